Context: an optimization exercise on an open-source flow, tuned for small area, a short achievable clock period and few clock cycles. The choices shown serve that exercise and are no tape-out recipe.
RTL that was checked went through simulation tests only; none was proved equivalent to the original.
Order is by start time. A run may have started before the one above it ended, and the first run may already hold edits.
The series may have gaps, and a smaller design here may also do less where the tests do not look.
For runs 2, 3, 10 and 16, only the layout was checked, not whether the RTL still works.
Power figures rest on the tool's default switching activity, not on a simulated workload.

--- flow/config.mk ---
export PLATFORM = sky130hd
export DESIGN_NAME = cpu
export DESIGN_NICKNAME = cpu
export VERILOG_FILES = /design/flow/design.v
export SDC_FILE = /design/flow/constraint.sdc
export NUM_CORES = 4
export LEC_CHECK = 0
export CAP_MARGIN = 20
export CORE_MARGIN = 2
export CORE_UTILIZATION = 40
export SLEW_MARGIN = 20
export SYNTH_MEMORY_MAX_BITS = 16384
--- flow/constraint.sdc ---
create_clock -name core_clock -period 12.0 [get_ports {Clk}]
set_input_delay 2.4000 -clock core_clock [delete_from_list [all_inputs] [get_ports {Clk}]]
set_output_delay 2.4000 -clock core_clock [all_outputs]
set_load 0.01 [all_outputs]
--- flow/run.sh ---
#!/bin/bash
# synth_recipe.tcl (not shown) runs the flow's synth.tcl, then flattens the netlist and writes it again
# the make line also repeats each setting of config.mk as NAME=value (left out here)
make -C /OpenROAD-flow-scripts/flow DESIGN_CONFIG=/design/flow/config.mk WORK_HOME=/design/flow/orfs CLKGATE_MAP_FILE= SYNTH_SCRIPT=/design/flow/synth_recipe.tcl finish
--- flow/design.v ---
module ALU(A,B,OP,C, opcode);
	input signed [16-1:0]A;
	input signed [16-1:0]B;
	input [3:0]OP;
	output reg signed [16-1:0]C;					   
	input [3:0] opcode;
	always @ (A or B or OP) begin
		if(OP == 4'b0000) begin C = A + B; end               
		else if(OP == 4'b0001) begin                         
			C = A - B;
		end
		else if (OP == 4'b0010) begin C <= ~(A & B); end
		else if (OP == 4'b0011) begin C <= ~(A | B); end
		else if (OP == 4'b0100) begin C <= A ~^ B; end
		else if (OP == 4'b0101) begin C <= (A & B); end              
		else if (OP == 4'b0110) begin C <= (A | B); end              
		else if (OP == 4'b0111) begin C <= (A ^ B); end
		else if (OP == 4'b1000) begin C <= A; end
		else if (OP == 4'b1001) begin C <= ~A; end                   
		else if (OP == 4'b1010) begin C <= {A[15], A[15:1]}; end     
		else if (OP == 4'b1011) begin C <= A >>> 1; end
		else if (OP == 4'b1100) begin C <= ~(A) + 1; end             
		else if (OP == 4'b1101) begin C <= A << 1; end               
		else if (OP == 4'b1110) begin C <= A <<< 1; end
		else begin C <= {B[7:0], 8'h00}; end      
	end
endmodule
module br_resolve_unit (
	readData1,
	readData2,
	instruction,
	bcond
);
	input signed [16-1:0] readData1;
	input signed [16-1:0] readData2;
	input [16-1:0] instruction;
	output bcond;
	wire [3:0] opcode = instruction[15:12];
	wire equal = ((readData1 - readData2) == 0) ? 1 : 0;
	wire greater = (readData1 > 0) ? 1 : 0;
	wire less = (readData1 < 0) ? 1 : 0;
	wire BNE_taken = (opcode == 4'd0 && !equal) ? 1 : 0;
	wire BEQ_taken = (opcode == 4'd1 && equal) ? 1 : 0;
	wire BGZ_taken = (opcode == 4'd2 && greater) ? 1 : 0;
	wire BLZ_taken = (opcode == 4'd3 && less) ? 1 : 0;
	assign bcond = (BNE_taken || BEQ_taken || BGZ_taken || BLZ_taken) ? 1 : 0;
endmodule					
module control_unit (instruction, signal);
	input [16-1:0] instruction;
	output reg [16-1:0] signal;
	always @ (*)
	begin
		signal = 0;
		if(instruction[15:12] == 4'd15)        
		begin
			case(instruction[5:0])
				6'd0: signal = 16'h0810;    
				6'd1: signal = 16'h0811;	
				6'd7: signal = 16'h081a;
				6'd6: signal = 16'h081d;
				6'd3: signal = 16'h0816;
				6'd4: signal = 16'h0819;
				6'd5: signal = 16'h081c;
				6'd2: signal = 16'h0815;
				6'd28: signal = 16'h0001;
				6'd29: signal = 16'h2000;
				6'd25: signal = 16'h3400;
				6'd26: signal = 16'h5410;
			endcase
		end
		else
		begin
			case(instruction[15:12])
				4'd4: signal = 16'h0030;
				4'd8: signal = 16'h0060;
				4'd7: signal = 16'h01b0;
				4'd0: signal = 16'h0201;
				4'd1: signal = 16'h0201;
				4'd2: signal = 16'h0201;
				4'd3: signal = 16'h0201;
				4'd9: signal = 16'h0400;
				4'd6: signal = 16'h103f;
				4'd5: signal = 16'h0036;
				4'd10: signal = 16'h4410;
			endcase
		end
	end
endmodule					
module forwarding_unit (
	EX_MEM_RegWrite, 
	EX_MEM_rd, 
	MEM_WB_RegWrite, 
	MEM_WB_rd, 
	ID_EX_rs, 
	ID_EX_rt, 
	f_A, 
	f_B
);
	input EX_MEM_RegWrite;
	input [1:0] EX_MEM_rd;
	input MEM_WB_RegWrite;
	input [1:0] MEM_WB_rd;
	input [1:0] ID_EX_rs;
	input [1:0] ID_EX_rt;
	output [1:0] f_A;
	output [1:0] f_B;
	wire EX_rs_hazard;
	wire EX_rt_hazard;
	wire MEM_rs_hazard;
	wire MEM_rt_hazard;
	assign EX_rs_hazard = (EX_MEM_RegWrite && (EX_MEM_rd == ID_EX_rs));
	assign EX_rt_hazard = (EX_MEM_RegWrite && (EX_MEM_rd == ID_EX_rt));
	assign MEM_rs_hazard = (MEM_WB_RegWrite && (MEM_WB_rd == ID_EX_rs)) && (!EX_rs_hazard);
	assign MEM_rt_hazard = (MEM_WB_RegWrite && (MEM_WB_rd == ID_EX_rt)) && (!EX_rt_hazard);
	assign f_A = EX_rs_hazard ? 2'b10 : (MEM_rs_hazard ? 2'b01 : 2'b00);
	assign f_B = EX_rt_hazard ? 2'b10 : (MEM_rt_hazard ? 2'b01 : 2'b00);
endmodule					
module ID_forwarding_unit (
	EX_MEM_RegWrite, 
	EX_MEM_rd, 
	MEM_WB_RegWrite, 
	MEM_WB_rd, 
	IF_ID_rs, 
	IF_ID_rt, 
	f_A, 
	f_B
);
	input EX_MEM_RegWrite;
	input [1:0] EX_MEM_rd;
	input MEM_WB_RegWrite;
	input [1:0] MEM_WB_rd;
	input [1:0] IF_ID_rs;
	input [1:0] IF_ID_rt;
	output [1:0] f_A;
	output [1:0] f_B;
	wire EX_rs_hazard;
	wire EX_rt_hazard;
	wire MEM_rs_hazard;
	wire MEM_rt_hazard;
	assign EX_rs_hazard = (EX_MEM_RegWrite && (EX_MEM_rd == IF_ID_rs));
	assign EX_rt_hazard = (EX_MEM_RegWrite && (EX_MEM_rd == IF_ID_rt));
	assign MEM_rs_hazard = (MEM_WB_RegWrite && (MEM_WB_rd == IF_ID_rs)) && (!EX_rs_hazard);
	assign MEM_rt_hazard = (MEM_WB_RegWrite && (MEM_WB_rd == IF_ID_rt)) && (!EX_rt_hazard);
	assign f_A = EX_rs_hazard ? 2'b10 : (MEM_rs_hazard ? 2'b01 : 2'b00);
	assign f_B = EX_rt_hazard ? 2'b10 : (MEM_rt_hazard ? 2'b01 : 2'b00);
endmodule					
module hazard_detection_unit (
	ID_EX_signal, 
	ID_EX_rd,
	EX_MEM_signal,
	EX_MEM_rd,  
	IF_ID_rs, 
	IF_ID_rt, 
	IF_ID_signal,
	stall
);
	input [16-1:0] ID_EX_signal;
	input [1:0] ID_EX_rd;
	input [16-1:0] EX_MEM_signal;
	input [1:0] EX_MEM_rd;
	input [1:0] IF_ID_rs;
	input [1:0] IF_ID_rt;
	input [16-1:0] IF_ID_signal;
	output stall;
	wire ID_EX_MemRead = ID_EX_signal[8];
	wire IF_ID_isBR = IF_ID_signal[9];
	wire IF_ID_isJPR = (IF_ID_signal[15:12] == 3);
	wire IF_ID_isJRL = (IF_ID_signal[15:12] == 5);
	wire IF_ID_isRegJMP = IF_ID_isJPR || IF_ID_isJRL;
	wire ID_EX_isNOP = !ID_EX_signal[4];
	wire EX_MEM_isNOP = !EX_MEM_signal[4];
	wire EX_MEM_MemRead = EX_MEM_signal[8];
	wire br_jmp_stall = ID_EX_isNOP ? 0 : ((IF_ID_isBR || IF_ID_isRegJMP) ? ((ID_EX_rd == IF_ID_rs || ID_EX_rd == IF_ID_rt) ? 1 : 0) : 0);
	wire br_jmp_mem_stall = EX_MEM_isNOP ? 0 : (((IF_ID_isBR || IF_ID_isRegJMP) && EX_MEM_MemRead) ? ((EX_MEM_rd == IF_ID_rs || EX_MEM_rd == IF_ID_rt) ? 1 : 0) : 0);
	wire alu_stall = ID_EX_isNOP ? 0 : (ID_EX_MemRead ? ((ID_EX_rd == IF_ID_rs || ID_EX_rd == IF_ID_rt) ? 1 : 0) : 0);
	assign stall = br_jmp_stall || br_jmp_mem_stall || alu_stall;
endmodule					
module register_file (r1, r2, rd, writeData, regWrite, readData1, readData2, clk, reset_n);
	input [1:0] r1;
	input [1:0] r2;
	input [1:0] rd;
	input [16-1:0] writeData;
	input regWrite;
	output [16-1:0] readData1;
	output [16-1:0] readData2;
	input clk;
	input reset_n;
	reg [16-1:0] registers[0:3];
	assign readData1 = (regWrite && rd == r1) ? writeData : registers[r1];
	assign readData2 = (regWrite && rd == r2) ? writeData : registers[r2];
	always @(posedge clk)
	begin
		if(!reset_n)
		begin
			registers[0] <= 0;
			registers[1] <= 0;
			registers[2] <= 0;
			registers[3] <= 0;
		end
		else if(regWrite) registers[rd] <= writeData;
	end
endmodule
module i_cache(IF_PC, i_cache_result, clk, reset_n, outside_hit, readM1, address1, data1);
	input [16-1:0] IF_PC;
	input clk;
	input reset_n;
	output outside_hit;
	output [16-1:0] i_cache_result;
	output readM1;
	output [16-1:0] address1;
	input [64-1:0] data1;
	assign readM1 = 1;
	reg [128-1:0] data_bank [0:2-1];
	reg [32-1:0] tag_bank [0:2-1];
	reg [16-1:0] i;
	wire [12:0] IF_PC_tag = IF_PC[16-1:16-13];
	wire [0:0] IF_PC_idx = IF_PC[16-14:16-14];
	wire [1:0] IF_PC_bo = IF_PC[16-15:0];
	wire hit_1 = (IF_PC_tag == tag_bank[IF_PC_idx][32-1:32-13]) && (tag_bank[IF_PC_idx][32-14] == 1);
	wire hit_2 = (IF_PC_tag == tag_bank[IF_PC_idx][32-17:32-29]) && (tag_bank[IF_PC_idx][32-30] == 1);
	wire hit = hit_1 | hit_2;
	wire [16-1:0] hit_result = hit ? (hit_1 
		? (IF_PC_bo==0 ? data_bank[IF_PC_idx][127:112] : (IF_PC_bo==1 ? data_bank[IF_PC_idx][111:96]: (IF_PC_bo == 2 ? data_bank[IF_PC_idx][95:80]: data_bank[IF_PC_idx][79:64])))	 
		: (IF_PC_bo==0 ? data_bank[IF_PC_idx][63:48] : (IF_PC_bo==1 ? data_bank[IF_PC_idx][47:32]: (IF_PC_bo == 2 ? data_bank[IF_PC_idx][31:16]: data_bank[IF_PC_idx][15:0])))		 
		): 0;	 
	reg [3:0] miss_cnt;
	assign i_cache_result = (hit==1 && miss_cnt==0) ? hit_result :0 ;
	assign outside_hit = (hit==1 && miss_cnt==0) ? 1 :0 ;
	assign address1 = (miss_cnt) ? IF_PC - (IF_PC % 4) : 0;
	reg [16-1:0] i_cache_miss_cnt;
	always @ (posedge clk) begin
		if(!reset_n) begin
			for(i = 0; i < 2; i = i + 1) begin
				data_bank[i] <= 64'h0000000000000000;
				tag_bank[i] <=  32'h00000000;
				miss_cnt <= 0;
			end
			i_cache_miss_cnt <= 0;
		end
		else begin
			if(miss_cnt==1) begin
				i_cache_miss_cnt = i_cache_miss_cnt+1;
			end
			if(!hit || (miss_cnt != 0)) begin
				begin	 
					if(tag_bank[IF_PC_idx][32-16] == 0) begin
						if(tag_bank[IF_PC_idx][32-15] == 1) begin  
						end 
						else if(miss_cnt == 3) begin 
							data_bank[IF_PC_idx][128-1 : 128-64] <= data1;
						end
						if (miss_cnt==4) begin	 
							tag_bank[IF_PC_idx][32-1:32-13] <= IF_PC_tag;
							tag_bank[IF_PC_idx][32-14] <= 1;	 
							tag_bank[IF_PC_idx][32-15] <= 0;	 
							tag_bank[IF_PC_idx][32-16] <= 1;	 
							tag_bank[IF_PC_idx][32-32] <= 0;
							miss_cnt <= 0;
						end
						else begin
							miss_cnt <= miss_cnt +1;
						end
					end
					else begin
						if(tag_bank[IF_PC_idx][32-15] == 1) begin  
						end 
						else if(miss_cnt == 3) begin 
							data_bank[IF_PC_idx][128-65 : 128-128] <= data1;
						end
						if (miss_cnt==4) begin	
							tag_bank[IF_PC_idx][32-17:3] <= IF_PC_tag;
							tag_bank[IF_PC_idx][2] <= 1;	 
							tag_bank[IF_PC_idx][1] <= 0;	 
							tag_bank[IF_PC_idx][0] <= 1;	 
							tag_bank[IF_PC_idx][32-16] <= 0;	 
							miss_cnt <= 0;
						end
						else begin
							miss_cnt <= miss_cnt +1;
						end
					end 
				end
			end
		end
	end
endmodule
module d_cache(d_cache_result, clk, reset_n, outside_hit, 
	DP_readM2, DP_writeM2, DP_address2, DP_data2, readM2, writeM2, address2, data2_in, data2_out);
	output [16-1:0] d_cache_result;	 
	input clk;
	input reset_n;
	output outside_hit;
	input DP_readM2;
	input DP_writeM2;
	input [16-1:0] DP_address2;
	input [16-1:0] DP_data2;
	output readM2;
	output writeM2;
	output [16-1:0] address2;
	input [64-1:0] data2_in;
	output [64-1:0] data2_out;
	reg [128-1:0] data_bank [0:2-1];
	reg [32-1:0] tag_bank [0:2-1];
	reg [16-1:0] i;
	wire [12:0] addr_tag = DP_address2[16-1:16-13];
	wire [0:0] addr_idx = DP_address2[16-14:16-14];
	wire [1:0] addr_bo = DP_address2[16-15:0];
	wire hit_1 = (addr_tag == tag_bank[addr_idx][32-1:32-13]) && (tag_bank[addr_idx][32-14] == 1);
	wire hit_2 = (addr_tag == tag_bank[addr_idx][32-17:32-29]) && (tag_bank[addr_idx][32-30] == 1);
	wire hit = (!DP_readM2 && !DP_writeM2) ? 1 : (hit_1 | hit_2);
	reg [3:0] miss_cnt;
	wire [16-1:0] hit_result = hit ? (hit_1 
		? (addr_bo==0 ? data_bank[addr_idx][127:112] : (addr_bo==1 ? data_bank[addr_idx][111:96]: (addr_bo == 2 ? data_bank[addr_idx][95:80]: data_bank[addr_idx][79:64])))	 
		: (addr_bo==0 ? data_bank[addr_idx][63:48] : (addr_bo==1 ? data_bank[addr_idx][47:32]: (addr_bo == 2 ? data_bank[addr_idx][31:16]: data_bank[addr_idx][15:0])))		 
		): 0;	 
	assign d_cache_result = (hit==1 && miss_cnt==0) ? hit_result :0 ;
	assign outside_hit = (hit==1 && miss_cnt==0) ? 1 :0 ;
	wire victim_first = (tag_bank[addr_idx][32-16] == 0);
	wire victim_dirty = victim_first ? tag_bank[addr_idx][32-15] : tag_bank[addr_idx][1];
	wire [12:0] victim_tag = victim_first ? tag_bank[addr_idx][32-1:32-13] : tag_bank[addr_idx][32-17:3];
	assign address2 = (miss_cnt) ? ((victim_dirty == 1 && miss_cnt==1) ? {victim_tag, addr_idx, 2'b00} : DP_address2 - (DP_address2 % 4)) : 0;
	assign writeM2 = (miss_cnt==1) ? victim_dirty : 0;
	assign readM2 = (miss_cnt==2) ? 1 : 0;
	assign data2_out = victim_first ? data_bank[addr_idx][128-1 : 128-64]
		: data_bank[addr_idx][128-65 : 128-128];
	always @ (posedge clk) begin
		if(!reset_n) begin
			for(i = 0; i < 2; i = i + 1) begin
				data_bank[i] <= 128'h0;
				tag_bank[i] <= 32'h00000000;
			end
			miss_cnt <= 0;
		end
		else begin
			if(!hit || (miss_cnt != 0)) begin
				if(victim_first) begin
					if(miss_cnt == 4) begin 
						data_bank[addr_idx][128-1 : 128-64] <= data2_in;
					end
					else if(miss_cnt == 5) begin	 
						if(DP_writeM2) begin
							if(addr_bo==0) data_bank[addr_idx][128-1:128-16] <= DP_data2;
							if(addr_bo==1) data_bank[addr_idx][128-17:128-32] <= DP_data2;
							if(addr_bo==2) data_bank[addr_idx][128-33:128-48] <= DP_data2;
							if(addr_bo==3) data_bank[addr_idx][128-49:128-64] <= DP_data2;
						end
					end
					if (miss_cnt==6) begin	
						tag_bank[addr_idx][32-1:32-13] <= addr_tag;
						tag_bank[addr_idx][32-14] <= 1;	 
						tag_bank[addr_idx][32-15] <= DP_writeM2;	 
						tag_bank[addr_idx][32-16] <= 1;	 
						tag_bank[addr_idx][32-32] <= 0;
						miss_cnt <= 0;
					end
					else begin
						miss_cnt <= miss_cnt +1;
					end
				end
				else begin
					if(miss_cnt == 4) begin 
						data_bank[addr_idx][128-65 : 128-128] <= data2_in;
					end
					else if(miss_cnt == 5) begin
						if(DP_writeM2) begin
							if(addr_bo==0) data_bank[addr_idx][128-65:128-80] <= DP_data2;
							if(addr_bo==1) data_bank[addr_idx][128-81:128-96] <= DP_data2;
							if(addr_bo==2) data_bank[addr_idx][128-97:128-112] <= DP_data2;
							if(addr_bo==3) data_bank[addr_idx][128-113:128-128] <= DP_data2;
						end
					end
					if (miss_cnt==6) begin
						tag_bank[addr_idx][32-17:3] <= addr_tag;
						tag_bank[addr_idx][2] <= 1;	 
						tag_bank[addr_idx][1] <= DP_writeM2;	 
						tag_bank[addr_idx][0] <= 1;	 
						tag_bank[addr_idx][32-16] <= 0;	 
						miss_cnt <= 0;
					end
					else begin
						miss_cnt <= miss_cnt +1;
					end
				end 
			end
			else if(hit) begin   
				if(DP_writeM2) begin
					if(hit_1) begin
						if(addr_bo==0) data_bank[addr_idx][128-1:128-16] <= DP_data2;
						if(addr_bo==1) data_bank[addr_idx][128-17:128-32] <= DP_data2;
						if(addr_bo==2) data_bank[addr_idx][128-33:128-48] <= DP_data2;
						if(addr_bo==3) data_bank[addr_idx][128-49:128-64] <= DP_data2;
						tag_bank[addr_idx][32-15] <= 1;
					end
					else if(hit_2) begin
						if(addr_bo==0) data_bank[addr_idx][128-65:128-80] <= DP_data2;
						if(addr_bo==1) data_bank[addr_idx][128-81:128-96] <= DP_data2;
						if(addr_bo==2) data_bank[addr_idx][128-97:128-112] <= DP_data2;
						if(addr_bo==3) data_bank[addr_idx][128-113:128-128] <= DP_data2;
						tag_bank[addr_idx][1] <= 1;
					end
				end
			end
		end
	end
endmodule
module data_path (
	clk,
	reset_n,
	data1,
	readM2,
	writeM2,
	address2,
	wdata2,
	rdata2,
	output_reg,
	instruction,
	PC,
	nextPC,
	signal,
	is_halted,
	num_inst,
	hit,
	d_hit
);
	input clk;
	input reset_n;
	output readM2;
	output writeM2;
	output [16-1:0] address2;
	input [16-1:0] data1;
	output [16-1:0] wdata2;
	input [16-1:0] rdata2;
	output wire [16-1:0] output_reg;
	output [16-1:0] instruction;
	input [16-1:0] PC;
	output [16-1:0] nextPC;
	input [16-1:0] signal;
	output is_halted;
	output [16-1:0] num_inst;
	input hit;
	input d_hit;
	reg [16-1:0] num_inst_counter;
	assign num_inst = num_inst_counter;
	reg [16-1:0] IF_ID_ins;
	reg [16-1:0] IF_ID_nextPC;
	reg [16-1:0] IF_ID_PC;
	assign instruction = IF_ID_ins;
	wire IF_ID_isJAL = signal[15:12] == 4;
	wire IF_ID_isJPR = signal[15:12] == 3;
	wire IF_ID_isJRL = signal[15:12] == 5;
	wire [1:0] rs = IF_ID_ins[11:10];
	wire [1:0] rt = (IF_ID_isJAL || IF_ID_isJRL) ? 2 : IF_ID_ins[9:8];
	wire hazard_stall;
	wire [1:0] rd;
	wire isBR = signal[9];
	wire [16-1:0] writeData;
	wire [16-1:0] readData1;
	wire [16-1:0] readData2;
	reg [16-1:0] ID_EX_ins;
	reg [16-1:0] ID_EX_signal;
	reg [16-1:0] ID_EX_readData1;
	reg [16-1:0] ID_EX_readData2;
	reg [16-1:0] ID_EX_sign_extended;
	reg [1:0] ID_EX_rs;
	reg [1:0] ID_EX_rt;
	reg [1:0] ID_EX_rd;
	reg [16-1:0] ID_EX_nextPC;   		 
	wire [16-1:0] forward_readData1;     
	wire [16-1:0] forward_readData2;     
	wire [1:0] ID_f_A;                           
	wire [1:0] ID_f_B;                           
	wire [16-1:0] sign_extended = { {8{IF_ID_ins[7]}}, IF_ID_ins[7:0] };
	wire [16-1:0] jmp_target = (IF_ID_isJRL || IF_ID_isJPR) ? forward_readData1 : {PC[15:12], IF_ID_ins[11:0]};
	wire [16-1:0] br_target = IF_ID_PC + IF_ID_ins[7:0] + 1;
	wire regFileWrite;
	wire bcond;
	br_resolve_unit BR_RES (forward_readData1, forward_readData2, IF_ID_ins, bcond);
	register_file regFile (rs, rt, rd, writeData, regFileWrite, readData1, readData2, clk, reset_n);
	wire [3:0] OP = ID_EX_signal[3:0];
	wire [3:0] isLHI = ID_EX_signal[15:12] == 1;
	wire [3:0] ID_EX_isJAL = ID_EX_signal[15:12] == 4;
	wire [3:0] ID_EX_isJRL = ID_EX_signal[15:12] == 5;
	wire [3:0] opcode = ID_EX_ins[15:12];
	wire ALUSrc = ID_EX_signal[5];
	wire [16-1:0] forwardA;
	wire [16-1:0] A = (isLHI == 4'b0001) ? 0 : forwardA;         
	wire [16-1:0] forwardB;
	wire [16-1:0] B = ALUSrc ? ID_EX_sign_extended : forwardB;
	wire [16-1:0] ALUOut;
	ALU alu(A, B, OP, ALUOut, opcode);
	wire RegDst = ID_EX_signal[11];
	reg [16-1:0] EX_MEM_rs;
	reg [16-1:0] EX_MEM_rt;
	reg [16-1:0] EX_MEM_ALUout;
	reg [1:0] EX_MEM_rd;
	reg [16-1:0] EX_MEM_ins;
	reg [16-1:0] EX_MEM_sig;
	wire MemRead = EX_MEM_sig[8];
	wire MemWrite = EX_MEM_sig[6];
	assign wdata2 = MemWrite ? EX_MEM_rt : 0;
	wire [16-1:0] data2 = MemRead ? rdata2 : wdata2;
	assign readM2 = MemRead ? 1 : 0;
	assign writeM2 = MemWrite ? 1 : 0;
	reg [16-1:0] MEM_WB_ins;
	reg [16-1:0] MEM_WB_sig;
	reg [16-1:0] MEM_WB_data;
	reg [16-1:0] MEM_WB_ALUout;
	reg [16-1:0] MEM_WB_rs;
	reg [16-1:0] MEM_WB_rt;
	reg [1:0] MEM_WB_rd;
	assign address2 = EX_MEM_ALUout;
	wire MemtoReg = MEM_WB_sig[7];
	wire RegWrite = MEM_WB_sig[4];
	reg [16-1:0] WWD_output;
	assign writeData = MemtoReg ? MEM_WB_data : MEM_WB_ALUout;
	assign regFileWrite = RegWrite;
	assign output_reg = WWD_output;
	assign rd = MEM_WB_rd;
	wire [1:0] f_A;
	wire [1:0] f_B;
	forwarding_unit FOW (EX_MEM_sig[4], EX_MEM_rd, MEM_WB_sig[4], MEM_WB_rd, ID_EX_rs, ID_EX_rt, f_A, f_B);
	ID_forwarding_unit ID_FOW (EX_MEM_sig[4], EX_MEM_rd, MEM_WB_sig[4], MEM_WB_rd, rs, rt, ID_f_A, ID_f_B);
	assign forwardA = (f_A == 2'b10) ? EX_MEM_ALUout : ((f_A == 2'b01) ? writeData : ID_EX_readData1);
	assign forwardB = (f_B == 2'b10) ? EX_MEM_ALUout : ((f_B == 2'b01) ? writeData : ID_EX_readData2);
	assign forward_readData1 = (ID_f_A == 2'b10) ? EX_MEM_ALUout : ((ID_f_A == 2'b01) ? writeData : readData1);
	assign forward_readData2 = (ID_f_B == 2'b10) ? EX_MEM_ALUout : ((ID_f_B == 2'b01) ? writeData : readData2);
	wire isJMP = signal[10];
	hazard_detection_unit HAZ(ID_EX_signal, RegDst ? ID_EX_rd : ID_EX_rt, EX_MEM_sig, EX_MEM_rd, rs, rt, signal, hazard_stall);
	wire IF_mem_stall = !hit;
	wire MEM_mem_stall = !d_hit;
	wire MEM_access = ID_EX_signal[6] || ID_EX_signal[8];
	wire stall = hazard_stall || IF_mem_stall || MEM_mem_stall;
	assign is_halted = (MEM_WB_sig[15:12] == 2);
	wire [16-1:0] btb_result;
	wire take;
	assign btb_result = PC + 1;
	assign take = 1'b0;
	wire prediction_fail = isBR ? (bcond ? PC != br_target : PC != IF_ID_PC + 1) : (isJMP ? PC!=jmp_target : 0);
	wire flush = prediction_fail;
	wire [16-1:0] right_br_target = bcond ? br_target : IF_ID_PC + 1;
	wire [16-1:0] predict_PC = isJMP ? btb_result : ((take && isBR) ? btb_result : PC + 1);
	assign nextPC = stall || MEM_mem_stall ? PC : ((isBR) ? (!prediction_fail ? predict_PC : right_br_target) : (isJMP ? (!prediction_fail ? predict_PC : jmp_target) : predict_PC));
	always @ (posedge clk) begin
		if(!reset_n) begin
			IF_ID_ins <= 16'hf00f;
			IF_ID_nextPC <= 0;
		end
		else begin
			if(!MEM_mem_stall) begin
				if(flush && !stall) IF_ID_ins <= 16'hf00f;
				if (!stall && !flush) begin 
					IF_ID_ins <= data1;
					IF_ID_nextPC <= nextPC;
					IF_ID_PC <= PC;
				end
			end
		end
	end
	always @ (posedge clk) begin
		if(!reset_n) begin
			ID_EX_ins <= 16'hf00f;
			ID_EX_signal <= 16'b0;
		end
		else begin
			if(!MEM_mem_stall) begin
				if(!stall) begin
					ID_EX_ins <= IF_ID_ins;
					ID_EX_signal <= signal;
					ID_EX_readData1 <= readData1;
					ID_EX_readData2 <= readData2;
					ID_EX_sign_extended <= sign_extended;
					ID_EX_rs <= rs;
					ID_EX_rt <= rt;
					ID_EX_rd <= IF_ID_ins[7:6];
					ID_EX_nextPC <= IF_ID_PC + 1;
				end
				if(stall) begin
					ID_EX_ins <= 16'hf00f;
					ID_EX_signal <= 16'b0;
				end
			end
		end
	end
	always @ (posedge clk) begin
		if(!reset_n) begin
			EX_MEM_ins <= 16'hf00f;
			EX_MEM_sig <= 16'b0;
		end
		else if(!MEM_mem_stall) begin
			EX_MEM_rs <= forwardA;
			EX_MEM_rt <= forwardB;
			EX_MEM_rd <= RegDst ? ID_EX_rd : ID_EX_rt;
			EX_MEM_ALUout <= (ID_EX_isJAL || ID_EX_isJRL)  ? ID_EX_nextPC : ALUOut;
			EX_MEM_ins <= ID_EX_ins;
			EX_MEM_sig <= ID_EX_signal;
		end
	end
	reg [16-1:0] WWD_reg;
	always @ (posedge clk) begin
		if(!reset_n) begin
			MEM_WB_ins <= 16'hf00f;
			MEM_WB_sig <= 16'b0;
		end
		else if(!MEM_mem_stall) begin
			MEM_WB_ins <= EX_MEM_ins;
			MEM_WB_sig <= EX_MEM_sig;
			MEM_WB_rs <= EX_MEM_rs;
			MEM_WB_rt <= EX_MEM_rt;
			MEM_WB_rd <= EX_MEM_rd;
			MEM_WB_ALUout <= EX_MEM_ALUout;
			MEM_WB_data <= data2;
			WWD_reg <= MEM_WB_rs;
		end
	end
	always @ (posedge clk) begin
		if(!reset_n) begin
			num_inst_counter <= 0;
		end
		else if(MEM_WB_sig && !MEM_mem_stall) begin 
			num_inst_counter <= num_inst_counter + 1;
			WWD_output <= MEM_WB_rs;
		end
	end
endmodule
module cpu(Clk, Reset_N, readM1, address1, data1, readM2, writeM2, address2, data2_in, data2_out, num_inst, output_port, is_halted);
	input Clk;
	wire Clk;
	input Reset_N;
	wire Reset_N;
	output readM1;
	wire readM1;
	output [16-1:0] address1;
	wire [16-1:0] address1;
	output readM2;
	wire readM2;
	output writeM2;
	wire writeM2;
	output [16-1:0] address2;
	wire [16-1:0] address2;
	input [64-1:0] data1;
	wire [64-1:0] data1;
	input [64-1:0] data2_in;
	wire [64-1:0] data2_in;
	output [64-1:0] data2_out;
	wire [64-1:0] data2_out;
	output [16-1:0] num_inst;
	wire [16-1:0] num_inst;
	output [16-1:0] output_port;
	wire [16-1:0] output_port;
	output is_halted;
	wire is_halted;
	wire [16-1:0] output_reg;
	wire [16-1:0] instruction;
	reg [16-1:0] PC;
	wire [16-1:0] nextPC;
	wire [16-1:0] signal;
	assign output_port = output_reg;
	wire [16-1:0] i_cache_result;
	wire hit;
	i_cache INS_CACHE (PC, i_cache_result, Clk, Reset_N, hit, readM1, address1, data1);
	wire [16-1:0] d_cache_result;
	wire d_hit;
	wire DP_readM2;
	wire DP_writeM2;
	wire [16-1:0] DP_address2;
	wire [16-1:0] DP_wdata2;
	d_cache DATA_CACHE(d_cache_result, Clk, Reset_N, d_hit,
		DP_readM2, DP_writeM2, DP_address2, DP_wdata2, readM2, writeM2, address2, data2_in, data2_out);
	data_path DP (
		Clk,
		Reset_N,
		i_cache_result,
		DP_readM2,
		DP_writeM2,
		DP_address2,
		DP_wdata2,
		d_cache_result,
		output_reg,
		instruction,
		PC,
		nextPC,
		signal,
		is_halted,
		num_inst,
		hit,
		d_hit
	);
	control_unit CON (instruction, signal);
	always @ (posedge Clk) begin
		if(!Reset_N) begin
			PC <= 0;
		end
		else begin
			PC <= nextPC;
		end
	end
endmodule
==> impl_metrics.json, run 1 <==
{
  "final_common_cell": "edfxtp_1",
  "cts_resized": 0,
  "synthFlopType": "edfxtp_1",
  "yosys_register_bits": 1009,
  "status": "timing/DRC/antenna clean",
  "antenna_found_initial": 15,
  "post_drt_wl_per_cell_um": 26.8,
  "clockBufferDepth": 3,
  "cts_inserted_buffers": 113,
  "die_h_um": 377,
  "required_ns": 12.63,
  "power_leakage_nw": 22.7,
  "clk_pin_slew_ns": 0.06,
  "ant_nets": 0,
  "yosysSeqAreaShare_pct": 52.1,
  "setup-tns-final_ns": 0,
  "initial_core_util_pct": 40.4,
  "fillers": 12647,
  "period_share_pct": 87.5,
  "grt_pass1_vias": 40320,
  "setup_viol": 0,
  "core_area_um2": 138000,
  "dp_cells": 6858,
  "power.density_nw_per_um2": 133,
  "synth-edff-count": 880,
  "worst_pin_slew_ns": 1.18,
  "critPathLaunchType": "register",
  "avgSynthCellArea_um2": 11.0,
  "cts_hold_buf": 0,
  "placementRows": 136,
  "yosysTopAreaCellShare_pct": 47.4,
  "rsz0062_at_grt": "no",
  "ir_drop_mv": 0.122,
  "ios": 262,
  "drt_iter0_drc": 4747,
  "ys_types": 103,
  "critPathSlowestCell": "nand3_1",
  "diodes": 0,
  "gp_congestion": 0.962,
  "fin_skew_ns": 0.0846,
  "path_max_fanout": 30,
  "worstSkewPairLatency_ns": 0.77,
  "synthToLayoutAreaGrowth_pct": 14.8,
  "critPathTopFamily": "simple AND/OR/NAND/NOR gates",
  "dp_hpwl_um": 130000,
  "endpoint_kind": "register",
  "crit_buf_inv": 1,
  "layout_common_cells": "edfxtp_1, nor2_1, and2_1, mux2i_1, nand2_1",
  "dieArea_um2": 142000,
  "port_buffers": 256,
  "post_cts_buffers": 0,
  "synth_cells": 5047,
  "slowest_delay_ns": 0.74,
  "viasPerCell": 5.95,
  "grt_max_degree": 165,
  "synthArstFlopShare_pct": 0,
  "vias": 42061,
  "dr.pass1.iters": 9,
  "cts_root_buf": "clkbuf_16",
  "cts_tree": "yes",
  "hold_ws_ns": 0.418,
  "fin_cells": 7073,
  "overflow": 0,
  "grt_util_all_layers_pct": 26.1,
  "drive_gt1_share_pct": 10.9,
  "cp.arrival_ns": 11.14,
  "synthTopCellsByArea": "edfxtp_1, mux2i_1, mux4_2",
  "wirelength_um": 189000,
  "synthesis.area_um2": 55700,
  "cts.sinks": 1009,
  "drc_errors": 0,
  "crit_top_cell": "mux2i_1",
  "min_path_type": "reg -> reg",
  "relSlewSlack_pct": 21.0,
  "crit_type": "reg -> reg",
  "slew_viol_final": 0,
  "cts_max_level": 3,
  "die_w_um": 377,
  "nets": 5399,
  "grt_pass1_wl_um": 275000,
  "timing.max_cap.violations": 0,
  "fmax_mhz": 95.2,
  "synth_warnings": 7,
  "hold_viol": 0,
  "synth_top_area_cell": "edfxtp_1",
  "period_minus_slack_ns": 10.50
}
[metal layers]
metal,GRT usage [%],share of wire [%],wire length (um),vias up
li1,-,-,-,18762
met1,35.4,41,78000,20813
met2,40.9,46,86200,2080
met3,6.04,9.6,18300,382
met4,9.20,3.6,6750,24
met5,0,0.082,155,-
[power by group]
| group | leakage, nW | switching (mW) | internal [mW] |
|---|---|---|---|
| clock network | 1.84 | 1.49 | 2.05 |
| registers | 9.89 | 0.0827 | 3.96 |
| logic | 11.0 | 0.567 | 0.378 |
| total | 22.7 | 2.14 | 6.39 |
[path summary, 6_finish.rpt]
check / startpoint / to / slack [ns] / depth (start not counted)
worst max-delay path: DP.IF_ID_ins[12]$_SDFFE_PN1P_ / register / 1.50 / 31
worst min-delay path: DP.EX_MEM_rs[12]$_DFFE_PP_ / DP.MEM_WB_rs[12]$_DFFE_PP_ / 0.42 / 0
worst max register to register: DP.IF_ID_ins[12]$_SDFFE_PN1P_ / register / 1.50 / 31
worst min register to register: DP.EX_MEM_rs[12]$_DFFE_PP_ / DP.MEM_WB_rs[12]$_DFFE_PP_ / 0.42 / 0
[metrics by stage]
stage | power, mW | area [um2] | utilization [%] | worst slack, ns
after global routing | 8.78 | 64000 | 46.4 | 0.780
after global placement | 5.04 | 60200 | 43.6 | 1.82
after detailed placement | 5.05 | 60200 | 43.6 | 1.62
after floorplan | 4.61 | 55700 | - | 4.08
after CTS | 8.58 | 63900 | 46.4 | 1.66
final | 8.53 | 64000 | 46.4 | 1.50
[registers in the layout, summed over array words and instances (netlist names), 58 cells and up, named ones only]
signal	count
INS_CACHE.data_bank	256
DP.regFile.registers	64
INS_CACHE.tag_bank	58
DATA_CACHE.tag_bank	62
DATA_CACHE.data_bank	256
[cells by family (layout without fill, tap and decap cells)]
logic type	after synthesis	count (layout)	synth area share, %
mux	543	543	13.0
flops	1009	1009	52.1
fa+ha+maj	89	89	2.04
other cells	2	5	0.0135
compound gates	913	913	10.5
simple gates	1834	1834	16.1
xor+xnor	185	185	2.97
buf+inv	472	701	3.41
[area by class of cell]
cell class	instances	area [um2]	area share [%]
timing repair buffer	386	3570	5.58
inverter	101	380	0.595
clock buffer	145	3000	4.69
sequential	1009	29000	45.4
tap	1794	2240	3.51
multi-input combinational	3569	25000	39.0
clock inverter	69	783	1.22
[synthesized netlist by cell type (all sizes together) (23+ instances only)]
cell and number:
a211oi 117, a21oi 279, a31oi 39, and2 365, and3 53, buf 81, clkbuf 290, dfxtp 129
edfxtp 880, ha 86, inv 99, mux2 48, mux2i 356, mux4 139, nand2 348, nand2b 32
nand3 90, nand4 29, nor2 626, nor2b 96, nor3 76, nor4 41, o211ai 54, o21ai 203
o31ai 23, or2 23, xnor2 128, xor2 57
[worst reg2reg max path: cells and delay by family (launching register included)]
kind / cells / cell delay, ns
flops: 1 / 0.44
fa+ha+maj: 2 / 0.71
simple gates: 12 / 4.15
buf+inv: 1 / 0.36
xor+xnor: 1 / 0.23
mux: 5 / 1.58
compound gates: 10 / 2.92
==> run 2, diff against run 1 <==
==> flow/design.v (replaced) <==
module cpu(Clk, Reset_N, readM1, address1, data1, readM2, writeM2, address2, data2_in, data2_out, num_inst, output_port, is_halted);
	input Clk;
	input Reset_N;
	output readM1;
	output [16-1:0] address1;
	input [64-1:0] data1;
	output readM2;
	output writeM2;
	output [16-1:0] address2;
	input [64-1:0] data2_in;
	output [64-1:0] data2_out;
	output [16-1:0] num_inst;
	output [16-1:0] output_port;
	output is_halted;
	reg [15:0] pc;               
	reg [63:0] s0, s1;
	reg vs0, vs1;                
	reg pa0, pa1;                
	reg pb0, pb1;                
	reg [13:0] ra;               
	reg rqv, rqs;                
	assign readM1 = rqv;
	assign address1 = {ra, 2'b00};
	wire cur = pc[2];
	wire [13:0] cl = pc[15:2];
	wire [13:0] cl1 = cl + 14'd1;
	wire [13:0] cl2 = cl + 14'd2;
	wire vcur = cur ? vs1 : vs0;
	wire acur = cur ? pb1 : pb0;
	wire [63:0] scur = cur ? s1 : s0;
	reg [15:0] wbuf, warr;
	always @(*) begin
		case (pc[1:0])
			2'd0: begin wbuf = scur[63:48]; warr = data1[63:48]; end
			2'd1: begin wbuf = scur[47:32]; warr = data1[47:32]; end
			2'd2: begin wbuf = scur[31:16]; warr = data1[31:16]; end
			default: begin wbuf = scur[15:0]; warr = data1[15:0]; end
		endcase
	end
	wire f_have = vcur || acur;
	wire [15:0] fw = vcur ? wbuf : warr;
	wire f_jmp = vcur && ((wbuf[15:12] == 4'd9) || (wbuf[15:12] == 4'd10));
	wire [15:0] f_jtgt = {pc[15:12], wbuf[11:0]};
	wire f_jsame = (wbuf[11:2] == cl[9:0]);
	wire f_jnext = (wbuf[11:2] == cl1[9:0]) && (cl1[13:10] == pc[15:12]);
	reg [15:0] ir;
	reg xv;
	reg xpd;                     
	reg [15:0] xl;               
	reg m1v, m1w, m1ld, m1st, m1hlt;
	reg [1:0] m1rd, m1rs, m1rt;
	reg [15:0] m1res;
	reg m2v, m2w, m2ld, m2st, m2hlt;
	reg [1:0] m2rd, m2rs, m2rt;
	reg [15:0] m2res;
	reg m3v, m3w, m3ld, m3st, m3hlt;
	reg [1:0] m3rd, m3rs, m3rt;
	reg [15:0] m3res;
	reg [15:0] R0, R1, R2, R3;
	wire [3:0] op = ir[15:12];
	wire [5:0] fn = ir[5:0];
	wire [1:0] rs = ir[11:10];
	wire [1:0] rt = ir[9:8];
	wire isR = (op == 4'd15);
	wire d_add = isR && fn == 6'd0;
	wire d_sub = isR && fn == 6'd1;
	wire d_and = isR && fn == 6'd2;
	wire d_orr = isR && fn == 6'd3;
	wire d_not = isR && fn == 6'd4;
	wire d_tcp = isR && fn == 6'd5;
	wire d_shl = isR && fn == 6'd6;
	wire d_shr = isR && fn == 6'd7;
	wire d_jpr = isR && fn == 6'd25;
	wire d_jrl = isR && fn == 6'd26;
	wire d_wwd = isR && fn == 6'd28;
	wire d_hlt = isR && fn == 6'd29;
	wire d_adi = (op == 4'd4);
	wire d_ori = (op == 4'd5);
	wire d_lhi = (op == 4'd6);
	wire d_lwd = (op == 4'd7);
	wire d_swd = (op == 4'd8);
	wire d_bne = (op == 4'd0);
	wire d_beq = (op == 4'd1);
	wire d_bgz = (op == 4'd2);
	wire d_blz = (op == 4'd3);
	wire d_jmp = (op == 4'd9);
	wire d_jal = (op == 4'd10);
	wire d_alu2 = d_add || d_sub || d_and || d_orr;
	wire d_alu1 = d_not || d_tcp || d_shl || d_shr;
	wire d_br = d_bne || d_beq || d_bgz || d_blz;
	wire d_jr = d_jpr || d_jrl;
	wire d_defined = d_alu2 || d_alu1 || d_jr || d_wwd || d_hlt || d_adi || d_ori || d_lhi
		|| d_lwd || d_swd || d_br || d_jmp || d_jal;
	wire d_wr = d_alu2 || d_alu1 || d_jrl || d_adi || d_ori || d_lhi || d_lwd || d_jal;
	wire [1:0] d_rd = (d_jal || d_jrl) ? 2'd2 : (isR ? ir[7:6] : rt);
	wire use_rs = d_alu2 || d_alu1 || d_jr || d_adi || d_ori || d_lwd || d_swd || d_br;
	wire use_rt = d_alu2 || d_bne || d_beq;
	wire d_mem = d_lwd || d_swd;
	reg [15:0] rfa, rfb;
	always @(*) begin
		case (rs)
			2'd0: rfa = R0; 2'd1: rfa = R1; 2'd2: rfa = R2; default: rfa = R3;
		endcase
		case (rt)
			2'd0: rfb = R0; 2'd1: rfb = R1; 2'd2: rfb = R2; default: rfb = R3;
		endcase
	end
	wire [15:0] A = (m1w && m1rd == rs) ? m1res : (m2w && m2rd == rs) ? m2res : (m3w && m3rd == rs) ? m3res : rfa;
	wire [15:0] B = (m1w && m1rd == rt) ? m1res : (m2w && m2rd == rt) ? m2res : (m3w && m3rd == rt) ? m3res : rfb;
	wire haz_rs = (m1ld && m1rd == rs) || (m2ld && m2rd == rs) || (m3ld && m3rd == rs);
	wire haz_rt = (m1ld && m1rd == rt) || (m2ld && m2rd == rt) || (m3ld && m3rd == rt);
	wire st_busy = m1st || m2st || m3st;
	wire x_stall = xv && ((use_rs && haz_rs) || (use_rt && haz_rt) || (d_mem && st_busy));
	wire x_go = xv && !x_stall;
	wire [15:0] simm = {{8{ir[7]}}, ir[7:0]};
	wire addimm = d_adi || d_lwd || d_swd;
	wire [15:0] ax = d_tcp ? 16'd0 : A;
	wire [15:0] ay = d_sub ? ~B : (d_tcp ? ~A : (addimm ? simm : B));
	wire [15:0] sum = ax + ay + {15'd0, (d_sub || d_tcp)};
	reg [15:0] res;
	always @(*) begin
		if (d_add || d_sub || d_tcp || addimm) res = sum;
		else if (d_and) res = A & B;
		else if (d_orr) res = A | B;
		else if (d_ori) res = A | simm;
		else if (d_not) res = ~A;
		else if (d_shl) res = {A[14:0], 1'b0};
		else if (d_shr) res = {A[15], A[15:1]};
		else if (d_lhi) res = {ir[7:0], 8'd0};
		else res = xl;       
	end
	wire eq = (A == B);
	wire taken = (d_bne && !eq) || (d_beq && eq) || (d_bgz && !A[15] && (A != 16'd0)) || (d_blz && A[15]);
	wire d_jx = (d_jmp || d_jal) && !xpd;
	wire x_redir = x_go && (taken || d_jr || d_jx);
	wire [9:0] boff = {8'd0, xl[1:0]} + {2'd0, ir[7:0]};
	wire [3:0] xtop = (xl[11:0] == 12'd0) ? xl[15:12] - 4'd1 : xl[15:12];
	wire [15:0] x_rtgt = d_jr ? A : {xtop, ir[11:0]};
	wire x_rsame = (x_rtgt[15:2] == cl);
	wire x_rnext = (x_rtgt[15:2] == cl1);
	wire [15:0] x_tgt = d_br ? (xl + {8'd0, ir[7:0]}) : x_rtgt;
	wire x_same = d_br ? (boff[9:2] == 8'd0) : x_rsame;
	wire x_next = d_br ? (boff[9:2] == 8'd1) : x_rnext;
	wire f_go = f_have && !x_stall;        
	wire f_redir = f_go && f_jmp;
	wire [15:0] pc_inc = pc + 16'd1;
	reg [15:0] pc_n;
	reg k_shift, k_miss;
	always @(*) begin
		pc_n = pc;
		k_shift = 1'b0;
		k_miss = 1'b0;
		if (x_redir) begin
			pc_n = x_tgt;
			k_shift = !x_same && x_next;
			k_miss = !x_same && !x_next;
		end else if (f_redir) begin
			pc_n = f_jtgt;
			k_shift = !f_jsame && f_jnext;
			k_miss = !f_jsame && !f_jnext;
		end else if (f_go) begin
			pc_n = pc_inc;
			k_shift = (pc[1:0] == 2'd3);
		end
	end
	wire cancel0 = k_miss || (k_shift && !cur);
	wire cancel1 = k_miss || (k_shift && cur);
	wire nvs0 = !cancel0 && (vs0 || pb0);
	wire nvs1 = !cancel1 && (vs1 || pb1);
	wire npa0 = !cancel0 && rqv && !rqs;
	wire npa1 = !cancel1 && rqv && rqs;
	wire npb0 = !cancel0 && pa0;
	wire npb1 = !cancel1 && pa1;
	wire ncur = k_shift ? !cur : cur;
	wire need_c = ncur ? !(nvs1 || npa1 || npb1) : !(nvs0 || npa0 || npb0);
	wire need_n = ncur ? !(nvs0 || npa0 || npb0) : !(nvs1 || npa1 || npb1);
	always @(posedge Clk) begin
		if (!Reset_N) begin
			pc <= 16'd0;
			vs0 <= 1'b0; vs1 <= 1'b0;
			pa0 <= 1'b0; pa1 <= 1'b0;
			pb0 <= 1'b0; pb1 <= 1'b0;
			ra <= 14'd0;
			rqv <= 1'b1;
			rqs <= 1'b0;
		end else begin
			pc <= pc_n;
			vs0 <= nvs0; vs1 <= nvs1;
			pa0 <= npa0; pa1 <= npa1;
			pb0 <= npb0; pb1 <= npb1;
			if (k_miss) begin
				ra <= pc_n[15:2];
				rqs <= pc_n[2];
				rqv <= 1'b1;
			end else if (need_c) begin
				ra <= k_shift ? cl1 : cl;
				rqs <= ncur;
				rqv <= 1'b1;
			end else begin
				ra <= k_shift ? cl2 : cl1;
				rqs <= !ncur;
				rqv <= need_n;
			end
		end
		if (pb0) s0 <= data1;
		if (pb1) s1 <= data1;
	end
	always @(posedge Clk) begin
		if (!Reset_N) begin
			xv <= 1'b0;
		end else if (x_redir) begin
			xv <= 1'b0;
		end else if (!x_stall) begin
			xv <= f_have;
			xpd <= f_jmp;
			ir <= fw;
			xl <= pc_inc;
		end
	end
	always @(posedge Clk) begin
		if (!Reset_N) begin
			m1v <= 1'b0; m1w <= 1'b0; m1ld <= 1'b0; m1st <= 1'b0; m1hlt <= 1'b0;
			m2v <= 1'b0; m2w <= 1'b0; m2ld <= 1'b0; m2st <= 1'b0; m2hlt <= 1'b0;
			m3v <= 1'b0; m3w <= 1'b0; m3ld <= 1'b0; m3st <= 1'b0; m3hlt <= 1'b0;
		end else begin
			m1v <= x_go && d_defined;
			m1w <= x_go && d_wr;
			m1ld <= x_go && d_lwd;
			m1st <= x_go && d_swd;
			m1hlt <= x_go && d_hlt;
			m2v <= m1v; m2w <= m1w; m2ld <= m1ld; m2st <= m1st; m2hlt <= m1hlt;
			m3v <= m2v; m3w <= m2w; m3ld <= m2ld; m3st <= m2st; m3hlt <= m2hlt;
		end
		m1rd <= d_rd; m1rs <= rs; m1rt <= rt; m1res <= res;
		m2rd <= m1rd; m2rs <= m1rs; m2rt <= m1rt; m2res <= m1res;
		m3rd <= m2rd; m3rs <= m2rs; m3rt <= m2rt; m3res <= m2res;
	end
	reg [63:0] sline;
	reg [13:0] saddr;
	reg swr;
	assign readM2 = m1ld || m1st;
	assign writeM2 = swr;
	assign address2 = swr ? {saddr, 2'b00} : m1res;
	assign data2_out = sline;
	reg [15:0] ldw;
	always @(*) begin
		case (m3res[1:0])
			2'd0: ldw = data2_in[63:48];
			2'd1: ldw = data2_in[47:32];
			2'd2: ldw = data2_in[31:16];
			default: ldw = data2_in[15:0];
		endcase
	end
	reg [15:0] rf_rs3, rf_rt3;
	always @(*) begin
		case (m3rs)
			2'd0: rf_rs3 = R0; 2'd1: rf_rs3 = R1; 2'd2: rf_rs3 = R2; default: rf_rs3 = R3;
		endcase
		case (m3rt)
			2'd0: rf_rt3 = R0; 2'd1: rf_rt3 = R1; 2'd2: rf_rt3 = R2; default: rf_rt3 = R3;
		endcase
	end
	wire [15:0] wd = m3ld ? ldw : m3res;
	always @(posedge Clk) begin
		if (!Reset_N) begin
			R0 <= 16'd0; R1 <= 16'd0; R2 <= 16'd0; R3 <= 16'd0;
		end else if (m3w) begin
			case (m3rd)
				2'd0: R0 <= wd;
				2'd1: R1 <= wd;
				2'd2: R2 <= wd;
				default: R3 <= wd;
			endcase
		end
	end
	always @(posedge Clk) begin
		if (!Reset_N) begin
			swr <= 1'b0;
		end else begin
			swr <= m3st;
		end
		saddr <= m3res[15:2];
		sline[63:48] <= (m3res[1:0] == 2'd0) ? rf_rt3 : data2_in[63:48];
		sline[47:32] <= (m3res[1:0] == 2'd1) ? rf_rt3 : data2_in[47:32];
		sline[31:16] <= (m3res[1:0] == 2'd2) ? rf_rt3 : data2_in[31:16];
		sline[15:0]  <= (m3res[1:0] == 2'd3) ? rf_rt3 : data2_in[15:0];
	end
	reg [15:0] ninst;
	reg [15:0] outp;
	always @(posedge Clk) begin
		if (!Reset_N) begin
			ninst <= 16'd0;
		end else if (m3v) begin
			ninst <= ninst + 16'd1;
			outp <= rf_rs3;
		end
	end
	assign num_inst = ninst;
	assign output_port = outp;
	assign is_halted = m3v && m3hlt;
endmodule
--- a/flow/config.mk
+++ b/flow/config.mk
@@ -5,6 +5,7 @@
 export SDC_FILE = /design/flow/constraint.sdc
 export NUM_CORES = 4
 export LEC_CHECK = 0
+export ABC_CLOCK_PERIOD_IN_PS = 3000
 export CAP_MARGIN = 20
 export CORE_MARGIN = 2
 export CORE_UTILIZATION = 40
==> impl_metrics.json, run 2 <==
{
  "nets": 2762,
  "yosysTopAreaCellShare_pct": 22.5,
  "wl_met3_um": 5520,
  "min_path_type": "reg -> reg",
  "fin_ws_ns": 4.84,
  "crit_top_cell": "inv_1",
  "ir_drop_mv": 0.140,
  "critPathSlowestCell": "dfxtp_1",
  "rsz0062_at_grt": "no",
  "ys_types": 93,
  "wl_met1_um": 36400,
  "power.density_nw_per_um2": 212,
  "top_layer": "met5",
  "die_w_um": 253,
  "fillers": 5700,
  "synth-edff-count": 177,
  "total_power_mw": 6.30,
  "synthFlopType": "dfxtp_1",
  "dp_hpwl_um": 63300,
  "placementRows": 91,
  "dieArea_um2": 64200,
  "synthesis.area_um2": 24900,
  "timing.max_cap.violations": 0,
  "cp.arrival_ns": 7.69,
  "status": "timing/DRC/antenna clean",
  "cts_hold_buf": 0,
  "relSlewSlack_pct": 29.4,
  "preCtsSetupSlack_ns": 4.73,
  "overflow": 0,
  "ios": 262,
  "wirelength_um": 87200,
  "hold_ws_ns": 0.311,
  "grt_pass1_wl_um": 130000,
  "setup_viol": 0,
  "wl_met2_um": 42000,
  "post_cts_buffers": 0,
  "cts_inserted_buffers": 51,
  "slowest_delay_ns": 0.85,
  "slew_viol_final": 0,
  "grt_pass1_vias": 20070,
  "initial_core_util_pct": 40.4,
  "synthTopCellsByArea": "dfxtp_1, edfxtp_1, mux4_2",
  "yosys_register_bits": 456,
  "vias": 20599,
  "synth.most_common_cell": "dfxtp_1",
  "crit_start": "m3w$_SDFF_PN0_",
  "synth_cells": 2396,
  "port_buffers": 259,
  "worstPathCellList": "inv_1 > o31ai_1 > a31oi_1 > mux2i_1 > inv_1 > ha_1 > nor4_1 > nand4_1 > xor2_1 > a21oi_1 > a31oi_1 > a21oi_2 > buf_4 > o211ai_2 > and2_1 > ha_1 > a21oi_1 > inv_1 > o21ai_1 > and3_1 > nor4_1 > or4_1 > nand3_1",
  "layout_common_cells": "dfxtp_1, clkdlybuf4s50_1, nor2_1, edfxtp_1, nand2_1",
  "cts_tree": "yes",
  "largest_registers": "s0 (64), s1 (64), sline (64)",
  "grt_max_degree": 91,
  "clockBufferDepth": 3,
  "synthArstFlopShare_pct": 0,
  "clk_pin_slew_ns": 0.06,
  "hold_viol": 0,
  "antenna_found_initial": 1,
  "place_area_um2": 28000,
  "cts_root_buf": "clkbuf_16",
  "final_util_pct": 48.2,
  "fin_cells": 3442,
  "viasPerCell": 5.98,
  "power_leakage_nw": 10.9,
  "dr.pass1.iters": 7,
  "drt_iter0_drc": 1837,
  "synth_warnings": 1,
  "drc_errors": 0,
  "fin_skew_ns": 0.0196,
  "required_ns": 12.54,
  "final_common_cell": "dfxtp_1",
  "post_drt_wl_per_cell_um": 25.3,
  "diodes": 0,
  "hold_start": "m2rt[1]$_DFF_P_",
  "avgSynthCellArea_um2": 10.4,
  "finish.instance_area_um2": 29700,
  "crit-reg2reg-launch": "m3w$_SDFF_PN0_",
  "ant_nets": 0,
  "cts_resized": 0,
  "drive_gt1_share_pct": 12.9,
  "synthToLayoutAreaGrowth_pct": 19.5,
  "crit_type": "reg -> reg",
  "core_area_um2": 61600,
  "grt_util_all_layers_pct": 26.8,
  "worstSkewPairLatency_ns": 0.61,
  "synth_top_area_cell": "dfxtp_1",
  "synthTopCellsByCount": "dfxtp_1, nor2_1, edfxtp_1",
  "critPathLaunchType": "register",
  "fmax_mhz": 140,
  "yosysSeqAreaShare_pct": 43.8,
  "gp_congestion": 0.940,
  "die_h_um": 253,
  "worst_pin_slew_ns": 1.06,
  "path_max_fanout": 38,
  "period_minus_slack_ns": 7.16,
  "period_share_pct": 59.6,
  "dp_cells": 3347,
  "cts.sinks": 456,
  "endpoint_kind": "register",
  "setup-tns-final_ns": 0,
  "cts_max_level": 2
}
-- run 2: cell types whose count changed after synthesis, moves of 57 or more --
cell / change
a21oi_1: -164
and2_1: -328
clkbuf_1: -164
dfxtp_1: +150
edfxtp_1: -703
mux2i_1: -296
mux4_2: -57
nand2_1: -211
nor2_1: -401
nor2b_1: -79
o21ai_0: -101
xnor2_1: -59
-- run 2: cell type report --
type,count,area (um2),area share [%]
Tap cell,837,1050,3.53
Inverter,80,300,1.01
Sequential cell,456,10900,36.7
Clock buffer,68,1380,4.65
Timing Repair Buffer,305,2950,9.92
Clock inverter,26,254,0.855
Multi-Input combinational cell,1670,12900,43.3
-- run 2: logic make-up after synthesis --
| group | share of synthesized area (%) |
|---|---|
| adder cells (fa/ha/maj) | 3.51 |
| AND/OR/NAND/NOR | 12.3 |
| buffers and inverters | 4.54 |
| XOR/XNOR | 4.49 |
| other | 0.0151 |
| multiplexers | 14.1 |
| AO/OA/AOI/OAI | 17.2 |
| flip-flops | 43.8 |
-- run 2: path summary, 6_finish.rpt --
path                            to  depth (start not counted)  slack, ns
setup / recovery  ra[8]$_SDFF_PN0_                         23       4.84
hold / removal     m3rt[1]$_DFF_P_                          0       0.31
setup reg to reg  ra[8]$_SDFF_PN0_                         23       4.84
hold reg to reg    m3rt[1]$_DFF_P_                          0       0.31
-- run 2: layer usage --
metal,global-route usage [%],up-vias
li1,-,9377
met1,35.1,10218
met2,45.4,847
met3,3.77,155
met4,9.37,2
met5,0,-
-- run 2: worst max-delay path, delay by kind of cell (launching register included) --
family | cells | cell delay (ns)
AOI/OAI and AO/OA | 8 | 1.85
and+or+nand+nor | 7 | 1.82
buffers and inverters | 4 | 1.09
DFF | 1 | 0.85
muxes | 1 | 0.68
adders and majority gates | 2 | 0.54
xor gates and xnor gates | 1 | 0.20
-- run 2: report_power, final --
group / leakage, nW / internal, mW / total [mW] / switching [mW]
registers: 3.95 / 1.96 / 2.35 / 0.394
clock network: 0.800 / 0.878 / 1.54 / 0.661
logic: 6.11 / 0.996 / 2.41 / 1.41
total: 10.9 / 3.83 / 6.30 / 2.47
==> run 3, diff against run 2 <==
--- a/flow/config.mk
+++ b/flow/config.mk
@@ -9,5 +9,6 @@
 export CAP_MARGIN = 20
 export CORE_MARGIN = 2
 export CORE_UTILIZATION = 40
+export SETUP_SLACK_MARGIN = 5
 export SLEW_MARGIN = 20
 export SYNTH_MEMORY_MAX_BITS = 16384
==> impl_metrics.json, run 3 <==
{
  "yosys_register_bits": 456,
  "worst_pin_slew_ns": 1.05,
  "finish.instance_area_um2": 29800,
  "power_leakage_nw": 10.9,
  "worstSkewPairLatency_ns": 0.61,
  "preCtsSetupSlack_ns": 4.73,
  "crit-reg2reg-launch": "ir[11]$_DFFE_PP_",
  "path_max_fanout": 38,
  "synth-edff-count": 177,
  "post_drt_wl_per_cell_um": 25.4,
  "relSlewSlack_pct": 30.2,
  "fin_ws_ns": 5.44,
  "dp_hpwl_um": 63300,
  "setup-tns-final_ns": 0,
  "grt_max_degree": 91,
  "synth_warnings": 1,
  "initial_core_util_pct": 40.4,
  "status": "timing/DRC/antenna clean",
  "cts_hold_buf": 0,
  "core_area_um2": 61600,
  "period_share_pct": 54.7,
  "cp.arrival_ns": 7.10,
  "synth_cells": 2396,
  "drt_iter0_drc": 1897,
  "critPathTopFamily": "simple AND/OR/NAND/NOR gates",
  "ys_types": 93,
  "antenna_found_initial": 1,
  "min_path_type": "reg -> reg",
  "port_buffers": 259,
  "worstRegToRegCells": 25,
  "drc_errors": 0,
  "fin_skew_ns": 0.0202,
  "largest_registers": "s0 (64), s1 (64), sline (64)",
  "die_h_um": 253,
  "fmax_mhz": 152,
  "layout_common_cells": "dfxtp_1, clkdlybuf4s50_1, nor2_1, edfxtp_1, nand2_1",
  "yosysTopAreaCellShare_pct": 22.5,
  "fin_cells": 3444,
  "wirelength_um": 87300,
  "clockBufferDepth": 3,
  "synthTopCellsByArea": "dfxtp_1, edfxtp_1, mux4_2",
  "clk_pin_slew_ns": 0.06,
  "dieArea_um2": 64200,
  "viasPerCell": 5.96,
  "dp_cells": 3347,
  "cts_max_level": 2,
  "die_w_um": 253,
  "power.density_nw_per_um2": 212,
  "ios": 262,
  "crit_cells": 25,
  "cts_tree": "yes",
  "vias": 20535,
  "final_common_cell": "dfxtp_1",
  "placementRows": 91,
  "diodes": 0,
  "synthArstFlopShare_pct": 0,
  "hold_start": "m2rt[1]$_DFF_P_",
  "setup_viol": 0,
  "yosysSeqAreaShare_pct": 43.8,
  "avgSynthCellArea_um2": 10.4,
  "cts_inserted_buffers": 51,
  "slew_viol_final": 0,
  "grt_pass1_wl_um": 130000,
  "ant_nets": 0,
  "rsz0062_at_grt": "no",
  "total_power_mw": 6.33,
  "critPathLaunchType": "register",
  "hold_ws_ns": 0.310,
  "hold_viol": 0,
  "crit_type": "reg -> reg",
  "endpoint_kind": "register",
  "synthToLayoutAreaGrowth_pct": 19.9,
  "gp_congestion": 0.940,
  "slowest_delay_ns": 0.49,
  "synthFlopType": "dfxtp_1",
  "dr.pass1.iters": 6,
  "synth_top_area_cell": "dfxtp_1",
  "synthesis.area_um2": 24900,
  "place_area_um2": 28000,
  "cts.sinks": 456,
  "nets": 2764,
  "critPathSlowestCell": "or4_1",
  "rrSetupSlack_ns": 5.44,
  "overflow": 0,
  "synthTopCellsByCount": "dfxtp_1, nor2_1, edfxtp_1",
  "final_util_pct": 48.4,
  "synth.most_common_cell": "dfxtp_1",
  "cts_root_buf": "clkbuf_16",
  "crit_buf_inv": 3,
  "timing.max_cap.violations": 0,
  "crit_start": "ir[11]$_DFFE_PP_",
  "grt_util_all_layers_pct": 26.9,
  "drive_gt1_share_pct": 13.4,
  "period_minus_slack_ns": 6.56,
  "required_ns": 12.54,
  "holdPathStages": 0,
  "ir_drop_mv": 0.140,
  "grt_pass1_vias": 20051
}
-- run 3: changes by cell type in the layout (fill, tap and decap cells not counted), moves of 2 or more --
cell / delta
buf_6: +4
dfxtp_1: -3
dfxtp_2: +3
nor2_1: -3
nor2_2: +3
xnor2_2: -2
xnor2_4: +2
xor2_2: -2
xor2_4: +2
-- run 3: repair_timing --
action,in CTS,in global routing
hold endpoints to repair,0,0
gates resized for setup,1,18
endpoints found under the setup margin,12,13
cloned,0,0
buffers inserted,1,2
-- run 3: layout make-up --
cell class,instances,area (um2)
fillers,5696,31800
multi-input cells,1670,12900
flip-flops and latches,456,10900
repair buffers,307,2970
clock buffers,68,1380
well taps,837,1050
inverters,80,300
clock inverters,26,254
-- run 3: worst paths after layout --
check / endpoint
worst max-delay path: ra[8]$_SDFF_PN0_
worst min-delay path: m3rt[1]$_DFF_P_
worst max register to register: ra[8]$_SDFF_PN0_
worst min register to register: m3rt[1]$_DFF_P_
-- run 3: report_power, final --
group	internal, mW	leakage, nW	switching (mW)
Combinational	1.01	6.13	1.42
Sequential	1.96	3.95	0.400
Clock	0.878	0.800	0.659
Total	3.85	10.9	2.48
-- run 3: cells by family after synthesis --
kind of cell / Yosys count / share of synthesized area (%)
AOI/OAI and AO/OA: 601 / 17.2
xor gates and xnor gates: 124 / 4.49
adders and majority gates: 68 / 3.51
buffers and inverters: 271 / 4.54
DFF: 456 / 43.8
muxes: 235 / 14.1
other: 1 / 0.0151
and+or+nand+nor: 640 / 12.3
-- run 3: metal layers --
layer / track usage (%) / up-vias / part of all wire, %
met5: 0 / - / 0.014
met1: 35.1 / 10185 / 42
met3: 3.87 / 150 / 6.2
li1: - / 9396 / -
met4: 9.65 / 2 / 3.7
met2: 45.4 / 802 / 48
==> run 4, diff against run 3 <==
==> flow/design.v (replaced) <==
module cpu(Clk, Reset_N, readM1, address1, data1, readM2, writeM2, address2, data2_in, data2_out, num_inst, output_port, is_halted);
	input Clk;
	input Reset_N;
	output readM1;
	output [16-1:0] address1;
	input [64-1:0] data1;
	output readM2;
	output writeM2;
	output [16-1:0] address2;
	input [64-1:0] data2_in;
	output [64-1:0] data2_out;
	output [16-1:0] num_inst;
	output [16-1:0] output_port;
	output is_halted;
	reg [15:0] pc;               
	reg [63:0] s0, s1;           
	reg vs0, vs1;                
	reg pa0, pa1;                
	reg pb0, pb1;                
	reg [13:0] ra;               
	reg rqv, rqs;                
	reg xv;                      
	reg [15:0] ir;
	reg [15:0] xl;               
	reg [3:0] xtop;              
	reg xdef, xwr, xld, xst, xhlt, xmem;
	reg [1:0] xrd;
	reg xbne, xbeq, xbgz, xblz, xjr, xjx, xlnk;
	reg xurs, xurt;              
	reg xadd, xsub, xtcp, xaddi, xand, xorr, xori, xnot, xshl, xshr, xlhi;
	reg fa1, fa2, fa3;           
	reg fb1, fb2, fb3;           
	reg la1, la2, la3;           
	reg lb1, lb2, lb3;           
	reg m1v, m1w, m1ld, m1st, m1hlt, m1mem;
	reg [1:0] m1rd, m1rs, m1rt;
	reg [15:0] m1res;
	reg m2v, m2w, m2ld, m2st, m2hlt;
	reg [1:0] m2rd, m2rs, m2rt;
	reg [15:0] m2res;
	reg m3v, m3w, m3ld, m3st, m3hlt;
	reg [1:0] m3rd, m3rs, m3rt;
	reg [15:0] m3res;
	reg [15:0] R0, R1, R2, R3;
	reg [63:0] sline;            
	reg [15:0] a2;               
	reg swr;
	reg [15:0] ninst;
	reg [15:0] outp;
	assign readM1 = rqv;
	assign address1 = {ra, 2'b00};
	wire cur = pc[2];
	wire [13:0] cl = pc[15:2];
	wire [13:0] cl1 = cl + 14'd1;
	wire [13:0] cl2 = cl + 14'd2;
	wire vcur = cur ? vs1 : vs0;
	wire acur = cur ? pb1 : pb0;
	reg [15:0] wbuf, warr;
	always @(*) begin
		case (pc[2:0])
			3'd0: wbuf = s0[63:48];
			3'd1: wbuf = s0[47:32];
			3'd2: wbuf = s0[31:16];
			3'd3: wbuf = s0[15:0];
			3'd4: wbuf = s1[63:48];
			3'd5: wbuf = s1[47:32];
			3'd6: wbuf = s1[31:16];
			default: wbuf = s1[15:0];
		endcase
		case (pc[1:0])
			2'd0: warr = data1[63:48];
			2'd1: warr = data1[47:32];
			2'd2: warr = data1[31:16];
			default: warr = data1[15:0];
		endcase
	end
	wire f_have = vcur || acur;
	wire [15:0] fw = vcur ? wbuf : warr;
	wire f_jmp = vcur && ((wbuf[15:12] == 4'd9) || (wbuf[15:12] == 4'd10));
	wire [15:0] f_jtgt = {pc[15:12], wbuf[11:0]};
	wire f_jsame = (wbuf[11:2] == cl[9:0]);
	wire f_jnext = (wbuf[11:2] == cl1[9:0]) && (cl1[13:10] == pc[15:12]);
	wire [3:0] f_op = fw[15:12];
	wire [5:0] f_fn = fw[5:0];
	wire [1:0] f_rs = fw[11:10];
	wire [1:0] f_rt = fw[9:8];
	wire f_isR = (f_op == 4'd15);
	wire f_add = f_isR && f_fn == 6'd0;
	wire f_sub = f_isR && f_fn == 6'd1;
	wire f_and = f_isR && f_fn == 6'd2;
	wire f_orr = f_isR && f_fn == 6'd3;
	wire f_not = f_isR && f_fn == 6'd4;
	wire f_tcp = f_isR && f_fn == 6'd5;
	wire f_shl = f_isR && f_fn == 6'd6;
	wire f_shr = f_isR && f_fn == 6'd7;
	wire f_jpr = f_isR && f_fn == 6'd25;
	wire f_jrl = f_isR && f_fn == 6'd26;
	wire f_wwd = f_isR && f_fn == 6'd28;
	wire f_hlt = f_isR && f_fn == 6'd29;
	wire f_adi = (f_op == 4'd4);
	wire f_ori = (f_op == 4'd5);
	wire f_lhi = (f_op == 4'd6);
	wire f_lwd = (f_op == 4'd7);
	wire f_swd = (f_op == 4'd8);
	wire f_bne = (f_op == 4'd0);
	wire f_beq = (f_op == 4'd1);
	wire f_bgz = (f_op == 4'd2);
	wire f_blz = (f_op == 4'd3);
	wire f_jmpop = (f_op == 4'd9);
	wire f_jal = (f_op == 4'd10);
	wire f_alu2 = f_add || f_sub || f_and || f_orr;
	wire f_alu1 = f_not || f_tcp || f_shl || f_shr;
	wire f_br = f_bne || f_beq || f_bgz || f_blz;
	wire f_jr = f_jpr || f_jrl;
	wire f_def = f_alu2 || f_alu1 || f_jr || f_wwd || f_hlt || f_adi || f_ori || f_lhi
		|| f_lwd || f_swd || f_br || f_jmpop || f_jal;
	wire f_wr = f_alu2 || f_alu1 || f_jrl || f_adi || f_ori || f_lhi || f_lwd || f_jal;
	wire [1:0] f_rd = (f_jal || f_jrl) ? 2'd2 : (f_isR ? fw[7:6] : f_rt);
	wire f_urs = f_alu2 || f_alu1 || f_jr || f_adi || f_ori || f_lwd || f_swd || f_br;
	wire f_urt = f_alu2 || f_bne || f_beq;
	wire [1:0] rs = ir[11:10];
	wire [1:0] rt = ir[9:8];
	reg [15:0] rfa, rfb;
	always @(*) begin
		case (rs)
			2'd0: rfa = R0; 2'd1: rfa = R1; 2'd2: rfa = R2; default: rfa = R3;
		endcase
		case (rt)
			2'd0: rfb = R0; 2'd1: rfb = R1; 2'd2: rfb = R2; default: rfb = R3;
		endcase
	end
	wire fa0 = !(fa1 || fa2 || fa3);
	wire fb0 = !(fb1 || fb2 || fb3);
	wire [15:0] A = ({16{fa1}} & m1res) | ({16{fa2}} & m2res) | ({16{fa3}} & m3res) | ({16{fa0}} & rfa);
	wire [15:0] B = ({16{fb1}} & m1res) | ({16{fb2}} & m2res) | ({16{fb3}} & m3res) | ({16{fb0}} & rfb);
	wire st_busy = m1st || m2st || m3st;
	wire x_stall = xv && ((xurs && (la1 || la2 || la3)) || (xurt && (lb1 || lb2 || lb3)) || (xmem && st_busy));
	wire x_go = xv && !x_stall;
	wire [15:0] simm = {{8{ir[7]}}, ir[7:0]};
	wire [15:0] ax = xtcp ? 16'd0 : A;
	wire [15:0] ay = xsub ? ~B : (xtcp ? ~A : (xaddi ? simm : B));
	wire [15:0] sum = ax + ay + {15'd0, (xsub || xtcp)};
	wire [15:0] res = ({16{xadd || xsub || xtcp || xaddi}} & sum)
		| ({16{xand}} & (A & B))
		| ({16{xorr}} & (A | B))
		| ({16{xori}} & (A | simm))
		| ({16{xnot}} & ~A)
		| ({16{xshl}} & {A[14:0], 1'b0})
		| ({16{xshr}} & {A[15], A[15:1]})
		| ({16{xlhi}} & {ir[7:0], 8'd0})
		| ({16{xlnk}} & xl);             
	wire eq = (A == B);
	wire taken = (xbne && !eq) || (xbeq && eq) || (xbgz && !A[15] && (A != 16'd0)) || (xblz && A[15]);
	wire xbr = xbne || xbeq || xbgz || xblz;
	wire x_redir = x_go && (taken || xjr || xjx);
	wire [2:0] blo = {1'b0, xl[1:0]} + {1'b0, ir[1:0]};
	wire bhi0 = (ir[7:2] == 6'd0);
	wire bhi1 = (ir[7:2] == 6'd1);
	wire b_same = bhi0 && !blo[2];
	wire b_next = (bhi0 && blo[2]) || (bhi1 && !blo[2]);
	wire [15:0] b_tgt = xl + {8'd0, ir[7:0]};
	wire [15:0] j_tgt = xjr ? A : {xtop, ir[11:0]};
	wire j_same = xjr ? (A[15:2] == cl) : ({xtop, ir[11:2]} == cl);
	wire j_next = xjr ? (A[15:2] == cl1) : ({xtop, ir[11:2]} == cl1);
	wire [15:0] x_tgt = xbr ? b_tgt : j_tgt;
	wire x_same = xbr ? b_same : j_same;
	wire x_next = xbr ? b_next : j_next;
	wire x_shift = !x_same && x_next;
	wire x_miss = !x_same && !x_next;
	wire f_go = f_have && !x_stall;        
	wire f_redir = f_go && f_jmp;
	wire [15:0] pc_inc = pc + 16'd1;
	wire n_shift = f_redir ? (!f_jsame && f_jnext) : (f_go && pc[1:0] == 2'd3);
	wire n_miss = f_redir && !f_jsame && !f_jnext;
	wire [15:0] n_pc = f_redir ? f_jtgt : (f_go ? pc_inc : pc);
	wire k_shift = x_redir ? x_shift : n_shift;
	wire k_miss = x_redir ? x_miss : n_miss;
	wire [15:0] pc_n = x_redir ? x_tgt : n_pc;
	wire keep0 = vs0 || pb0 || pa0 || (rqv && !rqs);
	wire keep1 = vs1 || pb1 || pa1 || (rqv && rqs);
	wire need_stay = cur ? !keep1 : !keep0;        
	wire need_shift = cur ? !keep0 : !keep1;       
	wire [13:0] ra_stay = need_stay ? cl : cl1;
	wire stay_rqv = need_stay || need_shift;
	wire rqs_stay = need_stay ? cur : !cur;
	wire [13:0] ra_shift = need_shift ? cl1 : cl2;
	wire rqs_shift = !cur;
	always @(posedge Clk) begin
		if (!Reset_N) begin
			pc <= 16'd0;
			vs0 <= 1'b0; vs1 <= 1'b0;
			pa0 <= 1'b0; pa1 <= 1'b0;
			pb0 <= 1'b0; pb1 <= 1'b0;
			ra <= 14'd0;
			rqv <= 1'b1;
			rqs <= 1'b0;
		end else begin
			pc <= pc_n;
			if (k_miss) begin
				vs0 <= 1'b0; vs1 <= 1'b0;
				pa0 <= 1'b0; pa1 <= 1'b0;
				pb0 <= 1'b0; pb1 <= 1'b0;
			end else if (k_shift) begin
				if (cur) begin
					vs1 <= 1'b0; pa1 <= 1'b0; pb1 <= 1'b0;
					vs0 <= vs0 || pb0; pa0 <= rqv && !rqs; pb0 <= pa0;
				end else begin
					vs0 <= 1'b0; pa0 <= 1'b0; pb0 <= 1'b0;
					vs1 <= vs1 || pb1; pa1 <= rqv && rqs; pb1 <= pa1;
				end
			end else begin
				vs0 <= vs0 || pb0; pa0 <= rqv && !rqs; pb0 <= pa0;
				vs1 <= vs1 || pb1; pa1 <= rqv && rqs; pb1 <= pa1;
			end
			if (x_redir) begin
				ra <= x_tgt[15:2];
				rqs <= x_tgt[2];
				rqv <= 1'b1;
			end else if (n_miss) begin
				ra <= f_jtgt[15:2];
				rqs <= f_jtgt[2];
				rqv <= 1'b1;
			end else if (n_shift) begin
				ra <= ra_shift;
				rqs <= need_shift ? !cur : cur;
				rqv <= 1'b1;
			end else begin
				ra <= ra_stay;
				rqs <= rqs_stay;
				rqv <= stay_rqv;
			end
		end
		if (pb0) s0 <= data1;
		if (pb1) s1 <= data1;
	end
	wire nx1w = xv && xwr;       
	always @(posedge Clk) begin
		if (!Reset_N) begin
			xv <= 1'b0;
		end else if (x_redir) begin
			xv <= 1'b0;
		end else if (!x_stall) begin
			xv <= f_have;
		end
		if (!x_stall) begin
			ir <= fw;
			xl <= pc_inc;
			xtop <= pc[15:12];
			xdef <= f_def; xwr <= f_wr; xld <= f_lwd; xst <= f_swd; xhlt <= f_hlt;
			xmem <= f_lwd || f_swd;
			xrd <= f_rd;
			xbne <= f_bne; xbeq <= f_beq; xbgz <= f_bgz; xblz <= f_blz;
			xjr <= f_jr;
			xlnk <= f_jal || f_jrl;
			xjx <= (f_jmpop || f_jal) && !f_jmp;
			xurs <= f_urs; xurt <= f_urt;
			xadd <= f_add; xsub <= f_sub; xtcp <= f_tcp; xaddi <= f_adi || f_lwd || f_swd;
			xand <= f_and; xorr <= f_orr; xori <= f_ori; xnot <= f_not;
			xshl <= f_shl; xshr <= f_shr; xlhi <= f_lhi;
			fa1 <= nx1w && xrd == f_rs;
			fa2 <= !(nx1w && xrd == f_rs) && m1w && m1rd == f_rs;
			fa3 <= !(nx1w && xrd == f_rs) && !(m1w && m1rd == f_rs) && m2w && m2rd == f_rs;
			fb1 <= nx1w && xrd == f_rt;
			fb2 <= !(nx1w && xrd == f_rt) && m1w && m1rd == f_rt;
			fb3 <= !(nx1w && xrd == f_rt) && !(m1w && m1rd == f_rt) && m2w && m2rd == f_rt;
			la1 <= xv && xld && xrd == f_rs;
			la2 <= m1ld && m1rd == f_rs;
			la3 <= m2ld && m2rd == f_rs;
			lb1 <= xv && xld && xrd == f_rt;
			lb2 <= m1ld && m1rd == f_rt;
			lb3 <= m2ld && m2rd == f_rt;
		end else begin
			fa1 <= 1'b0; fa2 <= fa1; fa3 <= fa2;
			fb1 <= 1'b0; fb2 <= fb1; fb3 <= fb2;
			la1 <= 1'b0; la2 <= la1; la3 <= la2;
			lb1 <= 1'b0; lb2 <= lb1; lb3 <= lb2;
		end
	end
	always @(posedge Clk) begin
		if (!Reset_N) begin
			m1v <= 1'b0; m1w <= 1'b0; m1ld <= 1'b0; m1st <= 1'b0; m1hlt <= 1'b0; m1mem <= 1'b0;
			m2v <= 1'b0; m2w <= 1'b0; m2ld <= 1'b0; m2st <= 1'b0; m2hlt <= 1'b0;
			m3v <= 1'b0; m3w <= 1'b0; m3ld <= 1'b0; m3st <= 1'b0; m3hlt <= 1'b0;
		end else begin
			m1v <= x_go && xdef;
			m1w <= x_go && xwr;
			m1ld <= x_go && xld;
			m1st <= x_go && xst;
			m1hlt <= x_go && xhlt;
			m1mem <= x_go && xmem;
			m2v <= m1v; m2w <= m1w; m2ld <= m1ld; m2st <= m1st; m2hlt <= m1hlt;
			m3v <= m2v; m3w <= m2w; m3ld <= m2ld; m3st <= m2st; m3hlt <= m2hlt;
		end
		m1rd <= xrd; m1rs <= rs; m1rt <= rt; m1res <= res;
		m2rd <= m1rd; m2rs <= m1rs; m2rt <= m1rt; m2res <= m1res;
		m3rd <= m2rd; m3rs <= m2rs; m3rt <= m2rt; m3res <= m2res;
	end
	assign readM2 = m1mem;
	assign writeM2 = swr;
	assign address2 = a2;
	assign data2_out = sline;
	reg [15:0] ldw;
	always @(*) begin
		case (m3res[1:0])
			2'd0: ldw = data2_in[63:48];
			2'd1: ldw = data2_in[47:32];
			2'd2: ldw = data2_in[31:16];
			default: ldw = data2_in[15:0];
		endcase
	end
	reg [15:0] rf_rs3, rf_rt3;
	always @(*) begin
		case (m3rs)
			2'd0: rf_rs3 = R0; 2'd1: rf_rs3 = R1; 2'd2: rf_rs3 = R2; default: rf_rs3 = R3;
		endcase
		case (m3rt)
			2'd0: rf_rt3 = R0; 2'd1: rf_rt3 = R1; 2'd2: rf_rt3 = R2; default: rf_rt3 = R3;
		endcase
	end
	wire [15:0] wd = m3ld ? ldw : m3res;
	always @(posedge Clk) begin
		if (!Reset_N) begin
			R0 <= 16'd0; R1 <= 16'd0; R2 <= 16'd0; R3 <= 16'd0;
		end else if (m3w) begin
			case (m3rd)
				2'd0: R0 <= wd;
				2'd1: R1 <= wd;
				2'd2: R2 <= wd;
				default: R3 <= wd;
			endcase
		end
	end
	always @(posedge Clk) begin
		if (!Reset_N) begin
			swr <= 1'b0;
		end else begin
			swr <= m3st;
		end
		a2 <= m3st ? {m3res[15:2], 2'b00} : sum;
		sline[63:48] <= (m3res[1:0] == 2'd0) ? rf_rt3 : data2_in[63:48];
		sline[47:32] <= (m3res[1:0] == 2'd1) ? rf_rt3 : data2_in[47:32];
		sline[31:16] <= (m3res[1:0] == 2'd2) ? rf_rt3 : data2_in[31:16];
		sline[15:0]  <= (m3res[1:0] == 2'd3) ? rf_rt3 : data2_in[15:0];
	end
	always @(posedge Clk) begin
		if (!Reset_N) begin
			ninst <= 16'd0;
		end else if (m3v) begin
			ninst <= ninst + 16'd1;
			outp <= rf_rs3;
		end
	end
	assign num_inst = ninst;
	assign output_port = outp;
	assign is_halted = m3hlt;
endmodule
==> flow/flow/run.sh (new file) <==
#!/bin/bash
# The standard layout, with timing repair aimed at a shorter period than
# the clock constraint (the constraint itself is unchanged).
bash standard.sh SETUP_SLACK_MARGIN=8.5 finish > standard.log 2>&1
==> flow/standard.sh (new file) <==
#!/bin/bash
# synth_recipe.tcl (not shown) runs the flow's synth.tcl, then flattens the netlist and writes it again
# the make line also repeats each setting of config.mk as NAME=value (left out here)
make -C /OpenROAD-flow-scripts/flow DESIGN_CONFIG=/design/flow/config.mk WORK_HOME=/design/flow/orfs CLKGATE_MAP_FILE= SYNTH_SCRIPT=/design/flow/synth_recipe.tcl "${@:-finish}"
removed: flow/run.sh
==> impl_metrics.json, run 4 <==
{
  "regArea_um2": 12100,
  "gp_congestion": 0.966,
  "layout_common_cells": "dfxtp_1, nor2_1, edfxtp_1, nand2_1, buf_4",
  "worstSkewPairLatency_ns": 0.64,
  "power.density_nw_per_um2": 237,
  "cts.sinks": 497,
  "wirelength_um": 92500,
  "path_max_fanout": 3,
  "grt_pass1_vias": 22298,
  "preCtsSetupSlack_ns": 6.85,
  "final_common_cell": "dfxtp_1",
  "core_area_um2": 63100,
  "slew_viol_final": 0,
  "grt_max_degree": 87,
  "fin_ws_ns": 7.95,
  "crit_type": "in -> reg",
  "multi_input_area_um2": 14300,
  "finish.instance_area_um2": 34400,
  "drive_gt1_share_pct": 35.3,
  "ir_drop_mv": 0.150,
  "hold_start": "m1rt[1]$_DFF_P_",
  "rrSetupSlack_ns": 7.97,
  "min_path_type": "reg -> reg",
  "cts_tree": "yes",
  "ant_nets": 0,
  "rr_endpoint": "ra[4]$_SDFF_PN0_",
  "synthToLayoutAreaGrowth_pct": 34.9,
  "rsz0062_at_grt": "yes",
  "synth.most_common_cell": "dfxtp_1",
  "overflow": 0,
  "relSlewSlack_pct": 30.5,
  "initial_core_util_pct": 40.4,
  "largest_registers": "s0 (64), s1 (64), sline (64)",
  "fmax_mhz": 247,
  "worstRegToRegCells": 17,
  "place_area_um2": 28900,
  "yosys_register_bits": 497,
  "status": "timing/DRC/antenna clean",
  "worst_pin_slew_ns": 1.04,
  "crit-reg2reg-launch": "pc[0]$_SDFFE_PN0P_",
  "synth_cells": 2450,
  "cts_root_buf": "clkbuf_16",
  "viasPerCell": 6.00,
  "holdPathStages": 0,
  "clk_pin_slew_ns": 0.06,
  "period_share_pct": 33.7,
  "cp.arrival_ns": 4.39,
  "timing.max_cap.violations": 0,
  "power_leakage_nw": 12.9,
  "dp_hpwl_um": 61400,
  "vias": 22427,
  "final_util_pct": 54.5,
  "synth_top_area_cell": "edfxtp_1",
  "yosysTopAreaCellShare_pct": 24.0,
  "cts_max_level": 2,
  "fillers": 5500,
  "hold_viol": 0,
  "endpoint_kind": "register",
  "nets": 3044,
  "setup-tns-final_ns": 0,
  "synthArstFlopShare_pct": 0,
  "synth-edff-count": 204,
  "grt_pass1_wl_um": 139000,
  "synth_warnings": 1,
  "yosysSeqAreaShare_pct": 47.1,
  "drc_errors": 0,
  "port_buffers": 259,
  "dieArea_um2": 65700,
  "clockBufferDepth": 3,
  "fin_skew_ns": 0.0387,
  "dr.pass1.iters": 8,
  "placementRows": 92,
  "synthTopCellsByArea": "edfxtp_1, dfxtp_1, mux4_2",
  "grt_util_all_layers_pct": 27.0,
  "worstHoldEndpoint": "m2rt[1]$_DFF_P_",
  "avgSynthCellArea_um2": 10.4,
  "synthFlopType": "dfxtp_1",
  "die_h_um": 256,
  "synthesis.area_um2": 25500,
  "antenna_found_initial": 2,
  "die_w_um": 256,
  "drt_iter0_drc": 2741,
  "ys_types": 93,
  "required_ns": 12.35,
  "critPathLaunchType": "primary input",
  "post_drt_wl_per_cell_um": 24.7,
  "setup_viol": 0,
  "synthTopCellsByCount": "dfxtp_1, nor2_1, edfxtp_1",
  "cts_inserted_buffers": 54,
  "period_minus_slack_ns": 4.05,
  "ios": 262
}
-- run 4: critical path, cell delays in order --
cell	delay [ns]
buf_6	0.09
a222oi_1	0.51
o21ai_2	0.12
mux2i_4	0.21
nor4_4	0.08
and2_4	0.16
nand4b_1	0.15
buf_4	0.16
a21oi_4	0.04
or4_4	0.47
-- run 4: cells by family (layout without fill, tap and decap cells) --
family / Yosys count / in the layout / share of synthesized area [%]
AND/OR/NAND/NOR: 692 / 693 / 12.5
flip-flops: 497 / 497 / 47.1
other: 1 / 3 / 0.0147
XOR/XNOR: 114 / 114 / 3.97
buffers and inverters: 261 / 702 / 4.09
multiplexers: 227 / 227 / 12.8
AO/OA/AOI/OAI: 591 / 591 / 16.2
adder cells (fa/ha/maj): 67 / 67 / 3.37
-- run 4: layout make-up --
cell class | count | share of cell area, %
Multi-Input combinational cell | 1694 | 41.5
Sequential cell | 497 | 35.1
Timing Repair Buffer | 511 | 13.8
Clock buffer | 64 | 4.19
Tap cell | 846 | 3.08
Clock inverter | 37 | 1.17
Inverter | 88 | 1.07
Timing Repair inverter | 2 | 0.0437
Antenna cell | 1 | 0.00728
-- run 4: per-stage QoR --
stage	total power [mW]	hold WS, ns	std cells
5_1_grt	8.47	0.330	3739
3_3_place_gp	5.04	0.311	3425
4_1_cts	7.74	0.314	3687
3_5_place_dp	5.05	0.315	3425
2_1_floorplan	4.09	0.310	2451
6_report	8.14	0.315	3740
-- run 4: how the worst max path moves through the flow --
stage / start / endpoint / slack (ns) / cells past startpoint
final: data1[28] / xurs$_DFFE_PN_ / 7.95 / 10
after global routing: ir[11]$_DFFE_PN_ / m1res[14]$_DFF_P_ / 7.85 / 20
after CTS: ir[11]$_DFFE_PN_ / m1res[14]$_DFF_P_ / 7.95 / 19
after detailed placement: data1[28] / xurs$_DFFE_PN_ / 6.85 / 9
after global placement: data1[28] / xurs$_DFFE_PN_ / 6.90 / 9
after floorplan: data1[28] / xurs$_DFFE_PN_ / 7.69 / 8
-- run 4: metal layers --
| layer | GRT usage, % | wire length [um] |
|---|---|---|
| met5 | 0 | 23 |
| met4 | 11.9 | 4380 |
| met3 | 4.26 | 7410 |
| met2 | 44.2 | 43700 |
| met1 | 35.4 | 37000 |
-- run 4: what timing repair did --
item / 4_1_cts / 5_1_grt
pin swaps: 119 / 101
setup buffers: 146 / 50
hold buffers: 0 / 0
gates cloned: 15 / 2
setup endpoints to repair: 326 / 151
gates resized for setup: 1069 / 172
-- run 4: report_power, final --
group          internal (mW)  leakage [nW]  total (mW)  switching (mW)
Clock                  0.995         0.895        1.73           0.738
Combinational           1.82          7.54        3.95            2.13
Sequential              2.11          4.44        2.46           0.346
Testbench counts for the RTL of run 4, summed over its fixed seeds: cycles 9,944.
==> run 5, diff against run 4 <==
==> flow/flow/run.sh (replaced) <==
#!/bin/bash
# The standard layout, with timing repair aimed at a shorter period than
# the clock constraint (the constraint itself is unchanged).
bash standard.sh SETUP_SLACK_MARGIN=9.5 finish > standard.log 2>&1
==> impl_metrics.json, run 5 <==
{
  "status": "timing/DRC/antenna clean",
  "synth-edff-count": 204,
  "hold_start": "m2rs[0]$_DFF_P_",
  "crit_buf_inv": 3,
  "grtUsageMet3_pct": 5.57,
  "dieArea_um2": 65700,
  "cp-endpoint": "xdef$_DFFE_PN_",
  "seqPwrFrac_pct": 29.3,
  "critPathLaunchType": "primary input",
  "largest_registers": "s0 (64), s1 (64), sline (64)",
  "setup-tns-final_ns": 0,
  "min_path_type": "reg -> reg",
  "dp_cells": 3425,
  "synthArstFlopShare_pct": 0,
  "power.density_nw_per_um2": 233,
  "dr.pass1.iters": 9,
  "path_max_fanout": 3,
  "relSlewSlack_pct": 21.0,
  "timing.max_cap.violations": 0,
  "ios": 262,
  "p_sw_mw": 3.41,
  "grt_pass1_wl_um": 145000,
  "yosys_register_bits": 497,
  "nets": 3118,
  "worstPathCellList": "buf_6 > a222oi_1 > o21ai_2 > a21boi_2 > buf_4 > nor4_4 > and2_4 > buf_4 > nand4_1 > o21ai_0 > or3_1",
  "hold_ws_ns": 0.320,
  "endpoint_kind": "register",
  "overflow": 0,
  "synth.most_common_cell": "dfxtp_1",
  "initial_core_util_pct": 40.4,
  "crit_type": "in -> reg",
  "cp.arrival_ns": 4.48,
  "die_h_um": 256,
  "layout_common_cells": "buf_6, nor2_1, buf_4, edfxtp_1, dfxtp_1",
  "critPathSlowestCell": "a222oi_1",
  "fin_skew_ns": 0.0307,
  "grt_pass1_vias": 22559,
  "final_common_cell": "buf_6",
  "grt_max_degree": 68,
  "total_power_mw": 8.55,
  "vias": 23183,
  "critPathTopFamily": "compound AO/OA/AOI/OAI gates",
  "preCtsSetupSlack_ns": 6.56,
  "met1_usage_pct": 37.1,
  "yosysSeqAreaShare_pct": 47.1,
  "die_w_um": 256,
  "required_ns": 12.38,
  "antenna_found_initial": 2,
  "place_area_um2": 29400,
  "crit_top_cell": "buf_4",
  "clk_pin_slew_ns": 0.06,
  "ir_drop_mv": 0.168,
  "synth_cells": 2450,
  "synth_warnings": 1,
  "cts_tree": "yes",
  "drc_errors": 0,
  "worstSkewPairLatency_ns": 0.63,
  "cts_root_buf": "clkbuf_16",
  "p_int_mw": 5.14,
  "synthTopCellsByCount": "dfxtp_1, nor2_1, edfxtp_1",
  "synthesis.area_um2": 25500,
  "rr_endpoint": "a2[13]$_DFF_P_",
  "avgSynthCellArea_um2": 10.4,
  "synthTopCellsByArea": "edfxtp_1, dfxtp_1, mux4_2",
  "rrSetupSlack_ns": 7.93,
  "ant_nets": 0,
  "crit_start": "data1[31]",
  "synthToLayoutAreaGrowth_pct": 44.1,
  "port_buffers": 259,
  "wirelength_um": 100000,
  "period_share_pct": 34.2,
  "cts_inserted_buffers": 55,
  "gr-max-usage-layer": "met2",
  "cts.sinks": 497,
  "setup_viol": 0,
  "power_leakage_nw": 14.0,
  "rsz0062_at_grt": "yes",
  "drt_iter0_drc": 2441,
  "slew_viol_final": 0,
  "clkPwrFrac_pct": 19.9,
  "crit_cells": 11,
  "final_util_pct": 58.2,
  "worstRegToRegCells": 18,
  "clockBufferDepth": 3,
  "placementRows": 92,
  "ys_types": 93,
  "drive_gt1_share_pct": 46.1,
  "crit-reg2reg-launch": "ir[11]$_DFFE_PN_",
  "cts_max_level": 2,
  "use_met2_pct": 47.2,
  "core_area_um2": 63100,
  "fmax_mhz": 244,
  "dp_hpwl_um": 63600,
  "post_drt_wl_per_cell_um": 26.3,
  "period_minus_slack_ns": 4.10,
  "hold_viol": 0,
  "synth_top_area_cell": "edfxtp_1",
  "yosysTopAreaCellShare_pct": 24.0,
  "slowest_delay_ns": 0.65,
  "cts_hold_buf": 0,
  "synthFlopType": "dfxtp_1",
  "gp_congestion": 0.949,
  "grt_util_all_layers_pct": 28.9,
  "worst_pin_slew_ns": 1.18,
  "fin_cells": 3817,
  "finish.instance_area_um2": 36700,
  "viasPerCell": 6.07,
  "switching_share_pct": 39.9,
  "fin_ws_ns": 7.90,
  "combPwrFrac_pct": 50.8
}
==> run 5: cell counts after synthesis <==
No cell type changed its count.
==> run 5: final cells by class <==
| cell class | count | area [um2] |
|---|---|---|
| fillers | 5256 | 26400 |
| multi-input cells | 1694 | 15100 |
| flip-flops and latches | 497 | 12200 |
| repair buffers | 578 | 5940 |
| clock buffers | 76 | 1570 |
| well taps | 846 | 1060 |
| inverters | 88 | 400 |
| clock inverters | 28 | 260 |
| repair inverters | 8 | 168 |
| diodes | 2 | 5.00 |
==> run 5: power by group through the flow <==
stage	registers (mW)	logic, mW	clock network [mW]
final	2.50	4.35	1.70
after global routing	2.52	4.55	1.80
after CTS	2.47	3.74	1.73
after detailed placement	2.49	2.73	0
after global placement	2.48	2.71	0
after floorplan	2.34	1.86	0
==> run 5: worst min path at each step <==
stage                       to  slack (ns)  cells after the start
6_report       m3rs[0]$_DFF_P_        0.32                      0
5_1_grt        m3rt[1]$_DFF_P_        0.33                      0
4_1_cts        m3rs[0]$_DFF_P_        0.32                      0
3_5_place_dp   m3rs[0]$_DFF_P_        0.31                      0
3_3_place_gp   m2rt[1]$_DFF_P_        0.31                      0
2_1_floorplan  m2rs[0]$_DFF_P_        0.31                      0
==> run 5: cell families after synthesis <==
logic type | count (synthesis) | synth area share [%]
AND/OR/NAND/NOR | 692 | 12.5
AO/OA/AOI/OAI | 591 | 16.2
flip-flops | 497 | 47.1
buffers and inverters | 261 | 4.09
multiplexers | 227 | 12.8
XOR/XNOR | 114 | 3.97
adder cells (fa/ha/maj) | 67 | 3.37
other | 1 | 0.0147
==> run 5: layer usage <==
metal  up-vias  routed length [um]
li1      10102                   -
met1     11508               39600
met2      1277               46900
met3       296                8650
met4         0                5350
met5         -                   0
==> run 5: repair_timing <==
action	in CTS	in global routing
pin swaps	174	151
cloned	19	4
endpoints found under the hold margin	0	0
resized for setup	1518	260
buffers inserted	174	89
endpoints found under the setup margin	447	421
==> run 6, diff against run 5 <==
==> flow/flow/run.sh (replaced) <==
#!/bin/bash
# The standard layout, with timing repair aimed at a shorter period than
# the clock constraint (the constraint itself is unchanged).
bash standard.sh SETUP_SLACK_MARGIN=8.5 finish > standard.log 2>&1
--- a/flow/config.mk
+++ b/flow/config.mk
@@ -5,7 +5,7 @@
 export SDC_FILE = /design/flow/constraint.sdc
 export NUM_CORES = 4
 export LEC_CHECK = 0
-export ABC_CLOCK_PERIOD_IN_PS = 3000
+export ABC_CLOCK_PERIOD_IN_PS = 2000
 export CAP_MARGIN = 20
 export CORE_MARGIN = 2
 export CORE_UTILIZATION = 40
==> impl_metrics.json, run 6 <==
{
  "cts_inserted_buffers": 54,
  "fin_skew_ns": 0.0387,
  "core_area_um2": 63100,
  "vias": 22427,
  "synthesis.area_um2": 25500,
  "ir_drop_mv": 0.150,
  "crit_type": "in -> reg",
  "status": "timing/DRC/antenna clean",
  "synth.most_common_cell": "dfxtp_1",
  "synth_top_area_cell": "edfxtp_1",
  "synthToLayoutAreaGrowth_pct": 34.9,
  "place_area_um2": 28900,
  "worstPathCellList": "buf_6 > a222oi_1 > o21ai_2 > mux2i_4 > nor4_4 > and2_4 > nand4b_1 > buf_4 > a21oi_4 > or4_4",
  "viasPerCell": 6.00,
  "synthXorXnorAreaFrac_pct": 3.97,
  "synth_cells": 2450,
  "ant_nets": 0,
  "synthTopCellsByArea": "edfxtp_1, dfxtp_1, mux4_2",
  "die_w_um": 256,
  "placementRows": 92,
  "timing.max_cap.violations": 0,
  "slowest_delay_ns": 0.51,
  "dr.pass1.iters": 8,
  "post_drt_wl_per_cell_um": 24.7,
  "endpoint_kind": "register",
  "synthMuxAreaShare_pct": 12.8,
  "crit-reg2reg-launch": "pc[0]$_SDFFE_PN0P_",
  "ys_types": 93,
  "wirelength_um": 92500,
  "critPathLaunchType": "primary input",
  "setup-tns-final_ns": 0,
  "relSlewSlack_pct": 30.5,
  "layout_common_cells": "dfxtp_1, nor2_1, edfxtp_1, nand2_1, buf_4",
  "cts_hold_buf": 0,
  "dp_cells": 3425,
  "synthTopCellsByCount": "dfxtp_1, nor2_1, edfxtp_1",
  "grt_pass1_wl_um": 139000,
  "rr_endpoint": "ra[4]$_SDFF_PN0_",
  "synth_adder_area_share_pct": 3.37,
  "grt_max_degree": 87,
  "cts_root_buf": "clkbuf_16",
  "required_ns": 12.35,
  "overflow": 0,
  "die_h_um": 256,
  "cts.sinks": 497,
  "total_power_mw": 8.14,
  "final_util_pct": 54.5,
  "largest_registers": "s0 (64), s1 (64), sline (64)",
  "power.density_nw_per_um2": 237,
  "critPathSlowestCell": "a222oi_1",
  "cp.arrival_ns": 4.39,
  "hold_viol": 0,
  "worst_pin_slew_ns": 1.04,
  "dieArea_um2": 65700,
  "antenna_found_initial": 2,
  "port_buffers": 259,
  "hold_start": "m1rt[1]$_DFF_P_",
  "gp_congestion": 0.966,
  "setup_viol": 0,
  "final_common_cell": "dfxtp_1",
  "rsz0062_at_grt": "yes",
  "worstRegToRegCells": 17,
  "nets": 3044,
  "avgSynthCellArea_um2": 10.4,
  "yosys_register_bits": 497,
  "synthArstFlopShare_pct": 0,
  "synthFlopType": "dfxtp_1",
  "cts_tree": "yes",
  "holdPathStages": 0,
  "synth_top_family_by_area": "compound AO/OA/AOI/OAI gates",
  "path_max_fanout": 3,
  "drt_iter0_drc": 2741,
  "preCtsSetupSlack_ns": 6.85,
  "power_leakage_nw": 12.9,
  "initial_core_util_pct": 40.4,
  "ios": 262,
  "rrSetupSlack_ns": 7.97,
  "worstSkewPairLatency_ns": 0.64,
  "cts_max_level": 2,
  "fmax_mhz": 247,
  "fin_cells": 3740,
  "yosysTopAreaCellShare_pct": 24.0,
  "slew_viol_final": 0,
  "synth_compound_area_share_pct": 16.2,
  "synth-edff-count": 204,
  "synthSimpleGateAreaFrac_pct": 12.5,
  "synth_warnings": 1,
  "dp_hpwl_um": 61400,
  "fin_ws_ns": 7.95,
  "clk_pin_slew_ns": 0.06,
  "min_path_type": "reg -> reg",
  "grt_pass1_vias": 22298,
  "period_share_pct": 33.7,
  "yosysSeqAreaShare_pct": 47.1,
  "hold_ws_ns": 0.315,
  "finish.instance_area_um2": 34400,
  "fillers": 5500,
  "clockBufferDepth": 3,
  "period_minus_slack_ns": 4.05,
  "drc_errors": 0,
  "worstHoldEndpoint": "m2rt[1]$_DFF_P_",
  "drive_gt1_share_pct": 35.3,
  "grt_util_all_layers_pct": 27.0
}
-- run 6: cell counts after synthesis --
No cell type changed its count.
-- run 6: worst max-delay path by stage --
stage | endpoint | from | slack (ns)
after global placement | xurs$_DFFE_PN_ | data1[28] | 6.90
after floorplan | xurs$_DFFE_PN_ | data1[28] | 7.69
after global routing | m1res[14]$_DFF_P_ | ir[11]$_DFFE_PN_ | 7.85
after detailed placement | xurs$_DFFE_PN_ | data1[28] | 6.85
after CTS | m1res[14]$_DFF_P_ | ir[11]$_DFFE_PN_ | 7.95
final | xurs$_DFFE_PN_ | data1[28] | 7.95
-- run 6: power breakdown --
| part | internal (mW) | switching (mW) |
|---|---|---|
| clock | 0.995 | 0.738 |
| sequential | 2.11 | 0.346 |
| combinational | 1.82 | 2.13 |
| total | 4.93 | 3.22 |
-- run 6: per-layer routing --
layer / vias up / routed length, um / track usage [%]
met5: - / 23 / 0
met4: 4 / 4380 / 11.9
met3: 268 / 7410 / 4.26
met2: 1146 / 43700 / 44.2
met1: 11036 / 37000 / 35.4
li1: 9973 / - / -
-- run 6: timing repair --
item / CTS / global route
gates cloned: 15 / 2
setup buffers: 146 / 50
pin swaps: 119 / 101
endpoints found under the setup margin: 326 / 151
resized for setup: 1069 / 172
-- run 6: area by class of cell --
cell class                 count  area (um2)  area share [%]
multi-input combinational   1694       14300            41.5
sequential                   497       12100            35.1
timing repair buffer         511        4740            13.8
clock buffer                  64        1440            4.19
tap                          846        1060            3.08
clock inverter                37         402            1.17
inverter                      88         367            1.07
timing repair inverter         2        15.0          0.0437
antenna                        1        2.50         0.00728
-- run 6: critical path: cells and delay by family --
kind,cells,cell delay (ns)
and+or+nand+nor,4,0.86
muxes,1,0.21
AOI/OAI and AO/OA,3,0.67
buffers and inverters,2,0.25
-- run 6: cell families after synthesis --
kind of cell | count (synthesis)
adders and majority gates | 67
muxes | 227
buffers and inverters | 261
DFF | 497
other | 1
and+or+nand+nor | 692
AOI/OAI and AO/OA | 591
xor gates and xnor gates | 114
==> run 7, diff against run 6 <==
==> flow/config.mk (replaced) <==
export PLATFORM = sky130hd
export DESIGN_NAME = cpu
export DESIGN_NICKNAME = cpu
export VERILOG_FILES = /design/flow/design.v
export SDC_FILE = /design/flow/constraint.sdc
export NUM_CORES = 4
export LEC_CHECK = 0
export ABC_CLOCK_PERIOD_IN_PS = 3000
export CAP_MARGIN = 20
export CORE_MARGIN = 2
export CORE_UTILIZATION = 60
export SETUP_SLACK_MARGIN = 5
export SLEW_MARGIN = 20
export SYNTH_MEMORY_MAX_BITS = 16384
==> impl_metrics.json, run 7 <==
{
  "clk_pin_slew_ns": 0.06,
  "cts_root_buf": "clkbuf_16",
  "port_buffers": 259,
  "cts_inserted_buffers": 52,
  "hold_start": "m1rt[0]$_DFF_P_",
  "wirelength_um": 98400,
  "dr.pass1.iters": 14,
  "status": "timing/DRC/antenna clean",
  "synthFlopType": "dfxtp_1",
  "drive_gt1_share_pct": 35.5,
  "synth-edff-count": 204,
  "avgSynthCellArea_um2": 10.4,
  "ir_drop_mv": 0.181,
  "power_leakage_nw": 13.1,
  "final_common_cell": "dfxtp_1",
  "cts_hold_buf": 0,
  "hold_viol": 0,
  "yosys_register_bits": 497,
  "synth.most_common_cell": "dfxtp_1",
  "crit-reg2reg-launch": "ir[11]$_DFFE_PN_",
  "rsz0062_at_grt": "yes",
  "nets": 3074,
  "yosysSeqAreaShare_pct": 47.1,
  "ys_types": 93,
  "layout_common_cells": "dfxtp_1, nor2_1, edfxtp_1, buf_4, nand2_1",
  "fmax_mhz": 236,
  "synthTopCellsByCount": "dfxtp_1, nor2_1, edfxtp_1",
  "viasPerCell": 6.97,
  "synthToLayoutAreaGrowth_pct": 34.0,
  "post_drt_wl_per_cell_um": 28.4,
  "fin_skew_ns": 0.0236,
  "worstSkewPairLatency_ns": 0.64,
  "antenna_found_initial": 2,
  "cts.sinks": 497,
  "endpoint_kind": "register",
  "die_w_um": 210,
  "ios": 262,
  "overflow": 0,
  "relSlewSlack_pct": 33.5,
  "grt_pass1_wl_um": 140000,
  "drt_iter0_drc": 4088,
  "gp_congestion": 1.02,
  "min_path_type": "reg -> reg",
  "grt_util_all_layers_pct": 42.0,
  "grt_max_degree": 95,
  "synthTopCellsByArea": "edfxtp_1, dfxtp_1, mux4_2",
  "synth_cells": 2450,
  "synth_top_area_cell": "edfxtp_1",
  "initial_core_util_pct": 60.7,
  "clockBufferDepth": 3,
  "ant_nets": 0,
  "fillers": 2406,
  "cts_tree": "yes",
  "dp_hpwl_um": 59900,
  "finish.instance_area_um2": 34200,
  "cts_max_level": 2,
  "place_area_um2": 28600,
  "placementRows": 75,
  "synthArstFlopShare_pct": 0,
  "die_h_um": 210,
  "grt_pass1_vias": 22901,
  "timing.max_cap.violations": 0,
  "synth_warnings": 1,
  "critPathLaunchType": "register",
  "period_minus_slack_ns": 4.24,
  "setup-tns-final_ns": 0,
  "cp.arrival_ns": 4.79,
  "drc_errors": 0,
  "required_ns": 12.55,
  "power.density_nw_per_um2": 235,
  "largest_registers": "s0 (64), s1 (64), sline (64)",
  "slew_viol_final": 0,
  "yosysTopAreaCellShare_pct": 24.0,
  "critPathSlowestCell": "mux4_2",
  "dp_cells": 3123,
  "worst_pin_slew_ns": 0.996,
  "worstPathCellList": "buf_12 > buf_6 > buf_6 > buf_6 > mux4_2 > buf_6 > or4_4 > o21ai_2 > nand4_1 > o211ai_1 > a41o_2 > buf_12 > buf_12 > clkinvlp_4 > buf_12 > nor3_4 > nand4_1 > a41oi_2",
  "core_area_um2": 41900,
  "synthesis.area_um2": 25500,
  "slowest_delay_ns": 0.48,
  "crit_type": "reg -> reg",
  "vias": 24107,
  "period_share_pct": 35.3,
  "dieArea_um2": 44100,
  "fin_cells": 3461,
  "crit_start": "ir[11]$_DFFE_PN_",
  "diodes": 0,
  "setup_viol": 0,
  "path_max_fanout": 8
}
-- run 7: cell count changes in the layout (fill, tap and decap cells not counted), sizes merged --
cell | before | now
buf | 398 | 428
dlygate4sd2 | 15 | 9
clkbuf | 69 | 74
dlymetal6s2s | 1 | 4
bufbuf | 6 | 8
bufinv | 6 | 4
clkdlybuf4s15 | 6 | 4
clkdlybuf4s50 | 80 | 82
clkinv | 23 | 21
clkinvlp | 9 | 7
a21oi | 132 | 133
diode | 1 | 0
nor4 | 24 | 23
or4 | 8 | 9
-- run 7: path summary, 6_finish.rpt --
path / endpoint / slack [ns] / depth (start not counted)
hold / removal: m2rt[0]$_DFF_P_ / 0.33 / 0
setup reg to reg: ra[6]$_SDFF_PN0_ / 7.76 / 18
setup / recovery: ra[6]$_SDFF_PN0_ / 7.76 / 18
hold reg to reg: m2rt[0]$_DFF_P_ / 0.33 / 0
-- run 7: layout make-up --
class	instances	area, um2	share of cell area [%]
Multi-Input combinational cell	1695	14400	42.1
Clock inverter	31	295	0.865
Timing Repair Buffer	542	4920	14.4
Inverter	88	367	1.07
Clock buffer	67	1430	4.18
Sequential cell	497	12100	35.4
Timing Repair inverter	2	16.3	0.0476
Tap cell	539	674	1.97
-- run 7: worst max-delay path: cells and delay by family (launching register included) --
| kind | cells | cell delay [ns] |
|---|---|---|
| flops | 1 | 0.43 |
| buf+inv | 9 | 1.23 |
| simple gates | 4 | 0.79 |
| compound gates | 4 | 1.20 |
| mux | 1 | 0.48 |
-- run 7: kinds of logic (layout without fill, tap and decap cells) --
kind of cell / Yosys count / after routing / share of synthesized area (%)
multiplexers: 227 / 227 / 12.8
other: 1 / 2 / 0.0147
flip-flops: 497 / 497 / 47.1
AND/OR/NAND/NOR: 692 / 693 / 12.5
XOR/XNOR: 114 / 114 / 3.97
AO/OA/AOI/OAI: 591 / 592 / 16.2
adder cells (fa/ha/maj): 67 / 67 / 3.37
buffers and inverters: 261 / 730 / 4.09
-- run 7: timing repair --
item,CTS,global route
resized for setup,1004,213
pin swaps,154,126
setup buffers,158,64
endpoints found under the setup margin,324,153
cloned,17,1
-- run 7: through the flow --
step	worst slack, ns	hold slack, ns	util, %	total power [mW]
floorplan	7.69	0.310	-	4.09
global placement	6.80	0.310	68.2	4.99
detailed placement	6.73	0.312	68.2	5.02
CTS	7.95	0.326	78.0	7.37
global route	7.73	0.332	81.4	8.24
finish	7.76	0.328	81.4	8.03
-- run 7: where the power goes --
part           leakage [nW]  switching, mW  total, mW  internal, mW
clock                 0.852          0.725       1.66         0.932
sequential             4.44          0.366       2.48          2.11
combinational          7.79           2.16       3.90          1.74
total                  13.1           3.25       8.03          4.78
-- run 7: routing by layer --
layer	vias up	GRT usage, %	wire length (um)
met2	2012	67.8	45900
met5	-	0	22
met1	11436	50.1	33000
met3	627	10.9	11600
met4	4	27.2	7880
li1	10028	-	-
==> run 8, diff against run 7 <==
--- a/flow/config.mk
+++ b/flow/config.mk
@@ -8,7 +8,8 @@
 export ABC_CLOCK_PERIOD_IN_PS = 3000
 export CAP_MARGIN = 20
 export CORE_MARGIN = 2
-export CORE_UTILIZATION = 60
+export CORE_UTILIZATION = 40
 export SETUP_SLACK_MARGIN = 5
 export SLEW_MARGIN = 20
 export SYNTH_MEMORY_MAX_BITS = 16384
+export TNS_END_PERCENT = 10
==> impl_metrics.json, run 8 <==
{
  "grt_pass1_vias": 21898,
  "ir_drop_mv": 0.137,
  "grt_pass1_wl_um": 134000,
  "yosys_register_bits": 497,
  "synth_cells": 2450,
  "synth_top_area_cell": "edfxtp_1",
  "period_share_pct": 34.6,
  "vias": 22229,
  "die_h_um": 256,
  "cts.sinks": 497,
  "dieArea_um2": 65700,
  "nets": 3008,
  "largest_registers": "s0 (64), s1 (64), sline (64)",
  "synth-edff-count": 204,
  "wl_met3_um": 7130,
  "synth.most_common_cell": "dfxtp_1",
  "synthesis.area_um2": 25500,
  "holdPathStages": 0,
  "clockBufferDepth": 3,
  "die_w_um": 256,
  "worstHoldEndpoint": "m3rs[0]$_DFF_P_",
  "port_buffers": 259,
  "fin_skew_ns": 0.0412,
  "required_ns": 12.46,
  "power.density_nw_per_um2": 229,
  "fin_ws_ns": 7.85,
  "post_drt_wl_per_cell_um": 24.2,
  "synthFlopType": "dfxtp_1",
  "ios": 262,
  "power_leakage_nw": 12.5,
  "dp_hpwl_um": 59600,
  "setup-tns-final_ns": 0,
  "fillers": 5550,
  "rsz0062_at_grt": "yes",
  "overflow": 0,
  "yosysSeqAreaShare_pct": 47.1,
  "wl_met2_um": 42800,
  "critPathLaunchType": "register",
  "wirelength_um": 89900,
  "total_power_mw": 7.78,
  "final_common_cell": "dfxtp_1",
  "grt_max_degree": 83,
  "ant_nets": 0,
  "cts_inserted_buffers": 55,
  "viasPerCell": 5.99,
  "worst_pin_slew_ns": 1.16,
  "layout_common_cells": "dfxtp_1, nor2_1, clkdlybuf4s50_1, edfxtp_1, nand2_1",
  "cts_tree": "yes",
  "cts_max_level": 2,
  "core_area_um2": 63100,
  "rr_endpoint": "m1res[12]$_DFF_P_",
  "endpoint_kind": "register",
  "min_path_type": "reg -> reg",
  "avgSynthCellArea_um2": 10.4,
  "gp_congestion": 0.940,
  "hold_viol": 0,
  "hold_start": "m2rs[0]$_DFF_P_",
  "status": "timing/DRC/antenna clean",
  "drc_errors": 0,
  "cp.arrival_ns": 4.61,
  "period_minus_slack_ns": 4.15,
  "timing.max_cap.violations": 0,
  "relSlewSlack_pct": 22.4,
  "setup_viol": 0,
  "drive_gt1_share_pct": 26.7,
  "placementRows": 92,
  "path_max_fanout": 5,
  "cts_root_buf": "clkbuf_16",
  "yosysTopAreaCellShare_pct": 24.0,
  "slew_viol_final": 0,
  "rrSetupSlack_ns": 7.85,
  "synth_warnings": 1,
  "synthTopCellsByCount": "dfxtp_1, nor2_1, edfxtp_1",
  "clk_pin_slew_ns": 0.06,
  "wl_met1_um": 36200,
  "worstSkewPairLatency_ns": 0.64,
  "top_layer": "met5",
  "grt_util_all_layers_pct": 26.2,
  "synthTopCellsByArea": "edfxtp_1, dfxtp_1, mux4_2",
  "antenna_found_initial": 6,
  "ys_types": 93,
  "crit_type": "reg -> reg",
  "preCtsSetupSlack_ns": 6.81,
  "worstRegToRegCells": 21,
  "synthArstFlopShare_pct": 0,
  "synthToLayoutAreaGrowth_pct": 33.3,
  "crit-reg2reg-launch": "ir[9]$_DFFE_PN_",
  "drt_iter0_drc": 2367,
  "initial_core_util_pct": 40.4,
  "fmax_mhz": 241,
  "dr.pass1.iters": 13
}
run 8: changes by cell type in the layout (fill, tap and decap cells not counted), moves of 10 or more:
cell	before	now
clkdlybuf4s50_1	82	212
o21ai_0	73	83
dfxtp_2	35	10
o21ai_1	30	16
nor2_4	15	3
buf_6	78	41
buf_4	202	154
buf_2	117	9
dfxtp_1	248	278
run 8: routing by layer:
metal | vias to the layer above | global-route usage (%)
li1 | 9923 | -
met1 | 10960 | 34.2
met2 | 1092 | 43.4
met3 | 250 | 4.71
met4 | 4 | 9.96
met5 | - | 0
run 8: how the worst max path moves through the flow:
stage / start / end / cells past startpoint
global placement: data1[28] / xurs$_DFFE_PN_ / 9
detailed placement: data1[28] / xurs$_DFFE_PN_ / 9
finish: ir[9]$_DFFE_PN_ / m1res[12]$_DFF_P_ / 21
global route: ir[9]$_DFFE_PN_ / m1res[14]$_DFF_P_ / 20
floorplan: data1[28] / xurs$_DFFE_PN_ / 8
CTS: pc[0]$_SDFFE_PN0P_ / ra[10]$_SDFF_PN0_ / 14
run 8: final cells by class:
type | instances | area, um2 | share of cell area (%)
timing repair inverter | 1 | 7.51 | 0.0221
clock buffer | 73 | 1530 | 4.49
antenna | 3 | 7.51 | 0.0221
sequential | 497 | 12000 | 35.4
tap | 846 | 1060 | 3.12
timing repair buffer | 475 | 4720 | 13.9
clock inverter | 31 | 302 | 0.888
multi-input combinational | 1694 | 14000 | 41.1
inverter | 88 | 352 | 1.04
run 8: cells by family (layout without fill, tap and decap cells):
logic type                 after synthesis  count (layout)  share of synthesized area, %
AOI/OAI and AO/OA                      591             591                          16.2
DFF                                    497             497                          47.1
adders and majority gates               67              67                          3.37
other                                    1               5                        0.0147
and+or+nand+nor                        692             693                          12.5
buffers and inverters                  261             668                          4.09
xor gates and xnor gates               114             114                          3.97
muxes                                  227             227                          12.8
run 8: stage by stage:
step	hold slack, ns	area [um2]	util, %	std cells
after global routing	0.334	33900	53.8	3707
after global placement	0.310	28900	45.8	3425
after CTS	0.327	33000	52.3	3660
after detailed placement	0.312	28900	45.8	3425
final	0.316	34000	53.8	3708
after floorplan	0.310	25700	-	2451
run 8: power by group:
| group | leakage (nW) | switching [mW] | internal [mW] | total [mW] |
|---|---|---|---|---|
| Sequential | 4.43 | 0.337 | 2.11 | 2.45 |
| Clock | 0.891 | 0.727 | 0.984 | 1.71 |
| Combinational | 7.21 | 1.97 | 1.66 | 3.62 |
| Total | 12.5 | 3.03 | 4.75 | 7.78 |
run 8: repair_timing:
item                                    in CTS  in global routing
gates cloned                                11                  1
hold buffers                                 0                  0
resized for setup                          320                177
endpoints found under the setup margin     343                333
pin swaps                                  106                108
setup buffers                              120                 44
run 8: worst max-delay path, stage by stage, from the launching register on:
cell	delay [ns]
edfxtp_1	0.42
buf_12	0.17
mux4_2	0.35
inv_2	0.05
o21ai_4	0.17
mux2i_1	0.12
o21ai_2	0.15
o21ai_2	0.08
fa_2	0.41
fa_2	0.40
inv_2	0.06
a21oi_2	0.04
o21bai_1	0.20
a21o_1	0.17
a21o_1	0.25
a21oi_2	0.10
o211ai_1	0.18
buf_4	0.18
buf_4	0.12
nand2_4	0.05
xor2_4	0.17
o21ai_0	0.13
==> run 9, diff against run 8 <==
==> flow/flow/run.sh (replaced) <==
#!/bin/bash
# The standard layout, with timing repair aimed at a shorter period than
# the clock constraint (the constraint itself is unchanged).
bash standard.sh SETUP_SLACK_MARGIN=7.9 finish > standard.log 2>&1
--- a/flow/config.mk
+++ b/flow/config.mk
@@ -12,4 +12,3 @@
 export SETUP_SLACK_MARGIN = 5
 export SLEW_MARGIN = 20
 export SYNTH_MEMORY_MAX_BITS = 16384
-export TNS_END_PERCENT = 10
==> impl_metrics.json, run 9 <==
{
  "status": "timing/DRC/antenna clean",
  "fin_skew_ns": 0.0486,
  "avgSynthCellArea_um2": 10.4,
  "regArea_um2": 12000,
  "setup_viol": 0,
  "power.density_nw_per_um2": 228,
  "overflow": 0,
  "synthFlopType": "dfxtp_1",
  "synth.most_common_cell": "dfxtp_1",
  "vias": 21613,
  "cts_inserted_buffers": 54,
  "final_util_pct": 51.9,
  "path_max_fanout": 5,
  "hold_viol": 0,
  "multi_input_area_um2": 13200,
  "grt_pass1_vias": 20979,
  "cts_root_buf": "clkbuf_16",
  "worstSkewPairLatency_ns": 0.63,
  "drt_iter0_drc": 2338,
  "period_minus_slack_ns": 4.10,
  "cts_tree": "yes",
  "gp_congestion": 0.951,
  "port_buffers": 259,
  "critPathLaunchType": "register",
  "dp_hpwl_um": 59300,
  "placementRows": 92,
  "largest_registers": "s0 (64), s1 (64), sline (64)",
  "grt_pass1_wl_um": 129000,
  "core_area_um2": 63100,
  "endpoint_kind": "register",
  "grt_util_all_layers_pct": 25.0,
  "ys_types": 93,
  "ios": 262,
  "ant_nets": 0,
  "synthTopCellsByCount": "dfxtp_1, nor2_1, edfxtp_1",
  "period_share_pct": 34.2,
  "cts.sinks": 497,
  "crit_type": "reg -> reg",
  "timing.max_cap.violations": 0,
  "clk_pin_slew_ns": 0.06,
  "setup-tns-final_ns": 0,
  "yosysSeqAreaShare_pct": 47.1,
  "synth-edff-count": 204,
  "synthToLayoutAreaGrowth_pct": 28.4,
  "cts_max_level": 2,
  "final_common_cell": "dfxtp_1",
  "viasPerCell": 5.94,
  "die_h_um": 256,
  "drive_gt1_share_pct": 21.0,
  "post_drt_wl_per_cell_um": 24.0,
  "synth_top_area_cell": "edfxtp_1",
  "nets": 2943,
  "drc_errors": 0,
  "required_ns": 12.48,
  "yosysTopAreaCellShare_pct": 24.0,
  "rsz0062_at_grt": "yes",
  "slew_viol_final": 0,
  "initial_core_util_pct": 40.4,
  "synth_cells": 2450,
  "synth_warnings": 1,
  "antenna_found_initial": 3,
  "min_path_type": "reg -> reg",
  "synthArstFlopShare_pct": 0,
  "power_leakage_nw": 12.0,
  "relSlewSlack_pct": 26.1,
  "rrSetupSlack_ns": 7.90,
  "die_w_um": 256,
  "layout_common_cells": "dfxtp_1, nor2_1, clkdlybuf4s50_1, edfxtp_1, nand2_1",
  "yosys_register_bits": 497,
  "dr.pass1.iters": 8,
  "wirelength_um": 87400,
  "worst_pin_slew_ns": 1.10,
  "clockBufferDepth": 3,
  "fillers": 5702,
  "synthTopCellsByArea": "edfxtp_1, dfxtp_1, mux4_2",
  "fmax_mhz": 244,
  "grt_max_degree": 84,
  "synthesis.area_um2": 25500,
  "ir_drop_mv": 0.151,
  "cp.arrival_ns": 4.58,
  "dieArea_um2": 65700
}
## run 9: changes by cell type in the layout (fill, tap and decap cells not counted), sizes merged, moves of 2 or more
cell           change
buf               -78
bufbuf             -4
clkbuf             +6
clkdlybuf4s15      +4
clkdlybuf4s50     +19
clkinv            -12
diode              -2
dlygate4sd2        -6
inv                +2
## run 9: cells by family after synthesis
kind of cell | share of synthesized area (%)
other cells | 0.0147
fa+ha+maj | 3.37
compound gates | 16.2
simple gates | 12.5
mux | 12.8
flops | 47.1
buf+inv | 4.09
xor+xnor | 3.97
## run 9: area by class of cell
type / count / area share (%)
clock inverters: 22 / 0.864
flip-flops and latches: 497 / 36.7
diodes: 1 / 0.00765
repair buffers: 410 / 12.5
clock buffers: 80 / 5.15
repair inverters: 2 / 0.0382
inverters: 88 / 1.06
well taps: 846 / 3.23
multi-input cells: 1694 / 40.4
## run 9: repair_timing
item / in CTS / in global routing
setup endpoints to repair: 118 / 61
hold buffers: 0 / 0
gates cloned: 6 / 5
gates resized for setup: 138 / 129
endpoints found under the hold margin: 0 / 0
pin swaps: 44 / 71
buffers inserted: 45 / 53
## run 9: metal layers
layer	vias to the layer above	GRT usage, %	part of all wire [%]
li1	9763	-	-
met1	10581	33.7	41
met2	1087	41.2	48
met3	182	3.73	8.2
met4	0	8.62	3.3
met5	-	0	0
## run 9: metrics by stage
stage | setup slack (ns) | area, um2 | hold WS [ns] | total power [mW] | cells
after detailed placement | 6.15 | 28800 | 0.313 | 5.00 | 3428
after global placement | 6.29 | 28800 | 0.312 | 4.98 | 3428
after global routing | 7.73 | 32700 | 0.321 | 7.78 | 3639
final | 7.90 | 32700 | 0.320 | 7.47 | 3640
after floorplan | 7.69 | 25500 | 0.310 | 4.06 | 2451
after CTS | 7.78 | 31700 | 0.312 | 7.07 | 3581
## run 9: worst max-delay path, stage by stage (launching register included)
cell,delay [ns]
edfxtp_1,0.41
buf_12,0.14
mux4_2,0.51
inv_2,0.09
o21ai_4,0.07
nor2_2,0.14
a211oi_1,0.07
o31a_1,0.33
ha_1,0.27
nor2b_1,0.12
o21ai_1,0.20
a21oi_2,0.09
o21ai_2,0.20
a21boi_4,0.11
o2111ai_2,0.24
nand3_2,0.15
a41o_4,0.30
nand3_1,0.08
or3b_2,0.46
## run 9: worst paths after layout
check,end,from,cells after the start
setup / recovery,m1res[15]$_DFF_P_,ir[9]$_DFFE_PN_,18
setup reg to reg,m1res[15]$_DFF_P_,ir[9]$_DFFE_PN_,18
hold / removal,m2rt[0]$_DFF_P_,m1rt[0]$_DFF_P_,0
hold reg to reg,m2rt[0]$_DFF_P_,m1rt[0]$_DFF_P_,0
## run 9: power by group
| part | switching [mW] | internal [mW] | total, mW |
|---|---|---|---|
| Clock | 0.724 | 1.09 | 1.81 |
| Sequential | 0.311 | 2.11 | 2.42 |
| Combinational | 1.83 | 1.40 | 3.24 |
==> run 10, diff against run 9 <==
--- a/flow/design.v
+++ b/flow/design.v
@@ -80,44 +80,18 @@
 	wire [15:0] f_jtgt = {pc[15:12], wbuf[11:0]};
 	wire f_jsame = (wbuf[11:2] == cl[9:0]);
 	wire f_jnext = (wbuf[11:2] == cl1[9:0]) && (cl1[13:10] == pc[15:12]);
-	wire [3:0] f_op = fw[15:12];
-	wire [5:0] f_fn = fw[5:0];
+	wire [26:0] dbuf, darr;
+	fdec DBUF (wbuf, dbuf);
+	fdec DARR (warr, darr);
+	wire [26:0] fd = vcur ? dbuf : darr;
 	wire [1:0] f_rs = fw[11:10];
 	wire [1:0] f_rt = fw[9:8];
-	wire f_isR = (f_op == 4'd15);
-	wire f_add = f_isR && f_fn == 6'd0;
-	wire f_sub = f_isR && f_fn == 6'd1;
-	wire f_and = f_isR && f_fn == 6'd2;
-	wire f_orr = f_isR && f_fn == 6'd3;
-	wire f_not = f_isR && f_fn == 6'd4;
-	wire f_tcp = f_isR && f_fn == 6'd5;
-	wire f_shl = f_isR && f_fn == 6'd6;
-	wire f_shr = f_isR && f_fn == 6'd7;
-	wire f_jpr = f_isR && f_fn == 6'd25;
-	wire f_jrl = f_isR && f_fn == 6'd26;
-	wire f_wwd = f_isR && f_fn == 6'd28;
-	wire f_hlt = f_isR && f_fn == 6'd29;
-	wire f_adi = (f_op == 4'd4);
-	wire f_ori = (f_op == 4'd5);
-	wire f_lhi = (f_op == 4'd6);
-	wire f_lwd = (f_op == 4'd7);
-	wire f_swd = (f_op == 4'd8);
-	wire f_bne = (f_op == 4'd0);
-	wire f_beq = (f_op == 4'd1);
-	wire f_bgz = (f_op == 4'd2);
-	wire f_blz = (f_op == 4'd3);
-	wire f_jmpop = (f_op == 4'd9);
-	wire f_jal = (f_op == 4'd10);
-	wire f_alu2 = f_add || f_sub || f_and || f_orr;
-	wire f_alu1 = f_not || f_tcp || f_shl || f_shr;
-	wire f_br = f_bne || f_beq || f_bgz || f_blz;
-	wire f_jr = f_jpr || f_jrl;
-	wire f_def = f_alu2 || f_alu1 || f_jr || f_wwd || f_hlt || f_adi || f_ori || f_lhi
-		|| f_lwd || f_swd || f_br || f_jmpop || f_jal;
-	wire f_wr = f_alu2 || f_alu1 || f_jrl || f_adi || f_ori || f_lhi || f_lwd || f_jal;
-	wire [1:0] f_rd = (f_jal || f_jrl) ? 2'd2 : (f_isR ? fw[7:6] : f_rt);
-	wire f_urs = f_alu2 || f_alu1 || f_jr || f_adi || f_ori || f_lwd || f_swd || f_br;
-	wire f_urt = f_alu2 || f_bne || f_beq;
+	wire f_def = fd[0], f_wr = fd[1], f_lwd = fd[2], f_swd = fd[3], f_hlt = fd[4];
+	wire [1:0] f_rd = fd[6:5];
+	wire f_bne = fd[7], f_beq = fd[8], f_bgz = fd[9], f_blz = fd[10], f_jr = fd[11];
+	wire f_jop = fd[12], f_lnk = fd[13], f_urs = fd[14], f_urt = fd[15];
+	wire f_add = fd[16], f_sub = fd[17], f_tcp = fd[18], f_addi = fd[19], f_and = fd[20];
+	wire f_orr = fd[21], f_ori = fd[22], f_not = fd[23], f_shl = fd[24], f_shr = fd[25], f_lhi = fd[26];
 	wire [1:0] rs = ir[11:10];
 	wire [1:0] rt = ir[9:8];
 	reg [15:0] rfa, rfb;
@@ -139,7 +113,8 @@
 	wire [15:0] simm = {{8{ir[7]}}, ir[7:0]};
 	wire [15:0] ax = xtcp ? 16'd0 : A;
 	wire [15:0] ay = xsub ? ~B : (xtcp ? ~A : (xaddi ? simm : B));
-	wire [15:0] sum = ax + ay + {15'd0, (xsub || xtcp)};
+	wire [15:0] sum;
+	add16 ADD (ax, ay, xsub || xtcp, sum);
 	wire [15:0] res = ({16{xadd || xsub || xtcp || xaddi}} & sum)
 		| ({16{xand}} & (A & B))
 		| ({16{xorr}} & (A | B))
@@ -251,10 +226,10 @@
 			xrd <= f_rd;
 			xbne <= f_bne; xbeq <= f_beq; xbgz <= f_bgz; xblz <= f_blz;
 			xjr <= f_jr;
-			xlnk <= f_jal || f_jrl;
-			xjx <= (f_jmpop || f_jal) && !f_jmp;
+			xlnk <= f_lnk;
+			xjx <= f_jop && !f_jmp;
 			xurs <= f_urs; xurt <= f_urt;
-			xadd <= f_add; xsub <= f_sub; xtcp <= f_tcp; xaddi <= f_adi || f_lwd || f_swd;
+			xadd <= f_add; xsub <= f_sub; xtcp <= f_tcp; xaddi <= f_addi;
 			xand <= f_and; xorr <= f_orr; xori <= f_ori; xnot <= f_not;
 			xshl <= f_shl; xshr <= f_shr; xlhi <= f_lhi;
 			fa1 <= nx1w && xrd == f_rs;
@@ -354,3 +329,72 @@
 	assign output_port = outp;
 	assign is_halted = m3hlt;
 endmodule
+module fdec(w, o);
+	input [15:0] w;
+	output [26:0] o;
+	wire [3:0] op = w[15:12];
+	wire [5:0] fn = w[5:0];
+	wire isR = (op == 4'd15);
+	wire add = isR && fn == 6'd0;
+	wire sub = isR && fn == 6'd1;
+	wire an = isR && fn == 6'd2;
+	wire orr = isR && fn == 6'd3;
+	wire nt = isR && fn == 6'd4;
+	wire tcp = isR && fn == 6'd5;
+	wire shl = isR && fn == 6'd6;
+	wire shr = isR && fn == 6'd7;
+	wire jpr = isR && fn == 6'd25;
+	wire jrl = isR && fn == 6'd26;
+	wire wwd = isR && fn == 6'd28;
+	wire hlt = isR && fn == 6'd29;
+	wire adi = (op == 4'd4);
+	wire ori = (op == 4'd5);
+	wire lhi = (op == 4'd6);
+	wire lwd = (op == 4'd7);
+	wire swd = (op == 4'd8);
+	wire bne = (op == 4'd0);
+	wire beq = (op == 4'd1);
+	wire bgz = (op == 4'd2);
+	wire blz = (op == 4'd3);
+	wire jmp = (op == 4'd9);
+	wire jal = (op == 4'd10);
+	wire alu2 = add || sub || an || orr;
+	wire alu1 = nt || tcp || shl || shr;
+	wire br = bne || beq || bgz || blz;
+	wire jr = jpr || jrl;
+	wire def = alu2 || alu1 || jr || wwd || hlt || adi || ori || lhi || lwd || swd || br || jmp || jal;
+	wire wr = alu2 || alu1 || jrl || adi || ori || lhi || lwd || jal;
+	wire [1:0] rd = (jal || jrl) ? 2'd2 : (isR ? w[7:6] : w[9:8]);
+	wire urs = alu2 || alu1 || jr || adi || ori || lwd || swd || br;
+	wire urt = alu2 || bne || beq;
+	assign o = {lhi, shr, shl, nt, ori, orr, an, adi || lwd || swd, tcp, sub, add,
+		urt, urs, jal || jrl, jmp || jal, jr, blz, bgz, beq, bne, rd, hlt, swd, lwd, wr, def};
+endmodule
+module add16(a, b, cin, s);
+	input [15:0] a, b;
+	input cin;
+	output [15:0] s;
+	wire [15:0] p = a ^ b;
+	wire [15:0] g0 = a & b;
+	wire [15:0] G1, P1, G2, P2, G3, P3, G4, P4;
+	genvar i;
+	generate
+		for (i = 0; i < 16; i = i + 1) begin : lvl
+			wire gi = (i == 0) ? (g0[0] | (p[0] & cin)) : g0[i];
+			assign G1[i] = (i >= 1) ? (gi | (p[i] & ((i == 1) ? (g0[0] | (p[0] & cin)) : g0[i-1]))) : gi;
+			assign P1[i] = (i >= 1) ? (p[i] & p[i-1]) : p[i];
+		end
+		for (i = 0; i < 16; i = i + 1) begin : l2
+			assign G2[i] = (i >= 2) ? (G1[i] | (P1[i] & G1[i-2])) : G1[i];
+			assign P2[i] = (i >= 2) ? (P1[i] & P1[i-2]) : P1[i];
+		end
+		for (i = 0; i < 16; i = i + 1) begin : l3
+			assign G3[i] = (i >= 4) ? (G2[i] | (P2[i] & G2[i-4])) : G2[i];
+			assign P3[i] = (i >= 4) ? (P2[i] & P2[i-4]) : P2[i];
+		end
+		for (i = 0; i < 16; i = i + 1) begin : l4
+			assign G4[i] = (i >= 8) ? (G3[i] | (P3[i] & G3[i-8])) : G3[i];
+		end
+	endgenerate
+	assign s = p ^ {G4[14:0], cin};
+endmodule
==> flow/flow/run.sh (replaced) <==
#!/bin/bash
# The standard layout, with timing repair aimed at a shorter period than
# the clock constraint (the constraint itself is unchanged).
bash standard.sh SETUP_SLACK_MARGIN=8.5 finish > standard.log 2>&1
==> impl_metrics.json, run 10 <==
{
  "synthFlopType": "dfxtp_1",
  "drive_gt1_share_pct": 35.5,
  "grt_pass1_wl_um": 137000,
  "synth_cells": 2456,
  "gr-max-usage-layer": "met2",
  "synth_top_area_cell": "edfxtp_1",
  "clockBufferDepth": 3,
  "synth-edff-count": 204,
  "die_h_um": 257,
  "crit-reg2reg-launch": "ir[10]$_DFFE_PN_",
  "nets": 3065,
  "endpoint_kind": "register",
  "synth_warnings": 1,
  "total_power_mw": 9.40,
  "crit_start": "ir[10]$_DFFE_PN_",
  "viasPerCell": 5.99,
  "hold_ws_ns": 0.313,
  "yosysSeqAreaShare_pct": 46.9,
  "synthToLayoutAreaGrowth_pct": 35.2,
  "cts.sinks": 497,
  "cp-endpoint": "ra[8]$_SDFF_PN0_",
  "rsz0062_at_grt": "yes",
  "preCtsSetupSlack_ns": 6.80,
  "worstRegToRegCells": 17,
  "synth.most_common_cell": "dfxtp_1",
  "setup_viol": 0,
  "rrSetupSlack_ns": 7.77,
  "drc_errors": 0,
  "cts_max_level": 2,
  "power.density_nw_per_um2": 272,
  "timing.max_cap.violations": 0,
  "slowest_delay_ns": 0.44,
  "crit_type": "reg -> reg",
  "antenna_found_initial": 0,
  "diodes": 0,
  "period_minus_slack_ns": 4.23,
  "required_ns": 12.53,
  "port_buffers": 259,
  "synthArstFlopShare_pct": 0,
  "worst_pin_slew_ns": 1.16,
  "vias": 22516,
  "core_area_um2": 63100,
  "setup-tns-final_ns": 0,
  "slew_viol_final": 0,
  "placementRows": 92,
  "dp_hpwl_um": 61700,
  "drt_iter0_drc": 2405,
  "hold_viol": 0,
  "dr.pass1.iters": 9,
  "worstSkewPairLatency_ns": 0.63,
  "cts_inserted_buffers": 53,
  "grtUsageMet3_pct": 3.89,
  "synthTopCellsByCount": "dfxtp_1, nor2_1, nand2_1",
  "path_max_fanout": 8,
  "synthesis.area_um2": 25600,
  "relSlewSlack_pct": 22.0,
  "post_drt_wl_per_cell_um": 24.7,
  "fin_ws_ns": 7.77,
  "fin_skew_ns": 0.0403,
  "critPathSlowestCell": "or3b_2",
  "overflow": 0,
  "final_common_cell": "dfxtp_1",
  "yosysTopAreaCellShare_pct": 24.0,
  "ys_types": 85,
  "ir_drop_mv": 0.151,
  "cts_hold_buf": 0,
  "grt_max_degree": 80,
  "worstPathCellList": "buf_6 > buf_8 > clkbuf_16 > or3b_2 > o2111ai_1 > nand2_2 > ha_1 > nor4_2 > nand4_1 > mux2_4 > a2111oi_4 > o21ai_4 > and2_4 > buf_6 > nor2_4 > a21boi_0 > o221ai_1",
  "cp.arrival_ns": 4.76,
  "power_leakage_nw": 13.0,
  "use_met2_pct": 44.5,
  "initial_core_util_pct": 40.5,
  "cts_tree": "yes",
  "status": "timing/DRC/antenna clean",
  "ios": 262,
  "cts_root_buf": "clkbuf_16",
  "crit_top_cell": "buf_6",
  "die_w_um": 257,
  "met1_usage_pct": 34.7,
  "avgSynthCellArea_um2": 10.4,
  "yosys_register_bits": 497,
  "critPathLaunchType": "register",
  "layout_common_cells": "dfxtp_1, edfxtp_1, nor2_1, nand2_1, buf_4",
  "clk_pin_slew_ns": 0.06,
  "ant_nets": 0,
  "min_path_type": "reg -> reg",
  "largest_registers": "s0 (64), s1 (64), sline (64)",
  "grt_util_all_layers_pct": 26.9,
  "gp_congestion": 0.972,
  "dieArea_um2": 65900,
  "period_share_pct": 35.3,
  "rr_endpoint": "ra[8]$_SDFF_PN0_",
  "fmax_mhz": 236,
  "synthTopCellsByArea": "edfxtp_1, dfxtp_1, mux4_2",
  "grt_pass1_vias": 21833,
  "wirelength_um": 92800
}
==> run 10: cell count changes in the layout (fill, tap and decap cells not counted), moves of 32 or more <==
| cell | previous run | this run |
|---|---|---|
| clkdlybuf4s50_1 | 231 | 81 |
| dfxtp_2 | 8 | 44 |
| dfxtp_1 | 283 | 225 |
| buf_4 | 123 | 173 |
| buf_6 | 4 | 110 |
| buf_2 | 2 | 90 |
| a21oi_1 | 103 | 71 |
| nor2_1 | 257 | 196 |
==> run 10: repair_timing <==
action                                  CTS  global route
buffers inserted                        151            55
resized for setup                       963           192
cloned                                   11             6
pin swaps                               117            98
endpoints found under the setup margin  310           188
==> run 10: power by group <==
group | total (mW) | internal (mW) | switching [mW]
registers | 2.52 | 2.14 | 0.374
clock network | 1.76 | 1.03 | 0.726
logic | 5.12 | 2.26 | 2.86
total | 9.40 | 5.44 | 3.96
==> run 10: worst min-delay path by stage <==
stage,slack [ns],depth (start not counted),end,from
2_1_floorplan,0.31,0,m2rs[0]$_DFF_P_,m1rs[0]$_DFF_P_
3_3_place_gp,0.31,0,m3rt[1]$_DFF_P_,m2rt[1]$_DFF_P_
3_5_place_dp,0.31,0,m3rt[1]$_DFF_P_,m2rt[1]$_DFF_P_
4_1_cts,0.32,0,m3rs[0]$_DFF_P_,m2rs[0]$_DFF_P_
5_1_grt,0.31,0,m3rs[0]$_DFF_P_,m2rs[0]$_DFF_P_
6_report,0.31,0,m3rs[0]$_DFF_P_,m2rs[0]$_DFF_P_
==> run 10: layer usage <==
metal	up-vias	wire length [um]	share of wire, %
met4	0	4780	5.2
met1	11027	37200	40
met3	270	6800	7.3
met5	-	0	0
li1	10068	-	-
met2	1151	44000	47
==> run 10: logic make-up after synthesis <==
group / Yosys count / share of synthesized area, %
AOI/OAI and AO/OA: 573 / 15.5
xor gates and xnor gates: 115 / 3.94
adders and majority gates: 68 / 3.40
buffers and inverters: 244 / 3.81
DFF: 497 / 46.9
muxes: 236 / 12.8
other: 1 / 0.0147
and+or+nand+nor: 722 / 13.6
==> run 10: critical path, delay by kind of cell (launching register included) <==
kind / cells / cell delay [ns]
flops: 1 / 0.41
simple gates: 6 / 1.47
mux: 1 / 0.35
compound gates: 5 / 0.99
buf+inv: 4 / 0.57
fa+ha+maj: 1 / 0.33
==> run 10: cell type report <==
type | instances | area [um2]
inverters | 80 | 314
well taps | 846 | 1060
multi-input cells | 1721 | 14400
repair buffers | 516 | 4790
clock buffers | 67 | 1560
fillers | 5409 | 28500
clock inverters | 31 | 330
flip-flops and latches | 497 | 12100
==> run 10: per-stage QoR <==
step | std cells | utilization, % | area [um2]
global placement | 3436 | 46.4 | 29300
floorplan | 2457 | - | 26100
detailed placement | 3436 | 46.4 | 29300
CTS | 3696 | 52.7 | 33300
global route | 3758 | 54.8 | 34500
finish | 3758 | 54.8 | 34500
==> run 11, diff against run 10 <==
==> flow/design.v: back to that of run 4 <==
==> flow/flow/run.sh (replaced) <==
#!/bin/bash
# The standard layout, with timing repair aimed at a shorter period than
# the clock constraint (the constraint itself is unchanged).
bash standard.sh SETUP_SLACK_MARGIN=7.6 finish > standard.log 2>&1
==> impl_metrics.json, run 11 <==
{
  "cts_root_buf": "clkbuf_16",
  "clkPwrFrac_pct": 24.1,
  "layout_common_cells": "dfxtp_1, nor2_1, clkdlybuf4s50_1, edfxtp_1, nand2_1",
  "relSlewSlack_pct": 29.9,
  "grt_max_degree": 83,
  "diodes": 0,
  "fmax_mhz": 228,
  "avgSynthCellArea_um2": 10.4,
  "crit_top_cell": "nor2_1",
  "initial_core_util_pct": 40.4,
  "period_share_pct": 36.5,
  "timing.max_cap.violations": 0,
  "slew_viol_final": 0,
  "endpoint_kind": "register",
  "yosysTopAreaCellShare_pct": 24.0,
  "yosysSeqAreaShare_pct": 47.1,
  "required_ns": 12.33,
  "ant_nets": 0,
  "die_h_um": 256,
  "synthArstFlopShare_pct": 0,
  "viasPerCell": 5.96,
  "status": "timing/DRC/antenna clean",
  "rsz0062_at_grt": "yes",
  "port_buffers": 259,
  "synthesis.area_um2": 25500,
  "switching_share_pct": 39.1,
  "placementRows": 92,
  "final_util_pct": 49.9,
  "drc_errors": 0,
  "combPwrFrac_pct": 41.6,
  "crit_type": "in -> reg",
  "synthToLayoutAreaGrowth_pct": 23.5,
  "p_sw_mw": 2.74,
  "overflow": 0,
  "antenna_found_initial": 0,
  "synth-edff-count": 204,
  "synth_top_area_cell": "edfxtp_1",
  "dr.pass1.iters": 6,
  "multi_input_area_um2": 12800,
  "die_w_um": 256,
  "critPathLaunchType": "primary input",
  "cts_hold_buf": 0,
  "grt_util_all_layers_pct": 25.3,
  "nets": 2886,
  "ios": 262,
  "ys_types": 93,
  "worst_pin_slew_ns": 1.05,
  "ir_drop_mv": 0.129,
  "synthFlopType": "dfxtp_1",
  "cts_max_level": 2,
  "power.density_nw_per_um2": 223,
  "grt_pass1_wl_um": 130000,
  "dieArea_um2": 65700,
  "synth_warnings": 1,
  "power_leakage_nw": 11.4,
  "critPathSlowestCell": "o21ai_0",
  "p_int_mw": 4.27,
  "hold_ws_ns": 0.325,
  "synth.most_common_cell": "dfxtp_1",
  "clk_pin_slew_ns": 0.06,
  "hold_viol": 0,
  "synth_cells": 2450,
  "final_common_cell": "dfxtp_1",
  "vias": 21358,
  "post_drt_wl_per_cell_um": 24.3,
  "seqPwrFrac_pct": 34.3,
  "regArea_um2": 12000,
  "setup_viol": 0,
  "drive_gt1_share_pct": 16.0,
  "synthTopCellsByArea": "edfxtp_1, dfxtp_1, mux4_2",
  "dp_hpwl_um": 60500,
  "synthTopCellsByCount": "dfxtp_1, nor2_1, edfxtp_1",
  "cts_tree": "yes",
  "worstPathCellList": "clkdlybuf4s50_1 > a222oi_1 > nor2_1 > a21oi_1 > o21ai_0 > nor2_1 > nand2_2 > nand2_1 > or4_1",
  "grt_pass1_vias": 21025,
  "cts.sinks": 497,
  "yosys_register_bits": 497,
  "fillers": 5820,
  "gp_congestion": 0.958,
  "core_area_um2": 63100,
  "fin_skew_ns": 0.0448,
  "setup-tns-final_ns": 0,
  "wirelength_um": 87100,
  "cts_inserted_buffers": 56,
  "cp.arrival_ns": 4.71,
  "slowest_delay_ns": 0.65,
  "path_max_fanout": 4,
  "min_path_type": "reg -> reg",
  "drt_iter0_drc": 2495,
  "worstSkewPairLatency_ns": 0.64,
  "clockBufferDepth": 3,
  "period_minus_slack_ns": 4.38,
  "largest_registers": "s0 (64), s1 (64), sline (64)"
}
## run 11: changes by cell type after synthesis, moves of 15 or more
cell	change
a21oi_1	+26
nor2_1	+47
nor3_1	+17
nor2b_1	-19
mux2_2	-25
xor2_1	-15
nand2_1	-32
nand3b_1	-15
## run 11: final cells by class
type                    count  share of cell area [%]
multi-input cells        1693                    40.5
flip-flops and latches    497                    38.1
repair buffers            353                    11.1
clock buffers              76                    4.91
well taps                 846                    3.36
inverters                  88                    1.06
clock inverters            29                   0.831
repair inverters            1                  0.0239
## run 11: what timing repair did
| action | 4_1_cts | 5_1_grt |
|---|---|---|
| gates cloned | 1 | 2 |
| setup buffers | 21 | 23 |
| pin swaps | 11 | 26 |
| setup endpoints to repair | 66 | 57 |
| gates resized for setup | 48 | 51 |
## run 11: worst paths after layout
path	start	to	slack, ns	depth (start not counted)
max	data1[20]	xurs$_DFFE_PN_	7.62	9
min	m2rs[1]$_DFF_P_	m3rs[1]$_DFF_P_	0.32	0
max reg2reg	ir[11]$_DFFE_PN_	ra[7]$_SDFF_PN0_	7.63	12
min reg2reg	m2rs[1]$_DFF_P_	m3rs[1]$_DFF_P_	0.32	0
## run 11: metal layers
| metal | routed length (um) | global-route usage (%) | part of all wire [%] | vias to the layer above |
|---|---|---|---|---|
| met1 | 35700 | 34.1 | 41 | 10486 |
| met4 | 3070 | 8.46 | 3.5 | 0 |
| met5 | 0 | 0 | 0 | - |
| met2 | 41500 | 42.0 | 48 | 1039 |
| met3 | 6810 | 3.59 | 7.8 | 196 |
| li1 | - | - | - | 9637 |
## run 11: cells by family after synthesis
group           share of synthesized area [%]
compound gates                           16.2
xor+xnor                                 3.97
fa+ha+maj                                3.37
buf+inv                                  4.09
flops                                    47.1
mux                                      12.8
other cells                            0.0147
simple gates                             12.5
## run 11: per-stage QoR
step	cells	cell area, um2	setup slack, ns	total power [mW]
after floorplan	2451	25500	7.61	4.05
after detailed placement	3431	28800	6.73	5.01
after global placement	3431	28800	6.79	5.00
after CTS	3558	31100	7.58	6.85
final	3583	31500	7.62	7.01
after global routing	3583	31500	7.49	7.32
## run 11: power groups by stage
stage / registers (mW) / clock network, mW / logic, mW
3_5_place_dp: 2.42 / 0 / 2.59
6_report: 2.40 / 1.69 / 2.92
2_1_floorplan: 2.32 / 0 / 1.72
5_1_grt: 2.43 / 1.79 / 3.11
4_1_cts: 2.39 / 1.72 / 2.74
3_3_place_gp: 2.41 / 0 / 2.59
## run 11: critical path, delay by kind of cell
family          cells  cell delay [ns]
simple gates        5             0.91
buf+inv             1             0.55
compound gates      3             0.84
Testbench counts for the RTL of run 11, summed over its fixed seeds: cycles 9,944.
==> run 12, diff against run 11 <==
==> flow/flow/run.sh (replaced) <==
#!/bin/bash
# The standard layout, with timing repair aimed at a shorter period than
# the clock constraint (the constraint itself is unchanged).
bash standard.sh SETUP_SLACK_MARGIN=7.9 finish > standard.log 2>&1
--- a/flow/config.mk
+++ b/flow/config.mk
@@ -6,9 +6,9 @@
 export NUM_CORES = 4
 export LEC_CHECK = 0
 export ABC_CLOCK_PERIOD_IN_PS = 3000
-export CAP_MARGIN = 20
+export CAP_MARGIN = 10
 export CORE_MARGIN = 2
 export CORE_UTILIZATION = 40
 export SETUP_SLACK_MARGIN = 5
-export SLEW_MARGIN = 20
+export SLEW_MARGIN = 10
 export SYNTH_MEMORY_MAX_BITS = 16384
==> impl_metrics.json, run 12 <==
{
  "period_minus_slack_ns": 4.10,
  "cts_max_level": 2,
  "synthesis.area_um2": 25500,
  "synth_cells": 2450,
  "clkPwrFrac_pct": 24.3,
  "endpoint_kind": "register",
  "yosysTopAreaCellShare_pct": 24.0,
  "synth-edff-count": 204,
  "drive_gt1_share_pct": 21.0,
  "grt_pass1_wl_um": 129000,
  "switching_share_pct": 38.4,
  "synthTopCellsByCount": "dfxtp_1, nor2_1, edfxtp_1",
  "worstPathCellList": "buf_12 > mux4_2 > inv_2 > o21ai_4 > nor2_2 > a211oi_1 > o31a_1 > ha_1 > nor2b_1 > o21ai_1 > a21oi_2 > o21ai_2 > a21boi_4 > o2111ai_2 > nand3_2 > a41o_4 > nand3_1 > or3b_2",
  "gp_congestion": 0.951,
  "synth.most_common_cell": "dfxtp_1",
  "nets": 2943,
  "path_max_fanout": 5,
  "cts_root_buf": "clkbuf_16",
  "drt_iter0_drc": 2338,
  "seqPwrFrac_pct": 32.4,
  "overflow": 0,
  "status": "timing/DRC/antenna clean",
  "setup-tns-final_ns": 0,
  "yosysSeqAreaShare_pct": 47.1,
  "grt_pass1_vias": 20979,
  "drc_errors": 0,
  "synth_top_area_cell": "edfxtp_1",
  "setup_viol": 0,
  "ys_types": 93,
  "cts_inserted_buffers": 54,
  "worstSkewPairLatency_ns": 0.63,
  "min_path_type": "reg -> reg",
  "timing.max_cap.violations": 0,
  "final_util_pct": 51.9,
  "dr.pass1.iters": 8,
  "ir_drop_mv": 0.151,
  "viasPerCell": 5.94,
  "dp_hpwl_um": 59300,
  "avgSynthCellArea_um2": 10.4,
  "slowest_delay_ns": 0.51,
  "dieArea_um2": 65700,
  "synth_warnings": 1,
  "placementRows": 92,
  "required_ns": 12.48,
  "antenna_found_initial": 3,
  "synthFlopType": "dfxtp_1",
  "die_w_um": 256,
  "clk_pin_slew_ns": 0.06,
  "critPathLaunchType": "register",
  "fin_skew_ns": 0.0486,
  "layout_common_cells": "dfxtp_1, nor2_1, clkdlybuf4s50_1, edfxtp_1, nand2_1",
  "grt_max_degree": 84,
  "cp.arrival_ns": 4.58,
  "slew_viol_final": 0,
  "synthToLayoutAreaGrowth_pct": 28.4,
  "fin_cells": 3640,
  "vias": 21613,
  "wirelength_um": 87400,
  "clockBufferDepth": 3,
  "cts_hold_buf": 0,
  "p_int_mw": 4.60,
  "relSlewSlack_pct": 26.1,
  "yosys_register_bits": 497,
  "post_drt_wl_per_cell_um": 24.0,
  "cts.sinks": 497,
  "grt_util_all_layers_pct": 25.0,
  "ios": 262,
  "die_h_um": 256,
  "core_area_um2": 63100,
  "ant_nets": 0,
  "cts_tree": "yes",
  "final_common_cell": "dfxtp_1",
  "fmax_mhz": 244,
  "p_sw_mw": 2.87,
  "synthTopCellsByArea": "edfxtp_1, dfxtp_1, mux4_2",
  "dp_cells": 3428,
  "period_share_pct": 34.2,
  "worst_pin_slew_ns": 1.10,
  "rsz0062_at_grt": "yes",
  "port_buffers": 259,
  "hold_viol": 0,
  "fillers": 5702,
  "crit_type": "reg -> reg",
  "power_leakage_nw": 12.0,
  "combPwrFrac_pct": 43.3,
  "power.density_nw_per_um2": 228,
  "synthArstFlopShare_pct": 0,
  "largest_registers": "s0 (64), s1 (64), sline (64)",
  "initial_core_util_pct": 40.4,
  "critPathSlowestCell": "mux4_2"
}
[run 12: area by class of cell]
type / count / area [um2] / area share [%]
Antenna cell: 1 / 2.50 / 0.00765
Timing Repair Buffer: 410 / 4100 / 12.5
Timing Repair inverter: 2 / 12.5 / 0.0382
Clock buffer: 80 / 1690 / 5.15
Clock inverter: 22 / 283 / 0.864
Multi-Input combinational cell: 1694 / 13200 / 40.4
Sequential cell: 497 / 12000 / 36.7
Inverter: 88 / 345 / 1.06
Tap cell: 846 / 1060 / 3.23
[run 12: metal layers]
metal  up-vias  track usage [%]  routed length (um)
li1       9763                -                   -
met1     10581             33.7               35700
met2      1087             41.2               41600
met3       182             3.73                7140
met4         0             8.62                2870
met5         -                0                   0
[run 12: critical path: cells and delay by family (launching register included)]
kind	cells	cell delay [ns]
compound gates	9	1.61
fa+ha+maj	1	0.27
flops	1	0.41
simple gates	5	0.95
mux	1	0.51
buf+inv	2	0.23
[run 12: power groups by stage]
stage	clock network (mW)	logic (mW)	registers [mW]
6_report	1.81	3.24	2.42
3_5_place_dp	0	2.57	2.44
4_1_cts	1.84	2.83	2.40
3_3_place_gp	0	2.55	2.43
5_1_grt	1.91	3.43	2.45
2_1_floorplan	0	1.73	2.32
[run 12: logic make-up after synthesis]
group | count (synthesis) | synth area share (%)
other | 1 | 0.0147
and+or+nand+nor | 692 | 12.5
buffers and inverters | 261 | 4.09
AOI/OAI and AO/OA | 591 | 16.2
xor gates and xnor gates | 114 | 3.97
DFF | 497 | 47.1
muxes | 227 | 12.8
adders and majority gates | 67 | 3.37
[run 12: final timing paths]
check	start	end	slack, ns	depth (start not counted)
max	ir[9]$_DFFE_PN_	m1res[15]$_DFF_P_	7.90	18
min	m1rt[0]$_DFF_P_	m2rt[0]$_DFF_P_	0.32	0
max reg2reg	ir[9]$_DFFE_PN_	m1res[15]$_DFF_P_	7.90	18
min reg2reg	m1rt[0]$_DFF_P_	m2rt[0]$_DFF_P_	0.32	0
[run 12: repair_timing]
action | 4_1_cts | 5_1_grt
endpoints found under the setup margin | 118 | 61
buffers inserted | 45 | 53
cloned | 6 | 5
pin swaps | 44 | 71
resized for setup | 138 | 129
[run 12: through the flow]
step,hold WS [ns],setup slack (ns),instance area [um2],total power [mW]
floorplan,0.310,7.69,25500,4.06
global placement,0.312,6.29,28800,4.98
detailed placement,0.313,6.15,28800,5.00
CTS,0.312,7.78,31700,7.07
global route,0.321,7.73,32700,7.78
finish,0.320,7.90,32700,7.47
==> run 13, diff against run 12 <==
==> flow/flow/run.sh (replaced) <==
#!/bin/bash
# The standard layout, with timing repair aimed at a shorter period than
# the clock constraint (the constraint itself is unchanged).
bash standard.sh SETUP_SLACK_MARGIN=8.2 finish > standard.log 2>&1
--- a/flow/config.mk
+++ b/flow/config.mk
@@ -6,9 +6,9 @@
 export NUM_CORES = 4
 export LEC_CHECK = 0
 export ABC_CLOCK_PERIOD_IN_PS = 3000
-export CAP_MARGIN = 10
+export CAP_MARGIN = 20
 export CORE_MARGIN = 2
 export CORE_UTILIZATION = 40
 export SETUP_SLACK_MARGIN = 5
-export SLEW_MARGIN = 10
+export SLEW_MARGIN = 20
 export SYNTH_MEMORY_MAX_BITS = 16384
==> impl_metrics.json, run 13 <==
{
  "power_leakage_nw": 12.8,
  "slowest_delay_ns": 0.41,
  "yosysSeqAreaShare_pct": 47.1,
  "cts.sinks": 497,
  "synthTopCellsByArea": "edfxtp_1, dfxtp_1, mux4_2",
  "worstRegToRegCells": 18,
  "ir_drop_mv": 0.121,
  "die_h_um": 256,
  "hold_viol": 0,
  "fin_ws_ns": 7.86,
  "worstHoldEndpoint": "m3rt[0]$_DFF_P_",
  "worstPathCellList": "buf_12 > buf_6 > buf_12 > mux4_2 > a221o_2 > buf_6 > ha_4 > nor4_4 > nand4_1 > mux2i_1 > a41o_2 > buf_12 > buf_12 > buf_4 > a311oi_4 > a21oi_4 > a21oi_2 > and4b_1",
  "relSlewSlack_pct": 27.5,
  "critPathLaunchType": "register",
  "synth_cells": 2450,
  "endpoint_kind": "register",
  "rsz0062_at_grt": "yes",
  "synth_warnings": 1,
  "required_ns": 12.49,
  "fmax_mhz": 241,
  "synth-edff-count": 204,
  "synthToLayoutAreaGrowth_pct": 32.9,
  "vias": 22059,
  "crit_start": "ir[11]$_DFFE_PN_",
  "layout_common_cells": "dfxtp_1, nor2_1, edfxtp_1, nand2_1, dlygate4sd2_1",
  "avgSynthCellArea_um2": 10.4,
  "path_max_fanout": 5,
  "placementRows": 92,
  "use_met2_pct": 42.5,
  "hold_start": "m2rt[0]$_DFF_P_",
  "cts_max_level": 2,
  "cts_inserted_buffers": 54,
  "synthArstFlopShare_pct": 0,
  "grtUsageMet3_pct": 4.41,
  "drt_iter0_drc": 2305,
  "slew_viol_final": 0,
  "holdPathStages": 0,
  "drc_errors": 0,
  "multi_input_area_um2": 14100,
  "grt_util_all_layers_pct": 26.1,
  "period_minus_slack_ns": 4.14,
  "cts_hold_buf": 0,
  "setup_viol": 0,
  "gr-max-usage-layer": "met2",
  "synthTopCellsByCount": "dfxtp_1, nor2_1, edfxtp_1",
  "dieArea_um2": 65700,
  "crit-reg2reg-launch": "ir[11]$_DFFE_PN_",
  "drive_gt1_share_pct": 26.7,
  "diodes": 0,
  "grt_pass1_vias": 21688,
  "cp.arrival_ns": 4.63,
  "grt_pass1_wl_um": 133000,
  "ys_types": 93,
  "crit_buf_inv": 7,
  "synth_top_area_cell": "edfxtp_1",
  "die_w_um": 256,
  "fin_skew_ns": 0.0637,
  "period_share_pct": 34.5,
  "viasPerCell": 5.97,
  "crit_top_cell": "buf_12",
  "wirelength_um": 89000,
  "rrSetupSlack_ns": 7.86,
  "crit_type": "reg -> reg",
  "dp_hpwl_um": 59500,
  "yosysTopAreaCellShare_pct": 24.0,
  "synth.most_common_cell": "dfxtp_1",
  "met1_usage_pct": 34.3,
  "synthesis.area_um2": 25500,
  "cts_tree": "yes",
  "status": "timing/DRC/antenna clean",
  "critPathSlowestCell": "edfxtp_1",
  "preCtsSetupSlack_ns": 6.86,
  "antenna_found_initial": 2,
  "min_path_type": "reg -> reg",
  "worst_pin_slew_ns": 1.09,
  "fillers": 5633,
  "ios": 262,
  "regArea_um2": 12000,
  "initial_core_util_pct": 40.4,
  "ant_nets": 0,
  "worstSkewPairLatency_ns": 0.65,
  "gp_congestion": 0.986,
  "port_buffers": 259,
  "clockBufferDepth": 3,
  "nets": 3002,
  "power.density_nw_per_um2": 226,
  "grt_max_degree": 85,
  "timing.max_cap.violations": 0,
  "core_area_um2": 63100,
  "synthFlopType": "dfxtp_1",
  "post_drt_wl_per_cell_um": 24.1,
  "setup-tns-final_ns": 0,
  "clk_pin_slew_ns": 0.06,
  "yosys_register_bits": 497,
  "cts_root_buf": "clkbuf_16",
  "largest_registers": "s0 (64), s1 (64), sline (64)",
  "dr.pass1.iters": 9,
  "critPathTopFamily": "compound AO/OA/AOI/OAI gates",
  "rr_endpoint": "pa1$_SDFF_PP0_",
  "overflow": 0,
  "final_common_cell": "dfxtp_1"
}
-- run 13: cell counts after synthesis --
Identical to the previous run, type by type.
-- run 13: metrics by stage --
| step | cells | utilization [%] | area (um2) | power (mW) | hold WS [ns] |
|---|---|---|---|---|---|
| 3_3_place_gp | 3425 | 45.8 | 28900 | 5.01 | 0.310 |
| 6_report | 3697 | 53.7 | 33900 | 7.65 | 0.324 |
| 3_5_place_dp | 3425 | 45.8 | 28900 | 5.04 | 0.312 |
| 5_1_grt | 3697 | 53.7 | 33900 | 7.96 | 0.332 |
| 2_1_floorplan | 2451 | - | 25700 | 4.08 | 0.310 |
| 4_1_cts | 3656 | 52.0 | 32800 | 7.32 | 0.325 |
-- run 13: routing by layer --
layer / share of wire (%) / wire length (um)
met3: 7.8 / 6910
met4: 4.2 / 3700
met5: 0.030 / 27
met1: 41 / 36200
met2: 47 / 42200
-- run 13: what timing repair did --
action	CTS	global route
pin swaps	117	114
resized for setup	485	198
cloned	12	2
setup endpoints to repair	307	95
buffers inserted	118	39
-- run 13: cell type report --
class                           count  area share (%)
Clock buffer                       81            4.56
Clock inverter                     20           0.536
Inverter                           88            1.03
Multi-Input combinational cell   1694            41.5
Sequential cell                   497            35.5
Tap cell                          846            3.13
Timing Repair Buffer              470            13.7
Timing Repair inverter              1          0.0222
-- run 13: how the worst max path moves through the flow --
stage                         to  depth (start not counted)
2_1_floorplan     xurs$_DFFE_PN_                          8
3_3_place_gp      xurs$_DFFE_PN_                          9
3_5_place_dp      xurs$_DFFE_PN_                          9
4_1_cts        m1res[14]$_DFF_P_                         19
5_1_grt        ra[13]$_SDFF_PN0_                         18
6_report          pa1$_SDFF_PP0_                         18
-- run 13: kinds of logic after synthesis --
family	Yosys count	share of synthesized area, %
DFF	497	47.1
muxes	227	12.8
AOI/OAI and AO/OA	591	16.2
xor gates and xnor gates	114	3.97
buffers and inverters	261	4.09
other	1	0.0147
adders and majority gates	67	3.37
and+or+nand+nor	692	12.5
-- run 13: where the power goes --
| group | switching, mW | total [mW] | internal, mW |
|---|---|---|---|
| clock network | 0.708 | 1.62 | 0.915 |
| logic | 1.97 | 3.57 | 1.59 |
| registers | 0.344 | 2.45 | 2.11 |
| total | 3.03 | 7.65 | 4.62 |
==> run 14, diff against run 13 <==
==> flow/flow/run.sh (replaced) <==
#!/bin/bash
# The standard layout, with timing repair aimed at a shorter period than
# the clock constraint (the constraint itself is unchanged).
bash standard.sh SETUP_SLACK_MARGIN=7.6 finish > standard.log 2>&1
--- a/flow/config.mk
+++ b/flow/config.mk
@@ -5,7 +5,7 @@
 export SDC_FILE = /design/flow/constraint.sdc
 export NUM_CORES = 4
 export LEC_CHECK = 0
-export ABC_CLOCK_PERIOD_IN_PS = 3000
+export ABC_AREA = 1
 export CAP_MARGIN = 20
 export CORE_MARGIN = 2
 export CORE_UTILIZATION = 40
==> impl_metrics.json, run 14 <==
{
  "synthesis.area_um2": 26400,
  "layout_common_cells": "nand2_1, o21ai_0, dfxtp_1, inv_1, nor2_1",
  "drt_iter0_drc": 2702,
  "finish.instance_area_um2": 31600,
  "endpoint_kind": "register",
  "port_buffers": 259,
  "antenna_found_initial": 2,
  "viasPerCell": 5.50,
  "worstRegToRegCells": 21,
  "ant_nets": 0,
  "power.density_nw_per_um2": 258,
  "synthTopCellsByCount": "nand2_1, o21ai_0, dfxtp_1",
  "grt_util_all_layers_pct": 27.8,
  "status": "timing/DRC/antenna clean",
  "grt_pass1_wl_um": 144000,
  "crit_type": "reg -> reg",
  "synthArstFlopShare_pct": 0,
  "path_max_fanout": 10,
  "worst_pin_slew_ns": 1.08,
  "power_leakage_nw": 13.0,
  "setup_viol": 0,
  "synthTopCellsByArea": "edfxtp_1, dfxtp_1, nand2_1",
  "critPathLaunchType": "register",
  "ys_types": 66,
  "post_drt_wl_per_cell_um": 21.2,
  "drive_gt1_share_pct": 6.96,
  "cts_max_level": 2,
  "final_common_cell": "nand2_1",
  "relSlewSlack_pct": 27.7,
  "dieArea_um2": 68000,
  "place_area_um2": 29500,
  "fmax_mhz": 242,
  "synth_cells": 3440,
  "period_minus_slack_ns": 4.14,
  "synthFlopType": "dfxtp_1",
  "synth-edff-count": 204,
  "gp_congestion": 0.985,
  "holdPathStages": 0,
  "overflow": 0,
  "yosys_register_bits": 497,
  "yosysTopAreaCellShare_pct": 23.2,
  "required_ns": 12.46,
  "drc_errors": 0,
  "clk_pin_slew_ns": 0.06,
  "cp.arrival_ns": 4.60,
  "crit-reg2reg-launch": "ir[9]$_DFFE_PN_",
  "rsz0062_at_grt": "no",
  "hold_viol": 0,
  "vias": 25045,
  "grt_max_degree": 69,
  "synth.most_common_cell": "nand2_1",
  "grt_pass1_vias": 23272,
  "rr_endpoint": "m1res[9]$_DFF_P_",
  "slew_viol_final": 0,
  "largest_registers": "s0 (64), s1 (64), sline (64)",
  "synth_top_area_cell": "edfxtp_1",
  "avgSynthCellArea_um2": 7.67,
  "worstHoldEndpoint": "m3rt[1]$_DFF_P_",
  "cts_inserted_buffers": 55,
  "period_share_pct": 34.5,
  "initial_core_util_pct": 40.3,
  "ir_drop_mv": 0.138,
  "worstSkewPairLatency_ns": 0.64,
  "fillers": 6463,
  "setup-tns-final_ns": 0,
  "nets": 3840,
  "cts_tree": "yes",
  "core_area_um2": 65500,
  "rrSetupSlack_ns": 7.86,
  "yosysSeqAreaShare_pct": 45.5,
  "die_h_um": 261,
  "clockBufferDepth": 3,
  "cts_root_buf": "clkbuf_16",
  "wirelength_um": 96400,
  "placementRows": 94,
  "die_w_um": 261,
  "timing.max_cap.violations": 0,
  "total_power_mw": 8.16,
  "final_util_pct": 48.2,
  "hold_start": "m2rt[1]$_DFF_P_",
  "dp_hpwl_um": 71500,
  "ios": 262,
  "fin_skew_ns": 0.0386,
  "cts.sinks": 497,
  "min_path_type": "reg -> reg",
  "dr.pass1.iters": 6,
  "synthToLayoutAreaGrowth_pct": 19.7,
  "synth_warnings": 1
}
-- run 14: how the worst max path moves through the flow --
stage,startpoint,endpoint,slack [ns],cells past startpoint
3_3_place_gp,ir[9]$_DFFE_PN_,a2[12]$_DFF_P_,7.30,19
6_report,ir[9]$_DFFE_PN_,m1res[9]$_DFF_P_,7.86,21
2_1_floorplan,data1[60],xurs$_DFFE_PN_,8.13,12
3_5_place_dp,ir[9]$_DFFE_PN_,m1res[12]$_DFF_P_,7.30,19
4_1_cts,fb3$_DFF_P_,m1res[12]$_DFF_P_,7.61,21
5_1_grt,ir[8]$_DFFE_PN_,a2[12]$_DFF_P_,7.60,24
-- run 14: cell type report --
cell class	count	area (um2)	area share, %
Timing Repair Buffer	302	2930	9.26
Clock buffer	67	1510	4.79
Multi-Input combinational cell	2485	12500	39.6
Sequential cell	497	12000	38.0
Antenna cell	2	5.00	0.0158
Inverter	303	1150	3.63
Clock inverter	37	397	1.26
Tap cell	864	1080	3.42
-- run 14: cells by family (layout without fill, tap and decap cells) --
group                      Yosys count  count (layout)  synth area share [%]
buffers and inverters              459             709                  7.31
DFF                                497             497                  45.5
and+or+nand+nor                   1636            1636                  26.3
xor gates and xnor gates            46              46                  1.53
other                                1               4                0.0142
adders and majority gates           66              66                  3.22
AOI/OAI and AO/OA                  732             732                  16.0
muxes                                3               3                 0.128
-- run 14: per-layer routing --
metal	global-route usage, %	up-vias	part of all wire (%)
met3	4.03	249	7.2
met4	12.9	0	5.0
met1	35.9	11643	41
met2	45.9	1152	47
met5	0	-	0
li1	-	12001	-
-- run 14: worst max-delay path: stages (launching register included) --
cell and delay (ns):
edfxtp_1 0.45, buf_4 0.16, buf_4 0.15, clkinvlp_4 0.18, o2111ai_1 0.13, o211ai_1 0.20, nand4_1 0.35, nand2_1 0.14
o211ai_1 0.10, a22oi_1 0.30, inv_1 0.08, ha_1 0.28, nand2_1 0.06, nor3_1 0.17, nor2_1 0.10, o21ai_0 0.29
a21oi_1 0.12, or2_2 0.30, nand2_1 0.06, nand2_1 0.06, nand3_1 0.09, o2111ai_1 0.21
-- run 14: power breakdown --
part           internal [mW]  switching [mW]  total (mW)  leakage (nW)
Clock                   1.03           0.749        1.78         0.935
Combinational           1.22            2.72        3.94          7.69
Sequential              2.14           0.301        2.44          4.41
Total                   4.39            3.77        8.16          13.0
-- run 14: repair_timing --
item / in CTS / in global routing
hold buffers: 0 / 0
pin swaps: 0 / 2
endpoints found under the setup margin: 5 / 35
resized for setup: 6 / 12
setup buffers: 8 / 6
-- run 14: per-stage QoR --
step | hold WS (ns) | setup slack [ns] | std cells
2_1_floorplan | 0.310 | 8.13 | 3441
3_3_place_gp | 0.312 | 7.30 | 4437
3_5_place_dp | 0.312 | 7.30 | 4437
4_1_cts | 0.326 | 7.61 | 4549
5_1_grt | 0.334 | 7.60 | 4557
6_report | 0.326 | 7.86 | 4557
==> run 15, diff against run 14 <==
==> flow/flow/run.sh (replaced) <==
#!/bin/bash
# The standard layout, with timing repair aimed at a shorter period than
# the clock constraint (the constraint itself is unchanged).
bash standard.sh SETUP_SLACK_MARGIN=8.3 finish > standard.log 2>&1
==> impl_metrics.json, run 15 <==
{
  "synthTopCellsByCount": "nand2_1, o21ai_0, dfxtp_1",
  "ios": 262,
  "grt_pass1_wl_um": 146000,
  "post_drt_wl_per_cell_um": 21.4,
  "cts_root_buf": "clkbuf_16",
  "fin_ws_ns": 8.10,
  "drive_gt1_share_pct": 12.9,
  "setup_viol": 0,
  "ys_types": 66,
  "critPathLaunchType": "register",
  "viasPerCell": 5.54,
  "cts_inserted_buffers": 55,
  "fmax_mhz": 256,
  "drc_errors": 0,
  "status": "timing/DRC/antenna clean",
  "synthArstFlopShare_pct": 0,
  "period_minus_slack_ns": 3.90,
  "preCtsSetupSlack_ns": 7.34,
  "drt_iter0_drc": 2889,
  "wirelength_um": 99800,
  "worst_pin_slew_ns": 1.16,
  "power_leakage_nw": 14.2,
  "clk_pin_slew_ns": 0.07,
  "gp_congestion": 0.989,
  "fin_cells": 4654,
  "relSlewSlack_pct": 22.6,
  "cts_tree": "yes",
  "worstSkewPairLatency_ns": 0.66,
  "setup-tns-final_ns": 0,
  "path_max_fanout": 10,
  "synth_cells": 3440,
  "synth_warnings": 1,
  "ant_nets": 0,
  "dp_cells": 4436,
  "cts.sinks": 497,
  "dr.pass1.iters": 8,
  "fin_skew_ns": 0.0401,
  "yosysTopAreaCellShare_pct": 23.2,
  "vias": 25772,
  "synthTopCellsByArea": "edfxtp_1, dfxtp_1, nand2_1",
  "port_buffers": 259,
  "grt_pass1_vias": 23603,
  "placementRows": 94,
  "synthFlopType": "dfxtp_1",
  "dieArea_um2": 68000,
  "required_ns": 12.52,
  "endpoint_kind": "register",
  "yosys_register_bits": 497,
  "grt_util_all_layers_pct": 28.3,
  "period_share_pct": 32.5,
  "die_w_um": 261,
  "synthesis.area_um2": 26400,
  "rsz0062_at_grt": "yes",
  "synth-edff-count": 204,
  "largest_registers": "s0 (64), s1 (64), sline (64)",
  "dp_hpwl_um": 71800,
  "grt_max_degree": 69,
  "synth.most_common_cell": "nand2_1",
  "timing.max_cap.violations": 0,
  "avgSynthCellArea_um2": 7.67,
  "core_area_um2": 65500,
  "power.density_nw_per_um2": 263,
  "initial_core_util_pct": 40.3,
  "min_path_type": "reg -> reg",
  "slew_viol_final": 0,
  "clockBufferDepth": 3,
  "cts_max_level": 2,
  "nets": 3938,
  "antenna_found_initial": 0,
  "hold_viol": 0,
  "synth_top_area_cell": "edfxtp_1",
  "yosysSeqAreaShare_pct": 45.5,
  "die_h_um": 261,
  "synthToLayoutAreaGrowth_pct": 25.4,
  "layout_common_cells": "nand2_1, o21ai_0, dfxtp_1, inv_1, nor2_1",
  "cp.arrival_ns": 4.42,
  "final_common_cell": "nand2_1",
  "fillers": 6387,
  "overflow": 0,
  "crit_type": "reg -> reg",
  "ir_drop_mv": 0.152
}
==> run 15: layout make-up <==
cell class	count	area [um2]	share of cell area [%]
timing repair buffer	396	3650	11.0
antenna	1	2.50	0.00757
inverter	303	1180	3.56
multi-input combinational	2489	13400	40.4
clock inverter	34	337	1.02
clock buffer	70	1460	4.42
tap	864	1080	3.27
sequential	497	12000	36.3
==> run 15: through the flow <==
| step | hold slack, ns | utilization (%) | cell area [um2] | total power [mW] |
|---|---|---|---|---|
| 3_3_place_gp | 0.311 | 45.1 | 29500 | 6.27 |
| 6_report | 0.328 | 50.5 | 33100 | 8.70 |
| 4_1_cts | 0.324 | 48.9 | 32000 | 8.22 |
| 3_5_place_dp | 0.313 | 45.1 | 29500 | 6.27 |
| 2_1_floorplan | 0.310 | - | 26400 | 4.88 |
| 5_1_grt | 0.332 | 50.5 | 33100 | 9.18 |
==> run 15: final timing paths <==
kind | startpoint | to | slack [ns] | cells after the start
max reg2reg | ir[9]$_DFFE_PN_ | ra[6]$_SDFF_PN0_ | 8.10 | 22
min reg2reg | m2rd[0]$_DFF_P_ | m3rd[0]$_DFF_P_ | 0.33 | 0
max | ir[9]$_DFFE_PN_ | ra[6]$_SDFF_PN0_ | 8.10 | 22
min | m2rd[0]$_DFF_P_ | m3rd[0]$_DFF_P_ | 0.33 | 0
==> run 15: worst max-delay path, stage by stage (launching register included) <==
cell	delay (ns)
edfxtp_1	0.46
buf_4	0.23
inv_6	0.13
o2111ai_2	0.14
o211ai_1	0.15
nand4_1	0.29
buf_4	0.23
buf_4	0.14
ha_4	0.24
nor2_4	0.12
nand2_2	0.06
nor2_2	0.12
nand2_1	0.07
a21oi_2	0.13
nand3_1	0.10
a21oi_2	0.24
nand2_4	0.15
nand2_8	0.17
clkinv_8	0.09
buf_12	0.13
buf_4	0.14
nand3_1	0.12
nand2_1	0.11
==> run 15: layer usage <==
metal | track usage, % | wire length [um]
met1 | 36.3 | 40000
met2 | 47.1 | 46600
met3 | 4.00 | 7770
met4 | 13.3 | 5340
met5 | 0 | 0
==> run 15: kinds of logic (layout without fill, tap and decap cells) <==
kind of cell / count (synthesis) / after routing / share of synthesized area (%)
other: 1 / 3 / 0.0142
AO/OA/AOI/OAI: 732 / 732 / 16.0
buffers and inverters: 459 / 803 / 7.31
flip-flops: 497 / 497 / 45.5
AND/OR/NAND/NOR: 1636 / 1640 / 26.3
adder cells (fa/ha/maj): 66 / 66 / 3.22
XOR/XNOR: 46 / 46 / 1.53
multiplexers: 3 / 3 / 0.128
==> run 15: report_power, final <==
group          switching, mW  leakage [nW]  internal, mW
clock                  0.742         0.866         0.955
sequential             0.313          4.41          2.14
combinational           3.02          8.88          1.54
==> run 15: timing repair <==
action | CTS | global route
buffers inserted | 60 | 49
cloned | 3 | 1
resized for setup | 252 | 204
setup endpoints to repair | 220 | 106
hold buffers | 0 | 0
pin swaps | 38 | 79
==> run 16, diff against run 15 <==
==> flow/design.v: back to that of run 10 <==
==> flow/flow/run.sh (replaced) <==
#!/bin/bash
# The standard layout, with timing repair aimed at a shorter period than
# the clock constraint (the constraint itself is unchanged).
bash standard.sh SETUP_SLACK_MARGIN=7.9 finish > standard.log 2>&1
==> impl_metrics.json, run 16 <==
{
  "placementRows": 94,
  "cp.arrival_ns": 4.39,
  "slew_viol_final": 0,
  "synth_compound_area_share_pct": 16.7,
  "largest_registers": "s0 (64), s1 (64), sline (64)",
  "antenna_found_initial": 2,
  "viasPerCell": 5.62,
  "grt_pass1_vias": 23957,
  "crit_type": "in -> reg",
  "synth_warnings": 1,
  "relSlewSlack_pct": 24.3,
  "min_path_type": "reg -> reg",
  "worstSkewPairLatency_ns": 0.64,
  "hold_viol": 0,
  "synthesis.area_um2": 26600,
  "period_minus_slack_ns": 4.02,
  "finish.instance_area_um2": 32000,
  "synthToLayoutAreaGrowth_pct": 20.5,
  "ir_drop_mv": 0.150,
  "grt_util_all_layers_pct": 28.9,
  "synthSimpleGateAreaFrac_pct": 25.8,
  "power.density_nw_per_um2": 256,
  "path_max_fanout": 4,
  "cts_tree": "yes",
  "power_leakage_nw": 13.2,
  "p_int_mw": 4.41,
  "clockBufferDepth": 3,
  "required_ns": 12.37,
  "setup_viol": 0,
  "synth-edff-count": 204,
  "post_drt_wl_per_cell_um": 21.8,
  "synth.most_common_cell": "nand2_1",
  "hold_ws_ns": 0.325,
  "endpoint_kind": "register",
  "cts_max_level": 2,
  "synth_top_family_by_area": "simple AND/OR/NAND/NOR gates",
  "clk_pin_slew_ns": 0.06,
  "drc_errors": 0,
  "yosysTopAreaCellShare_pct": 23.0,
  "synthFlopType": "dfxtp_1",
  "core_area_um2": 65700,
  "yosys_register_bits": 497,
  "multi_input_area_um2": 12900,
  "cts_inserted_buffers": 55,
  "clkPwrFrac_pct": 21.6,
  "drive_gt1_share_pct": 6.48,
  "avgSynthCellArea_um2": 7.57,
  "total_power_mw": 8.20,
  "synthMuxAreaShare_pct": 0.0377,
  "regArea_um2": 12000,
  "rsz0062_at_grt": "yes",
  "dr.pass1.iters": 7,
  "grt_max_degree": 67,
  "layout_common_cells": "nand2_1, o21ai_0, inv_1, dfxtp_1, nor2_1",
  "period_share_pct": 33.5,
  "dieArea_um2": 68500,
  "grt_pass1_wl_um": 151000,
  "vias": 26025,
  "timing.max_cap.violations": 0,
  "dp_hpwl_um": 75400,
  "status": "timing/DRC/antenna clean",
  "die_h_um": 262,
  "place_area_um2": 29800,
  "synthXorXnorAreaFrac_pct": 1.94,
  "worst_pin_slew_ns": 1.13,
  "critPathLaunchType": "primary input",
  "initial_core_util_pct": 40.4,
  "final_util_pct": 48.7,
  "wirelength_um": 101000,
  "ant_nets": 0,
  "overflow": 0,
  "cts_hold_buf": 0,
  "gp_congestion": 1.03,
  "synth_adder_area_share_pct": 3.19,
  "yosysSeqAreaShare_pct": 45.1,
  "cts.sinks": 497,
  "synth_top_area_cell": "edfxtp_1",
  "die_w_um": 262,
  "drt_iter0_drc": 3013,
  "p_sw_mw": 3.79,
  "ys_types": 61,
  "synthTopCellsByArea": "edfxtp_1, dfxtp_1, nand2_1",
  "seqPwrFrac_pct": 29.9,
  "ios": 262,
  "final_common_cell": "nand2_1",
  "switching_share_pct": 46.2,
  "cts_root_buf": "clkbuf_16",
  "nets": 3916,
  "synth_cells": 3512,
  "fillers": 6487,
  "synthTopCellsByCount": "nand2_1, o21ai_0, inv_1",
  "port_buffers": 259,
  "combPwrFrac_pct": 48.5,
  "fin_skew_ns": 0.0442,
  "synthArstFlopShare_pct": 0,
  "fmax_mhz": 249,
  "setup-tns-final_ns": 0
}
==> run 16: cell count changes in the layout (fill, tap and decap cells not counted), moves of 16 or more <==
cell | previous run | this run
o22ai_1 | 30 | 66
nand2_1 | 952 | 1005
clkdlybuf4s50_1 | 101 | 258
inv_1 | 270 | 302
nand3_1 | 219 | 255
buf_6 | 18 | 0
buf_4 | 115 | 48
a21oi_1 | 157 | 176
nand3_2 | 18 | 0
dlygate4sd2_1 | 97 | 0
clkdlybuf4s15_1 | 34 | 0
dlymetal6s2s_1 | 21 | 0
nand2_2 | 33 | 17
==> run 16: final timing paths <==
path / start / to / slack (ns) / depth (start not counted)
min reg2reg: m1rs[1]$_DFF_P_ / m2rs[1]$_DFF_P_ / 0.32 / 0
max: data1[35] / xurs$_DFFE_PN_ / 7.98 / 10
max reg2reg: ir[9]$_DFFE_PN_ / pc[2]$_SDFFE_PN0P_ / 8.10 / 20
min: m1rs[1]$_DFF_P_ / m2rs[1]$_DFF_P_ / 0.32 / 0
==> run 16: cell families after synthesis <==
kind of cell	after synthesis
AND/OR/NAND/NOR	1658
other	1
multiplexers	1
adder cells (fa/ha/maj)	66
flip-flops	497
buffers and inverters	472
XOR/XNOR	58
AO/OA/AOI/OAI	759
==> run 16: power by group through the flow <==
stage | registers [mW] | logic [mW] | clock network [mW]
6_report | 2.45 | 3.98 | 1.77
5_1_grt | 2.47 | 4.33 | 1.86
4_1_cts | 2.44 | 3.81 | 1.80
3_5_place_dp | 2.47 | 3.78 | 0
3_3_place_gp | 2.47 | 3.78 | 0
2_1_floorplan | 2.37 | 2.44 | 0
==> run 16: repair_timing <==
item	4_1_cts	5_1_grt
gates resized for setup	15	44
setup buffers	3	11
setup endpoints to repair	54	71
pin swaps	1	3
==> run 16: critical path: stages <==
cell and delay (ns):
clkdlybuf4s50_1 0.51, nand2_1 0.07, a31oi_1 0.60, nor3b_1 0.15, nand2_1 0.16, nand2_1 0.07
inv_1 0.08, nand4_1 0.10, a21oi_2 0.18, nand2_1 0.07
==> run 16: layout make-up <==
type	instances	share of cell area, %
inverter	314	3.71
clock inverter	35	1.34
antenna	2	0.0156
clock buffer	68	4.54
tap	864	3.37
timing repair buffer	308	9.25
sequential	497	37.5
multi-input combinational	2544	40.3
==> run 16: through the flow <==
step                worst slack [ns]  instances
detailed placement              7.20       4513
global placement                7.20       4513
floorplan                       8.07       3513
global route                    7.83       4632
CTS                             7.89       4619
finish                          7.98       4632
==> run 16: per-layer routing <==
metal | vias to the layer above | GRT usage, % | wire length [um]
li1 | 12310 | - | -
met1 | 12120 | 38.0 | 41900
met2 | 1329 | 47.0 | 46500
met3 | 266 | 4.49 | 7460
met4 | 0 | 13.3 | 5310
met5 | - | 0 | 0
==> run 17, diff against run 16 <==
==> flow/design.v: back to that of run 4 <==
==> impl_metrics.json, run 17 <==
{
  "wirelength_um": 96800,
  "path_max_fanout": 4,
  "cp.arrival_ns": 1.61,
  "synthToLayoutAreaGrowth_pct": 20.6,
  "drive_gt1_share_pct": 7.63,
  "clk_pin_slew_ns": 0.06,
  "required_ns": 9.60,
  "final_common_cell": "nand2_1",
  "power.density_nw_per_um2": 259,
  "min_path_type": "reg -> reg",
  "critPathSlowestCell": "clkdlybuf4s50_1",
  "overflow": 0,
  "layout_common_cells": "nand2_1, o21ai_0, dfxtp_1, inv_1, nor2_1",
  "grt_util_all_layers_pct": 27.8,
  "cts.sinks": 497,
  "setup_viol": 0,
  "finish.instance_area_um2": 31800,
  "synth-edff-count": 204,
  "p_sw_mw": 3.81,
  "crit_buf_inv": 1,
  "synthArstFlopShare_pct": 0,
  "clkPwrFrac_pct": 21.7,
  "switching_share_pct": 46.2,
  "vias": 25187,
  "crit_type": "reg -> out",
  "ir_drop_mv": 0.139,
  "worstPathCellList": "clkdlybuf4s50_1",
  "worst_pin_slew_ns": 1.05,
  "critPathLaunchType": "register",
  "antenna_found_initial": 2,
  "combPwrFrac_pct": 48.7,
  "synth.most_common_cell": "nand2_1",
  "die_h_um": 261,
  "clockBufferDepth": 3,
  "grt_pass1_vias": 23277,
  "yosysTopAreaCellShare_pct": 23.2,
  "cts_root_buf": "clkbuf_16",
  "place_area_um2": 29500,
  "relSlewSlack_pct": 29.8,
  "critPathTopFamily": "buffers and inverters",
  "synthTopCellsByArea": "edfxtp_1, dfxtp_1, nand2_1",
  "rsz0062_at_grt": "yes",
  "largest_registers": "s0 (64), s1 (64), sline (64)",
  "avgSynthCellArea_um2": 7.67,
  "ant_nets": 0,
  "worstSkewPairLatency_ns": 0.64,
  "fillers": 6445,
  "total_power_mw": 8.24,
  "post_drt_wl_per_cell_um": 21.1,
  "period_share_pct": 33.4,
  "endpoint_kind": "output port",
  "cts_tree": "yes",
  "ios": 262,
  "die_w_um": 261,
  "seqPwrFrac_pct": 29.6,
  "setup-tns-final_ns": 0,
  "drt_iter0_drc": 2731,
  "dr.pass1.iters": 8,
  "nets": 3858,
  "holdPathStages": 0,
  "initial_core_util_pct": 40.3,
  "final_util_pct": 48.6,
  "viasPerCell": 5.51,
  "crit_cells": 1,
  "fmax_mhz": 250,
  "grt_pass1_wl_um": 144000,
  "slew_viol_final": 0,
  "synth_cells": 3440,
  "synth_warnings": 1,
  "cts_inserted_buffers": 55,
  "timing.max_cap.violations": 0,
  "core_area_um2": 65500,
  "worstRegToRegCells": 23,
  "fin_ws_ns": 7.99,
  "ys_types": 66,
  "synthTopCellsByCount": "nand2_1, o21ai_0, dfxtp_1",
  "synth_top_area_cell": "edfxtp_1",
  "yosysSeqAreaShare_pct": 45.5,
  "port_buffers": 259,
  "power_leakage_nw": 13.1,
  "cts_max_level": 2,
  "gp_congestion": 0.985,
  "grt_max_degree": 69,
  "cts_hold_buf": 0,
  "yosys_register_bits": 497,
  "dp_hpwl_um": 71500,
  "slowest_delay_ns": 0.57,
  "p_int_mw": 4.43,
  "synthFlopType": "dfxtp_1",
  "dieArea_um2": 68000,
  "period_minus_slack_ns": 4.01,
  "preCtsSetupSlack_ns": 7.30,
  "fin_skew_ns": 0.0374,
  "drc_errors": 0,
  "placementRows": 94,
  "synthesis.area_um2": 26400,
  "hold_viol": 0,
  "status": "timing/DRC/antenna clean"
}
-- run 17: cell count changes after synthesis, moves of 6 or more --
cell      change
o211ai_1      +7
xor2_1       -11
nand2_1      -37
nor2_1        +6
inv_1        -22
nand3_1      -21
o221ai_1     -13
a21oi_1      -12
buf_6         +7
a22o_1        -8
a41oi_1       +6
o21ai_0      +35
o22ai_1      -40
-- run 17: logic make-up after synthesis --
family	Yosys count	synth area share (%)
buffers and inverters	459	7.31
and+or+nand+nor	1636	26.3
DFF	497	45.5
adders and majority gates	66	3.22
AOI/OAI and AO/OA	732	16.0
muxes	3	0.128
xor gates and xnor gates	46	1.53
other	1	0.0142
-- run 17: path summary, 6_finish.rpt --
| kind | start | to | slack (ns) |
|---|---|---|---|
| min reg2reg | m2rt[1]$_DFF_P_ | m3rt[1]$_DFF_P_ | 0.33 |
| min | m2rt[1]$_DFF_P_ | m3rt[1]$_DFF_P_ | 0.33 |
| max | ninst[0]$_SDFFE_PN0P_ | num_inst[0] | 7.99 |
| max reg2reg | ir[8]$_DFFE_PN_ | ra[10]$_SDFF_PN0_ | 8.03 |
-- run 17: what timing repair did --
item / CTS / global route
setup endpoints to repair: 57 / 65
buffers inserted: 10 / 21
resized for setup: 14 / 29
pin swaps: 4 / 8
gates cloned: 0 / 1
-- run 17: metrics by stage --
step / std cells / hold WS (ns)
after floorplan: 3441 / 0.310
after global placement: 4437 / 0.312
after detailed placement: 4437 / 0.312
after CTS: 4551 / 0.326
after global routing: 4575 / 0.334
final: 4575 / 0.326
-- run 17: area by class of cell --
class | count | area (um2) | share of cell area [%]
multi-input cells | 2486 | 12600 | 39.6
clock inverters | 37 | 397 | 1.25
inverters | 303 | 1150 | 3.62
well taps | 864 | 1080 | 3.40
flip-flops and latches | 497 | 12000 | 37.7
repair buffers | 319 | 3060 | 9.62
diodes | 2 | 5.00 | 0.0157
clock buffers | 67 | 1510 | 4.76
-- run 17: metal layers --
layer | GRT usage [%] | part of all wire, % | up-vias
met5 | 0 | 0 | -
met4 | 12.9 | 4.9 | 0
met3 | 4.03 | 7.5 | 250
met2 | 45.9 | 47 | 1145
met1 | 35.9 | 41 | 11762
li1 | - | - | 12030
-- run 17: worst reg2reg max path, delay by kind of cell, from the launching register on --
kind                     cells  cell delay, ns
AO/OA/AOI/OAI                7            0.99
buffers and inverters        4            0.70
AND/OR/NAND/NOR             11            1.45
adder cells (fa/ha/maj)      1            0.29
flip-flops                   1            0.45
-- run 17: power by group through the flow --
| stage | Sequential, mW | Clock, mW | Combinational, mW |
|---|---|---|---|
| 5_1_grt | 2.46 | 1.88 | 4.38 |
| 2_1_floorplan | 2.35 | 0 | 2.52 |
| 6_report | 2.44 | 1.78 | 4.01 |
| 3_5_place_dp | 2.47 | 0 | 3.78 |
| 4_1_cts | 2.43 | 1.81 | 3.85 |
| 3_3_place_gp | 2.47 | 0 | 3.78 |
Testbench counts for the RTL of run 17, summed over its fixed seeds: cycles 9,944.
==> run 18, diff against run 17 <==
--- a/flow/config.mk
+++ b/flow/config.mk
@@ -8,7 +8,7 @@
 export ABC_AREA = 1
 export CAP_MARGIN = 20
 export CORE_MARGIN = 2
-export CORE_UTILIZATION = 40
+export CORE_UTILIZATION = 30
 export SETUP_SLACK_MARGIN = 5
 export SLEW_MARGIN = 20
 export SYNTH_MEMORY_MAX_BITS = 16384
==> impl_metrics.json, run 18 <==
{
  "required_ns": 9.60,
  "synthArstFlopShare_pct": 0,
  "worst_pin_slew_ns": 1.14,
  "synth_top_area_cell": "edfxtp_1",
  "ant_nets": 0,
  "setup-tns-final_ns": 0,
  "crit_start": "outp[8]$_DFFE_PP_",
  "cts_inserted_buffers": 57,
  "status": "timing/DRC/antenna clean",
  "crit_cells": 1,
  "grt_util_all_layers_pct": 20.9,
  "power_leakage_nw": 13.2,
  "antenna_found_initial": 1,
  "yosysSeqAreaShare_pct": 45.5,
  "vias": 25325,
  "cts_root_buf": "clkbuf_16",
  "synth_cells": 3440,
  "synth-edff-count": 204,
  "port_buffers": 259,
  "grt_pass1_vias": 23520,
  "worstSkewPairLatency_ns": 0.66,
  "slowest_delay_ns": 0.57,
  "drc_errors": 0,
  "rr_endpoint": "a2[10]$_DFF_P_",
  "fmax_mhz": 249,
  "cts_max_level": 2,
  "crit_buf_inv": 1,
  "hold_viol": 0,
  "period_minus_slack_ns": 4.01,
  "finish.instance_area_um2": 32300,
  "ys_types": 66,
  "cts_tree": "yes",
  "gp_congestion": 0.986,
  "drive_gt1_share_pct": 7.97,
  "synth.most_common_cell": "nand2_1",
  "path_max_fanout": 1,
  "core_area_um2": 87000,
  "yosys_register_bits": 497,
  "clk_pin_slew_ns": 0.06,
  "synthFlopType": "dfxtp_1",
  "rsz0062_at_grt": "no",
  "viasPerCell": 5.20,
  "fin_cells": 4870,
  "synthTopCellsByArea": "edfxtp_1, dfxtp_1, nand2_1",
  "die_h_um": 301,
  "cp.arrival_ns": 1.61,
  "grt_max_degree": 69,
  "largest_registers": "s0 (64), s1 (64), sline (64)",
  "nets": 3863,
  "wirelength_um": 97900,
  "critPathTopFamily": "buffers and inverters",
  "final_util_pct": 37.2,
  "diodes": 0,
  "post_drt_wl_per_cell_um": 20.1,
  "overflow": 0,
  "grt_pass1_wl_um": 146000,
  "ir_drop_mv": 0.143,
  "dp_cells": 4729,
  "endpoint_kind": "output port",
  "place_area_um2": 29900,
  "crit_type": "reg -> out",
  "die_w_um": 301,
  "slew_viol_final": 0,
  "layout_common_cells": "nand2_1, o21ai_0, dfxtp_1, inv_1, nor2_1",
  "ios": 262,
  "dr.pass1.iters": 7,
  "initial_core_util_pct": 30.3,
  "fin_skew_ns": 0.0436,
  "cts_hold_buf": 0,
  "final_common_cell": "nand2_1",
  "yosysTopAreaCellShare_pct": 23.2,
  "critPathLaunchType": "register",
  "synthesis.area_um2": 26400,
  "cp-endpoint": "output_port[8]",
  "synthTopCellsByCount": "nand2_1, o21ai_0, dfxtp_1",
  "setup_viol": 0,
  "crit-reg2reg-launch": "ir[9]$_DFFE_PN_",
  "drt_iter0_drc": 2446,
  "timing.max_cap.violations": 0,
  "worstPathCellList": "clkdlybuf4s50_1",
  "power.density_nw_per_um2": 259,
  "period_share_pct": 33.4,
  "rrSetupSlack_ns": 8.06,
  "dieArea_um2": 90300,
  "min_path_type": "reg -> reg",
  "relSlewSlack_pct": 23.8,
  "critPathSlowestCell": "clkdlybuf4s50_1",
  "dp_hpwl_um": 72300,
  "avgSynthCellArea_um2": 7.67,
  "clockBufferDepth": 3,
  "cts.sinks": 497,
  "synthToLayoutAreaGrowth_pct": 22.6,
  "placementRows": 108,
  "synth_warnings": 1,
  "worstRegToRegCells": 20
}
==> run 18: where the power goes <==
part	internal (mW)	total (mW)	switching [mW]
logic	1.27	4.03	2.76
registers	2.14	2.46	0.322
clock network	1.11	1.87	0.757
==> run 18: routing by layer <==
| metal | track usage [%] | vias to the layer above | wire [um] |
|---|---|---|---|
| met5 | 0 | - | 12 |
| met4 | 8.60 | 2 | 4180 |
| met3 | 3.10 | 221 | 7460 |
| met2 | 34.5 | 1197 | 45200 |
| met1 | 27.3 | 11855 | 41000 |
| li1 | - | 12050 | - |
==> run 18: through the flow <==
stage / hold WS, ns / total power, mW / setup WS (ns)
after detailed placement: 0.312 / 6.29 / 7.30
after CTS: 0.325 / 8.21 / 7.89
after global placement: 0.312 / 6.28 / 7.33
final: 0.326 / 8.36 / 7.99
after floorplan: 0.310 / 4.87 / 8.13
after global routing: 0.329 / 8.87 / 7.87
==> run 18: kinds of logic (layout without fill, tap and decap cells) <==
group           after synthesis  after routing  share of synthesized area, %
xor+xnor                     46             46                          1.53
simple gates               1636           1638                          26.3
mux                           3              3                         0.128
flops                       497            497                          45.5
other cells                   1              2                        0.0142
buf+inv                     459            731                          7.31
fa+ha+maj                    66             66                          3.22
compound gates              732            732                          16.0
==> run 18: worst min path at each step <==
stage	startpoint	end	cells after the start
5_1_grt	m2rt[1]$_DFF_P_	m3rt[1]$_DFF_P_	0
3_3_place_gp	m2rs[0]$_DFF_P_	m3rs[0]$_DFF_P_	0
3_5_place_dp	m2rs[0]$_DFF_P_	m3rs[0]$_DFF_P_	0
4_1_cts	m2rs[0]$_DFF_P_	m3rs[0]$_DFF_P_	0
2_1_floorplan	m1rs[0]$_DFF_P_	m2rs[0]$_DFF_P_	0
6_report	m2rs[1]$_DFF_P_	m3rs[1]$_DFF_P_	0
==> run 18: final cells by class <==
class                           count  area [um2]
Fill cell                        9132       54700
Multi-Input combinational cell   2487       12600
Sequential cell                   497       12000
Timing Repair Buffer              321        3090
Clock buffer                       75        1560
Tap cell                         1155        1450
Inverter                          303        1150
Clock inverter                     32         452
==> run 18: repair_timing <==
item                                    in CTS  in global routing
resized for setup                           11                 43
buffers inserted                             9                 23
pin swaps                                    0                 10
endpoints found under the setup margin      54                 97
gates cloned                                 0                  2
==> run 19, diff against run 18 <==
--- a/flow/config.mk
+++ b/flow/config.mk
@@ -8,7 +8,9 @@
 export ABC_AREA = 1
 export CAP_MARGIN = 20
 export CORE_MARGIN = 2
-export CORE_UTILIZATION = 30
+export CORE_UTILIZATION = 50
+export CTS_BUF_LIST = sky130_fd_sc_hd__clkbuf_8
+export CTS_CLUSTER_SIZE = 30
 export SETUP_SLACK_MARGIN = 5
 export SLEW_MARGIN = 20
 export SYNTH_MEMORY_MAX_BITS = 16384
==> impl_metrics.json, run 19 <==
{
  "setup-tns-final_ns": 0,
  "rsz0062_at_grt": "no",
  "endpoint_kind": "register",
  "dp_cells": 4262,
  "layout_common_cells": "nand2_1, o21ai_0, inv_1, dfxtp_1, nor2_1",
  "ios": 262,
  "fmax_mhz": 245,
  "worstSkewPairLatency_ns": 0.71,
  "worstPathCellList": "buf_4 > nand2_8 > o211ai_1 > nand4_1 > buf_4 > buf_4 > ha_1 > nor2_1 > nand2_1 > nor2_2 > nand2_1 > a21oi_1 > nand3_1 > a21oi_2 > nand2_4 > nand2_8 > nand2_2 > a21oi_4 > nand4_1",
  "crit_top_cell": "buf_4",
  "cts_inserted_buffers": 85,
  "antenna_found_initial": 8,
  "clockBufferDepth": 3,
  "initial_core_util_pct": 50.4,
  "port_buffers": 259,
  "grt_pass1_vias": 24422,
  "slowest_delay_ns": 0.51,
  "cts_tree": "yes",
  "dieArea_um2": 54600,
  "synthFlopType": "dfxtp_1",
  "slew_viol_final": 0,
  "ant_nets": 0,
  "dp_hpwl_um": 74600,
  "synth_warnings": 1,
  "gp_congestion": 1.06,
  "grt_pass1_wl_um": 148000,
  "relSlewSlack_pct": 26.2,
  "synthesis.area_um2": 26400,
  "total_power_mw": 8.17,
  "cts_max_level": 3,
  "crit_type": "reg -> reg",
  "synthArstFlopShare_pct": 0,
  "synth.most_common_cell": "nand2_1",
  "synthTopCellsByCount": "nand2_1, o21ai_0, dfxtp_1",
  "overflow": 0,
  "fin_cells": 4461,
  "grt_util_all_layers_pct": 36.0,
  "timing.max_cap.violations": 0,
  "die_w_um": 234,
  "cts.sinks": 497,
  "final_util_pct": 60.3,
  "hold_viol": 0,
  "yosysTopAreaCellShare_pct": 23.2,
  "die_h_um": 234,
  "drive_gt1_share_pct": 8.94,
  "status": "timing/DRC/antenna clean",
  "core_area_um2": 52300,
  "yosys_register_bits": 497,
  "synthToLayoutAreaGrowth_pct": 19.6,
  "cp.arrival_ns": 4.62,
  "viasPerCell": 5.92,
  "period_share_pct": 34.0,
  "largest_registers": "s0 (64), s1 (64), sline (64)",
  "synthTopCellsByArea": "edfxtp_1, dfxtp_1, nand2_1",
  "finish.instance_area_um2": 31600,
  "final_common_cell": "nand2_1",
  "cts_root_buf": "clkbuf_8",
  "wirelength_um": 101000,
  "synth_cells": 3440,
  "synth_top_area_cell": "edfxtp_1",
  "required_ns": 12.53,
  "dr.pass1.iters": 6,
  "path_max_fanout": 24,
  "power_leakage_nw": 13.3,
  "clk_pin_slew_ns": 0.06,
  "drt_iter0_drc": 3066,
  "fin_skew_ns": 0.0370,
  "ys_types": 66,
  "synth-edff-count": 204,
  "ir_drop_mv": 0.143,
  "nets": 3893,
  "yosysSeqAreaShare_pct": 45.5,
  "vias": 26407,
  "drc_errors": 0,
  "period_minus_slack_ns": 4.08,
  "post_drt_wl_per_cell_um": 22.6,
  "avgSynthCellArea_um2": 7.67,
  "crit_buf_inv": 3,
  "worst_pin_slew_ns": 1.10,
  "min_path_type": "reg -> reg",
  "critPathTopFamily": "simple AND/OR/NAND/NOR gates",
  "power.density_nw_per_um2": 259,
  "place_area_um2": 29300,
  "placementRows": 84,
  "critPathLaunchType": "register",
  "grt_max_degree": 69,
  "setup_viol": 0,
  "critPathSlowestCell": "edfxtp_1"
}
## run 19: power by group
part | total [mW] | internal [mW] | switching [mW]
Combinational | 4.09 | 1.27 | 2.82
Sequential | 2.47 | 2.14 | 0.333
Clock | 1.61 | 0.871 | 0.740
## run 19: kinds of logic after synthesis
group | after synthesis | share of synthesized area [%]
other cells | 1 | 0.0142
mux | 3 | 0.128
compound gates | 732 | 16.0
xor+xnor | 46 | 1.53
buf+inv | 459 | 7.31
simple gates | 1636 | 26.3
flops | 497 | 45.5
fa+ha+maj | 66 | 3.22
## run 19: routing by layer
layer	vias up	global-route usage [%]	part of all wire [%]
met5	-	0	0.042
met4	6	22.1	6.9
met3	393	6.10	8.6
met2	1576	59.2	47
met1	12306	44.2	38
li1	12126	-	-
## run 19: layout make-up
cell class / instances / area, um2
Multi-Input combinational cell: 2487 / 12600
Tap cell: 688 / 861
Clock buffer: 103 / 1420
Inverter: 303 / 1150
Sequential cell: 497 / 12000
Antenna cell: 5 / 12.5
Fill cell: 4868 / 20800
Timing Repair Buffer: 323 / 3100
Clock inverter: 55 / 369
## run 19: worst register-to-register path, stage by stage, from the launching register on
cell,delay (ns)
edfxtp_1,0.51
buf_4,0.20
nand2_8,0.12
o211ai_1,0.39
nand4_1,0.32
buf_4,0.24
buf_4,0.12
ha_1,0.29
nor2_1,0.09
nand2_1,0.08
nor2_2,0.11
nand2_1,0.07
a21oi_1,0.16
nand3_1,0.13
a21oi_2,0.28
nand2_4,0.15
nand2_8,0.15
nand2_2,0.10
a21oi_4,0.29
nand4_1,0.13
## run 19: stage by stage
stage          hold WS, ns  worst slack [ns]
2_1_floorplan        0.310              8.13
3_3_place_gp         0.312              7.31
3_5_place_dp         0.312              7.23
4_1_cts              0.325              7.89
5_1_grt              0.327              7.82
6_report             0.325              7.92
## run 19: path summary, 6_finish.rpt
kind,start,end,slack [ns],cells after the start
worst max-delay path,ir[9]$_DFFE_PN_,rqv$_SDFF_PP1_,7.92,19
worst min-delay path,m1rt[0]$_DFF_P_,m2rt[0]$_DFF_P_,0.33,0
worst max register to register,ir[9]$_DFFE_PN_,rqv$_SDFF_PP1_,7.92,19
worst min register to register,m1rt[0]$_DFF_P_,m2rt[0]$_DFF_P_,0.33,0
## run 19: repair_timing
item	CTS	global route
pin swaps	4	16
hold buffers	0	0
setup buffers	11	23
setup endpoints to repair	66	70
gates cloned	0	2
resized for setup	21	36
==> run 20, diff against run 19 <==
--- a/flow/config.mk
+++ b/flow/config.mk
@@ -9,8 +9,6 @@
 export CAP_MARGIN = 20
 export CORE_MARGIN = 2
 export CORE_UTILIZATION = 50
-export CTS_BUF_LIST = sky130_fd_sc_hd__clkbuf_8
-export CTS_CLUSTER_SIZE = 30
 export SETUP_SLACK_MARGIN = 5
 export SLEW_MARGIN = 20
 export SYNTH_MEMORY_MAX_BITS = 16384
==> impl_metrics.json, run 20 <==
{
  "largest_registers": "s0 (64), s1 (64), sline (64)",
  "period_share_pct": 33.6,
  "layout_common_cells": "nand2_1, o21ai_0, dfxtp_1, inv_1, nor2_1",
  "min_path_type": "reg -> reg",
  "p_int_mw": 4.41,
  "placementRows": 84,
  "fmax_mhz": 248,
  "synthTopCellsByCount": "nand2_1, o21ai_0, dfxtp_1",
  "yosysSeqAreaShare_pct": 45.5,
  "final_util_pct": 60.4,
  "overflow": 0,
  "seqPwrFrac_pct": 29.8,
  "crit_type": "reg -> out",
  "required_ns": 9.60,
  "grt_util_all_layers_pct": 35.7,
  "synthFlopType": "dfxtp_1",
  "synthMuxAreaShare_pct": 0.128,
  "yosys_register_bits": 497,
  "final_common_cell": "nand2_1",
  "slowest_delay_ns": 0.59,
  "nets": 3860,
  "vias": 26129,
  "cts_tree": "yes",
  "critPathSlowestCell": "clkdlybuf4s50_1",
  "ios": 262,
  "wirelength_um": 100000,
  "ir_drop_mv": 0.143,
  "synth-edff-count": 204,
  "critPathTopFamily": "buffers and inverters",
  "dp_hpwl_um": 74600,
  "switching_share_pct": 46.8,
  "cp.arrival_ns": 1.63,
  "worstPathCellList": "clkdlybuf4s50_1",
  "critPathLaunchType": "register",
  "period_minus_slack_ns": 4.03,
  "synth_top_family_by_area": "simple AND/OR/NAND/NOR gates",
  "dr.pass1.iters": 6,
  "hold_viol": 0,
  "fillers": 4803,
  "clkPwrFrac_pct": 20.9,
  "crit_buf_inv": 1,
  "die_h_um": 234,
  "p_sw_mw": 3.88,
  "power_leakage_nw": 13.1,
  "worstSkewPairLatency_ns": 0.62,
  "timing.max_cap.violations": 0,
  "synthesis.area_um2": 26400,
  "cts.sinks": 497,
  "clk_pin_slew_ns": 0.07,
  "drt_iter0_drc": 2819,
  "synth_top_area_cell": "edfxtp_1",
  "drc_errors": 0,
  "dieArea_um2": 54600,
  "avgSynthCellArea_um2": 7.67,
  "viasPerCell": 5.93,
  "synthSimpleGateAreaFrac_pct": 26.3,
  "synth_adder_area_share_pct": 3.22,
  "grt_pass1_wl_um": 147000,
  "status": "timing/DRC/antenna clean",
  "grt_pass1_vias": 24213,
  "relSlewSlack_pct": 29.5,
  "synth_warnings": 1,
  "setup_viol": 0,
  "setup-tns-final_ns": 0,
  "drive_gt1_share_pct": 7.87,
  "port_buffers": 259,
  "synth_cells": 3440,
  "total_power_mw": 8.30,
  "path_max_fanout": 3,
  "worst_pin_slew_ns": 1.05,
  "clockBufferDepth": 3,
  "cts_root_buf": "clkbuf_16",
  "die_w_um": 234,
  "synth.most_common_cell": "nand2_1",
  "grt_max_degree": 69,
  "slew_viol_final": 0,
  "synthXorXnorAreaFrac_pct": 1.53,
  "core_area_um2": 52300,
  "gp_congestion": 1.06,
  "cts_max_level": 2,
  "endpoint_kind": "output port",
  "power.density_nw_per_um2": 263,
  "ys_types": 66,
  "yosysTopAreaCellShare_pct": 23.2,
  "combPwrFrac_pct": 49.3,
  "synthTopCellsByArea": "edfxtp_1, dfxtp_1, nand2_1",
  "synthArstFlopShare_pct": 0,
  "cts_inserted_buffers": 55,
  "rsz0062_at_grt": "yes",
  "synth_compound_area_share_pct": 16.0,
  "ant_nets": 0,
  "post_drt_wl_per_cell_um": 22.7,
  "antenna_found_initial": 6,
  "initial_core_util_pct": 50.4,
  "fin_skew_ns": 0.0133,
  "synthToLayoutAreaGrowth_pct": 19.7
}
## run 20: cell counts after synthesis
No cell type changed its count.
## run 20: metal layers
layer	track usage (%)	up-vias	share of wire, %
li1	-	12051	-
met4	23.3	2	7.3
met5	0	-	0.013
met1	43.7	12172	38
met2	58.4	1540	46
met3	5.51	364	8.6
## run 20: power by group through the flow
stage	clock (mW)	combinational, mW	sequential [mW]
3_3_place_gp	0	3.79	2.49
4_1_cts	1.75	3.88	2.46
6_report	1.74	4.09	2.47
3_5_place_dp	0	3.81	2.50
2_1_floorplan	0	2.52	2.35
5_1_grt	1.82	4.42	2.49
## run 20: logic make-up after synthesis
group / Yosys count
AOI/OAI and AO/OA: 732
DFF: 497
and+or+nand+nor: 1636
buffers and inverters: 459
adders and majority gates: 66
xor gates and xnor gates: 46
other: 1
muxes: 3
## run 20: stage by stage
step	setup WS, ns	area, um2	hold WS [ns]	instances
final	7.97	31600	0.327	4404
after global routing	7.86	31600	0.330	4402
after CTS	7.89	31300	0.328	4374
after detailed placement	7.23	29300	0.312	4262
after global placement	7.31	29300	0.312	4262
after floorplan	8.13	26400	0.310	3441
## run 20: layout make-up
class	instances	area [um2]	share of cell area, %
Antenna cell	5	12.5	0.0396
Clock buffer	77	1580	5.01
Clock inverter	27	282	0.891
Inverter	303	1150	3.65
Multi-Input combinational cell	2487	12600	40.0
Sequential cell	497	12000	38.0
Tap cell	688	861	2.72
Timing Repair Buffer	320	3050	9.66
## run 20: repair_timing
action | in CTS | in global routing
resized for setup | 19 | 33
buffers inserted | 8 | 23
gates cloned | 0 | 2
hold buffers | 0 | 0
setup endpoints to repair | 63 | 73
pin swaps | 4 | 16
## run 20: worst paths after layout
check / cells past startpoint / to / startpoint / slack (ns)
max: 1 / readM1 / rqv$_SDFF_PP1_ / 7.97
min: 0 / m2rt[0]$_DFF_P_ / m1rt[0]$_DFF_P_ / 0.33
max reg2reg: 20 / m1res[12]$_DFF_P_ / ir[11]$_DFFE_PN_ / 8.11
min reg2reg: 0 / m2rt[0]$_DFF_P_ / m1rt[0]$_DFF_P_ / 0.33

afterwards: timing with drivers on the ports:
How much do the figures lean on ideal ports? The routed layouts below were timed once more, with nothing changed but the port constraints.
Step 1, drivers: a clkbuf_16 drives Clk and a buf_2 each remaining input, both assumed.
Step 2 adds t to the input delays and takes it off the output delays; t is the mean of the earliest and latest rising clock arrival at the registers after step 1. Input paths then give back, and output paths get back, about the clock's delay inside the block.
Three values: ideal, step 1, step 2; two values: the first two.
| run | t, ns | setup slack, ns | clock arrival spread, ns |
|---|---|---|---|
| run 1 | 0.810 | 1.497 / 1.497 / 1.497 | 0.086 / 0.087 |
| run 2 | 0.665 | 4.844 / 4.844 / 4.844 | 0.020 / 0.019 |
| run 3 | 0.664 | 5.439 / 5.439 / 5.439 | 0.021 / 0.022 |
| run 4 | 0.683 | 7.953 / 7.973 / 7.300 | 0.039 / 0.039 |
| run 5 | 0.682 | 7.901 / 7.929 / 7.251 | 0.032 / 0.031 |
| run 6 | 0.683 | 7.953 / 7.973 / 7.300 | 0.039 / 0.039 |
| run 7 | 0.686 | 7.759 / 7.759 / 7.277 | 0.024 / 0.024 |
| run 8 | 0.677 | 7.852 / 7.852 / 7.421 | 0.041 / 0.042 |
| run 9 | 0.670 | 7.900 / 7.900 / 7.279 | 0.048 / 0.048 |
| run 10 | 0.674 | 7.768 / 7.768 / 7.502 | 0.040 / 0.041 |
| run 11 | 0.680 | 7.620 / 7.634 / 6.980 | 0.045 / 0.045 |
| run 12 | 0.670 | 7.900 / 7.900 / 7.279 | 0.048 / 0.048 |
| run 13 | 0.683 | 7.856 / 7.856 / 7.407 | 0.064 / 0.064 |
| run 14 | 0.689 | 7.862 / 7.862 / 7.287 | 0.039 / 0.039 |
| run 15 | 0.698 | 8.099 / 8.099 / 7.537 | 0.043 / 0.043 |
| run 16 | 0.688 | 7.979 / 7.945 / 7.333 | 0.045 / 0.044 |
| run 17 | 0.688 | 7.993 / 7.929 / 7.367 | 0.038 / 0.038 |
| run 18 | 0.702 | 7.987 / 7.920 / 7.340 | 0.049 / 0.049 |
| run 19 | 0.752 | 7.916 / 7.899 / 7.283 | 0.040 / 0.040 |
| run 20 | 0.680 | 7.966 / 7.900 / 7.402 | 0.013 / 0.014 |
After both steps every run listed still meets setup and hold.
